Source: an optimization exercise on an open RTL-to-GDS flow (aim: small area). Production flows keep margins and buffers that such runs may drop. Where RTL was checked, it was by simulation tests only, not by an equivalence proof against the original. Order is by start time. A run may have started before the one above it ended, and the first run may already hold edits. The series may have gaps, and a smaller design here may also do less where the tests do not look. The RTL of runs 4 and 5 was laid out without a check of its function.

## flow/config.mk

```make
export PLATFORM = sky130hd
export DESIGN_NAME = fir_ctrl
export DESIGN_NICKNAME = fir_ctrl
export VERILOG_FILES = /design/flow/design.v
export SDC_FILE = /design/flow/constraint.sdc
export NUM_CORES = 4
export LEC_CHECK = 0
export CAP_MARGIN = 20
export CORE_MARGIN = 2
export CORE_UTILIZATION = 40
export SLEW_MARGIN = 20
```

## flow/constraint.sdc

```tcl
create_clock -name core_clock -period 10.0 [get_ports {sys_clk}]
set_input_delay 2.0000 -clock core_clock [delete_from_list [all_inputs] [get_ports {sys_clk}]]
set_output_delay 2.0000 -clock core_clock [all_outputs]
set_load 0.01 [all_outputs]
```

## flow/design.v

```verilog
module mult_x8_h10_p18_dis3 (
    input  wire               CLK,
    input  wire signed [15:0] A,
    input  wire signed [9:0]  B,
    output wire signed [25:0] P
);
    assign P = A * B;
endmodule
module  fir_ctrl
#(
    parameter   FIR_IN  = 16,
    parameter   FIR_OUT = 16
)  
(
    input   wire                             sys_clk     ,
    input   wire                             sys_rst_n   ,  
    input   signed  [FIR_IN  - 1:0]          data_in     ,
    input   wire                             data_valid  ,
    output  signed  [FIR_OUT - 1:0]          fir_out     ,
    output  wire                             fir_out_valid
);
reg     signed  [9:0]   h[0:31];   
integer i;      
always@(posedge sys_clk or negedge sys_rst_n)
    if(sys_rst_n == 1'b0)
        begin
            for(i = 0;i < 32;i = i + 1)
                begin
                    h[i] <= 0;
                end
        end        
    else
        begin
            h[0 ] <= 10'd0;
            h[1 ] <= 10'd1;
            h[2 ] <= 10'd1;
            h[3 ] <= 10'd3;
            h[4 ] <= 10'd5;
            h[5 ] <= 10'd9;
            h[6 ] <= 10'd14;
            h[7 ] <= 10'd20;
            h[8 ] <= 10'd28;
            h[9 ] <= 10'd37;
            h[10] <= 10'd46;
            h[11] <= 10'd55;
            h[12] <= 10'd64;
            h[13] <= 10'd72;
            h[14] <= 10'd77;
            h[15] <= 10'd80;
            h[16] <= 10'd80;
            h[17] <= 10'd77;
            h[18] <= 10'd72;
            h[19] <= 10'd64;
            h[20] <= 10'd55;
            h[21] <= 10'd46;
            h[22] <= 10'd37;
            h[23] <= 10'd28;
            h[24] <= 10'd20;
            h[25] <= 10'd14;
            h[26] <= 10'd9;
            h[27] <= 10'd5;
            h[28] <= 10'd3;
            h[29] <= 10'd1;
            h[30] <= 10'd1;
            h[31] <= 10'd0; 
        end
reg     signed  [FIR_IN  - 1:0]  x[0:31];
genvar  k;
generate
    always@(posedge sys_clk or negedge sys_rst_n)
        if(sys_rst_n == 1'b0)
            x[0] <= 0;
        else 
            x[0] <= data_in;
    for(k = 1;k <  32;k = k + 1)    
        begin
            always@(posedge sys_clk or negedge sys_rst_n)
                if(sys_rst_n == 1'b0)
                    x[k] <= 0;
                else 
                    x[k] <= x[k - 1];
        end    
endgenerate               
wire     signed      [25:0]      xh_mul  [0:31];
genvar  q;
generate
    for(q = 0;q<32;q = q + 1)
        begin
            mult_x8_h10_p18_dis3  mult_x8_h10_p18_dis3_inst
            (
                .CLK  (sys_clk  ),            
                .A    (x[q]     ),            
                .B    (h[q]     ),            
                .P    (xh_mul[q])            
            );
        end
endgenerate
reg     signed    [26:0]    xh_add[0:7];    
integer     jk;
always@(posedge sys_clk or negedge sys_rst_n)
    if(sys_rst_n == 1'b0)
        for(jk = 0;jk < 8;jk = jk + 1)
            xh_add[jk] <= 0;
    else if(data_valid == 1'b1) 
        begin
            xh_add[0] <=  xh_mul[0 ] + xh_mul[1 ] + xh_mul[2 ] + xh_mul[3 ];
            xh_add[1] <=  xh_mul[4 ] + xh_mul[5 ] + xh_mul[6 ] + xh_mul[7 ]; 
            xh_add[2] <=  xh_mul[8 ] + xh_mul[9 ] + xh_mul[10] + xh_mul[11];
            xh_add[3] <=  xh_mul[12] + xh_mul[13] + xh_mul[14] + xh_mul[15];
            xh_add[4] <=  xh_mul[16] + xh_mul[17] + xh_mul[18] + xh_mul[19];
            xh_add[5] <=  xh_mul[20] + xh_mul[21] + xh_mul[22] + xh_mul[23];
            xh_add[6] <=  xh_mul[24] + xh_mul[25] + xh_mul[26] + xh_mul[27];
            xh_add[7] <=  xh_mul[28] + xh_mul[29] + xh_mul[30] + xh_mul[31];
        end
reg     signed    [26:0]    xh_add0123, xh_add4567;    
always@(posedge sys_clk or negedge sys_rst_n)
    if(sys_rst_n == 1'b0)
        begin
            xh_add0123 <= 0;
            xh_add4567 <= 0;
        end
    else if(data_valid == 1'b1) 
        begin
            xh_add0123 <=  xh_add[0] + xh_add[1] + xh_add[2] + xh_add[3];
            xh_add4567 <=  xh_add[4] + xh_add[5] + xh_add[6] + xh_add[7]; 
        end
reg     signed    [26:0]    xh_sum;    
always@(posedge sys_clk or negedge sys_rst_n)
    if(sys_rst_n == 1'b0)
        begin
            xh_sum <= 0;
        end
    else if(data_valid == 1'b1) 
            xh_sum <=  xh_add0123 + xh_add4567;
reg     signed        [FIR_OUT - 1:0]       fir_out_reg;          
always@(posedge sys_clk or negedge sys_rst_n)
    if(sys_rst_n == 1'b0)                  
        fir_out_reg <= 0;
    else if(data_valid == 1'b1)              
        fir_out_reg <= xh_sum[26:11];    
reg     out_valid_r1;        
reg     out_valid_r2;        
always@(posedge sys_clk or negedge sys_rst_n)
    if(sys_rst_n == 1'b0) 
        begin
            out_valid_r1 <= 1'b0;
            out_valid_r2 <= 1'b0;  
        end
    else             
        begin
            out_valid_r1 <= data_valid  ;
            out_valid_r2 <= out_valid_r1;
        end
reg     signed        [FIR_OUT - 1:0]       fir_out_hold;
always@(posedge sys_clk or negedge sys_rst_n)
    if(sys_rst_n == 1'b0)
        fir_out_hold <= 0;
    else if(data_valid == 1'b1)
        fir_out_hold <= fir_out_reg;
assign  fir_out = (data_valid == 1'b1)?fir_out_reg:fir_out_hold;                  
assign  fir_out_valid = out_valid_r2;                
endmodule                    
```

## flow/run.sh

```bash
#!/bin/bash
# synth_recipe.tcl (not shown) runs the flow's synth.tcl, then flattens the netlist and writes it again
# the make line also repeats each setting of config.mk as NAME=value (left out here)
make -C /OpenROAD-flow-scripts/flow DESIGN_CONFIG=/design/flow/config.mk WORK_HOME=/design/flow/orfs CLKGATE_MAP_FILE= SYNTH_SCRIPT=/design/flow/synth_recipe.tcl finish
```

==> metrics.md, run 1 <==
| Metric | Value |
|---|---|
| CP max stage delay | `0.86 ns` |
| I/O Buffers | `35` |
| Layout Nets | `9953` |
| ANT nets after route | `0` |
| Crit. End Element | `flip-flop` |
| I/O Pins | `36` |
| Multi-input combinational cell area | `0.05340 mm2` |
| Number of enable flip-flop cells after synthesis | `0` |
| Setup TNS Final | `0 ns` |
| Via total after detailed routing | `55120` |
| Fmax | `117.5 MHz` |
| TritonCTS Buffers | `95` |
| Final worst-path cycle share | `0.8511` |
| CTS root buffer | `clkbuf_16` |
| Fillcell total | `19050` |
| Clock Tree Buf Depth | `3` |
| CTS tree | `built` |
| First-pass GRT wire length | `312.3 mm` |
| Clk latency of the worst-skew pair | `0.73 ns` |
| Setup violators final | `0` |
| Reg2reg end | `xh_add[1][22]$_DFFE_PN0P_` |
| Synthesized area | `0.07949 mm2` |
| Rows | `163` |
| Initial antenna violation count | `9` |
| Unique masters post-synth | `86` |
| Setup slack, reg-to-reg | `1.49 ns` |
| Starting Density | `0.4027` |
| Ys Warns | `7` |
| Clock Skew | `0.02994 ns` |
| Resized cells post-CTS | `0` |
| Wire per inst | `17.59 um` |
| WHS Path Cells | `0` |
| #FFs+latches synth | `817` |
| Reg area | `0.02045 mm2` |
| RSZ-0062 raised after global routing | `false` |
| HP Start | `x[0][0]$_DFF_PN0_` |
| Largest Register | `x` |
| Sequential element share of the synthesized area | `0.2572` |
| WP data arrival | `9.07 ns` |
| Slew HR | `0.3202` |
| Post-Syn Instances | `8069` |
| Data required time of the critical path | `10.56 ns` |
| Syn-to-layout area delta | `8.457%` |
| Crit-path most repeated cell | `inv_1` |
| Drt first-iter violations | `3073` |
| Dpl hpwl | `156.3 mm` |
| Max reg flops | `496` |
| Vias in the first global route | `57530` |
| First-pass DRT Iterations | `8` |
| Placed Area | `0.08287 mm2` |
| Period minus WS final | `8.511 ns` |
| Placeable core area | `0.1974 mm2` |
| Hold endpoint | `x[1][0]$_DFF_PN0_` |
| Hold crit path type | `reg -> reg` |
| Mapped Avg Cell Area | `9.852 um2` |
| Worst-margin pin slew | `1.020 ns` |
| Layout cells sized above 1 | `0.05861` |
| Startpoint types | `flip-flop` |
| Post-route DRC | `0` |
| Vias per cell | `5.096` |
| Die width | `449.8 um` |
| Outcome | `no timing/DRC/antenna violations` |
| Clock Sinks | `817` |
| Fin. max-slew vios | `0` |
| Ys async rst share | `1.000` |
| Reg2Reg Depth | `29` |
| Htree depth | `3` |
| Die height | `449.8 um` |
| Post-synth top flop | `dfrtp_1` |
| Clock transition at path regs | `0.07 ns` |
| Kind of critical path | `reg -> reg` |
| Regs by FF count | `x (496), xh_add (216)` |
| Critical R2R Launch | `genblk2[10].mult_x8_h10_p18_dis3_inst.B[1]$_DFF_PN0_` |
| Largest fanout on the critical path | `102` |
| Grt total ovfl | `0` |
| All-layer global routing usage | `0.1919` |
| Routability-driven placement congestion ratio | `0.9049` |
| CTS hold repair buffers | `0` |
| Syn nets | `9929` |
| Die area | `0.2023 mm2` |
| Post-CTS Setup Bufs | `0` |
| Hold Fails Final Rpt | `0` |
| Slowest CP cell | `dfrtp_4` |
| Design area | `0.08622 mm2` |
| Max-Cap Viols | `0` |
| Largest net degree at the start of global routing | `166` |
| Drt total wl | `190.2 mm` |
-- worst max-delay path: cells and delay by family, from the launching register on --
family	cells	cell delay, ns
adders and majority gates	6	2.14
AOI/OAI and AO/OA	10	2.04
buffers and inverters	7	1.61
and+or+nand+nor	5	1.25
DFF	1	0.86
xor gates and xnor gates	1	0.19
-- area by class of cell --
type	count	area share
well taps	2640	0.03831
flip-flops and latches	817	0.2372
diodes	3	0.00008708
inverters	1370	0.05968
repair buffers	53	0.006618
multi-input cells	5756	0.6194
clock buffers	116	0.03024
clock inverters	61	0.008504
-- how the worst max path moves through the flow --
stage,start,end,slack [ns]
final,genblk2[10].mult_x8_h10_p18_dis3_inst.B[1]$_DFF_PN0_,xh_add[1][22]$_DFFE_PN0P_,1.49
after global routing,genblk2[10].mult_x8_h10_p18_dis3_inst.B[1]$_DFF_PN0_,xh_add[1][22]$_DFFE_PN0P_,0.90
after CTS,genblk2[10].mult_x8_h10_p18_dis3_inst.B[1]$_DFF_PN0_,xh_add[2][24]$_DFFE_PN0P_,1.58
after detailed placement,genblk2[10].mult_x8_h10_p18_dis3_inst.B[1]$_DFF_PN0_,xh_add[3][25]$_DFFE_PN0P_,1.63
after global placement,genblk2[10].mult_x8_h10_p18_dis3_inst.B[1]$_DFF_PN0_,xh_add[3][24]$_DFFE_PN0P_,1.74
after floorplan,genblk2[10].mult_x8_h10_p18_dis3_inst.B[1]$_DFF_PN0_,xh_add[4][23]$_DFFE_PN0P_,1.85
-- through the flow --
stage | hold slack (ns) | util | worst slack, ns | instances
2_1_floorplan | 0.3312 | - | 1.853 | 8069
3_3_place_gp | 0.3323 | 0.4198 | 1.736 | 10640
3_5_place_dp | 0.3347 | 0.4198 | 1.630 | 10640
4_1_cts | 0.3423 | 0.4367 | 1.575 | 10810
5_1_grt | 0.3563 | 0.4367 | 0.9016 | 10810
6_report | 0.3389 | 0.4367 | 1.489 | 10820
-- synthesized netlist by cell type, types with 46 or more instances --
| master | count | area share |
|---|---|---|
| inv_1 | 1370 | 0.065 |
| ha_1 | 1175 | 0.18 |
| dfrtp_1 | 817 | 0.26 |
| fa_1 | 666 | 0.17 |
| nand2_1 | 433 | 0.020 |
| a21oi_1 | 413 | 0.026 |
| xnor2_1 | 382 | 0.042 |
| nor2_1 | 334 | 0.016 |
| and2_1 | 321 | 0.025 |
| o21ai_0 | 279 | 0.018 |
| mux2_2 | 222 | 0.031 |
| xor2_1 | 203 | 0.022 |
| a21o_1 | 169 | 0.016 |
| clkbuf_1 | 115 | 0.0054 |
| nor3_1 | 108 | 0.0068 |
| nand3_1 | 107 | 0.0067 |
| nor2b_1 | 97 | 0.0076 |
| nand2b_1 | 73 | 0.0057 |
| o21a_1 | 67 | 0.0063 |
| a211oi_1 | 53 | 0.0050 |
| a21boi_0 | 50 | 0.0047 |
| o21bai_1 | 50 | 0.0047 |
| or3_1 | 46 | 0.0036 |
-- cells in the final DEF (no fill, tap or decap), drive strengths merged, types with 40 or more instances in the layout --
master  count
inv      1383
clkbuf    116
a21oi     416
and2      322
ha       1175
nand2b     73
mux2      223
dfrtp     817
o21ai     286
o21bai     50
xnor2     382
nand3     107
a211oi     53
a21boi     52
nor2      334
a21o      171
and3       41
nor3      108
nand2     433
a31oi      40
nor2b      97
fa        666
xor2      203
or3        46
o21a       67
-- layer usage --
layer | wire length (um) | global-route usage
met1 | 86020 | 0.2554
met2 | 94220 | 0.3349
met3 | 5271 | 0.01997
met4 | 4710 | 0.04368
met5 | 0 | 0
-- logic make-up after synthesis --
group,synth area share
multiplexers,0.03227
flip-flops,0.2572
adder cells (fa/ha/maj),0.3527
other,0.00004717
AO/OA/AOI/OAI,0.1154
buffers and inverters,0.07105
AND/OR/NAND/NOR,0.1069
XOR/XNOR,0.06445
Power of run 1 is not shown: the default activity estimate is doubtful for this run.
==> run 2: changes to the inputs <==
==> flow/design.v (replaced) <==
module mult_x8_h10_p18_dis3 (
    input  wire               CLK,
    input  wire signed [15:0] A,
    input  wire signed [9:0]  B,
    output wire signed [25:0] P
);
    assign P = A * B;
endmodule
module fir_ctrl
#(
    parameter   FIR_IN  = 16,
    parameter   FIR_OUT = 16
)
(
    input   wire                             sys_clk     ,
    input   wire                             sys_rst_n   ,
    input   signed  [FIR_IN  - 1:0]          data_in     ,
    input   wire                             data_valid  ,
    output  signed  [FIR_OUT - 1:0]          fir_out     ,
    output  wire                             fir_out_valid
);
    reg [15:0] x0;
    reg [15:0] x1;
    reg [15:0] x2;
    reg [15:0] x3;
    reg [15:0] x4;
    reg [15:0] x5;
    reg [15:0] x6;
    reg [15:0] x7;
    reg [15:0] x8;
    reg [15:0] x9;
    reg [15:0] x10;
    reg [15:0] x11;
    reg [15:0] x12;
    reg [15:0] x13;
    reg [15:0] x14;
    reg [15:0] x15;
    reg [15:0] x16;
    reg [15:0] x17;
    reg [15:0] x18;
    reg [15:0] x19;
    reg [15:0] x20;
    reg [15:0] x21;
    reg [15:0] x22;
    reg [15:0] x23;
    reg [15:0] x24;
    reg [15:0] x25;
    reg [15:0] x26;
    reg [15:0] x27;
    reg [15:0] x28;
    reg [15:0] x29;
    reg [15:0] x30;
    wire ud0 = ~data_in[15];
    always @(posedge sys_clk or negedge sys_rst_n)
        if (!sys_rst_n) begin
            x0 <= 16'h8000;
            x1 <= 16'h8000;
            x2 <= 16'h8000;
            x3 <= 16'h8000;
            x4 <= 16'h8000;
            x5 <= 16'h8000;
            x6 <= 16'h8000;
            x7 <= 16'h8000;
            x8 <= 16'h8000;
            x9 <= 16'h8000;
            x10 <= 16'h8000;
            x11 <= 16'h8000;
            x12 <= 16'h8000;
            x13 <= 16'h8000;
            x14 <= 16'h8000;
            x15 <= 16'h8000;
            x16 <= 16'h8000;
            x17 <= 16'h8000;
            x18 <= 16'h8000;
            x19 <= 16'h8000;
            x20 <= 16'h8000;
            x21 <= 16'h8000;
            x22 <= 16'h8000;
            x23 <= 16'h8000;
            x24 <= 16'h8000;
            x25 <= 16'h8000;
            x26 <= 16'h8000;
            x27 <= 16'h8000;
            x28 <= 16'h8000;
            x29 <= 16'h8000;
            x30 <= 16'h8000;
        end else begin
            x0 <= {ud0, data_in[14:0]};
            x1 <= x0;
            x2 <= x1;
            x3 <= x2;
            x4 <= x3;
            x5 <= x4;
            x6 <= x5;
            x7 <= x6;
            x8 <= x7;
            x9 <= x8;
            x10 <= x9;
            x11 <= x10;
            x12 <= x11;
            x13 <= x12;
            x14 <= x13;
            x15 <= x14;
            x16 <= x15;
            x17 <= x16;
            x18 <= x17;
            x19 <= x18;
            x20 <= x19;
            x21 <= x20;
            x22 <= x21;
            x23 <= x22;
            x24 <= x23;
            x25 <= x24;
            x26 <= x25;
            x27 <= x26;
            x28 <= x27;
            x29 <= x28;
            x30 <= x29;
        end
    reg [23:0] W;    
    reg [25:0] Y;    
    reg        cy;
    wire s1, c2;
    fir_fa us1 (.a(x0[0]), .b(x11[0]), .c(x18[0]), .s(s1), .co(c2));
    wire s3, c4;
    fir_fa us3 (.a(x0[1]), .b(x11[1]), .c(x13[0]), .s(s3), .co(c4));
    wire s5, c6;
    fir_fa us5 (.a(x16[0]), .b(x18[1]), .c(x29[1]), .s(s5), .co(c6));
    wire s7, c8;
    fir_fa us7 (.a(c2), .b(s3), .c(s5), .s(s7), .co(c8));
    wire s9, c10;
    fir_fa us9 (.a(x0[2]), .b(x11[2]), .c(x12[0]), .s(s9), .co(c10));
    wire s11, c12;
    fir_fa us11 (.a(x13[1]), .b(x14[0]), .c(x15[0]), .s(s11), .co(c12));
    wire s13, c14;
    fir_fa us13 (.a(x16[1]), .b(x17[0]), .c(x18[2]), .s(s13), .co(c14));
    wire s15, c16;
    fir_fa us15 (.a(x29[2]), .b(c4), .c(c6), .s(s15), .co(c16));
    wire s17, c18;
    fir_fa us17 (.a(s9), .b(s11), .c(s13), .s(s17), .co(c18));
    wire s19, c20;
    fir_fa us19 (.a(c8), .b(s15), .c(s17), .s(s19), .co(c20));
    wire s21, c22;
    fir_fa us21 (.a(x0[3]), .b(x11[3]), .c(x12[1]), .s(s21), .co(c22));
    wire s23, c24;
    fir_fa us23 (.a(x13[2]), .b(x14[1]), .c(x15[1]), .s(s23), .co(c24));
    wire s25, c26;
    fir_fa us25 (.a(x16[2]), .b(x17[1]), .c(x18[3]), .s(s25), .co(c26));
    wire s27, c28;
    fir_fa us27 (.a(x29[3]), .b(c10), .c(c12), .s(s27), .co(c28));
    wire s29, c30;
    fir_fa us29 (.a(c14), .b(s21), .c(s23), .s(s29), .co(c30));
    wire s31, c32;
    fir_fa us31 (.a(s25), .b(c16), .c(c18), .s(s31), .co(c32));
    wire s33, c34;
    fir_fa us33 (.a(s27), .b(s29), .c(c20), .s(s33), .co(c34));
    wire s35, c36;
    fir_fa us35 (.a(x0[4]), .b(x11[4]), .c(x12[2]), .s(s35), .co(c36));
    wire s37, c38;
    fir_fa us37 (.a(x13[3]), .b(x14[2]), .c(x15[2]), .s(s37), .co(c38));
    wire s39, c40;
    fir_fa us39 (.a(x16[3]), .b(x17[2]), .c(x18[4]), .s(s39), .co(c40));
    wire s41, c42;
    fir_fa us41 (.a(x29[4]), .b(c22), .c(c24), .s(s41), .co(c42));
    wire s43, c44;
    fir_fa us43 (.a(c26), .b(s35), .c(s37), .s(s43), .co(c44));
    wire s45, c46;
    fir_fa us45 (.a(s39), .b(c28), .c(c30), .s(s45), .co(c46));
    wire s47, c48;
    fir_fa us47 (.a(s41), .b(s43), .c(c32), .s(s47), .co(c48));
    wire s49, c50;
    fir_fa us49 (.a(s45), .b(c34), .c(s47), .s(s49), .co(c50));
    wire s51, c52;
    fir_fa us51 (.a(x0[5]), .b(x11[5]), .c(x12[3]), .s(s51), .co(c52));
    wire s53, c54;
    fir_fa us53 (.a(x13[4]), .b(x14[3]), .c(x15[3]), .s(s53), .co(c54));
    wire s55, c56;
    fir_fa us55 (.a(x16[4]), .b(x17[3]), .c(x18[5]), .s(s55), .co(c56));
    wire s57, c58;
    fir_fa us57 (.a(x29[5]), .b(c36), .c(c38), .s(s57), .co(c58));
    wire s59, c60;
    fir_fa us59 (.a(c40), .b(s51), .c(s53), .s(s59), .co(c60));
    wire s61, c62;
    fir_fa us61 (.a(s55), .b(c42), .c(c44), .s(s61), .co(c62));
    wire s63, c64;
    fir_fa us63 (.a(s57), .b(s59), .c(c46), .s(s63), .co(c64));
    wire s65, c66;
    fir_fa us65 (.a(s61), .b(c48), .c(s63), .s(s65), .co(c66));
    wire s67, c68;
    fir_fa us67 (.a(x0[6]), .b(x11[6]), .c(x12[4]), .s(s67), .co(c68));
    wire s69, c70;
    fir_fa us69 (.a(x13[5]), .b(x14[4]), .c(x15[4]), .s(s69), .co(c70));
    wire s71, c72;
    fir_fa us71 (.a(x16[5]), .b(x17[4]), .c(x18[6]), .s(s71), .co(c72));
    wire s73, c74;
    fir_fa us73 (.a(x29[6]), .b(c52), .c(c54), .s(s73), .co(c74));
    wire s75, c76;
    fir_fa us75 (.a(c56), .b(s67), .c(s69), .s(s75), .co(c76));
    wire s77, c78;
    fir_fa us77 (.a(s71), .b(c58), .c(c60), .s(s77), .co(c78));
    wire s79, c80;
    fir_fa us79 (.a(s73), .b(s75), .c(c62), .s(s79), .co(c80));
    wire s81, c82;
    fir_fa us81 (.a(s77), .b(c64), .c(s79), .s(s81), .co(c82));
    wire s83, c84;
    fir_fa us83 (.a(x0[7]), .b(x11[7]), .c(x12[5]), .s(s83), .co(c84));
    wire s85, c86;
    fir_fa us85 (.a(x13[6]), .b(x14[5]), .c(x15[5]), .s(s85), .co(c86));
    wire s87, c88;
    fir_fa us87 (.a(x16[6]), .b(x17[5]), .c(x18[7]), .s(s87), .co(c88));
    wire s89, c90;
    fir_fa us89 (.a(x29[7]), .b(c68), .c(c70), .s(s89), .co(c90));
    wire s91, c92;
    fir_fa us91 (.a(c72), .b(s83), .c(s85), .s(s91), .co(c92));
    wire s93, c94;
    fir_fa us93 (.a(s87), .b(c74), .c(c76), .s(s93), .co(c94));
    wire s95, c96;
    fir_fa us95 (.a(s89), .b(s91), .c(c78), .s(s95), .co(c96));
    wire s97, c98;
    fir_fa us97 (.a(s93), .b(c80), .c(s95), .s(s97), .co(c98));
    wire s99, c100;
    fir_fa us99 (.a(x0[8]), .b(x11[8]), .c(x12[6]), .s(s99), .co(c100));
    wire s101, c102;
    fir_fa us101 (.a(x13[7]), .b(x14[6]), .c(x15[6]), .s(s101), .co(c102));
    wire s103, c104;
    fir_fa us103 (.a(x16[7]), .b(x17[6]), .c(x18[8]), .s(s103), .co(c104));
    wire s105, c106;
    fir_fa us105 (.a(x29[8]), .b(c84), .c(c86), .s(s105), .co(c106));
    wire s107, c108;
    fir_fa us107 (.a(c88), .b(s99), .c(s101), .s(s107), .co(c108));
    wire s109, c110;
    fir_fa us109 (.a(s103), .b(c90), .c(c92), .s(s109), .co(c110));
    wire s111, c112;
    fir_fa us111 (.a(s105), .b(s107), .c(c94), .s(s111), .co(c112));
    wire s113, c114;
    fir_fa us113 (.a(s109), .b(c96), .c(s111), .s(s113), .co(c114));
    wire s115, c116;
    fir_fa us115 (.a(x0[9]), .b(x11[9]), .c(x12[7]), .s(s115), .co(c116));
    wire s117, c118;
    fir_fa us117 (.a(x13[8]), .b(x14[7]), .c(x15[7]), .s(s117), .co(c118));
    wire s119, c120;
    fir_fa us119 (.a(x16[8]), .b(x17[7]), .c(x18[9]), .s(s119), .co(c120));
    wire s121, c122;
    fir_fa us121 (.a(x29[9]), .b(c100), .c(c102), .s(s121), .co(c122));
    wire s123, c124;
    fir_fa us123 (.a(c104), .b(s115), .c(s117), .s(s123), .co(c124));
    wire s125, c126;
    fir_fa us125 (.a(s119), .b(c106), .c(c108), .s(s125), .co(c126));
    wire s127, c128;
    fir_fa us127 (.a(s121), .b(s123), .c(c110), .s(s127), .co(c128));
    wire s129, c130;
    fir_fa us129 (.a(s125), .b(c112), .c(s127), .s(s129), .co(c130));
    wire s131, c132;
    fir_fa us131 (.a(x0[10]), .b(x11[10]), .c(x12[8]), .s(s131), .co(c132));
    wire s133, c134;
    fir_fa us133 (.a(x13[9]), .b(x14[8]), .c(x15[8]), .s(s133), .co(c134));
    wire s135, c136;
    fir_fa us135 (.a(x16[9]), .b(x17[8]), .c(x18[10]), .s(s135), .co(c136));
    wire s137, c138;
    fir_fa us137 (.a(x29[10]), .b(c116), .c(c118), .s(s137), .co(c138));
    wire s139, c140;
    fir_fa us139 (.a(c120), .b(s131), .c(s133), .s(s139), .co(c140));
    wire s141, c142;
    fir_fa us141 (.a(s135), .b(c122), .c(c124), .s(s141), .co(c142));
    wire s143, c144;
    fir_fa us143 (.a(s137), .b(s139), .c(c126), .s(s143), .co(c144));
    wire s145, c146;
    fir_fa us145 (.a(s141), .b(c128), .c(s143), .s(s145), .co(c146));
    wire s147, c148;
    fir_fa us147 (.a(x0[11]), .b(x11[11]), .c(x12[9]), .s(s147), .co(c148));
    wire s149, c150;
    fir_fa us149 (.a(x13[10]), .b(x14[9]), .c(x15[9]), .s(s149), .co(c150));
    wire s151, c152;
    fir_fa us151 (.a(x16[10]), .b(x17[9]), .c(x18[11]), .s(s151), .co(c152));
    wire s153, c154;
    fir_fa us153 (.a(x29[11]), .b(c132), .c(c134), .s(s153), .co(c154));
    wire s155, c156;
    fir_fa us155 (.a(c136), .b(s147), .c(s149), .s(s155), .co(c156));
    wire s157, c158;
    fir_fa us157 (.a(s151), .b(c138), .c(c140), .s(s157), .co(c158));
    wire s159, c160;
    fir_fa us159 (.a(s153), .b(s155), .c(c142), .s(s159), .co(c160));
    wire s161, c162;
    fir_fa us161 (.a(s157), .b(c144), .c(s159), .s(s161), .co(c162));
    wire s163, c164;
    fir_fa us163 (.a(x0[12]), .b(x11[12]), .c(x12[10]), .s(s163), .co(c164));
    wire s165, c166;
    fir_fa us165 (.a(x13[11]), .b(x14[10]), .c(x15[10]), .s(s165), .co(c166));
    wire s167, c168;
    fir_fa us167 (.a(x16[11]), .b(x17[10]), .c(x18[12]), .s(s167), .co(c168));
    wire s169, c170;
    fir_fa us169 (.a(x29[12]), .b(c148), .c(c150), .s(s169), .co(c170));
    wire s171, c172;
    fir_fa us171 (.a(c152), .b(s163), .c(s165), .s(s171), .co(c172));
    wire s173, c174;
    fir_fa us173 (.a(s167), .b(c154), .c(c156), .s(s173), .co(c174));
    wire s175, c176;
    fir_fa us175 (.a(s169), .b(s171), .c(c158), .s(s175), .co(c176));
    wire s177, c178;
    fir_fa us177 (.a(s173), .b(c160), .c(s175), .s(s177), .co(c178));
    wire s179, c180;
    fir_fa us179 (.a(x0[13]), .b(x11[13]), .c(x12[11]), .s(s179), .co(c180));
    wire s181, c182;
    fir_fa us181 (.a(x13[12]), .b(x14[11]), .c(x15[11]), .s(s181), .co(c182));
    wire s183, c184;
    fir_fa us183 (.a(x16[12]), .b(x17[11]), .c(x18[13]), .s(s183), .co(c184));
    wire s185, c186;
    fir_fa us185 (.a(x29[13]), .b(c164), .c(c166), .s(s185), .co(c186));
    wire s187, c188;
    fir_fa us187 (.a(c168), .b(s179), .c(s181), .s(s187), .co(c188));
    wire s189, c190;
    fir_fa us189 (.a(s183), .b(c170), .c(c172), .s(s189), .co(c190));
    wire s191, c192;
    fir_fa us191 (.a(s185), .b(s187), .c(c174), .s(s191), .co(c192));
    wire s193, c194;
    fir_fa us193 (.a(s189), .b(c176), .c(s191), .s(s193), .co(c194));
    wire s195, c196;
    fir_fa us195 (.a(x0[14]), .b(x11[14]), .c(x12[12]), .s(s195), .co(c196));
    wire s197, c198;
    fir_fa us197 (.a(x13[13]), .b(x14[12]), .c(x15[12]), .s(s197), .co(c198));
    wire s199, c200;
    fir_fa us199 (.a(x16[13]), .b(x17[12]), .c(x18[14]), .s(s199), .co(c200));
    wire s201, c202;
    fir_fa us201 (.a(x29[14]), .b(c180), .c(c182), .s(s201), .co(c202));
    wire s203, c204;
    fir_fa us203 (.a(c184), .b(s195), .c(s197), .s(s203), .co(c204));
    wire s205, c206;
    fir_fa us205 (.a(s199), .b(c186), .c(c188), .s(s205), .co(c206));
    wire s207, c208;
    fir_fa us207 (.a(s201), .b(s203), .c(c190), .s(s207), .co(c208));
    wire s209, c210;
    fir_fa us209 (.a(s205), .b(c192), .c(s207), .s(s209), .co(c210));
    wire s211, c212;
    fir_fa us211 (.a(x0[15]), .b(x11[15]), .c(x12[13]), .s(s211), .co(c212));
    wire s213, c214;
    fir_fa us213 (.a(x13[14]), .b(x14[13]), .c(x15[13]), .s(s213), .co(c214));
    wire s215, c216;
    fir_fa us215 (.a(x16[14]), .b(x17[13]), .c(x18[15]), .s(s215), .co(c216));
    wire s217, c218;
    fir_fa us217 (.a(x29[15]), .b(c196), .c(c198), .s(s217), .co(c218));
    wire s219, c220;
    fir_fa us219 (.a(c200), .b(s211), .c(s213), .s(s219), .co(c220));
    wire s221, c222;
    fir_fa us221 (.a(s215), .b(c202), .c(c204), .s(s221), .co(c222));
    wire s223, c224;
    fir_fa us223 (.a(s217), .b(s219), .c(c206), .s(s223), .co(c224));
    wire s225, c226;
    fir_fa us225 (.a(s221), .b(c208), .c(s223), .s(s225), .co(c226));
    wire s227, c228;
    fir_fa us227 (.a(x12[14]), .b(x13[15]), .c(x14[14]), .s(s227), .co(c228));
    wire s229, c230;
    fir_fa us229 (.a(x15[14]), .b(x16[15]), .c(x17[14]), .s(s229), .co(c230));
    wire s231, c232;
    fir_fa us231 (.a(c212), .b(c214), .c(c216), .s(s231), .co(c232));
    wire s233, c234;
    fir_fa us233 (.a(s227), .b(s229), .c(c218), .s(s233), .co(c234));
    wire s235, c236;
    fir_fa us235 (.a(c220), .b(s231), .c(c222), .s(s235), .co(c236));
    wire s237, c238;
    fir_fa us237 (.a(s233), .b(c224), .c(s235), .s(s237), .co(c238));
    wire s239, c240;
    fir_fa us239 (.a(x12[15]), .b(x14[15]), .c(x15[15]), .s(s239), .co(c240));
    wire s241, c242;
    fir_fa us241 (.a(x17[15]), .b(c228), .c(c230), .s(s241), .co(c242));
    wire s243, c244;
    fir_fa us243 (.a(s239), .b(c232), .c(s241), .s(s243), .co(c244));
    wire s245, c246;
    fir_fa us245 (.a(c234), .b(s243), .c(c236), .s(s245), .co(c246));
    wire s247, c248;
    fir_fa us247 (.a(c240), .b(c242), .c(c244), .s(s247), .co(c248));
    wire i249 = ~x29[0];
    wire i250 = ~s1;
    wire i251 = ~s7;
    wire i252 = ~s19;
    wire i253 = ~s31;
    wire i254 = ~s33;
    wire i255 = ~s49;
    wire i256 = ~c50;
    wire i257 = ~s65;
    wire i258 = ~c66;
    wire i259 = ~s81;
    wire i260 = ~c82;
    wire i261 = ~s97;
    wire i262 = ~c98;
    wire i263 = ~s113;
    wire i264 = ~c114;
    wire i265 = ~s129;
    wire i266 = ~c130;
    wire i267 = ~s145;
    wire i268 = ~c146;
    wire i269 = ~s161;
    wire i270 = ~c162;
    wire i271 = ~s177;
    wire i272 = ~c178;
    wire i273 = ~s193;
    wire i274 = ~c194;
    wire i275 = ~s209;
    wire i276 = ~c210;
    wire i277 = ~s225;
    wire i278 = ~c226;
    wire i279 = ~s237;
    wire i280 = ~c238;
    wire i281 = ~s245;
    wire i282 = ~s247;
    wire i283 = ~c246;
    wire i284 = ~c248;
    wire s285, c286;
    fir_fa us285 (.a(x4[0]), .b(x5[0]), .c(x7[0]), .s(s285), .co(c286));
    wire s287, c288;
    fir_fa us287 (.a(x12[0]), .b(x14[0]), .c(x15[0]), .s(s287), .co(c288));
    wire s289, c290;
    fir_fa us289 (.a(x17[0]), .b(x22[0]), .c(x24[0]), .s(s289), .co(c290));
    wire s291, c292;
    fir_fa us291 (.a(x25[0]), .b(x30[0]), .c(W[0]), .s(s291), .co(c292));
    wire s293, c294;
    fir_fa us293 (.a(i249), .b(s285), .c(s287), .s(s293), .co(c294));
    wire s295, c296;
    fir_fa us295 (.a(s289), .b(s291), .c(i250), .s(s295), .co(c296));
    wire s297, c298;
    fir_fa us297 (.a(s293), .b(s295), .c(data_in[0]), .s(s297), .co(c298));
    wire s299, c300;
    fir_fa us299 (.a(x1[0]), .b(x3[0]), .c(x4[1]), .s(s299), .co(c300));
    wire s301, c302;
    fir_fa us301 (.a(x5[1]), .b(x6[0]), .c(x7[1]), .s(s301), .co(c302));
    wire s303, c304;
    fir_fa us303 (.a(x12[1]), .b(x14[1]), .c(x15[1]), .s(s303), .co(c304));
    wire s305, c306;
    fir_fa us305 (.a(x17[1]), .b(x22[1]), .c(x23[0]), .s(s305), .co(c306));
    wire s307, c308;
    fir_fa us307 (.a(x24[1]), .b(x25[1]), .c(x26[0]), .s(s307), .co(c308));
    wire s309, c310;
    fir_fa us309 (.a(x28[0]), .b(x30[1]), .c(W[1]), .s(s309), .co(c310));
    wire s311, c312;
    fir_fa us311 (.a(c286), .b(c288), .c(c290), .s(s311), .co(c312));
    wire s313, c314;
    fir_fa us313 (.a(c292), .b(s299), .c(s301), .s(s313), .co(c314));
    wire s315, c316;
    fir_fa us315 (.a(s303), .b(s305), .c(s307), .s(s315), .co(c316));
    wire s317, c318;
    fir_fa us317 (.a(s309), .b(c294), .c(s311), .s(s317), .co(c318));
    wire s319, c320;
    fir_fa us319 (.a(c296), .b(s313), .c(s315), .s(s319), .co(c320));
    wire s321, c322;
    fir_fa us321 (.a(i251), .b(s317), .c(s319), .s(s321), .co(c322));
    wire s323, c324;
    fir_fa us323 (.a(data_in[1]), .b(s321), .c(c298), .s(s323), .co(c324));
    wire s325, c326;
    fir_fa us325 (.a(x1[1]), .b(x3[1]), .c(x4[2]), .s(s325), .co(c326));
    wire s327, c328;
    fir_fa us327 (.a(x5[2]), .b(x6[1]), .c(x7[2]), .s(s327), .co(c328));
    wire s329, c330;
    fir_fa us329 (.a(x12[2]), .b(x14[2]), .c(x15[2]), .s(s329), .co(c330));
    wire s331, c332;
    fir_fa us331 (.a(x17[2]), .b(x22[2]), .c(x23[1]), .s(s331), .co(c332));
    wire s333, c334;
    fir_fa us333 (.a(x24[2]), .b(x25[2]), .c(x26[1]), .s(s333), .co(c334));
    wire s335, c336;
    fir_fa us335 (.a(x28[1]), .b(x30[2]), .c(W[2]), .s(s335), .co(c336));
    wire s337, c338;
    fir_fa us337 (.a(c300), .b(c302), .c(c304), .s(s337), .co(c338));
    wire s339, c340;
    fir_fa us339 (.a(c306), .b(c308), .c(c310), .s(s339), .co(c340));
    wire s341, c342;
    fir_fa us341 (.a(s325), .b(s327), .c(s329), .s(s341), .co(c342));
    wire s343, c344;
    fir_fa us343 (.a(s331), .b(s333), .c(s335), .s(s343), .co(c344));
    wire s345, c346;
    fir_fa us345 (.a(c312), .b(c314), .c(c316), .s(s345), .co(c346));
    wire s347, c348;
    fir_fa us347 (.a(s337), .b(s339), .c(s341), .s(s347), .co(c348));
    wire s349, c350;
    fir_fa us349 (.a(s343), .b(c318), .c(c320), .s(s349), .co(c350));
    wire s351, c352;
    fir_fa us351 (.a(s345), .b(s347), .c(i252), .s(s351), .co(c352));
    wire s353, c354;
    fir_fa us353 (.a(data_in[2]), .b(c322), .c(s349), .s(s353), .co(c354));
    wire s355, c356;
    fir_fa us355 (.a(s351), .b(s353), .c(c324), .s(s355), .co(c356));
    wire s357 = ~(x1[2] ^ x3[2]);
    wire c358 = x1[2] | x3[2];
    wire s359, c360;
    fir_fa us359 (.a(x4[3]), .b(x5[3]), .c(x6[2]), .s(s359), .co(c360));
    wire s361, c362;
    fir_fa us361 (.a(x7[3]), .b(x12[3]), .c(x14[3]), .s(s361), .co(c362));
    wire s363, c364;
    fir_fa us363 (.a(x15[3]), .b(x17[3]), .c(x22[3]), .s(s363), .co(c364));
    wire s365, c366;
    fir_fa us365 (.a(x23[2]), .b(x24[3]), .c(x25[3]), .s(s365), .co(c366));
    wire s367, c368;
    fir_fa us367 (.a(x26[2]), .b(x28[2]), .c(x30[3]), .s(s367), .co(c368));
    wire s369, c370;
    fir_fa us369 (.a(W[3]), .b(s357), .c(c326), .s(s369), .co(c370));
    wire s371, c372;
    fir_fa us371 (.a(c328), .b(c330), .c(c332), .s(s371), .co(c372));
    wire s373, c374;
    fir_fa us373 (.a(c334), .b(c336), .c(s359), .s(s373), .co(c374));
    wire s375, c376;
    fir_fa us375 (.a(s361), .b(s363), .c(s365), .s(s375), .co(c376));
    wire s377, c378;
    fir_fa us377 (.a(s367), .b(c338), .c(c340), .s(s377), .co(c378));
    wire s379, c380;
    fir_fa us379 (.a(c342), .b(c344), .c(s369), .s(s379), .co(c380));
    wire s381, c382;
    fir_fa us381 (.a(s371), .b(s373), .c(s375), .s(s381), .co(c382));
    wire s383, c384;
    fir_fa us383 (.a(c346), .b(s377), .c(c348), .s(s383), .co(c384));
    wire s385, c386;
    fir_fa us385 (.a(s379), .b(s381), .c(i253), .s(s385), .co(c386));
    wire s387, c388;
    fir_fa us387 (.a(c350), .b(data_in[3]), .c(s383), .s(s387), .co(c388));
    wire s389, c390;
    fir_fa us389 (.a(i254), .b(c352), .c(s385), .s(s389), .co(c390));
    wire s391, c392;
    fir_fa us391 (.a(c354), .b(s387), .c(s389), .s(s391), .co(c392));
    wire s393 = ~(x1[3] ^ x3[3]);
    wire c394 = x1[3] | x3[3];
    wire s395, c396;
    fir_fa us395 (.a(x4[4]), .b(x5[4]), .c(x6[3]), .s(s395), .co(c396));
    wire s397, c398;
    fir_fa us397 (.a(x7[4]), .b(x12[4]), .c(x14[4]), .s(s397), .co(c398));
    wire s399, c400;
    fir_fa us399 (.a(x15[4]), .b(x17[4]), .c(x22[4]), .s(s399), .co(c400));
    wire s401, c402;
    fir_fa us401 (.a(x23[3]), .b(x24[4]), .c(x25[4]), .s(s401), .co(c402));
    wire s403, c404;
    fir_fa us403 (.a(x26[3]), .b(x28[3]), .c(x30[4]), .s(s403), .co(c404));
    wire s405, c406;
    fir_fa us405 (.a(W[4]), .b(c358), .c(s393), .s(s405), .co(c406));
    wire s407, c408;
    fir_fa us407 (.a(c360), .b(c362), .c(c364), .s(s407), .co(c408));
    wire s409, c410;
    fir_fa us409 (.a(c366), .b(c368), .c(s395), .s(s409), .co(c410));
    wire s411, c412;
    fir_fa us411 (.a(s397), .b(s399), .c(s401), .s(s411), .co(c412));
    wire s413, c414;
    fir_fa us413 (.a(s403), .b(s405), .c(c370), .s(s413), .co(c414));
    wire s415, c416;
    fir_fa us415 (.a(c372), .b(c374), .c(c376), .s(s415), .co(c416));
    wire s417, c418;
    fir_fa us417 (.a(s407), .b(s409), .c(s411), .s(s417), .co(c418));
    wire s419, c420;
    fir_fa us419 (.a(c378), .b(c380), .c(s413), .s(s419), .co(c420));
    wire s421, c422;
    fir_fa us421 (.a(c382), .b(s415), .c(s417), .s(s421), .co(c422));
    wire s423, c424;
    fir_fa us423 (.a(c384), .b(s419), .c(data_in[4]), .s(s423), .co(c424));
    wire s425, c426;
    fir_fa us425 (.a(c386), .b(s421), .c(c388), .s(s425), .co(c426));
    wire s427, c428;
    fir_fa us427 (.a(s423), .b(i255), .c(c390), .s(s427), .co(c428));
    wire s429, c430;
    fir_fa us429 (.a(s425), .b(c392), .c(s427), .s(s429), .co(c430));
    wire s431, c432;
    fir_fa us431 (.a(x1[4]), .b(x3[4]), .c(x4[5]), .s(s431), .co(c432));
    wire s433, c434;
    fir_fa us433 (.a(x5[5]), .b(x6[4]), .c(x7[5]), .s(s433), .co(c434));
    wire s435, c436;
    fir_fa us435 (.a(x12[5]), .b(x14[5]), .c(x15[5]), .s(s435), .co(c436));
    wire s437, c438;
    fir_fa us437 (.a(x17[5]), .b(x22[5]), .c(x23[4]), .s(s437), .co(c438));
    wire s439, c440;
    fir_fa us439 (.a(x24[5]), .b(x25[5]), .c(x26[4]), .s(s439), .co(c440));
    wire s441, c442;
    fir_fa us441 (.a(x28[4]), .b(x30[5]), .c(W[5]), .s(s441), .co(c442));
    wire s443, c444;
    fir_fa us443 (.a(c394), .b(c396), .c(c398), .s(s443), .co(c444));
    wire s445, c446;
    fir_fa us445 (.a(c400), .b(c402), .c(c404), .s(s445), .co(c446));
    wire s447, c448;
    fir_fa us447 (.a(s431), .b(s433), .c(s435), .s(s447), .co(c448));
    wire s449, c450;
    fir_fa us449 (.a(s437), .b(s439), .c(s441), .s(s449), .co(c450));
    wire s451, c452;
    fir_fa us451 (.a(c406), .b(c408), .c(c410), .s(s451), .co(c452));
    wire s453, c454;
    fir_fa us453 (.a(c412), .b(s443), .c(s445), .s(s453), .co(c454));
    wire s455, c456;
    fir_fa us455 (.a(s447), .b(s449), .c(c414), .s(s455), .co(c456));
    wire s457, c458;
    fir_fa us457 (.a(c416), .b(c418), .c(s451), .s(s457), .co(c458));
    wire s459, c460;
    fir_fa us459 (.a(s453), .b(c420), .c(s455), .s(s459), .co(c460));
    wire s461, c462;
    fir_fa us461 (.a(data_in[5]), .b(c422), .c(s457), .s(s461), .co(c462));
    wire s463, c464;
    fir_fa us463 (.a(s459), .b(c424), .c(i256), .s(s463), .co(c464));
    wire s465, c466;
    fir_fa us465 (.a(s461), .b(i257), .c(c426), .s(s465), .co(c466));
    wire s467, c468;
    fir_fa us467 (.a(c428), .b(s463), .c(s465), .s(s467), .co(c468));
    wire s469, c470;
    fir_fa us469 (.a(x1[5]), .b(x3[5]), .c(x4[6]), .s(s469), .co(c470));
    wire s471, c472;
    fir_fa us471 (.a(x5[6]), .b(x6[5]), .c(x7[6]), .s(s471), .co(c472));
    wire s473, c474;
    fir_fa us473 (.a(x12[6]), .b(x14[6]), .c(x15[6]), .s(s473), .co(c474));
    wire s475, c476;
    fir_fa us475 (.a(x17[6]), .b(x22[6]), .c(x23[5]), .s(s475), .co(c476));
    wire s477, c478;
    fir_fa us477 (.a(x24[6]), .b(x25[6]), .c(x26[5]), .s(s477), .co(c478));
    wire s479, c480;
    fir_fa us479 (.a(x28[5]), .b(x30[6]), .c(W[6]), .s(s479), .co(c480));
    wire s481, c482;
    fir_fa us481 (.a(c432), .b(c434), .c(c436), .s(s481), .co(c482));
    wire s483, c484;
    fir_fa us483 (.a(c438), .b(c440), .c(c442), .s(s483), .co(c484));
    wire s485, c486;
    fir_fa us485 (.a(s469), .b(s471), .c(s473), .s(s485), .co(c486));
    wire s487, c488;
    fir_fa us487 (.a(s475), .b(s477), .c(s479), .s(s487), .co(c488));
    wire s489, c490;
    fir_fa us489 (.a(c444), .b(c446), .c(c448), .s(s489), .co(c490));
    wire s491, c492;
    fir_fa us491 (.a(c450), .b(s481), .c(s483), .s(s491), .co(c492));
    wire s493, c494;
    fir_fa us493 (.a(s485), .b(s487), .c(c452), .s(s493), .co(c494));
    wire s495, c496;
    fir_fa us495 (.a(c454), .b(s489), .c(s491), .s(s495), .co(c496));
    wire s497, c498;
    fir_fa us497 (.a(c456), .b(c458), .c(s493), .s(s497), .co(c498));
    wire s499, c500;
    fir_fa us499 (.a(data_in[6]), .b(s495), .c(c460), .s(s499), .co(c500));
    wire s501, c502;
    fir_fa us501 (.a(c462), .b(i258), .c(s497), .s(s501), .co(c502));
    wire s503, c504;
    fir_fa us503 (.a(i259), .b(s499), .c(c464), .s(s503), .co(c504));
    wire s505, c506;
    fir_fa us505 (.a(s501), .b(c466), .c(s503), .s(s505), .co(c506));
    wire s507, c508;
    fir_fa us507 (.a(x1[6]), .b(x3[6]), .c(x4[7]), .s(s507), .co(c508));
    wire s509, c510;
    fir_fa us509 (.a(x5[7]), .b(x6[6]), .c(x7[7]), .s(s509), .co(c510));
    wire s511, c512;
    fir_fa us511 (.a(x12[7]), .b(x14[7]), .c(x15[7]), .s(s511), .co(c512));
    wire s513, c514;
    fir_fa us513 (.a(x17[7]), .b(x22[7]), .c(x23[6]), .s(s513), .co(c514));
    wire s515, c516;
    fir_fa us515 (.a(x24[7]), .b(x25[7]), .c(x26[6]), .s(s515), .co(c516));
    wire s517, c518;
    fir_fa us517 (.a(x28[6]), .b(x30[7]), .c(W[7]), .s(s517), .co(c518));
    wire s519, c520;
    fir_fa us519 (.a(c470), .b(c472), .c(c474), .s(s519), .co(c520));
    wire s521, c522;
    fir_fa us521 (.a(c476), .b(c478), .c(c480), .s(s521), .co(c522));
    wire s523, c524;
    fir_fa us523 (.a(s507), .b(s509), .c(s511), .s(s523), .co(c524));
    wire s525, c526;
    fir_fa us525 (.a(s513), .b(s515), .c(s517), .s(s525), .co(c526));
    wire s527, c528;
    fir_fa us527 (.a(c482), .b(c484), .c(c486), .s(s527), .co(c528));
    wire s529, c530;
    fir_fa us529 (.a(c488), .b(s519), .c(s521), .s(s529), .co(c530));
    wire s531, c532;
    fir_fa us531 (.a(s523), .b(s525), .c(c490), .s(s531), .co(c532));
    wire s533, c534;
    fir_fa us533 (.a(c492), .b(s527), .c(s529), .s(s533), .co(c534));
    wire s535, c536;
    fir_fa us535 (.a(c494), .b(c496), .c(s531), .s(s535), .co(c536));
    wire s537, c538;
    fir_fa us537 (.a(data_in[7]), .b(s533), .c(c498), .s(s537), .co(c538));
    wire s539, c540;
    fir_fa us539 (.a(i260), .b(s535), .c(i261), .s(s539), .co(c540));
    wire s541, c542;
    fir_fa us541 (.a(c500), .b(c502), .c(s537), .s(s541), .co(c542));
    wire s543, c544;
    fir_fa us543 (.a(s539), .b(c504), .c(s541), .s(s543), .co(c544));
    wire s545, c546;
    fir_fa us545 (.a(x1[7]), .b(x3[7]), .c(x4[8]), .s(s545), .co(c546));
    wire s547, c548;
    fir_fa us547 (.a(x5[8]), .b(x6[7]), .c(x7[8]), .s(s547), .co(c548));
    wire s549, c550;
    fir_fa us549 (.a(x12[8]), .b(x14[8]), .c(x15[8]), .s(s549), .co(c550));
    wire s551, c552;
    fir_fa us551 (.a(x17[8]), .b(x22[8]), .c(x23[7]), .s(s551), .co(c552));
    wire s553, c554;
    fir_fa us553 (.a(x24[8]), .b(x25[8]), .c(x26[7]), .s(s553), .co(c554));
    wire s555, c556;
    fir_fa us555 (.a(x28[7]), .b(x30[8]), .c(W[8]), .s(s555), .co(c556));
    wire s557, c558;
    fir_fa us557 (.a(c508), .b(c510), .c(c512), .s(s557), .co(c558));
    wire s559, c560;
    fir_fa us559 (.a(c514), .b(c516), .c(c518), .s(s559), .co(c560));
    wire s561, c562;
    fir_fa us561 (.a(s545), .b(s547), .c(s549), .s(s561), .co(c562));
    wire s563, c564;
    fir_fa us563 (.a(s551), .b(s553), .c(s555), .s(s563), .co(c564));
    wire s565, c566;
    fir_fa us565 (.a(c520), .b(c522), .c(c524), .s(s565), .co(c566));
    wire s567, c568;
    fir_fa us567 (.a(c526), .b(s557), .c(s559), .s(s567), .co(c568));
    wire s569, c570;
    fir_fa us569 (.a(s561), .b(s563), .c(c528), .s(s569), .co(c570));
    wire s571, c572;
    fir_fa us571 (.a(c530), .b(s565), .c(s567), .s(s571), .co(c572));
    wire s573, c574;
    fir_fa us573 (.a(c532), .b(c534), .c(s569), .s(s573), .co(c574));
    wire s575, c576;
    fir_fa us575 (.a(data_in[8]), .b(s571), .c(c536), .s(s575), .co(c576));
    wire s577, c578;
    fir_fa us577 (.a(i262), .b(s573), .c(i263), .s(s577), .co(c578));
    wire s579, c580;
    fir_fa us579 (.a(c538), .b(s575), .c(c540), .s(s579), .co(c580));
    wire s581, c582;
    fir_fa us581 (.a(s577), .b(c542), .c(s579), .s(s581), .co(c582));
    wire s583, c584;
    fir_fa us583 (.a(x1[8]), .b(x3[8]), .c(x4[9]), .s(s583), .co(c584));
    wire s585, c586;
    fir_fa us585 (.a(x5[9]), .b(x6[8]), .c(x7[9]), .s(s585), .co(c586));
    wire s587, c588;
    fir_fa us587 (.a(x12[9]), .b(x14[9]), .c(x15[9]), .s(s587), .co(c588));
    wire s589, c590;
    fir_fa us589 (.a(x17[9]), .b(x22[9]), .c(x23[8]), .s(s589), .co(c590));
    wire s591, c592;
    fir_fa us591 (.a(x24[9]), .b(x25[9]), .c(x26[8]), .s(s591), .co(c592));
    wire s593, c594;
    fir_fa us593 (.a(x28[8]), .b(x30[9]), .c(W[9]), .s(s593), .co(c594));
    wire s595, c596;
    fir_fa us595 (.a(c546), .b(c548), .c(c550), .s(s595), .co(c596));
    wire s597, c598;
    fir_fa us597 (.a(c552), .b(c554), .c(c556), .s(s597), .co(c598));
    wire s599, c600;
    fir_fa us599 (.a(s583), .b(s585), .c(s587), .s(s599), .co(c600));
    wire s601, c602;
    fir_fa us601 (.a(s589), .b(s591), .c(s593), .s(s601), .co(c602));
    wire s603, c604;
    fir_fa us603 (.a(c558), .b(c560), .c(c562), .s(s603), .co(c604));
    wire s605, c606;
    fir_fa us605 (.a(c564), .b(s595), .c(s597), .s(s605), .co(c606));
    wire s607, c608;
    fir_fa us607 (.a(s599), .b(s601), .c(c566), .s(s607), .co(c608));
    wire s609, c610;
    fir_fa us609 (.a(c568), .b(s603), .c(s605), .s(s609), .co(c610));
    wire s611, c612;
    fir_fa us611 (.a(c570), .b(c572), .c(s607), .s(s611), .co(c612));
    wire s613, c614;
    fir_fa us613 (.a(data_in[9]), .b(s609), .c(c574), .s(s613), .co(c614));
    wire s615, c616;
    fir_fa us615 (.a(i264), .b(s611), .c(i265), .s(s615), .co(c616));
    wire s617, c618;
    fir_fa us617 (.a(c576), .b(s613), .c(c578), .s(s617), .co(c618));
    wire s619, c620;
    fir_fa us619 (.a(s615), .b(c580), .c(s617), .s(s619), .co(c620));
    wire s621, c622;
    fir_fa us621 (.a(x1[9]), .b(x3[9]), .c(x4[10]), .s(s621), .co(c622));
    wire s623, c624;
    fir_fa us623 (.a(x5[10]), .b(x6[9]), .c(x7[10]), .s(s623), .co(c624));
    wire s625, c626;
    fir_fa us625 (.a(x12[10]), .b(x14[10]), .c(x15[10]), .s(s625), .co(c626));
    wire s627, c628;
    fir_fa us627 (.a(x17[10]), .b(x22[10]), .c(x23[9]), .s(s627), .co(c628));
    wire s629, c630;
    fir_fa us629 (.a(x24[10]), .b(x25[10]), .c(x26[9]), .s(s629), .co(c630));
    wire s631, c632;
    fir_fa us631 (.a(x28[9]), .b(x30[10]), .c(W[10]), .s(s631), .co(c632));
    wire s633, c634;
    fir_fa us633 (.a(c584), .b(c586), .c(c588), .s(s633), .co(c634));
    wire s635, c636;
    fir_fa us635 (.a(c590), .b(c592), .c(c594), .s(s635), .co(c636));
    wire s637, c638;
    fir_fa us637 (.a(s621), .b(s623), .c(s625), .s(s637), .co(c638));
    wire s639, c640;
    fir_fa us639 (.a(s627), .b(s629), .c(s631), .s(s639), .co(c640));
    wire s641, c642;
    fir_fa us641 (.a(c596), .b(c598), .c(c600), .s(s641), .co(c642));
    wire s643, c644;
    fir_fa us643 (.a(c602), .b(s633), .c(s635), .s(s643), .co(c644));
    wire s645, c646;
    fir_fa us645 (.a(s637), .b(s639), .c(c604), .s(s645), .co(c646));
    wire s647, c648;
    fir_fa us647 (.a(c606), .b(s641), .c(s643), .s(s647), .co(c648));
    wire s649, c650;
    fir_fa us649 (.a(c608), .b(c610), .c(s645), .s(s649), .co(c650));
    wire s651, c652;
    fir_fa us651 (.a(data_in[10]), .b(s647), .c(c612), .s(s651), .co(c652));
    wire s653, c654;
    fir_fa us653 (.a(i266), .b(s649), .c(i267), .s(s653), .co(c654));
    wire s655, c656;
    fir_fa us655 (.a(c614), .b(s651), .c(c616), .s(s655), .co(c656));
    wire s657, c658;
    fir_fa us657 (.a(s653), .b(c618), .c(s655), .s(s657), .co(c658));
    wire s659, c660;
    fir_fa us659 (.a(x1[10]), .b(x3[10]), .c(x4[11]), .s(s659), .co(c660));
    wire s661, c662;
    fir_fa us661 (.a(x5[11]), .b(x6[10]), .c(x7[11]), .s(s661), .co(c662));
    wire s663, c664;
    fir_fa us663 (.a(x12[11]), .b(x14[11]), .c(x15[11]), .s(s663), .co(c664));
    wire s665, c666;
    fir_fa us665 (.a(x17[11]), .b(x22[11]), .c(x23[10]), .s(s665), .co(c666));
    wire s667, c668;
    fir_fa us667 (.a(x24[11]), .b(x25[11]), .c(x26[10]), .s(s667), .co(c668));
    wire s669, c670;
    fir_fa us669 (.a(x28[10]), .b(x30[11]), .c(W[11]), .s(s669), .co(c670));
    wire s671, c672;
    fir_fa us671 (.a(c622), .b(c624), .c(c626), .s(s671), .co(c672));
    wire s673, c674;
    fir_fa us673 (.a(c628), .b(c630), .c(c632), .s(s673), .co(c674));
    wire s675, c676;
    fir_fa us675 (.a(s659), .b(s661), .c(s663), .s(s675), .co(c676));
    wire s677, c678;
    fir_fa us677 (.a(s665), .b(s667), .c(s669), .s(s677), .co(c678));
    wire s679, c680;
    fir_fa us679 (.a(c634), .b(c636), .c(c638), .s(s679), .co(c680));
    wire s681, c682;
    fir_fa us681 (.a(c640), .b(s671), .c(s673), .s(s681), .co(c682));
    wire s683, c684;
    fir_fa us683 (.a(s675), .b(s677), .c(c642), .s(s683), .co(c684));
    wire s685, c686;
    fir_fa us685 (.a(c644), .b(s679), .c(s681), .s(s685), .co(c686));
    wire s687, c688;
    fir_fa us687 (.a(c646), .b(c648), .c(s683), .s(s687), .co(c688));
    wire s689, c690;
    fir_fa us689 (.a(data_in[11]), .b(s685), .c(c650), .s(s689), .co(c690));
    wire s691, c692;
    fir_fa us691 (.a(i268), .b(s687), .c(i269), .s(s691), .co(c692));
    wire s693, c694;
    fir_fa us693 (.a(c652), .b(s689), .c(c654), .s(s693), .co(c694));
    wire s695, c696;
    fir_fa us695 (.a(s691), .b(c656), .c(s693), .s(s695), .co(c696));
    wire s697, c698;
    fir_fa us697 (.a(x1[11]), .b(x3[11]), .c(x4[12]), .s(s697), .co(c698));
    wire s699, c700;
    fir_fa us699 (.a(x5[12]), .b(x6[11]), .c(x7[12]), .s(s699), .co(c700));
    wire s701, c702;
    fir_fa us701 (.a(x12[12]), .b(x14[12]), .c(x15[12]), .s(s701), .co(c702));
    wire s703, c704;
    fir_fa us703 (.a(x17[12]), .b(x22[12]), .c(x23[11]), .s(s703), .co(c704));
    wire s705, c706;
    fir_fa us705 (.a(x24[12]), .b(x25[12]), .c(x26[11]), .s(s705), .co(c706));
    wire s707, c708;
    fir_fa us707 (.a(x28[11]), .b(x30[12]), .c(W[12]), .s(s707), .co(c708));
    wire s709, c710;
    fir_fa us709 (.a(c660), .b(c662), .c(c664), .s(s709), .co(c710));
    wire s711, c712;
    fir_fa us711 (.a(c666), .b(c668), .c(c670), .s(s711), .co(c712));
    wire s713, c714;
    fir_fa us713 (.a(s697), .b(s699), .c(s701), .s(s713), .co(c714));
    wire s715, c716;
    fir_fa us715 (.a(s703), .b(s705), .c(s707), .s(s715), .co(c716));
    wire s717, c718;
    fir_fa us717 (.a(c672), .b(c674), .c(c676), .s(s717), .co(c718));
    wire s719, c720;
    fir_fa us719 (.a(c678), .b(s709), .c(s711), .s(s719), .co(c720));
    wire s721, c722;
    fir_fa us721 (.a(s713), .b(s715), .c(c680), .s(s721), .co(c722));
    wire s723, c724;
    fir_fa us723 (.a(c682), .b(s717), .c(s719), .s(s723), .co(c724));
    wire s725, c726;
    fir_fa us725 (.a(c684), .b(c686), .c(s721), .s(s725), .co(c726));
    wire s727, c728;
    fir_fa us727 (.a(data_in[12]), .b(s723), .c(c688), .s(s727), .co(c728));
    wire s729, c730;
    fir_fa us729 (.a(i270), .b(s725), .c(i271), .s(s729), .co(c730));
    wire s731, c732;
    fir_fa us731 (.a(c690), .b(s727), .c(c692), .s(s731), .co(c732));
    wire s733, c734;
    fir_fa us733 (.a(s729), .b(c694), .c(s731), .s(s733), .co(c734));
    wire s735, c736;
    fir_fa us735 (.a(x1[12]), .b(x3[12]), .c(x4[13]), .s(s735), .co(c736));
    wire s737, c738;
    fir_fa us737 (.a(x5[13]), .b(x6[12]), .c(x7[13]), .s(s737), .co(c738));
    wire s739, c740;
    fir_fa us739 (.a(x12[13]), .b(x14[13]), .c(x15[13]), .s(s739), .co(c740));
    wire s741, c742;
    fir_fa us741 (.a(x17[13]), .b(x22[13]), .c(x23[12]), .s(s741), .co(c742));
    wire s743, c744;
    fir_fa us743 (.a(x24[13]), .b(x25[13]), .c(x26[12]), .s(s743), .co(c744));
    wire s745, c746;
    fir_fa us745 (.a(x28[12]), .b(x30[13]), .c(W[13]), .s(s745), .co(c746));
    wire s747, c748;
    fir_fa us747 (.a(c698), .b(c700), .c(c702), .s(s747), .co(c748));
    wire s749, c750;
    fir_fa us749 (.a(c704), .b(c706), .c(c708), .s(s749), .co(c750));
    wire s751, c752;
    fir_fa us751 (.a(s735), .b(s737), .c(s739), .s(s751), .co(c752));
    wire s753, c754;
    fir_fa us753 (.a(s741), .b(s743), .c(s745), .s(s753), .co(c754));
    wire s755, c756;
    fir_fa us755 (.a(c710), .b(c712), .c(c714), .s(s755), .co(c756));
    wire s757, c758;
    fir_fa us757 (.a(c716), .b(s747), .c(s749), .s(s757), .co(c758));
    wire s759, c760;
    fir_fa us759 (.a(s751), .b(s753), .c(c718), .s(s759), .co(c760));
    wire s761, c762;
    fir_fa us761 (.a(c720), .b(s755), .c(s757), .s(s761), .co(c762));
    wire s763, c764;
    fir_fa us763 (.a(c722), .b(c724), .c(s759), .s(s763), .co(c764));
    wire s765, c766;
    fir_fa us765 (.a(data_in[13]), .b(s761), .c(c726), .s(s765), .co(c766));
    wire s767, c768;
    fir_fa us767 (.a(i272), .b(s763), .c(i273), .s(s767), .co(c768));
    wire s769, c770;
    fir_fa us769 (.a(c728), .b(s765), .c(c730), .s(s769), .co(c770));
    wire s771, c772;
    fir_fa us771 (.a(s767), .b(c732), .c(s769), .s(s771), .co(c772));
    wire s773, c774;
    fir_fa us773 (.a(x1[13]), .b(x3[13]), .c(x4[14]), .s(s773), .co(c774));
    wire s775, c776;
    fir_fa us775 (.a(x5[14]), .b(x6[13]), .c(x7[14]), .s(s775), .co(c776));
    wire s777, c778;
    fir_fa us777 (.a(x12[14]), .b(x14[14]), .c(x15[14]), .s(s777), .co(c778));
    wire s779, c780;
    fir_fa us779 (.a(x17[14]), .b(x22[14]), .c(x23[13]), .s(s779), .co(c780));
    wire s781, c782;
    fir_fa us781 (.a(x24[14]), .b(x25[14]), .c(x26[13]), .s(s781), .co(c782));
    wire s783, c784;
    fir_fa us783 (.a(x28[13]), .b(x30[14]), .c(W[14]), .s(s783), .co(c784));
    wire s785, c786;
    fir_fa us785 (.a(c736), .b(c738), .c(c740), .s(s785), .co(c786));
    wire s787, c788;
    fir_fa us787 (.a(c742), .b(c744), .c(c746), .s(s787), .co(c788));
    wire s789, c790;
    fir_fa us789 (.a(s773), .b(s775), .c(s777), .s(s789), .co(c790));
    wire s791, c792;
    fir_fa us791 (.a(s779), .b(s781), .c(s783), .s(s791), .co(c792));
    wire s793, c794;
    fir_fa us793 (.a(c748), .b(c750), .c(c752), .s(s793), .co(c794));
    wire s795, c796;
    fir_fa us795 (.a(c754), .b(s785), .c(s787), .s(s795), .co(c796));
    wire s797, c798;
    fir_fa us797 (.a(s789), .b(s791), .c(c756), .s(s797), .co(c798));
    wire s799, c800;
    fir_fa us799 (.a(c758), .b(s793), .c(s795), .s(s799), .co(c800));
    wire s801, c802;
    fir_fa us801 (.a(c760), .b(c762), .c(s797), .s(s801), .co(c802));
    wire s803, c804;
    fir_fa us803 (.a(data_in[14]), .b(s799), .c(c764), .s(s803), .co(c804));
    wire s805, c806;
    fir_fa us805 (.a(i274), .b(s801), .c(i275), .s(s805), .co(c806));
    wire s807, c808;
    fir_fa us807 (.a(c766), .b(s803), .c(c768), .s(s807), .co(c808));
    wire s809, c810;
    fir_fa us809 (.a(s805), .b(c770), .c(s807), .s(s809), .co(c810));
    wire s811, c812;
    fir_fa us811 (.a(x1[14]), .b(x3[14]), .c(x4[15]), .s(s811), .co(c812));
    wire s813, c814;
    fir_fa us813 (.a(x5[15]), .b(x6[14]), .c(x7[15]), .s(s813), .co(c814));
    wire s815, c816;
    fir_fa us815 (.a(x12[15]), .b(x14[15]), .c(x15[15]), .s(s815), .co(c816));
    wire s817, c818;
    fir_fa us817 (.a(x17[15]), .b(x22[15]), .c(x23[14]), .s(s817), .co(c818));
    wire s819, c820;
    fir_fa us819 (.a(x24[15]), .b(x25[15]), .c(x26[14]), .s(s819), .co(c820));
    wire s821, c822;
    fir_fa us821 (.a(x28[14]), .b(x30[15]), .c(W[15]), .s(s821), .co(c822));
    wire s823, c824;
    fir_fa us823 (.a(c774), .b(c776), .c(c778), .s(s823), .co(c824));
    wire s825, c826;
    fir_fa us825 (.a(c780), .b(c782), .c(c784), .s(s825), .co(c826));
    wire s827, c828;
    fir_fa us827 (.a(s811), .b(s813), .c(s815), .s(s827), .co(c828));
    wire s829, c830;
    fir_fa us829 (.a(s817), .b(s819), .c(s821), .s(s829), .co(c830));
    wire s831, c832;
    fir_fa us831 (.a(c786), .b(c788), .c(c790), .s(s831), .co(c832));
    wire s833, c834;
    fir_fa us833 (.a(c792), .b(s823), .c(s825), .s(s833), .co(c834));
    wire s835, c836;
    fir_fa us835 (.a(s827), .b(s829), .c(c794), .s(s835), .co(c836));
    wire s837, c838;
    fir_fa us837 (.a(c796), .b(s831), .c(s833), .s(s837), .co(c838));
    wire s839, c840;
    fir_fa us839 (.a(c798), .b(c800), .c(s835), .s(s839), .co(c840));
    wire s841, c842;
    fir_fa us841 (.a(ud0), .b(s837), .c(c802), .s(s841), .co(c842));
    wire s843, c844;
    fir_fa us843 (.a(i276), .b(s839), .c(i277), .s(s843), .co(c844));
    wire s845, c846;
    fir_fa us845 (.a(c804), .b(s841), .c(c806), .s(s845), .co(c846));
    wire s847, c848;
    fir_fa us847 (.a(s843), .b(c808), .c(s845), .s(s847), .co(c848));
    wire s849, c850;
    fir_fa us849 (.a(x1[15]), .b(x3[15]), .c(x6[15]), .s(s849), .co(c850));
    wire s851, c852;
    fir_fa us851 (.a(x23[15]), .b(x26[15]), .c(x28[15]), .s(s851), .co(c852));
    wire s853, c854;
    fir_fa us853 (.a(W[16]), .b(c812), .c(c814), .s(s853), .co(c854));
    wire s855, c856;
    fir_fa us855 (.a(c816), .b(c818), .c(c820), .s(s855), .co(c856));
    wire s857, c858;
    fir_fa us857 (.a(c822), .b(s849), .c(s851), .s(s857), .co(c858));
    wire s859, c860;
    fir_fa us859 (.a(c824), .b(c826), .c(c828), .s(s859), .co(c860));
    wire s861, c862;
    fir_fa us861 (.a(c830), .b(s853), .c(s855), .s(s861), .co(c862));
    wire s863, c864;
    fir_fa us863 (.a(s857), .b(c832), .c(c834), .s(s863), .co(c864));
    wire s865, c866;
    fir_fa us865 (.a(s859), .b(s861), .c(c836), .s(s865), .co(c866));
    wire s867, c868;
    fir_fa us867 (.a(c838), .b(s863), .c(c840), .s(s867), .co(c868));
    wire s869, c870;
    fir_fa us869 (.a(s865), .b(i278), .c(i279), .s(s869), .co(c870));
    wire s871, c872;
    fir_fa us871 (.a(c842), .b(s867), .c(c844), .s(s871), .co(c872));
    wire s873, c874;
    fir_fa us873 (.a(s869), .b(c846), .c(s871), .s(s873), .co(c874));
    wire s875, c876;
    fir_fa us875 (.a(W[17]), .b(c850), .c(c852), .s(s875), .co(c876));
    wire s877, c878;
    fir_fa us877 (.a(c854), .b(c856), .c(c858), .s(s877), .co(c878));
    wire s879, c880;
    fir_fa us879 (.a(s875), .b(c860), .c(c862), .s(s879), .co(c880));
    wire s881, c882;
    fir_fa us881 (.a(s877), .b(c864), .c(s879), .s(s881), .co(c882));
    wire s883, c884;
    fir_fa us883 (.a(c866), .b(i280), .c(i281), .s(s883), .co(c884));
    wire s885, c886;
    fir_fa us885 (.a(s881), .b(c868), .c(c870), .s(s885), .co(c886));
    wire s887, c888;
    fir_fa us887 (.a(s883), .b(c872), .c(s885), .s(s887), .co(c888));
    wire s889, c890;
    fir_fa us889 (.a(W[18]), .b(c876), .c(c878), .s(s889), .co(c890));
    wire s891, c892;
    fir_fa us891 (.a(c880), .b(s889), .c(i282), .s(s891), .co(c892));
    wire s893, c894;
    fir_fa us893 (.a(i283), .b(c882), .c(s891), .s(s893), .co(c894));
    wire s895, c896;
    fir_fa us895 (.a(c884), .b(s893), .c(c886), .s(s895), .co(c896));
    wire s897 = ~(W[19] ^ c890);
    wire c898 = W[19] | c890;
    wire s899, c900;
    fir_fa us899 (.a(i284), .b(s897), .c(c892), .s(s899), .co(c900));
    wire s901, c902;
    fir_fa us901 (.a(c894), .b(s899), .c(c896), .s(s901), .co(c902));
    wire s903, c904;
    fir_fa us903 (.a(W[20]), .b(c898), .c(c900), .s(s903), .co(c904));
    wire s905 = ~(W[21] ^ c904);
    wire c906 = W[21] | c904;
    wire s907 = ~(W[22] ^ c906);
    wire c908 = W[22] | c906;
    wire s909 = ~(W[23] ^ c908);
    wire c910 = W[23] | c908;
    wire s911, c912;
    fir_ha us911 (.a(s391), .b(c356), .s(s911), .co(c912));
    wire s913, c914;
    fir_ha us913 (.a(s429), .b(c912), .s(s913), .co(c914));
    wire s915, c916;
    fir_fa us915 (.a(c430), .b(s467), .c(c914), .s(s915), .co(c916));
    wire s917, c918;
    fir_fa us917 (.a(c468), .b(s505), .c(c916), .s(s917), .co(c918));
    wire s919, c920;
    fir_fa us919 (.a(c506), .b(s543), .c(c918), .s(s919), .co(c920));
    wire s921, c922;
    fir_fa us921 (.a(c544), .b(s581), .c(c920), .s(s921), .co(c922));
    wire s923, c924;
    fir_fa us923 (.a(c582), .b(s619), .c(c922), .s(s923), .co(c924));
    wire s925, c926;
    fir_fa us925 (.a(c620), .b(s657), .c(c924), .s(s925), .co(c926));
    wire s927, c928;
    fir_fa us927 (.a(c658), .b(s695), .c(c926), .s(s927), .co(c928));
    wire s929, c930;
    fir_fa us929 (.a(c696), .b(s733), .c(c928), .s(s929), .co(c930));
    wire s931, c932;
    fir_fa us931 (.a(c734), .b(s771), .c(c930), .s(s931), .co(c932));
    wire s933, c934;
    fir_fa us933 (.a(c772), .b(s809), .c(c932), .s(s933), .co(c934));
    wire s935, c936;
    fir_fa us935 (.a(c810), .b(s847), .c(c934), .s(s935), .co(c936));
    wire s937, c938;
    fir_ha us937 (.a(c848), .b(s873), .s(s937), .co(c938));
    wire s939, c940;
    fir_fa us939 (.a(c874), .b(s887), .c(c938), .s(s939), .co(c940));
    wire s941, c942;
    fir_fa us941 (.a(s895), .b(c888), .c(c940), .s(s941), .co(c942));
    wire s943, c944;
    fir_ha us943 (.a(s901), .b(c942), .s(s943), .co(c944));
    wire s945, c946;
    fir_fa us945 (.a(s903), .b(c902), .c(c944), .s(s945), .co(c946));
    wire s947, c948;
    fir_ha us947 (.a(s905), .b(c946), .s(s947), .co(c948));
    wire s949, c950;
    fir_ha us949 (.a(s907), .b(c948), .s(s949), .co(c950));
    wire s951, c952;
    fir_ha us951 (.a(s909), .b(c950), .s(s951), .co(c952));
    wire s953 = ~(c848 ^ s873);
    wire c954 = c848 | s873;
    wire s955, c956;
    fir_fa us955 (.a(c874), .b(s887), .c(c954), .s(s955), .co(c956));
    wire s957, c958;
    fir_fa us957 (.a(s895), .b(c888), .c(c956), .s(s957), .co(c958));
    wire s959, c960;
    fir_ha us959 (.a(s901), .b(c958), .s(s959), .co(c960));
    wire s961, c962;
    fir_fa us961 (.a(s903), .b(c902), .c(c960), .s(s961), .co(c962));
    wire s963, c964;
    fir_ha us963 (.a(s905), .b(c962), .s(s963), .co(c964));
    wire s965, c966;
    fir_ha us965 (.a(s907), .b(c964), .s(s965), .co(c966));
    wire s967, c968;
    fir_ha us967 (.a(s909), .b(c966), .s(s967), .co(c968));
    wire m969 = c936 ? s953 : s937;
    wire m970 = c936 ? s955 : s939;
    wire m971 = c936 ? s957 : s941;
    wire m972 = c936 ? s959 : s943;
    wire m973 = c936 ? s961 : s945;
    wire m974 = c936 ? s963 : s947;
    wire m975 = c936 ? s965 : s949;
    wire m976 = c936 ? s967 : s951;
    wire [23:0] W_next;
    assign W_next[0] = s297;
    assign W_next[1] = s323;
    assign W_next[2] = s355;
    assign W_next[3] = s911;
    assign W_next[4] = s913;
    assign W_next[5] = s915;
    assign W_next[6] = s917;
    assign W_next[7] = s919;
    assign W_next[8] = s921;
    assign W_next[9] = s923;
    assign W_next[10] = s925;
    assign W_next[11] = s927;
    assign W_next[12] = s929;
    assign W_next[13] = s931;
    assign W_next[14] = s933;
    assign W_next[15] = s935;
    assign W_next[16] = m969;
    assign W_next[17] = m970;
    assign W_next[18] = m971;
    assign W_next[19] = m972;
    assign W_next[20] = m973;
    assign W_next[21] = m974;
    assign W_next[22] = m975;
    assign W_next[23] = m976;
    wire s977, c978;
    fir_ha us977 (.a(Y[0]), .b(W[0]), .s(s977), .co(c978));
    wire s979, c980;
    fir_fa us979 (.a(Y[1]), .b(W[1]), .c(c978), .s(s979), .co(c980));
    wire s981, c982;
    fir_fa us981 (.a(Y[2]), .b(W[2]), .c(c980), .s(s981), .co(c982));
    wire s983, c984;
    fir_fa us983 (.a(Y[3]), .b(W[3]), .c(c982), .s(s983), .co(c984));
    wire s985, c986;
    fir_fa us985 (.a(Y[4]), .b(W[4]), .c(c984), .s(s985), .co(c986));
    wire s987, c988;
    fir_fa us987 (.a(Y[5]), .b(W[5]), .c(c986), .s(s987), .co(c988));
    wire s989, c990;
    fir_fa us989 (.a(Y[6]), .b(W[6]), .c(c988), .s(s989), .co(c990));
    wire s991, c992;
    fir_fa us991 (.a(Y[7]), .b(W[7]), .c(c990), .s(s991), .co(c992));
    wire s993, c994;
    fir_fa us993 (.a(Y[8]), .b(W[8]), .c(c992), .s(s993), .co(c994));
    wire s995, c996;
    fir_fa us995 (.a(Y[9]), .b(W[9]), .c(c994), .s(s995), .co(c996));
    wire s997, c998;
    fir_fa us997 (.a(Y[10]), .b(W[10]), .c(c996), .s(s997), .co(c998));
    wire s999, c1000;
    fir_fa us999 (.a(Y[11]), .b(W[11]), .c(c998), .s(s999), .co(c1000));
    wire s1001, c1002;
    fir_fa us1001 (.a(Y[12]), .b(W[12]), .c(c1000), .s(s1001), .co(c1002));
    wire s1003, c1004;
    fir_fa us1003 (.a(Y[13]), .b(W[13]), .c(c1002), .s(s1003), .co(c1004));
    wire s1005, c1006;
    fir_fa us1005 (.a(Y[14]), .b(W[14]), .c(c1004), .s(s1005), .co(c1006));
    wire s1007, c1008;
    fir_fa us1007 (.a(Y[15]), .b(W[15]), .c(c1006), .s(s1007), .co(c1008));
    wire s1009, c1010;
    fir_fa us1009 (.a(Y[16]), .b(W[16]), .c(c1008), .s(s1009), .co(c1010));
    wire s1011, c1012;
    fir_fa us1011 (.a(Y[17]), .b(W[17]), .c(c1010), .s(s1011), .co(c1012));
    wire s1013, c1014;
    fir_fa us1013 (.a(Y[18]), .b(W[18]), .c(c1012), .s(s1013), .co(c1014));
    wire s1015, c1016;
    fir_fa us1015 (.a(Y[19]), .b(W[19]), .c(c1014), .s(s1015), .co(c1016));
    wire s1017, c1018;
    fir_fa us1017 (.a(Y[20]), .b(W[20]), .c(cy), .s(s1017), .co(c1018));
    wire s1019, c1020;
    fir_fa us1019 (.a(Y[21]), .b(W[21]), .c(c1018), .s(s1019), .co(c1020));
    wire s1021, c1022;
    fir_fa us1021 (.a(Y[22]), .b(W[22]), .c(c1020), .s(s1021), .co(c1022));
    wire s1023, c1024;
    fir_fa us1023 (.a(Y[23]), .b(W[23]), .c(c1022), .s(s1023), .co(c1024));
    wire s1025, c1026;
    fir_fa us1025 (.a(Y[24]), .b(W[23]), .c(c1024), .s(s1025), .co(c1026));
    wire s1027, c1028;
    fir_fa us1027 (.a(Y[25]), .b(W[23]), .c(c1026), .s(s1027), .co(c1028));
    wire [25:0] Y_next;
    assign Y_next[0] = s977;
    assign Y_next[1] = s979;
    assign Y_next[2] = s981;
    assign Y_next[3] = s983;
    assign Y_next[4] = s985;
    assign Y_next[5] = s987;
    assign Y_next[6] = s989;
    assign Y_next[7] = s991;
    assign Y_next[8] = s993;
    assign Y_next[9] = s995;
    assign Y_next[10] = s997;
    assign Y_next[11] = s999;
    assign Y_next[12] = s1001;
    assign Y_next[13] = s1003;
    assign Y_next[14] = s1005;
    assign Y_next[15] = s1007;
    assign Y_next[16] = s1009;
    assign Y_next[17] = s1011;
    assign Y_next[18] = s1013;
    assign Y_next[19] = s1015;
    assign Y_next[20] = s1017;
    assign Y_next[21] = s1019;
    assign Y_next[22] = s1021;
    assign Y_next[23] = s1023;
    assign Y_next[24] = s1025;
    assign Y_next[25] = s1027;
    wire cy_next = c1016;
    wire s1029, c1030;
    fir_ha us1029 (.a(Y[20]), .b(cy), .s(s1029), .co(c1030));
    wire s1031, c1032;
    fir_ha us1031 (.a(Y[21]), .b(c1030), .s(s1031), .co(c1032));
    wire s1033, c1034;
    fir_ha us1033 (.a(Y[22]), .b(c1032), .s(s1033), .co(c1034));
    wire s1035, c1036;
    fir_ha us1035 (.a(Y[23]), .b(c1034), .s(s1035), .co(c1036));
    wire s1037, c1038;
    fir_ha us1037 (.a(Y[24]), .b(c1036), .s(s1037), .co(c1038));
    wire s1039, c1040;
    fir_ha us1039 (.a(Y[25]), .b(c1038), .s(s1039), .co(c1040));
    wire [14:0] a_in;
    assign a_in[0] = Y[11];
    assign a_in[1] = Y[12];
    assign a_in[2] = Y[13];
    assign a_in[3] = Y[14];
    assign a_in[4] = Y[15];
    assign a_in[5] = Y[16];
    assign a_in[6] = Y[17];
    assign a_in[7] = Y[18];
    assign a_in[8] = Y[19];
    assign a_in[9] = s1029;
    assign a_in[10] = s1031;
    assign a_in[11] = s1033;
    assign a_in[12] = s1035;
    assign a_in[13] = s1037;
    assign a_in[14] = s1039;
    always @(posedge sys_clk or negedge sys_rst_n)
        if (!sys_rst_n) begin
            W  <= 0;
            Y  <= 0;
            cy <= 1'b0;
        end else begin
            W  <= W_next;
            Y  <= Y_next;
            cy <= cy_next;
        end
    reg [14:0] pa, pb, ps, pr, ph;
    always @(posedge sys_clk or negedge sys_rst_n)
        if (!sys_rst_n) begin
            pa <= 0; pb <= 0; ps <= 0; pr <= 0; ph <= 0;
        end else if (data_valid) begin
            pa <= a_in;
            pb <= pa;
            ps <= pb;
            pr <= ps;
            ph <= pr;
        end
    reg out_valid_r1, out_valid_r2;
    always @(posedge sys_clk or negedge sys_rst_n)
        if (!sys_rst_n) begin
            out_valid_r1 <= 1'b0;
            out_valid_r2 <= 1'b0;
        end else begin
            out_valid_r1 <= data_valid;
            out_valid_r2 <= out_valid_r1;
        end
    wire [14:0] o = data_valid ? pr : ph;
    assign fir_out = {o[14], o};
    assign fir_out_valid = out_valid_r2;
endmodule
module fir_fa (input wire a, input wire b, input wire c, output wire s, output wire co);
    assign s  = a ^ b ^ c;
    assign co = (a & b) | (a & c) | (b & c);
endmodule
module fir_ha (input wire a, input wire b, output wire s, output wire co);
    assign s  = a ^ b;
    assign co = a & b;
endmodule
--- a/flow/config.mk
+++ b/flow/config.mk
@@ -5,7 +5,9 @@
 export SDC_FILE = /design/flow/constraint.sdc
 export NUM_CORES = 4
 export LEC_CHECK = 0
+export ABC_AREA = 1
 export CAP_MARGIN = 20
 export CORE_MARGIN = 2
 export CORE_UTILIZATION = 40
 export SLEW_MARGIN = 20
+export SYNTH_HIERARCHICAL = 1
==> metrics.md, run 2 <==
| Metric | Value |
|---|---|
| Drt first-iter violations | `699 (-77%)` |
| Clock Skew | `0.02716 ns (-0.002782 ns)` |
| Buf/Inv on CP | `1 (-6)` |
| Routability-driven placement congestion ratio | `0.8216 (-9.2%)` |
| Leading post-synthesis cells by instance count | `dfrtp_1, fa_1, nand2_1` |
| Outcome | `no timing/DRC/antenna violations` |
| Drt total wl | `46.15 mm (-76%)` |
| Resized cells post-CTS | `0 (unchanged)` |
| Number of enable flip-flop cells after synthesis | `0 (unchanged)` |
| Fin. max-slew vios | `0 (unchanged)` |
| Crit. End Element | `flip-flop` |
| Worst path top cell family by delay | `adder cells` |
| I/O Pins | `36 (unchanged)` |
| Syn nets | `1969 (-80%)` |
| Fillcell total | `5564 (-71%)` |
| Htree depth | `3 (unchanged)` |
| DP Worst Slack | `0.7180 ns (-0.9123 ns)` |
| Post-route DRC | `0 (unchanged)` |
| Kind of critical path | `reg -> reg` |
| Hold crit path type | `reg -> reg` |
| Most common cell after layout, fill and taps aside | `dfrtp_1` |
| # diodes | `0 (-3)` |
| Slowest CP cell | `fa_1` |
| Sequential element share of the synthesized area | `0.5861 (+0.3289)` |
| Die height | `262.4 um (-42%)` |
| Post-synth top area share | `0.5556 (+0.2984)` |
| Hold_ws | `0.3370 ns (-0.001842 ns)` |
| Slew HR | `0.3266 (+0.006461)` |
| Largest net degree at the start of global routing | `193 (+16%)` |
| TritonCTS Buffers | `67 (-29%)` |
| Critical path depth | `22 (-24%)` |
| Vias in the first global route | `13240 (-77%)` |
| Rows | `94 (-42%)` |
| Post-CTS Setup Bufs | `0 (unchanged)` |
| Startpoint types | `flip-flop` |
| ANT nets after route | `0 (unchanged)` |
| Max reg flops | `26 (-95%)` |
| Unique masters post-synth | `9 (-90%)` |
| CTS hold repair buffers | `0 (unchanged)` |
| Vias per cell | `4.418 (-13%)` |
| First-pass DRT Iterations | `4 (-4)` |
| Clock Sinks | `624 (-24%)` |
| Grt total ovfl | `0 (unchanged)` |
| Post-Syn Instances | `1453 (-82%)` |
| Reg area | `0.01565 mm2 (-23%)` |
| All-layer global routing usage | `0.1468 (-0.04515)` |
| Clock Tree Buf Depth | `3 (unchanged)` |
| WHS Path Cells | `0 (unchanged)` |
| Clock transition at path regs | `0.06 ns (about the same)` |
| Die width | `262.4 um (-42%)` |
| Hold Fails Final Rpt | `0 (unchanged)` |
| Layout Nets | `2062 (-79%)` |
| WP data arrival | `9.64 ns (+0.57 ns)` |
| Synth area leader | `dfrtp_1` |
| Final worst-path cycle share | `0.9116 (+0.06054)` |
| I/O Buffers | `35 (unchanged)` |
| #FFs+latches synth | `624 (-24%)` |
| Multi-input combinational cell area | `0.01072 mm2 (-80%)` |
| Initial antenna violation count | `0 (-9)` |
| Starting Density | `0.4048 (+0.002109)` |
| RSZ-0062 raised after global routing | `false` |
| Crit-path most repeated cell | `fa_1` |
| Data required time of the critical path | `10.53 ns (-0.03 ns)` |
| Ys async rst share | `1.000 (unchanged)` |
| Layout cells sized above 1 | `0.09881 (+0.04020)` |
| Worst-margin pin slew | `1.010 ns (-0.009691 ns)` |
| Dpl hpwl | `35.14 mm (-78%)` |
| Syn-to-layout area delta | `14.27%` |
| CTS tree | `built` |
| Regs by FF count | `Y (26), W (24)` |
| Placeable core area | `0.06598 mm2 (-67%)` |
| Setup violators final | `0 (unchanged)` |
| Ys Warns | `7 (unchanged)` |
| Wire per inst | `18.74 um (+6.6%)` |
| CTS root buffer | `clkbuf_16` |
| CP max stage delay | `0.54 ns (-0.32 ns)` |
| Top-count cell post-synth | `dfrtp_1` |
| First-pass GRT wire length | `76.85 mm (-75%)` |
| Fmax | `109.7 MHz (-6.6%)` |
| Reg2Reg Depth | `22 (-24%)` |
| Setup TNS Final | `0 ns (unchanged)` |
| Largest fanout on the critical path | `9 (-91%)` |
| Die area | `0.06885 mm2 (-66%)` |
| Synthesized area | `0.02671 mm2 (-66%)` |
| Period minus WS final | `9.116 ns (+0.6054 ns)` |
| Commonest cells after routing, fill and taps aside | `dfrtp_1, fa_1, nand2_1` |
| Top cells by area, synth | `dfrtp_1, fa_1, nand2_1` |
| Clk latency of the worst-skew pair | `0.61 ns (-0.12 ns)` |
| Mapped Avg Cell Area | `18.38 um2 (+87%)` |
| Final WS setup | `0.8838 ns (-0.6054 ns)` |
| Via total after detailed routing | `10880 (-80%)` |
| Sequence of cells on the critical path | `fa_1 > fa_1 > fa_1 > fa_1 > fa_1 > fa_1 > fa_1 > fa_1 > fa_1 > fa_1 > fa_1 > fa_1 > fa_1 > fa_1 > fa_1 > fa_1 > fa_1 > fa_1 > fa_1 > inv_1 > nand2_1 > nand2_1` |
| Largest Register | `Y` |
| Post-synth top flop | `dfrtp_1` |
| Max-Cap Viols | `0 (unchanged)` |
run 2: cell type report:
class	instances	area share
flip-flops and latches	624	0.5129
inverters	62	0.007626
multi-input cells	749	0.3511
clock inverters	34	0.01509
clock buffers	88	0.06314
well taps	864	0.03542
repair buffers	42	0.01468
run 2: metrics by stage:
stage	cell area, um2	instances	util
floorplan	26710	1453	-
global placement	28100	2340	0.4259
detailed placement	28100	2340	0.4259
CTS	30490	2462	0.4621
finish	30520	2463	0.4625
global route	30520	2463	0.4625
run 2: final timing paths:
path | start | end | slack [ns]
worst max register to register | x17[0]$_DFF_PN0_ | W[18]$_DFF_PN0_ | 0.88
worst min register to register | x20[3]$_DFF_PN0_ | x21[3]$_DFF_PN0_ | 0.34
max in group asynchronous | sys_rst_n | x6[10]$_DFF_PN0_ | 6.27
min in group asynchronous | sys_rst_n | Y[1]$_DFF_PN0_ | 1.48
worst max-delay path | x17[0]$_DFF_PN0_ | W[18]$_DFF_PN0_ | 0.88
worst min-delay path | x20[3]$_DFF_PN0_ | x21[3]$_DFF_PN0_ | 0.34
run 2: per-module statistics from Yosys (local to each module, per instance):
module,area [um2],flip-flops and latches,copies in the design,cells
fir_ha,12.51,0,18,1
fir_ctrl,17010,624,1,962
fir_fa,20.02,0,473,1
run 2: metal layers:
layer / share of wire / track usage
met3: 0.030 / 0.03017
met4: 0.022 / 0.04070
met2: 0.49 / 0.2320
met1: 0.45 / 0.2092
met5: 0 / 0
run 2: logic make-up after synthesis:
family / Yosys count / share of synthesized area
flip-flops: 624 / 0.5861
buffers and inverters: 80 / 0.01265
adder cells (fa/ha/maj): 497 / 0.3658
AND/OR/NAND/NOR: 252 / 0.03542
Power of run 2 is left out: the tool's default activity adds up to more than one toggle a clock period on the data nets, which glitch-free logic cannot reach.
==> run 3: changes to the inputs <==
--- a/flow/design.v
+++ b/flow/design.v
@@ -1053,11 +1053,11 @@
     wire s931, c932;
     fir_fa us931 (.a(c734), .b(s771), .c(c930), .s(s931), .co(c932));
     wire s933, c934;
-    fir_fa us933 (.a(c772), .b(s809), .c(c932), .s(s933), .co(c934));
+    fir_ha us933 (.a(c772), .b(s809), .s(s933), .co(c934));
     wire s935, c936;
     fir_fa us935 (.a(c810), .b(s847), .c(c934), .s(s935), .co(c936));
     wire s937, c938;
-    fir_ha us937 (.a(c848), .b(s873), .s(s937), .co(c938));
+    fir_fa us937 (.a(c848), .b(s873), .c(c936), .s(s937), .co(c938));
     wire s939, c940;
     fir_fa us939 (.a(c874), .b(s887), .c(c938), .s(s939), .co(c940));
     wire s941, c942;
@@ -1072,30 +1072,36 @@
     fir_ha us949 (.a(s907), .b(c948), .s(s949), .co(c950));
     wire s951, c952;
     fir_ha us951 (.a(s909), .b(c950), .s(s951), .co(c952));
-    wire s953 = ~(c848 ^ s873);
-    wire c954 = c848 | s873;
+    wire s953 = ~(c772 ^ s809);
+    wire c954 = c772 | s809;
     wire s955, c956;
-    fir_fa us955 (.a(c874), .b(s887), .c(c954), .s(s955), .co(c956));
+    fir_fa us955 (.a(c810), .b(s847), .c(c954), .s(s955), .co(c956));
     wire s957, c958;
-    fir_fa us957 (.a(s895), .b(c888), .c(c956), .s(s957), .co(c958));
+    fir_fa us957 (.a(c848), .b(s873), .c(c956), .s(s957), .co(c958));
     wire s959, c960;
-    fir_ha us959 (.a(s901), .b(c958), .s(s959), .co(c960));
+    fir_fa us959 (.a(c874), .b(s887), .c(c958), .s(s959), .co(c960));
     wire s961, c962;
-    fir_fa us961 (.a(s903), .b(c902), .c(c960), .s(s961), .co(c962));
+    fir_fa us961 (.a(s895), .b(c888), .c(c960), .s(s961), .co(c962));
     wire s963, c964;
-    fir_ha us963 (.a(s905), .b(c962), .s(s963), .co(c964));
+    fir_ha us963 (.a(s901), .b(c962), .s(s963), .co(c964));
     wire s965, c966;
-    fir_ha us965 (.a(s907), .b(c964), .s(s965), .co(c966));
+    fir_fa us965 (.a(s903), .b(c902), .c(c964), .s(s965), .co(c966));
     wire s967, c968;
-    fir_ha us967 (.a(s909), .b(c966), .s(s967), .co(c968));
-    wire m969 = c936 ? s953 : s937;
-    wire m970 = c936 ? s955 : s939;
-    wire m971 = c936 ? s957 : s941;
-    wire m972 = c936 ? s959 : s943;
-    wire m973 = c936 ? s961 : s945;
-    wire m974 = c936 ? s963 : s947;
-    wire m975 = c936 ? s965 : s949;
-    wire m976 = c936 ? s967 : s951;
+    fir_ha us967 (.a(s905), .b(c966), .s(s967), .co(c968));
+    wire s969, c970;
+    fir_ha us969 (.a(s907), .b(c968), .s(s969), .co(c970));
+    wire s971, c972;
+    fir_ha us971 (.a(s909), .b(c970), .s(s971), .co(c972));
+    wire m973 = c932 ? s953 : s933;
+    wire m974 = c932 ? s955 : s935;
+    wire m975 = c932 ? s957 : s937;
+    wire m976 = c932 ? s959 : s939;
+    wire m977 = c932 ? s961 : s941;
+    wire m978 = c932 ? s963 : s943;
+    wire m979 = c932 ? s965 : s945;
+    wire m980 = c932 ? s967 : s947;
+    wire m981 = c932 ? s969 : s949;
+    wire m982 = c932 ? s971 : s951;
     wire [23:0] W_next;
     assign W_next[0] = s297;
     assign W_next[1] = s323;
@@ -1111,108 +1117,108 @@
     assign W_next[11] = s927;
     assign W_next[12] = s929;
     assign W_next[13] = s931;
-    assign W_next[14] = s933;
-    assign W_next[15] = s935;
-    assign W_next[16] = m969;
-    assign W_next[17] = m970;
-    assign W_next[18] = m971;
-    assign W_next[19] = m972;
-    assign W_next[20] = m973;
-    assign W_next[21] = m974;
-    assign W_next[22] = m975;
-    assign W_next[23] = m976;
-    wire s977, c978;
-    fir_ha us977 (.a(Y[0]), .b(W[0]), .s(s977), .co(c978));
-    wire s979, c980;
-    fir_fa us979 (.a(Y[1]), .b(W[1]), .c(c978), .s(s979), .co(c980));
-    wire s981, c982;
-    fir_fa us981 (.a(Y[2]), .b(W[2]), .c(c980), .s(s981), .co(c982));
+    assign W_next[14] = m973;
+    assign W_next[15] = m974;
+    assign W_next[16] = m975;
+    assign W_next[17] = m976;
+    assign W_next[18] = m977;
+    assign W_next[19] = m978;
+    assign W_next[20] = m979;
+    assign W_next[21] = m980;
+    assign W_next[22] = m981;
+    assign W_next[23] = m982;
     wire s983, c984;
-    fir_fa us983 (.a(Y[3]), .b(W[3]), .c(c982), .s(s983), .co(c984));
+    fir_ha us983 (.a(Y[0]), .b(W[0]), .s(s983), .co(c984));
     wire s985, c986;
-    fir_fa us985 (.a(Y[4]), .b(W[4]), .c(c984), .s(s985), .co(c986));
+    fir_fa us985 (.a(Y[1]), .b(W[1]), .c(c984), .s(s985), .co(c986));
     wire s987, c988;
-    fir_fa us987 (.a(Y[5]), .b(W[5]), .c(c986), .s(s987), .co(c988));
+    fir_fa us987 (.a(Y[2]), .b(W[2]), .c(c986), .s(s987), .co(c988));
     wire s989, c990;
-    fir_fa us989 (.a(Y[6]), .b(W[6]), .c(c988), .s(s989), .co(c990));
+    fir_fa us989 (.a(Y[3]), .b(W[3]), .c(c988), .s(s989), .co(c990));
     wire s991, c992;
-    fir_fa us991 (.a(Y[7]), .b(W[7]), .c(c990), .s(s991), .co(c992));
+    fir_fa us991 (.a(Y[4]), .b(W[4]), .c(c990), .s(s991), .co(c992));
     wire s993, c994;
-    fir_fa us993 (.a(Y[8]), .b(W[8]), .c(c992), .s(s993), .co(c994));
+    fir_fa us993 (.a(Y[5]), .b(W[5]), .c(c992), .s(s993), .co(c994));
     wire s995, c996;
-    fir_fa us995 (.a(Y[9]), .b(W[9]), .c(c994), .s(s995), .co(c996));
+    fir_fa us995 (.a(Y[6]), .b(W[6]), .c(c994), .s(s995), .co(c996));
     wire s997, c998;
-    fir_fa us997 (.a(Y[10]), .b(W[10]), .c(c996), .s(s997), .co(c998));
+    fir_fa us997 (.a(Y[7]), .b(W[7]), .c(c996), .s(s997), .co(c998));
     wire s999, c1000;
-    fir_fa us999 (.a(Y[11]), .b(W[11]), .c(c998), .s(s999), .co(c1000));
+    fir_fa us999 (.a(Y[8]), .b(W[8]), .c(c998), .s(s999), .co(c1000));
     wire s1001, c1002;
-    fir_fa us1001 (.a(Y[12]), .b(W[12]), .c(c1000), .s(s1001), .co(c1002));
+    fir_fa us1001 (.a(Y[9]), .b(W[9]), .c(c1000), .s(s1001), .co(c1002));
     wire s1003, c1004;
-    fir_fa us1003 (.a(Y[13]), .b(W[13]), .c(c1002), .s(s1003), .co(c1004));
+    fir_fa us1003 (.a(Y[10]), .b(W[10]), .c(c1002), .s(s1003), .co(c1004));
     wire s1005, c1006;
-    fir_fa us1005 (.a(Y[14]), .b(W[14]), .c(c1004), .s(s1005), .co(c1006));
+    fir_fa us1005 (.a(Y[11]), .b(W[11]), .c(c1004), .s(s1005), .co(c1006));
     wire s1007, c1008;
-    fir_fa us1007 (.a(Y[15]), .b(W[15]), .c(c1006), .s(s1007), .co(c1008));
+    fir_fa us1007 (.a(Y[12]), .b(W[12]), .c(c1006), .s(s1007), .co(c1008));
     wire s1009, c1010;
-    fir_fa us1009 (.a(Y[16]), .b(W[16]), .c(c1008), .s(s1009), .co(c1010));
+    fir_fa us1009 (.a(Y[13]), .b(W[13]), .c(c1008), .s(s1009), .co(c1010));
     wire s1011, c1012;
-    fir_fa us1011 (.a(Y[17]), .b(W[17]), .c(c1010), .s(s1011), .co(c1012));
+    fir_fa us1011 (.a(Y[14]), .b(W[14]), .c(c1010), .s(s1011), .co(c1012));
     wire s1013, c1014;
-    fir_fa us1013 (.a(Y[18]), .b(W[18]), .c(c1012), .s(s1013), .co(c1014));
+    fir_fa us1013 (.a(Y[15]), .b(W[15]), .c(c1012), .s(s1013), .co(c1014));
     wire s1015, c1016;
-    fir_fa us1015 (.a(Y[19]), .b(W[19]), .c(c1014), .s(s1015), .co(c1016));
+    fir_fa us1015 (.a(Y[16]), .b(W[16]), .c(c1014), .s(s1015), .co(c1016));
     wire s1017, c1018;
-    fir_fa us1017 (.a(Y[20]), .b(W[20]), .c(cy), .s(s1017), .co(c1018));
+    fir_fa us1017 (.a(Y[17]), .b(W[17]), .c(c1016), .s(s1017), .co(c1018));
     wire s1019, c1020;
-    fir_fa us1019 (.a(Y[21]), .b(W[21]), .c(c1018), .s(s1019), .co(c1020));
+    fir_fa us1019 (.a(Y[18]), .b(W[18]), .c(c1018), .s(s1019), .co(c1020));
     wire s1021, c1022;
-    fir_fa us1021 (.a(Y[22]), .b(W[22]), .c(c1020), .s(s1021), .co(c1022));
+    fir_fa us1021 (.a(Y[19]), .b(W[19]), .c(c1020), .s(s1021), .co(c1022));
     wire s1023, c1024;
-    fir_fa us1023 (.a(Y[23]), .b(W[23]), .c(c1022), .s(s1023), .co(c1024));
+    fir_fa us1023 (.a(Y[20]), .b(W[20]), .c(cy), .s(s1023), .co(c1024));
     wire s1025, c1026;
-    fir_fa us1025 (.a(Y[24]), .b(W[23]), .c(c1024), .s(s1025), .co(c1026));
+    fir_fa us1025 (.a(Y[21]), .b(W[21]), .c(c1024), .s(s1025), .co(c1026));
     wire s1027, c1028;
-    fir_fa us1027 (.a(Y[25]), .b(W[23]), .c(c1026), .s(s1027), .co(c1028));
-    wire [25:0] Y_next;
-    assign Y_next[0] = s977;
-    assign Y_next[1] = s979;
-    assign Y_next[2] = s981;
-    assign Y_next[3] = s983;
-    assign Y_next[4] = s985;
-    assign Y_next[5] = s987;
-    assign Y_next[6] = s989;
-    assign Y_next[7] = s991;
-    assign Y_next[8] = s993;
-    assign Y_next[9] = s995;
-    assign Y_next[10] = s997;
-    assign Y_next[11] = s999;
-    assign Y_next[12] = s1001;
-    assign Y_next[13] = s1003;
-    assign Y_next[14] = s1005;
-    assign Y_next[15] = s1007;
-    assign Y_next[16] = s1009;
-    assign Y_next[17] = s1011;
-    assign Y_next[18] = s1013;
-    assign Y_next[19] = s1015;
-    assign Y_next[20] = s1017;
-    assign Y_next[21] = s1019;
-    assign Y_next[22] = s1021;
-    assign Y_next[23] = s1023;
-    assign Y_next[24] = s1025;
-    assign Y_next[25] = s1027;
-    wire cy_next = c1016;
+    fir_fa us1027 (.a(Y[22]), .b(W[22]), .c(c1026), .s(s1027), .co(c1028));
     wire s1029, c1030;
-    fir_ha us1029 (.a(Y[20]), .b(cy), .s(s1029), .co(c1030));
+    fir_fa us1029 (.a(Y[23]), .b(W[23]), .c(c1028), .s(s1029), .co(c1030));
     wire s1031, c1032;
-    fir_ha us1031 (.a(Y[21]), .b(c1030), .s(s1031), .co(c1032));
+    fir_fa us1031 (.a(Y[24]), .b(W[23]), .c(c1030), .s(s1031), .co(c1032));
     wire s1033, c1034;
-    fir_ha us1033 (.a(Y[22]), .b(c1032), .s(s1033), .co(c1034));
+    fir_fa us1033 (.a(Y[25]), .b(W[23]), .c(c1032), .s(s1033), .co(c1034));
+    wire [25:0] Y_next;
+    assign Y_next[0] = s983;
+    assign Y_next[1] = s985;
+    assign Y_next[2] = s987;
+    assign Y_next[3] = s989;
+    assign Y_next[4] = s991;
+    assign Y_next[5] = s993;
+    assign Y_next[6] = s995;
+    assign Y_next[7] = s997;
+    assign Y_next[8] = s999;
+    assign Y_next[9] = s1001;
+    assign Y_next[10] = s1003;
+    assign Y_next[11] = s1005;
+    assign Y_next[12] = s1007;
+    assign Y_next[13] = s1009;
+    assign Y_next[14] = s1011;
+    assign Y_next[15] = s1013;
+    assign Y_next[16] = s1015;
+    assign Y_next[17] = s1017;
+    assign Y_next[18] = s1019;
+    assign Y_next[19] = s1021;
+    assign Y_next[20] = s1023;
+    assign Y_next[21] = s1025;
+    assign Y_next[22] = s1027;
+    assign Y_next[23] = s1029;
+    assign Y_next[24] = s1031;
+    assign Y_next[25] = s1033;
+    wire cy_next = c1022;
     wire s1035, c1036;
-    fir_ha us1035 (.a(Y[23]), .b(c1034), .s(s1035), .co(c1036));
+    fir_ha us1035 (.a(Y[20]), .b(cy), .s(s1035), .co(c1036));
     wire s1037, c1038;
-    fir_ha us1037 (.a(Y[24]), .b(c1036), .s(s1037), .co(c1038));
+    fir_ha us1037 (.a(Y[21]), .b(c1036), .s(s1037), .co(c1038));
     wire s1039, c1040;
-    fir_ha us1039 (.a(Y[25]), .b(c1038), .s(s1039), .co(c1040));
+    fir_ha us1039 (.a(Y[22]), .b(c1038), .s(s1039), .co(c1040));
+    wire s1041, c1042;
+    fir_ha us1041 (.a(Y[23]), .b(c1040), .s(s1041), .co(c1042));
+    wire s1043, c1044;
+    fir_ha us1043 (.a(Y[24]), .b(c1042), .s(s1043), .co(c1044));
+    wire s1045, c1046;
+    fir_ha us1045 (.a(Y[25]), .b(c1044), .s(s1045), .co(c1046));
     wire [14:0] a_in;
     assign a_in[0] = Y[11];
     assign a_in[1] = Y[12];
@@ -1223,12 +1229,12 @@
     assign a_in[6] = Y[17];
     assign a_in[7] = Y[18];
     assign a_in[8] = Y[19];
-    assign a_in[9] = s1029;
-    assign a_in[10] = s1031;
-    assign a_in[11] = s1033;
-    assign a_in[12] = s1035;
-    assign a_in[13] = s1037;
-    assign a_in[14] = s1039;
+    assign a_in[9] = s1035;
+    assign a_in[10] = s1037;
+    assign a_in[11] = s1039;
+    assign a_in[12] = s1041;
+    assign a_in[13] = s1043;
+    assign a_in[14] = s1045;
     always @(posedge sys_clk or negedge sys_rst_n)
         if (!sys_rst_n) begin
             W  <= 0;
==> metrics.md, run 3 <==
| Metric | Value |
|---|---|
| Outcome | `no timing/DRC/antenna violations` |
| Hold Fails Final Rpt | `0 (unchanged)` |
| Fmax | `119.3 MHz (+8.7%)` |
| Period minus WS final | `8.386 ns (-0.7305 ns)` |
| I/O Buffers | `35 (unchanged)` |
| Synth area leader | `dfrtp_1` |
| Commonest cells after routing, fill and taps aside | `dfrtp_1, fa_1, nand2_1` |
| Worst-margin pin slew | `1.047 ns (+0.03667 ns)` |
| Post-Syn Instances | `1461 (+0.55%)` |
| Clk latency of the worst-skew pair | `0.60 ns (about the same)` |
| Leading post-synthesis cells by instance count | `dfrtp_1, fa_1, nand2_1` |
| Most common cell after layout, fill and taps aside | `dfrtp_1` |
| Layout Nets | `2072 (+0.48%)` |
| Data required time of the critical path | `10.53 ns (about the same)` |
| Fillcell total | `5606 (+0.75%)` |
| Grt total ovfl | `0 (unchanged)` |
| WP data arrival | `8.91 ns (-0.73 ns)` |
| WHS Path Cells | `0 (unchanged)` |
| Setup violators final | `0 (unchanged)` |
| Startpoint types | `flip-flop` |
| Final worst-path cycle share | `0.8386 (-0.07305)` |
| Vias per cell | `4.445 (+0.60%)` |
| Ys async rst share | `1.000 (unchanged)` |
| Hold crit path type | `reg -> reg` |
| Rows | `94 (unchanged)` |
| Crit. End Element | `flip-flop` |
| Clock transition at path regs | `0.06 ns (about the same)` |
| First-pass DRT Iterations | `5 (+1)` |
| Fin. max-slew vios | `0 (unchanged)` |
| Post-synth top flop | `dfrtp_1` |
| Starting Density | `0.4056 (+0.0008154)` |
| Drt first-iter violations | `751 (+7.4%)` |
| CTS tree | `built` |
| Top-count cell post-synth | `dfrtp_1` |
| Dpl hpwl | `35.57 mm (+1.2%)` |
| Routability-driven placement congestion ratio | `0.8298 (+1.0%)` |
| Vias in the first global route | `13370 (+0.98%)` |
| Slew HR | `0.3022 (-0.02445)` |
| Wire per inst | `18.86 um (+0.65%)` |
| CTS root buffer | `clkbuf_16` |
| Largest fanout on the critical path | `11 (+2)` |
| Die area | `0.06899 mm2 (+0.20%)` |
| CTS hold repair buffers | `0 (unchanged)` |
| Clock Sinks | `624 (unchanged)` |
| Largest net degree at the start of global routing | `177 (-8.3%)` |
| Htree depth | `3 (unchanged)` |
| Reg2Reg Depth | `20 (-9.1%)` |
| CP max stage delay | `0.56 ns (+0.02 ns)` |
| Drt total wl | `46.51 mm (+0.77%)` |
| Layout cells sized above 1 | `0.09363 (-0.005179)` |
| I/O Pins | `36 (unchanged)` |
| RSZ-0062 raised after global routing | `false` |
| First-pass GRT wire length | `77.95 mm (+1.4%)` |
| Slowest CP cell | `fa_1` |
| Max-Cap Viols | `0 (unchanged)` |
| Die width | `262.7 um (about the same)` |
| Sequential element share of the synthesized area | `0.5850 (-0.001178)` |
| Via total after detailed routing | `10960 (+0.73%)` |
| Sequence of cells on the critical path | `fa_1 > fa_1 > fa_1 > fa_1 > fa_1 > fa_1 > fa_1 > fa_1 > fa_1 > fa_1 > fa_1 > fa_1 > fa_1 > fa_1 > fa_1 > fa_1 > fa_1 > clkinv_1 > nand2_1 > nand2_1` |
| Post-route DRC | `0 (unchanged)` |
| Unique masters post-synth | `11 (+2)` |
| Die height | `262.7 um (about the same)` |
| Clock Skew | `0.02082 ns (-0.006346 ns)` |
| Post-CTS Setup Bufs | `0 (unchanged)` |
| Clock Tree Buf Depth | `3 (unchanged)` |
| Post-synth top area share | `0.5545 (-0.001117)` |
| Synthesized area | `0.02676 mm2 (+0.20%)` |
| Top cells by area, synth | `dfrtp_1, fa_1, nand2_1` |
| Syn-to-layout area delta | `13.53%` |
| Max reg flops | `26 (unchanged)` |
| Mapped Avg Cell Area | `18.32 um2 (-0.35%)` |
| # diodes | `0 (unchanged)` |
| ANT nets after route | `0 (unchanged)` |
| Setup TNS Final | `0 ns (unchanged)` |
| Regs by FF count | `Y (26), W (24)` |
| Resized cells post-CTS | `0 (unchanged)` |
| Ys Warns | `7 (unchanged)` |
| Syn nets | `1979 (+0.51%)` |
| Initial antenna violation count | `1 (+1)` |
| All-layer global routing usage | `0.1494 (+0.002602)` |
| Placeable core area | `0.06598 mm2 (unchanged)` |
| Number of enable flip-flop cells after synthesis | `0 (unchanged)` |
| Largest Register | `Y` |
| Kind of critical path | `reg -> reg` |
| Crit-path most repeated cell | `fa_1` |
| #FFs+latches synth | `624 (unchanged)` |
| TritonCTS Buffers | `66 (-1.5%)` |
==> run 3: modules after synthesis, one instance, submodules excluded <==
module,copies in the design,flops+latches
fir_fa,475,0
fir_ctrl,1,624
fir_ha,18,0
==> run 3: critical path: cells and delay by family (launching register included) <==
kind,cells,cell delay [ns]
buf+inv,1,0.24
simple gates,2,0.15
flops,1,0.46
fa+ha+maj,17,7.47
==> run 3: path summary, 6_finish.rpt <==
| path | start | endpoint | slack (ns) |
|---|---|---|---|
| hold / removal | x9[10]$_DFF_PN0_ | x10[10]$_DFF_PN0_ | 0.34 |
| hold reg to reg | x9[10]$_DFF_PN0_ | x10[10]$_DFF_PN0_ | 0.34 |
| setup reg to reg | x17[0]$_DFF_PN0_ | W[22]$_DFF_PN0_ | 1.61 |
| max in group asynchronous | sys_rst_n | x7[12]$_DFF_PN0_ | 6.21 |
| setup / recovery | x17[0]$_DFF_PN0_ | W[22]$_DFF_PN0_ | 1.61 |
| min in group asynchronous | sys_rst_n | x22[0]$_DFF_PN0_ | 1.45 |
==> run 3: kinds of logic after synthesis <==
kind of cell,synth area share
flip-flops,0.5850
adder cells (fa/ha/maj),0.3666
AND/OR/NAND/NOR,0.03619
buffers and inverters,0.01230
==> run 3: stage by stage <==
step / area, um2 / hold slack, ns / instances / setup WS (ns) / utilization
after floorplan: 26760 / 0.3312 / 1461 / 2.066 / -
after global placement: 28170 / 0.3312 / 2350 / 1.554 / 0.4269
after detailed placement: 28170 / 0.3347 / 2350 / 1.383 / 0.4269
after CTS: 30380 / 0.3396 / 2466 / 1.519 / 0.4604
after global routing: 30380 / 0.3484 / 2466 / 1.246 / 0.4604
final: 30380 / 0.3413 / 2466 / 1.614 / 0.4604
==> run 3: layout make-up <==
type / instances / area [um2] / area share
inverters: 62 / 232.7 / 0.007660
well taps: 864 / 1081 / 0.03558
repair buffers: 43 / 422.9 / 0.01392
multi-input cells: 757 / 10780 / 0.3548
clock buffers: 83 / 1817 / 0.05980
flip-flops and latches: 624 / 15650 / 0.5153
clock inverters: 33 / 395.4 / 0.01301
==> run 3: layer usage <==
layer	global-route usage	vias to the layer above	routed length, um
met1	0.2118	6101	20570
met3	0.02895	81	1658
met5	0	-	0
met2	0.2378	154	23130
li1	-	4625	-
met4	0.04303	0	1155
Power of run 3 is left out for the same reason.
==> run 4: changes to the inputs <==
==> flow/design.v (replaced) <==
module mult_x8_h10_p18_dis3 (
    input  wire               CLK,
    input  wire signed [15:0] A,
    input  wire signed [9:0]  B,
    output wire signed [25:0] P
);
    assign P = A * B;
endmodule
module fir_ctrl
#(
    parameter   FIR_IN  = 16,
    parameter   FIR_OUT = 16
)
(
    input   wire                             sys_clk     ,
    input   wire                             sys_rst_n   ,
    input   signed  [FIR_IN  - 1:0]          data_in     ,
    input   wire                             data_valid  ,
    output  signed  [FIR_OUT - 1:0]          fir_out     ,
    output  wire                             fir_out_valid
);
    reg [15:0] x0;
    reg [15:0] x1;
    reg [15:0] x2;
    reg [15:0] x3;
    reg [15:0] x4;
    reg [15:0] x5;
    reg [15:0] x6;
    reg [15:0] x7;
    reg [15:0] x8;
    reg [15:0] x9;
    reg [15:0] x10;
    reg [15:0] x11;
    reg [15:0] x12;
    reg [15:0] x13;
    reg [15:0] x14;
    reg [15:0] x15;
    reg [15:0] x16;
    reg [15:0] x17;
    reg [15:0] x18;
    reg [15:0] x19;
    reg [15:0] x20;
    reg [15:0] x21;
    reg [15:0] x22;
    reg [15:0] x23;
    reg [15:0] x24;
    reg [15:0] x25;
    reg [15:0] x26;
    reg [15:0] x27;
    reg [15:0] x28;
    reg [15:0] x29;
    reg [15:0] x30;
    always @(posedge sys_clk or negedge sys_rst_n)
        if (!sys_rst_n) begin
            x0 <= 16'd0;
            x1 <= 16'd0;
            x2 <= 16'd0;
            x3 <= 16'd0;
            x4 <= 16'd0;
            x5 <= 16'd0;
            x6 <= 16'd0;
            x7 <= 16'd0;
            x8 <= 16'd0;
            x9 <= 16'd0;
            x10 <= 16'd0;
            x11 <= 16'd0;
            x12 <= 16'd0;
            x13 <= 16'd0;
            x14 <= 16'd0;
            x15 <= 16'd0;
            x16 <= 16'd0;
            x17 <= 16'd0;
            x18 <= 16'd0;
            x19 <= 16'd0;
            x20 <= 16'd0;
            x21 <= 16'd0;
            x22 <= 16'd0;
            x23 <= 16'd0;
            x24 <= 16'd0;
            x25 <= 16'd0;
            x26 <= 16'd0;
            x27 <= 16'd0;
            x28 <= 16'd0;
            x29 <= 16'd0;
            x30 <= 16'd0;
        end else begin
            x0 <= data_in;
            x1 <= x0;
            x2 <= x1;
            x3 <= x2;
            x4 <= x3;
            x5 <= x4;
            x6 <= x5;
            x7 <= x6;
            x8 <= x7;
            x9 <= x8;
            x10 <= x9;
            x11 <= x10;
            x12 <= x11;
            x13 <= x12;
            x14 <= x13;
            x15 <= x14;
            x16 <= x15;
            x17 <= x16;
            x18 <= x17;
            x19 <= x18;
            x20 <= x19;
            x21 <= x20;
            x22 <= x21;
            x23 <= x22;
            x24 <= x23;
            x25 <= x24;
            x26 <= x25;
            x27 <= x26;
            x28 <= x27;
            x29 <= x28;
            x30 <= x29;
        end
    reg [23:0] W;    
    reg [25:0] Y;    
    reg        cy;
    reg [14:0] pa, pb, ps, pr, ph;
    reg        pa_c;
    wire s1, c2;
    fir_fa us1 (.a(x11[3]), .b(x13[0]), .c(x16[0]), .s(s1), .co(c2));
    wire s3, c4;
    fir_fa us3 (.a(x11[4]), .b(x13[1]), .c(x16[1]), .s(s3), .co(c4));
    wire s5, c6;
    fir_fa us5 (.a(x18[4]), .b(c2), .c(s3), .s(s5), .co(c6));
    wire s7, c8;
    fir_fa us7 (.a(x11[5]), .b(x13[2]), .c(x16[2]), .s(s7), .co(c8));
    wire s9, c10;
    fir_fa us9 (.a(x18[5]), .b(c4), .c(s7), .s(s9), .co(c10));
    wire s11, c12;
    fir_fa us11 (.a(x11[6]), .b(x13[3]), .c(x16[3]), .s(s11), .co(c12));
    wire s13, c14;
    fir_fa us13 (.a(x18[6]), .b(c8), .c(s11), .s(s13), .co(c14));
    wire s15, c16;
    fir_fa us15 (.a(x11[7]), .b(x13[4]), .c(x16[4]), .s(s15), .co(c16));
    wire s17, c18;
    fir_fa us17 (.a(x18[7]), .b(c12), .c(s15), .s(s17), .co(c18));
    wire s19, c20;
    fir_fa us19 (.a(x11[8]), .b(x13[5]), .c(x16[5]), .s(s19), .co(c20));
    wire s21, c22;
    fir_fa us21 (.a(x18[8]), .b(c16), .c(s19), .s(s21), .co(c22));
    wire s23, c24;
    fir_fa us23 (.a(x11[9]), .b(x13[6]), .c(x16[6]), .s(s23), .co(c24));
    wire s25, c26;
    fir_fa us25 (.a(x18[9]), .b(c20), .c(s23), .s(s25), .co(c26));
    wire s27, c28;
    fir_fa us27 (.a(x11[10]), .b(x13[7]), .c(x16[7]), .s(s27), .co(c28));
    wire s29, c30;
    fir_fa us29 (.a(x18[10]), .b(c24), .c(s27), .s(s29), .co(c30));
    wire s31, c32;
    fir_fa us31 (.a(x11[11]), .b(x13[8]), .c(x16[8]), .s(s31), .co(c32));
    wire s33, c34;
    fir_fa us33 (.a(x18[11]), .b(c28), .c(s31), .s(s33), .co(c34));
    wire s35, c36;
    fir_fa us35 (.a(x11[12]), .b(x13[9]), .c(x16[9]), .s(s35), .co(c36));
    wire s37, c38;
    fir_fa us37 (.a(x18[12]), .b(c32), .c(s35), .s(s37), .co(c38));
    wire s39, c40;
    fir_fa us39 (.a(x11[13]), .b(x13[10]), .c(x16[10]), .s(s39), .co(c40));
    wire s41, c42;
    fir_fa us41 (.a(x18[13]), .b(c36), .c(s39), .s(s41), .co(c42));
    wire s43, c44;
    fir_fa us43 (.a(x11[14]), .b(x13[11]), .c(x16[11]), .s(s43), .co(c44));
    wire s45, c46;
    fir_fa us45 (.a(x18[14]), .b(c40), .c(s43), .s(s45), .co(c46));
    wire s47, c48;
    fir_fa us47 (.a(x4[15]), .b(x13[12]), .c(x16[12]), .s(s47), .co(c48));
    wire s49, c50;
    fir_fa us49 (.a(x25[15]), .b(c44), .c(s47), .s(s49), .co(c50));
    wire s51, c52;
    fir_fa us51 (.a(x1[15]), .b(x3[15]), .c(x13[13]), .s(s51), .co(c52));
    wire s53, c54;
    fir_fa us53 (.a(x16[13]), .b(x26[15]), .c(x28[15]), .s(s53), .co(c54));
    wire s55, c56;
    fir_fa us55 (.a(c48), .b(s51), .c(s53), .s(s55), .co(c56));
    wire s57, c58;
    fir_fa us57 (.a(x6[15]), .b(x13[14]), .c(x16[14]), .s(s57), .co(c58));
    wire s59, c60;
    fir_fa us59 (.a(x23[15]), .b(c52), .c(c54), .s(s59), .co(c60));
    wire s61, c62;
    fir_fa us61 (.a(s57), .b(c56), .c(s59), .s(s61), .co(c62));
    wire s63, c64;
    fir_fa us63 (.a(c58), .b(c60), .c(c62), .s(s63), .co(c64));
    wire i65 = ~x11[0];
    wire i66 = ~x18[0];
    wire i67 = ~x11[1];
    wire i68 = ~x18[1];
    wire i69 = ~x11[2];
    wire i70 = ~x18[2];
    wire i71 = ~x18[3];
    wire i72 = ~s1;
    wire i73 = ~s5;
    wire i74 = ~c6;
    wire i75 = ~s9;
    wire i76 = ~c10;
    wire i77 = ~s13;
    wire i78 = ~c14;
    wire i79 = ~s17;
    wire i80 = ~c18;
    wire i81 = ~s21;
    wire i82 = ~c22;
    wire i83 = ~s25;
    wire i84 = ~c26;
    wire i85 = ~s29;
    wire i86 = ~c30;
    wire i87 = ~s33;
    wire i88 = ~c34;
    wire i89 = ~s37;
    wire i90 = ~c38;
    wire i91 = ~s41;
    wire i92 = ~c42;
    wire i93 = ~s45;
    wire i94 = ~c46;
    wire i95 = ~s49;
    wire i96 = ~c50;
    wire i97 = ~s55;
    wire i98 = ~s61;
    wire i99 = ~s63;
    wire i100 = ~c64;
    wire s101, c102;
    fir_fa us101 (.a(W[0]), .b(x4[0]), .c(x25[0]), .s(s101), .co(c102));
    wire s103, c104;
    fir_fa us103 (.a(i65), .b(i66), .c(s101), .s(s103), .co(c104));
    wire s105 = ~(W[1] ^ x1[0]);
    wire c106 = W[1] | x1[0];
    wire s107, c108;
    fir_fa us107 (.a(x3[0]), .b(x4[1]), .c(x25[1]), .s(s107), .co(c108));
    wire s109, c110;
    fir_fa us109 (.a(x26[0]), .b(x28[0]), .c(i67), .s(s109), .co(c110));
    wire s111, c112;
    fir_fa us111 (.a(i68), .b(s105), .c(c102), .s(s111), .co(c112));
    wire s113, c114;
    fir_fa us113 (.a(s107), .b(s109), .c(c104), .s(s113), .co(c114));
    wire s115, c116;
    fir_fa us115 (.a(W[2]), .b(x1[1]), .c(x3[1]), .s(s115), .co(c116));
    wire s117, c118;
    fir_fa us117 (.a(x4[2]), .b(x6[0]), .c(x23[0]), .s(s117), .co(c118));
    wire s119, c120;
    fir_fa us119 (.a(x25[2]), .b(x26[1]), .c(x28[1]), .s(s119), .co(c120));
    wire s121, c122;
    fir_fa us121 (.a(i69), .b(i70), .c(c106), .s(s121), .co(c122));
    wire s123, c124;
    fir_fa us123 (.a(c108), .b(c110), .c(s115), .s(s123), .co(c124));
    wire s125, c126;
    fir_fa us125 (.a(s117), .b(s119), .c(s121), .s(s125), .co(c126));
    wire s127, c128;
    fir_fa us127 (.a(c112), .b(s123), .c(s125), .s(s127), .co(c128));
    wire s129, c130;
    fir_fa us129 (.a(W[3]), .b(x1[2]), .c(x3[2]), .s(s129), .co(c130));
    wire s131, c132;
    fir_fa us131 (.a(x4[3]), .b(x6[1]), .c(x23[1]), .s(s131), .co(c132));
    wire s133, c134;
    fir_fa us133 (.a(x25[3]), .b(x26[2]), .c(x28[2]), .s(s133), .co(c134));
    wire s135, c136;
    fir_fa us135 (.a(i71), .b(c116), .c(c118), .s(s135), .co(c136));
    wire s137, c138;
    fir_fa us137 (.a(c120), .b(s129), .c(s131), .s(s137), .co(c138));
    wire s139, c140;
    fir_fa us139 (.a(s133), .b(i72), .c(c122), .s(s139), .co(c140));
    wire s141, c142;
    fir_fa us141 (.a(c124), .b(s135), .c(s137), .s(s141), .co(c142));
    wire s143, c144;
    fir_fa us143 (.a(c126), .b(s139), .c(s141), .s(s143), .co(c144));
    wire s145 = ~(W[4] ^ x1[3]);
    wire c146 = W[4] | x1[3];
    wire s147, c148;
    fir_fa us147 (.a(x3[3]), .b(x4[4]), .c(x6[2]), .s(s147), .co(c148));
    wire s149, c150;
    fir_fa us149 (.a(x23[2]), .b(x25[4]), .c(x26[3]), .s(s149), .co(c150));
    wire s151, c152;
    fir_fa us151 (.a(x28[3]), .b(s145), .c(c130), .s(s151), .co(c152));
    wire s153, c154;
    fir_fa us153 (.a(c132), .b(c134), .c(s147), .s(s153), .co(c154));
    wire s155, c156;
    fir_fa us155 (.a(s149), .b(c136), .c(c138), .s(s155), .co(c156));
    wire s157, c158;
    fir_fa us157 (.a(s151), .b(s153), .c(c140), .s(s157), .co(c158));
    wire s159, c160;
    fir_fa us159 (.a(i73), .b(c142), .c(s155), .s(s159), .co(c160));
    wire s161, c162;
    fir_fa us161 (.a(s157), .b(c144), .c(s159), .s(s161), .co(c162));
    wire s163, c164;
    fir_fa us163 (.a(W[5]), .b(x1[4]), .c(x3[4]), .s(s163), .co(c164));
    wire s165, c166;
    fir_fa us165 (.a(x4[5]), .b(x6[3]), .c(x23[3]), .s(s165), .co(c166));
    wire s167, c168;
    fir_fa us167 (.a(x25[5]), .b(x26[4]), .c(x28[4]), .s(s167), .co(c168));
    wire s169, c170;
    fir_fa us169 (.a(c146), .b(c148), .c(c150), .s(s169), .co(c170));
    wire s171, c172;
    fir_fa us171 (.a(s163), .b(s165), .c(s167), .s(s171), .co(c172));
    wire s173, c174;
    fir_fa us173 (.a(c152), .b(c154), .c(s169), .s(s173), .co(c174));
    wire s175, c176;
    fir_fa us175 (.a(s171), .b(i74), .c(i75), .s(s175), .co(c176));
    wire s177, c178;
    fir_fa us177 (.a(c156), .b(s173), .c(c158), .s(s177), .co(c178));
    wire s179, c180;
    fir_fa us179 (.a(s175), .b(c160), .c(s177), .s(s179), .co(c180));
    wire s181, c182;
    fir_fa us181 (.a(W[6]), .b(x1[5]), .c(x3[5]), .s(s181), .co(c182));
    wire s183, c184;
    fir_fa us183 (.a(x4[6]), .b(x6[4]), .c(x23[4]), .s(s183), .co(c184));
    wire s185, c186;
    fir_fa us185 (.a(x25[6]), .b(x26[5]), .c(x28[5]), .s(s185), .co(c186));
    wire s187, c188;
    fir_fa us187 (.a(c164), .b(c166), .c(c168), .s(s187), .co(c188));
    wire s189, c190;
    fir_fa us189 (.a(s181), .b(s183), .c(s185), .s(s189), .co(c190));
    wire s191, c192;
    fir_fa us191 (.a(c170), .b(c172), .c(s187), .s(s191), .co(c192));
    wire s193, c194;
    fir_fa us193 (.a(s189), .b(i76), .c(i77), .s(s193), .co(c194));
    wire s195, c196;
    fir_fa us195 (.a(c174), .b(s191), .c(c176), .s(s195), .co(c196));
    wire s197, c198;
    fir_fa us197 (.a(s193), .b(c178), .c(s195), .s(s197), .co(c198));
    wire s199, c200;
    fir_fa us199 (.a(W[7]), .b(x1[6]), .c(x3[6]), .s(s199), .co(c200));
    wire s201, c202;
    fir_fa us201 (.a(x4[7]), .b(x6[5]), .c(x23[5]), .s(s201), .co(c202));
    wire s203, c204;
    fir_fa us203 (.a(x25[7]), .b(x26[6]), .c(x28[6]), .s(s203), .co(c204));
    wire s205, c206;
    fir_fa us205 (.a(c182), .b(c184), .c(c186), .s(s205), .co(c206));
    wire s207, c208;
    fir_fa us207 (.a(s199), .b(s201), .c(s203), .s(s207), .co(c208));
    wire s209, c210;
    fir_fa us209 (.a(c188), .b(c190), .c(s205), .s(s209), .co(c210));
    wire s211, c212;
    fir_fa us211 (.a(s207), .b(i78), .c(i79), .s(s211), .co(c212));
    wire s213, c214;
    fir_fa us213 (.a(c192), .b(s209), .c(c194), .s(s213), .co(c214));
    wire s215, c216;
    fir_fa us215 (.a(s211), .b(c196), .c(s213), .s(s215), .co(c216));
    wire s217, c218;
    fir_fa us217 (.a(W[8]), .b(x1[7]), .c(x3[7]), .s(s217), .co(c218));
    wire s219, c220;
    fir_fa us219 (.a(x4[8]), .b(x6[6]), .c(x23[6]), .s(s219), .co(c220));
    wire s221, c222;
    fir_fa us221 (.a(x25[8]), .b(x26[7]), .c(x28[7]), .s(s221), .co(c222));
    wire s223, c224;
    fir_fa us223 (.a(c200), .b(c202), .c(c204), .s(s223), .co(c224));
    wire s225, c226;
    fir_fa us225 (.a(s217), .b(s219), .c(s221), .s(s225), .co(c226));
    wire s227, c228;
    fir_fa us227 (.a(c206), .b(c208), .c(s223), .s(s227), .co(c228));
    wire s229, c230;
    fir_fa us229 (.a(s225), .b(i80), .c(i81), .s(s229), .co(c230));
    wire s231, c232;
    fir_fa us231 (.a(c210), .b(s227), .c(c212), .s(s231), .co(c232));
    wire s233, c234;
    fir_fa us233 (.a(s229), .b(c214), .c(s231), .s(s233), .co(c234));
    wire s235, c236;
    fir_fa us235 (.a(W[9]), .b(x1[8]), .c(x3[8]), .s(s235), .co(c236));
    wire s237, c238;
    fir_fa us237 (.a(x4[9]), .b(x6[7]), .c(x23[7]), .s(s237), .co(c238));
    wire s239, c240;
    fir_fa us239 (.a(x25[9]), .b(x26[8]), .c(x28[8]), .s(s239), .co(c240));
    wire s241, c242;
    fir_fa us241 (.a(c218), .b(c220), .c(c222), .s(s241), .co(c242));
    wire s243, c244;
    fir_fa us243 (.a(s235), .b(s237), .c(s239), .s(s243), .co(c244));
    wire s245, c246;
    fir_fa us245 (.a(c224), .b(c226), .c(s241), .s(s245), .co(c246));
    wire s247, c248;
    fir_fa us247 (.a(s243), .b(i82), .c(i83), .s(s247), .co(c248));
    wire s249, c250;
    fir_fa us249 (.a(c228), .b(s245), .c(c230), .s(s249), .co(c250));
    wire s251, c252;
    fir_fa us251 (.a(s247), .b(c232), .c(s249), .s(s251), .co(c252));
    wire s253, c254;
    fir_fa us253 (.a(W[10]), .b(x1[9]), .c(x3[9]), .s(s253), .co(c254));
    wire s255, c256;
    fir_fa us255 (.a(x4[10]), .b(x6[8]), .c(x23[8]), .s(s255), .co(c256));
    wire s257, c258;
    fir_fa us257 (.a(x25[10]), .b(x26[9]), .c(x28[9]), .s(s257), .co(c258));
    wire s259, c260;
    fir_fa us259 (.a(c236), .b(c238), .c(c240), .s(s259), .co(c260));
    wire s261, c262;
    fir_fa us261 (.a(s253), .b(s255), .c(s257), .s(s261), .co(c262));
    wire s263, c264;
    fir_fa us263 (.a(c242), .b(c244), .c(s259), .s(s263), .co(c264));
    wire s265, c266;
    fir_fa us265 (.a(s261), .b(i84), .c(i85), .s(s265), .co(c266));
    wire s267, c268;
    fir_fa us267 (.a(c246), .b(s263), .c(c248), .s(s267), .co(c268));
    wire s269, c270;
    fir_fa us269 (.a(s265), .b(c250), .c(s267), .s(s269), .co(c270));
    wire s271, c272;
    fir_fa us271 (.a(W[11]), .b(x1[10]), .c(x3[10]), .s(s271), .co(c272));
    wire s273, c274;
    fir_fa us273 (.a(x4[11]), .b(x6[9]), .c(x23[9]), .s(s273), .co(c274));
    wire s275, c276;
    fir_fa us275 (.a(x25[11]), .b(x26[10]), .c(x28[10]), .s(s275), .co(c276));
    wire s277, c278;
    fir_fa us277 (.a(c254), .b(c256), .c(c258), .s(s277), .co(c278));
    wire s279, c280;
    fir_fa us279 (.a(s271), .b(s273), .c(s275), .s(s279), .co(c280));
    wire s281, c282;
    fir_fa us281 (.a(c260), .b(c262), .c(s277), .s(s281), .co(c282));
    wire s283, c284;
    fir_fa us283 (.a(s279), .b(i86), .c(i87), .s(s283), .co(c284));
    wire s285, c286;
    fir_fa us285 (.a(c264), .b(s281), .c(c266), .s(s285), .co(c286));
    wire s287, c288;
    fir_fa us287 (.a(s283), .b(c268), .c(s285), .s(s287), .co(c288));
    wire s289, c290;
    fir_fa us289 (.a(W[12]), .b(x1[11]), .c(x3[11]), .s(s289), .co(c290));
    wire s291, c292;
    fir_fa us291 (.a(x4[12]), .b(x6[10]), .c(x23[10]), .s(s291), .co(c292));
    wire s293, c294;
    fir_fa us293 (.a(x25[12]), .b(x26[11]), .c(x28[11]), .s(s293), .co(c294));
    wire s295, c296;
    fir_fa us295 (.a(c272), .b(c274), .c(c276), .s(s295), .co(c296));
    wire s297, c298;
    fir_fa us297 (.a(s289), .b(s291), .c(s293), .s(s297), .co(c298));
    wire s299, c300;
    fir_fa us299 (.a(c278), .b(c280), .c(s295), .s(s299), .co(c300));
    wire s301, c302;
    fir_fa us301 (.a(s297), .b(i88), .c(i89), .s(s301), .co(c302));
    wire s303, c304;
    fir_fa us303 (.a(c282), .b(s299), .c(c284), .s(s303), .co(c304));
    wire s305, c306;
    fir_fa us305 (.a(s301), .b(c286), .c(s303), .s(s305), .co(c306));
    wire s307, c308;
    fir_fa us307 (.a(W[13]), .b(x1[12]), .c(x3[12]), .s(s307), .co(c308));
    wire s309, c310;
    fir_fa us309 (.a(x4[13]), .b(x6[11]), .c(x23[11]), .s(s309), .co(c310));
    wire s311, c312;
    fir_fa us311 (.a(x25[13]), .b(x26[12]), .c(x28[12]), .s(s311), .co(c312));
    wire s313, c314;
    fir_fa us313 (.a(c290), .b(c292), .c(c294), .s(s313), .co(c314));
    wire s315, c316;
    fir_fa us315 (.a(s307), .b(s309), .c(s311), .s(s315), .co(c316));
    wire s317, c318;
    fir_fa us317 (.a(c296), .b(c298), .c(s313), .s(s317), .co(c318));
    wire s319, c320;
    fir_fa us319 (.a(s315), .b(i90), .c(i91), .s(s319), .co(c320));
    wire s321, c322;
    fir_fa us321 (.a(c300), .b(s317), .c(c302), .s(s321), .co(c322));
    wire s323, c324;
    fir_fa us323 (.a(s319), .b(c304), .c(s321), .s(s323), .co(c324));
    wire s325, c326;
    fir_fa us325 (.a(W[14]), .b(x1[13]), .c(x3[13]), .s(s325), .co(c326));
    wire s327, c328;
    fir_fa us327 (.a(x4[14]), .b(x6[12]), .c(x23[12]), .s(s327), .co(c328));
    wire s329, c330;
    fir_fa us329 (.a(x25[14]), .b(x26[13]), .c(x28[13]), .s(s329), .co(c330));
    wire s331, c332;
    fir_fa us331 (.a(c308), .b(c310), .c(c312), .s(s331), .co(c332));
    wire s333, c334;
    fir_fa us333 (.a(s325), .b(s327), .c(s329), .s(s333), .co(c334));
    wire s335, c336;
    fir_fa us335 (.a(c314), .b(c316), .c(s331), .s(s335), .co(c336));
    wire s337, c338;
    fir_fa us337 (.a(s333), .b(i92), .c(i93), .s(s337), .co(c338));
    wire s339, c340;
    fir_fa us339 (.a(c318), .b(s335), .c(c320), .s(s339), .co(c340));
    wire s341, c342;
    fir_fa us341 (.a(s337), .b(c322), .c(s339), .s(s341), .co(c342));
    wire s343, c344;
    fir_fa us343 (.a(W[15]), .b(x1[14]), .c(x3[14]), .s(s343), .co(c344));
    wire s345, c346;
    fir_fa us345 (.a(x6[13]), .b(x11[15]), .c(x18[15]), .s(s345), .co(c346));
    wire s347, c348;
    fir_fa us347 (.a(x23[13]), .b(x26[14]), .c(x28[14]), .s(s347), .co(c348));
    wire s349, c350;
    fir_fa us349 (.a(c326), .b(c328), .c(c330), .s(s349), .co(c350));
    wire s351, c352;
    fir_fa us351 (.a(s343), .b(s345), .c(s347), .s(s351), .co(c352));
    wire s353, c354;
    fir_fa us353 (.a(c332), .b(c334), .c(s349), .s(s353), .co(c354));
    wire s355, c356;
    fir_fa us355 (.a(s351), .b(i94), .c(i95), .s(s355), .co(c356));
    wire s357, c358;
    fir_fa us357 (.a(c336), .b(s353), .c(c338), .s(s357), .co(c358));
    wire s359, c360;
    fir_fa us359 (.a(s355), .b(c340), .c(s357), .s(s359), .co(c360));
    wire s361, c362;
    fir_fa us361 (.a(W[16]), .b(x6[14]), .c(x23[14]), .s(s361), .co(c362));
    wire s363, c364;
    fir_fa us363 (.a(c344), .b(c346), .c(c348), .s(s363), .co(c364));
    wire s365, c366;
    fir_fa us365 (.a(s361), .b(c350), .c(c352), .s(s365), .co(c366));
    wire s367, c368;
    fir_fa us367 (.a(s363), .b(i96), .c(i97), .s(s367), .co(c368));
    wire s369, c370;
    fir_fa us369 (.a(c354), .b(s365), .c(c356), .s(s369), .co(c370));
    wire s371, c372;
    fir_fa us371 (.a(s367), .b(c358), .c(s369), .s(s371), .co(c372));
    wire s373 = ~(W[17] ^ c362);
    wire c374 = W[17] | c362;
    wire s375, c376;
    fir_fa us375 (.a(s373), .b(c364), .c(c366), .s(s375), .co(c376));
    wire s377, c378;
    fir_fa us377 (.a(c368), .b(i98), .c(s375), .s(s377), .co(c378));
    wire s379, c380;
    fir_fa us379 (.a(c370), .b(s377), .c(c372), .s(s379), .co(c380));
    wire s381 = ~(W[18] ^ x13[15]);
    wire c382 = W[18] | x13[15];
    wire s383, c384;
    fir_fa us383 (.a(x16[15]), .b(s381), .c(c374), .s(s383), .co(c384));
    wire s385, c386;
    fir_fa us385 (.a(s383), .b(c376), .c(i99), .s(s385), .co(c386));
    wire s387, c388;
    fir_fa us387 (.a(c378), .b(s385), .c(c380), .s(s387), .co(c388));
    wire s389 = ~(W[19] ^ c382);
    wire c390 = W[19] | c382;
    wire s391, c392;
    fir_fa us391 (.a(s389), .b(c384), .c(i100), .s(s391), .co(c392));
    wire s393, c394;
    fir_fa us393 (.a(c386), .b(s391), .c(c388), .s(s393), .co(c394));
    wire s395, c396;
    fir_fa us395 (.a(W[20]), .b(c390), .c(c392), .s(s395), .co(c396));
    wire s397 = ~(W[21] ^ c396);
    wire c398 = W[21] | c396;
    wire s399 = ~(W[22] ^ c398);
    wire c400 = W[22] | c398;
    wire s401 = ~(W[23] ^ c400);
    wire c402 = W[23] | c400;
    wire s403, c404;
    fir_ha us403 (.a(s111), .b(s113), .s(s403), .co(c404));
    wire s405, c406;
    fir_fa us405 (.a(c114), .b(s127), .c(c404), .s(s405), .co(c406));
    wire s407, c408;
    fir_fa us407 (.a(c128), .b(s143), .c(c406), .s(s407), .co(c408));
    wire s409, c410;
    fir_ha us409 (.a(s161), .b(c408), .s(s409), .co(c410));
    wire s411, c412;
    fir_fa us411 (.a(c162), .b(s179), .c(c410), .s(s411), .co(c412));
    wire s413, c414;
    fir_fa us413 (.a(c180), .b(s197), .c(c412), .s(s413), .co(c414));
    wire s415, c416;
    fir_fa us415 (.a(c198), .b(s215), .c(c414), .s(s415), .co(c416));
    wire s417, c418;
    fir_fa us417 (.a(c216), .b(s233), .c(c416), .s(s417), .co(c418));
    wire s419, c420;
    fir_fa us419 (.a(c234), .b(s251), .c(c418), .s(s419), .co(c420));
    wire s421, c422;
    fir_fa us421 (.a(c252), .b(s269), .c(c420), .s(s421), .co(c422));
    wire s423, c424;
    fir_fa us423 (.a(c270), .b(s287), .c(c422), .s(s423), .co(c424));
    wire s425, c426;
    fir_fa us425 (.a(c288), .b(s305), .c(c424), .s(s425), .co(c426));
    wire s427, c428;
    fir_fa us427 (.a(c306), .b(s323), .c(c426), .s(s427), .co(c428));
    wire s429, c430;
    fir_ha us429 (.a(c324), .b(s341), .s(s429), .co(c430));
    wire s431, c432;
    fir_fa us431 (.a(c342), .b(s359), .c(c430), .s(s431), .co(c432));
    wire s433, c434;
    fir_fa us433 (.a(c360), .b(s371), .c(c432), .s(s433), .co(c434));
    wire s435, c436;
    fir_ha us435 (.a(s379), .b(c434), .s(s435), .co(c436));
    wire s437, c438;
    fir_ha us437 (.a(s387), .b(c436), .s(s437), .co(c438));
    wire s439, c440;
    fir_ha us439 (.a(s393), .b(c438), .s(s439), .co(c440));
    wire s441, c442;
    fir_fa us441 (.a(s395), .b(c394), .c(c440), .s(s441), .co(c442));
    wire s443, c444;
    fir_ha us443 (.a(s397), .b(c442), .s(s443), .co(c444));
    wire s445, c446;
    fir_ha us445 (.a(s399), .b(c444), .s(s445), .co(c446));
    wire s447, c448;
    fir_ha us447 (.a(s401), .b(c446), .s(s447), .co(c448));
    wire s449 = ~(c324 ^ s341);
    wire c450 = c324 | s341;
    wire s451, c452;
    fir_fa us451 (.a(c342), .b(s359), .c(c450), .s(s451), .co(c452));
    wire s453, c454;
    fir_fa us453 (.a(c360), .b(s371), .c(c452), .s(s453), .co(c454));
    wire s455, c456;
    fir_ha us455 (.a(s379), .b(c454), .s(s455), .co(c456));
    wire s457, c458;
    fir_ha us457 (.a(s387), .b(c456), .s(s457), .co(c458));
    wire s459, c460;
    fir_ha us459 (.a(s393), .b(c458), .s(s459), .co(c460));
    wire s461, c462;
    fir_fa us461 (.a(s395), .b(c394), .c(c460), .s(s461), .co(c462));
    wire s463, c464;
    fir_ha us463 (.a(s397), .b(c462), .s(s463), .co(c464));
    wire s465, c466;
    fir_ha us465 (.a(s399), .b(c464), .s(s465), .co(c466));
    wire s467, c468;
    fir_ha us467 (.a(s401), .b(c466), .s(s467), .co(c468));
    wire m469 = c428 ? s449 : s429;
    wire m470 = c428 ? s451 : s431;
    wire m471 = c428 ? s453 : s433;
    wire m472 = c428 ? s455 : s435;
    wire m473 = c428 ? s457 : s437;
    wire m474 = c428 ? s459 : s439;
    wire m475 = c428 ? s461 : s441;
    wire m476 = c428 ? s463 : s443;
    wire m477 = c428 ? s465 : s445;
    wire m478 = c428 ? s467 : s447;
    wire [23:0] W_next;
    assign W_next[0] = s103;
    assign W_next[1] = s403;
    assign W_next[2] = s405;
    assign W_next[3] = s407;
    assign W_next[4] = s409;
    assign W_next[5] = s411;
    assign W_next[6] = s413;
    assign W_next[7] = s415;
    assign W_next[8] = s417;
    assign W_next[9] = s419;
    assign W_next[10] = s421;
    assign W_next[11] = s423;
    assign W_next[12] = s425;
    assign W_next[13] = s427;
    assign W_next[14] = m469;
    assign W_next[15] = m470;
    assign W_next[16] = m471;
    assign W_next[17] = m472;
    assign W_next[18] = m473;
    assign W_next[19] = m474;
    assign W_next[20] = m475;
    assign W_next[21] = m476;
    assign W_next[22] = m477;
    assign W_next[23] = m478;
    wire i479 = ~x30[0];
    wire i480 = ~x30[1];
    wire i481 = ~x30[2];
    wire i482 = ~x30[3];
    wire i483 = ~x30[4];
    wire i484 = ~x30[5];
    wire i485 = ~x30[6];
    wire i486 = ~x30[7];
    wire i487 = ~x30[8];
    wire i488 = ~x30[9];
    wire i489 = ~x30[10];
    wire i490 = ~x30[11];
    wire i491 = ~x30[12];
    wire i492 = ~x30[13];
    wire i493 = ~x30[14];
    wire i494 = ~x0[15];
    wire s495 = ~(Y[0] ^ W[0]);
    wire c496 = Y[0] | W[0];
    wire s497, c498;
    fir_fa us497 (.a(x0[0]), .b(i479), .c(s495), .s(s497), .co(c498));
    wire s499, c500;
    fir_fa us499 (.a(Y[1]), .b(W[1]), .c(x0[1]), .s(s499), .co(c500));
    wire s501, c502;
    fir_fa us501 (.a(i480), .b(c496), .c(s499), .s(s501), .co(c502));
    wire s503, c504;
    fir_fa us503 (.a(Y[2]), .b(W[2]), .c(x0[2]), .s(s503), .co(c504));
    wire s505, c506;
    fir_fa us505 (.a(i481), .b(c500), .c(s503), .s(s505), .co(c506));
    wire s507, c508;
    fir_fa us507 (.a(Y[3]), .b(W[3]), .c(x0[3]), .s(s507), .co(c508));
    wire s509, c510;
    fir_fa us509 (.a(i482), .b(c504), .c(s507), .s(s509), .co(c510));
    wire s511, c512;
    fir_fa us511 (.a(Y[4]), .b(W[4]), .c(x0[4]), .s(s511), .co(c512));
    wire s513, c514;
    fir_fa us513 (.a(i483), .b(c508), .c(s511), .s(s513), .co(c514));
    wire s515, c516;
    fir_fa us515 (.a(Y[5]), .b(W[5]), .c(x0[5]), .s(s515), .co(c516));
    wire s517, c518;
    fir_fa us517 (.a(i484), .b(c512), .c(s515), .s(s517), .co(c518));
    wire s519, c520;
    fir_fa us519 (.a(Y[6]), .b(W[6]), .c(x0[6]), .s(s519), .co(c520));
    wire s521, c522;
    fir_fa us521 (.a(i485), .b(c516), .c(s519), .s(s521), .co(c522));
    wire s523, c524;
    fir_fa us523 (.a(Y[7]), .b(W[7]), .c(x0[7]), .s(s523), .co(c524));
    wire s525, c526;
    fir_fa us525 (.a(i486), .b(c520), .c(s523), .s(s525), .co(c526));
    wire s527, c528;
    fir_fa us527 (.a(Y[8]), .b(W[8]), .c(x0[8]), .s(s527), .co(c528));
    wire s529, c530;
    fir_fa us529 (.a(i487), .b(c524), .c(s527), .s(s529), .co(c530));
    wire s531, c532;
    fir_fa us531 (.a(Y[9]), .b(W[9]), .c(x0[9]), .s(s531), .co(c532));
    wire s533, c534;
    fir_fa us533 (.a(i488), .b(c528), .c(s531), .s(s533), .co(c534));
    wire s535, c536;
    fir_fa us535 (.a(Y[10]), .b(W[10]), .c(x0[10]), .s(s535), .co(c536));
    wire s537, c538;
    fir_fa us537 (.a(i489), .b(c532), .c(s535), .s(s537), .co(c538));
    wire s539, c540;
    fir_fa us539 (.a(Y[11]), .b(W[11]), .c(x0[11]), .s(s539), .co(c540));
    wire s541, c542;
    fir_fa us541 (.a(i490), .b(c536), .c(s539), .s(s541), .co(c542));
    wire s543, c544;
    fir_fa us543 (.a(Y[12]), .b(W[12]), .c(x0[12]), .s(s543), .co(c544));
    wire s545, c546;
    fir_fa us545 (.a(i491), .b(c540), .c(s543), .s(s545), .co(c546));
    wire s547, c548;
    fir_fa us547 (.a(Y[13]), .b(W[13]), .c(x0[13]), .s(s547), .co(c548));
    wire s549, c550;
    fir_fa us549 (.a(i492), .b(c544), .c(s547), .s(s549), .co(c550));
    wire s551, c552;
    fir_fa us551 (.a(Y[14]), .b(W[14]), .c(x0[14]), .s(s551), .co(c552));
    wire s553, c554;
    fir_fa us553 (.a(i493), .b(c548), .c(s551), .s(s553), .co(c554));
    wire s555, c556;
    fir_fa us555 (.a(Y[15]), .b(W[15]), .c(x30[15]), .s(s555), .co(c556));
    wire s557, c558;
    fir_fa us557 (.a(i494), .b(c552), .c(s555), .s(s557), .co(c558));
    wire s559 = ~(Y[16] ^ W[16]);
    wire c560 = Y[16] | W[16];
    wire s561, c562;
    fir_fa us561 (.a(s559), .b(c556), .c(c558), .s(s561), .co(c562));
    wire s563 = ~(Y[17] ^ cy);
    wire c564 = Y[17] | cy;
    wire s565, c566;
    fir_fa us565 (.a(W[17]), .b(c560), .c(s563), .s(s565), .co(c566));
    wire s567 = ~(Y[18] ^ W[18]);
    wire c568 = Y[18] | W[18];
    wire s569, c570;
    fir_fa us569 (.a(c564), .b(s567), .c(c566), .s(s569), .co(c570));
    wire s571 = ~(Y[19] ^ W[19]);
    wire c572 = Y[19] | W[19];
    wire s573, c574;
    fir_fa us573 (.a(c568), .b(s571), .c(c570), .s(s573), .co(c574));
    wire s575 = ~(Y[20] ^ W[20]);
    wire c576 = Y[20] | W[20];
    wire s577, c578;
    fir_fa us577 (.a(c572), .b(s575), .c(c574), .s(s577), .co(c578));
    wire s579 = ~(Y[21] ^ W[21]);
    wire c580 = Y[21] | W[21];
    wire s581, c582;
    fir_fa us581 (.a(c576), .b(s579), .c(c578), .s(s581), .co(c582));
    wire s583 = ~(Y[22] ^ W[22]);
    wire c584 = Y[22] | W[22];
    wire s585, c586;
    fir_fa us585 (.a(c580), .b(s583), .c(c582), .s(s585), .co(c586));
    wire s587, c588;
    fir_fa us587 (.a(Y[23]), .b(W[23]), .c(c584), .s(s587), .co(c588));
    wire s589 = ~(Y[24] ^ c588);
    wire c590 = Y[24] | c588;
    wire s591 = ~(Y[25] ^ c590);
    wire c592 = Y[25] | c590;
    wire s593, c594;
    fir_ha us593 (.a(c498), .b(s501), .s(s593), .co(c594));
    wire s595, c596;
    fir_fa us595 (.a(c502), .b(s505), .c(c594), .s(s595), .co(c596));
    wire s597, c598;
    fir_fa us597 (.a(c506), .b(s509), .c(c596), .s(s597), .co(c598));
    wire s599, c600;
    fir_fa us599 (.a(c510), .b(s513), .c(c598), .s(s599), .co(c600));
    wire s601, c602;
    fir_fa us601 (.a(c514), .b(s517), .c(c600), .s(s601), .co(c602));
    wire s603, c604;
    fir_fa us603 (.a(c518), .b(s521), .c(c602), .s(s603), .co(c604));
    wire s605, c606;
    fir_fa us605 (.a(c522), .b(s525), .c(c604), .s(s605), .co(c606));
    wire s607, c608;
    fir_fa us607 (.a(c526), .b(s529), .c(c606), .s(s607), .co(c608));
    wire s609, c610;
    fir_fa us609 (.a(c530), .b(s533), .c(c608), .s(s609), .co(c610));
    wire s611, c612;
    fir_fa us611 (.a(c534), .b(s537), .c(c610), .s(s611), .co(c612));
    wire s613, c614;
    fir_fa us613 (.a(c538), .b(s541), .c(c612), .s(s613), .co(c614));
    wire s615, c616;
    fir_fa us615 (.a(c542), .b(s545), .c(c614), .s(s615), .co(c616));
    wire s617, c618;
    fir_fa us617 (.a(c546), .b(s549), .c(c616), .s(s617), .co(c618));
    wire s619, c620;
    fir_fa us619 (.a(c550), .b(s553), .c(c618), .s(s619), .co(c620));
    wire s621, c622;
    fir_fa us621 (.a(c554), .b(s557), .c(c620), .s(s621), .co(c622));
    wire s623, c624;
    fir_ha us623 (.a(s561), .b(c622), .s(s623), .co(c624));
    wire s625, c626;
    fir_ha us625 (.a(s565), .b(c562), .s(s625), .co(c626));
    wire s627, c628;
    fir_ha us627 (.a(s569), .b(c626), .s(s627), .co(c628));
    wire s629, c630;
    fir_ha us629 (.a(s573), .b(c628), .s(s629), .co(c630));
    wire s631, c632;
    fir_ha us631 (.a(s577), .b(c630), .s(s631), .co(c632));
    wire s633, c634;
    fir_ha us633 (.a(s581), .b(c632), .s(s633), .co(c634));
    wire s635, c636;
    fir_ha us635 (.a(s585), .b(c634), .s(s635), .co(c636));
    wire s637, c638;
    fir_fa us637 (.a(s587), .b(c586), .c(c636), .s(s637), .co(c638));
    wire s639, c640;
    fir_ha us639 (.a(s589), .b(c638), .s(s639), .co(c640));
    wire s641, c642;
    fir_ha us641 (.a(s591), .b(c640), .s(s641), .co(c642));
    wire [25:0] Y_next;
    assign Y_next[0] = s497;
    assign Y_next[1] = s593;
    assign Y_next[2] = s595;
    assign Y_next[3] = s597;
    assign Y_next[4] = s599;
    assign Y_next[5] = s601;
    assign Y_next[6] = s603;
    assign Y_next[7] = s605;
    assign Y_next[8] = s607;
    assign Y_next[9] = s609;
    assign Y_next[10] = s611;
    assign Y_next[11] = s613;
    assign Y_next[12] = s615;
    assign Y_next[13] = s617;
    assign Y_next[14] = s619;
    assign Y_next[15] = s621;
    assign Y_next[16] = s623;
    assign Y_next[17] = s625;
    assign Y_next[18] = s627;
    assign Y_next[19] = s629;
    assign Y_next[20] = s631;
    assign Y_next[21] = s633;
    assign Y_next[22] = s635;
    assign Y_next[23] = s637;
    assign Y_next[24] = s639;
    assign Y_next[25] = s641;
    wire cy_next = c624;
    wire s643, c644;
    fir_fa us643 (.a(x7[15]), .b(x14[15]), .c(x14[13]), .s(s643), .co(c644));
    wire s645, c646;
    fir_fa us645 (.a(x17[15]), .b(x17[13]), .c(x24[15]), .s(s645), .co(c646));
    wire s647, c648;
    fir_fa us647 (.a(x14[14]), .b(x17[14]), .c(c644), .s(s647), .co(c648));
    wire i649 = ~x14[0];
    wire i650 = ~x17[0];
    wire i651 = ~x14[1];
    wire i652 = ~x17[1];
    wire i653 = ~x14[2];
    wire i654 = ~x17[2];
    wire i655 = ~x14[3];
    wire i656 = ~x17[3];
    wire i657 = ~x14[4];
    wire i658 = ~x17[4];
    wire i659 = ~x14[5];
    wire i660 = ~x17[5];
    wire i661 = ~x14[6];
    wire i662 = ~x17[6];
    wire i663 = ~x14[7];
    wire i664 = ~x17[7];
    wire i665 = ~x14[8];
    wire i666 = ~x17[8];
    wire i667 = ~x14[9];
    wire i668 = ~x17[9];
    wire i669 = ~x14[10];
    wire i670 = ~x17[10];
    wire i671 = ~x14[11];
    wire i672 = ~x17[11];
    wire i673 = ~x14[12];
    wire i674 = ~x17[12];
    wire i675 = ~s643;
    wire i676 = ~s645;
    wire i677 = ~c646;
    wire i678 = ~s647;
    wire i679 = ~c648;
    wire s680, c681;
    fir_fa us680 (.a(Y[0]), .b(x7[0]), .c(x14[0]), .s(s680), .co(c681));
    wire s682, c683;
    fir_fa us682 (.a(x17[0]), .b(x24[0]), .c(s680), .s(s682), .co(c683));
    wire s684, c685;
    fir_fa us684 (.a(Y[1]), .b(x7[1]), .c(x14[1]), .s(s684), .co(c685));
    wire s686, c687;
    fir_fa us686 (.a(x17[1]), .b(x24[1]), .c(c681), .s(s686), .co(c687));
    wire s688, c689;
    fir_fa us688 (.a(s684), .b(c683), .c(s686), .s(s688), .co(c689));
    wire s690, c691;
    fir_fa us690 (.a(Y[2]), .b(x7[2]), .c(x14[2]), .s(s690), .co(c691));
    wire s692, c693;
    fir_fa us692 (.a(x17[2]), .b(x24[2]), .c(i649), .s(s692), .co(c693));
    wire s694, c695;
    fir_fa us694 (.a(i650), .b(c685), .c(s690), .s(s694), .co(c695));
    wire s696, c697;
    fir_fa us696 (.a(s692), .b(c687), .c(s694), .s(s696), .co(c697));
    wire s698 = ~(Y[3] ^ x7[3]);
    wire c699 = Y[3] | x7[3];
    wire s700, c701;
    fir_fa us700 (.a(x14[3]), .b(x17[3]), .c(x24[3]), .s(s700), .co(c701));
    wire s702, c703;
    fir_fa us702 (.a(i651), .b(i652), .c(s698), .s(s702), .co(c703));
    wire s704, c705;
    fir_fa us704 (.a(c691), .b(c693), .c(s700), .s(s704), .co(c705));
    wire s706, c707;
    fir_fa us706 (.a(s702), .b(c695), .c(s704), .s(s706), .co(c707));
    wire s708, c709;
    fir_fa us708 (.a(Y[4]), .b(x7[4]), .c(x14[4]), .s(s708), .co(c709));
    wire s710, c711;
    fir_fa us710 (.a(x17[4]), .b(x24[4]), .c(i653), .s(s710), .co(c711));
    wire s712, c713;
    fir_fa us712 (.a(i654), .b(c699), .c(c701), .s(s712), .co(c713));
    wire s714, c715;
    fir_fa us714 (.a(s708), .b(s710), .c(c703), .s(s714), .co(c715));
    wire s716, c717;
    fir_fa us716 (.a(c705), .b(s712), .c(s714), .s(s716), .co(c717));
    wire s718, c719;
    fir_fa us718 (.a(Y[5]), .b(x7[5]), .c(x14[5]), .s(s718), .co(c719));
    wire s720, c721;
    fir_fa us720 (.a(x17[5]), .b(x24[5]), .c(i655), .s(s720), .co(c721));
    wire s722, c723;
    fir_fa us722 (.a(i656), .b(c709), .c(c711), .s(s722), .co(c723));
    wire s724, c725;
    fir_fa us724 (.a(s718), .b(s720), .c(c713), .s(s724), .co(c725));
    wire s726, c727;
    fir_fa us726 (.a(s722), .b(c715), .c(s724), .s(s726), .co(c727));
    wire s728, c729;
    fir_fa us728 (.a(Y[6]), .b(x7[6]), .c(x14[6]), .s(s728), .co(c729));
    wire s730, c731;
    fir_fa us730 (.a(x17[6]), .b(x24[6]), .c(i657), .s(s730), .co(c731));
    wire s732, c733;
    fir_fa us732 (.a(i658), .b(c719), .c(c721), .s(s732), .co(c733));
    wire s734, c735;
    fir_fa us734 (.a(s728), .b(s730), .c(c723), .s(s734), .co(c735));
    wire s736, c737;
    fir_fa us736 (.a(s732), .b(c725), .c(s734), .s(s736), .co(c737));
    wire s738, c739;
    fir_fa us738 (.a(Y[7]), .b(x7[7]), .c(x14[7]), .s(s738), .co(c739));
    wire s740, c741;
    fir_fa us740 (.a(x17[7]), .b(x24[7]), .c(i659), .s(s740), .co(c741));
    wire s742, c743;
    fir_fa us742 (.a(i660), .b(c729), .c(c731), .s(s742), .co(c743));
    wire s744, c745;
    fir_fa us744 (.a(s738), .b(s740), .c(c733), .s(s744), .co(c745));
    wire s746, c747;
    fir_fa us746 (.a(s742), .b(c735), .c(s744), .s(s746), .co(c747));
    wire s748, c749;
    fir_fa us748 (.a(Y[8]), .b(x7[8]), .c(x14[8]), .s(s748), .co(c749));
    wire s750, c751;
    fir_fa us750 (.a(x17[8]), .b(x24[8]), .c(i661), .s(s750), .co(c751));
    wire s752, c753;
    fir_fa us752 (.a(i662), .b(c739), .c(c741), .s(s752), .co(c753));
    wire s754, c755;
    fir_fa us754 (.a(s748), .b(s750), .c(c743), .s(s754), .co(c755));
    wire s756, c757;
    fir_fa us756 (.a(s752), .b(c745), .c(s754), .s(s756), .co(c757));
    wire s758, c759;
    fir_fa us758 (.a(Y[9]), .b(x7[9]), .c(x14[9]), .s(s758), .co(c759));
    wire s760, c761;
    fir_fa us760 (.a(x17[9]), .b(x24[9]), .c(i663), .s(s760), .co(c761));
    wire s762, c763;
    fir_fa us762 (.a(i664), .b(c749), .c(c751), .s(s762), .co(c763));
    wire s764, c765;
    fir_fa us764 (.a(s758), .b(s760), .c(c753), .s(s764), .co(c765));
    wire s766, c767;
    fir_fa us766 (.a(s762), .b(c755), .c(s764), .s(s766), .co(c767));
    wire s768, c769;
    fir_fa us768 (.a(Y[10]), .b(x7[10]), .c(x14[10]), .s(s768), .co(c769));
    wire s770, c771;
    fir_fa us770 (.a(x17[10]), .b(x24[10]), .c(i665), .s(s770), .co(c771));
    wire s772, c773;
    fir_fa us772 (.a(i666), .b(c759), .c(c761), .s(s772), .co(c773));
    wire s774, c775;
    fir_fa us774 (.a(s768), .b(s770), .c(c763), .s(s774), .co(c775));
    wire s776, c777;
    fir_fa us776 (.a(s772), .b(c765), .c(s774), .s(s776), .co(c777));
    wire s778, c779;
    fir_fa us778 (.a(Y[11]), .b(x7[11]), .c(x14[11]), .s(s778), .co(c779));
    wire s780, c781;
    fir_fa us780 (.a(x17[11]), .b(x24[11]), .c(i667), .s(s780), .co(c781));
    wire s782, c783;
    fir_fa us782 (.a(i668), .b(c769), .c(c771), .s(s782), .co(c783));
    wire s784, c785;
    fir_fa us784 (.a(s778), .b(s780), .c(c773), .s(s784), .co(c785));
    wire s786, c787;
    fir_fa us786 (.a(s782), .b(c775), .c(s784), .s(s786), .co(c787));
    wire s788, c789;
    fir_fa us788 (.a(Y[12]), .b(x7[12]), .c(x14[12]), .s(s788), .co(c789));
    wire s790, c791;
    fir_fa us790 (.a(x17[12]), .b(x24[12]), .c(i669), .s(s790), .co(c791));
    wire s792, c793;
    fir_fa us792 (.a(i670), .b(c779), .c(c781), .s(s792), .co(c793));
    wire s794, c795;
    fir_fa us794 (.a(s788), .b(s790), .c(c783), .s(s794), .co(c795));
    wire s796, c797;
    fir_fa us796 (.a(s792), .b(c785), .c(s794), .s(s796), .co(c797));
    wire s798, c799;
    fir_fa us798 (.a(Y[13]), .b(x7[13]), .c(x14[13]), .s(s798), .co(c799));
    wire s800, c801;
    fir_fa us800 (.a(x17[13]), .b(x24[13]), .c(i671), .s(s800), .co(c801));
    wire s802, c803;
    fir_fa us802 (.a(i672), .b(c789), .c(c791), .s(s802), .co(c803));
    wire s804, c805;
    fir_fa us804 (.a(s798), .b(s800), .c(c793), .s(s804), .co(c805));
    wire s806, c807;
    fir_fa us806 (.a(s802), .b(c795), .c(s804), .s(s806), .co(c807));
    wire s808, c809;
    fir_fa us808 (.a(Y[14]), .b(x7[14]), .c(x14[14]), .s(s808), .co(c809));
    wire s810, c811;
    fir_fa us810 (.a(x17[14]), .b(x24[14]), .c(i673), .s(s810), .co(c811));
    wire s812, c813;
    fir_fa us812 (.a(i674), .b(c799), .c(c801), .s(s812), .co(c813));
    wire s814, c815;
    fir_fa us814 (.a(s808), .b(s810), .c(c803), .s(s814), .co(c815));
    wire s816, c817;
    fir_fa us816 (.a(s812), .b(c805), .c(s814), .s(s816), .co(c817));
    wire s818, c819;
    fir_fa us818 (.a(Y[15]), .b(c809), .c(c811), .s(s818), .co(c819));
    wire s820, c821;
    fir_fa us820 (.a(i675), .b(i676), .c(c813), .s(s820), .co(c821));
    wire s822, c823;
    fir_fa us822 (.a(s818), .b(c815), .c(s820), .s(s822), .co(c823));
    wire s824, c825;
    fir_fa us824 (.a(Y[16]), .b(i677), .c(c819), .s(s824), .co(c825));
    wire s826, c827;
    fir_fa us826 (.a(i678), .b(c821), .c(s824), .s(s826), .co(c827));
    wire s828 = ~(Y[17] ^ cy);
    wire c829 = Y[17] | cy;
    wire s830, c831;
    fir_fa us830 (.a(x14[15]), .b(x17[15]), .c(s828), .s(s830), .co(c831));
    wire s832, c833;
    fir_fa us832 (.a(s830), .b(i679), .c(c825), .s(s832), .co(c833));
    wire s834, c835;
    fir_fa us834 (.a(Y[18]), .b(c829), .c(c831), .s(s834), .co(c835));
    wire s836 = ~(Y[19] ^ c835);
    wire c837 = Y[19] | c835;
    wire s838 = ~(Y[20] ^ c837);
    wire c839 = Y[20] | c837;
    wire s840 = ~(Y[21] ^ c839);
    wire c841 = Y[21] | c839;
    wire s842 = ~(Y[22] ^ c841);
    wire c843 = Y[22] | c841;
    wire s844 = ~(Y[23] ^ c843);
    wire c845 = Y[23] | c843;
    wire s846 = ~(Y[24] ^ c845);
    wire c847 = Y[24] | c845;
    wire s848 = ~(Y[25] ^ c847);
    wire c849 = Y[25] | c847;
    wire c850 = c689 & s696;
    wire c851 = (c697 & s706) | (c697 & c850) | (s706 & c850);
    wire c852 = (c707 & s716) | (c707 & c851) | (s716 & c851);
    wire c853 = (c717 & s726) | (c717 & c852) | (s726 & c852);
    wire c854 = (c727 & s736) | (c727 & c853) | (s736 & c853);
    wire c855 = (c737 & s746) | (c737 & c854) | (s746 & c854);
    wire c856 = (c747 & s756) | (c747 & c855) | (s756 & c855);
    wire c857 = (c757 & s766) | (c757 & c856) | (s766 & c856);
    wire c858 = (c767 & s776) | (c767 & c857) | (s776 & c857);
    wire s859, c860;
    fir_fa us859 (.a(c777), .b(s786), .c(c858), .s(s859), .co(c860));
    wire s861, c862;
    fir_fa us861 (.a(c787), .b(s796), .c(c860), .s(s861), .co(c862));
    wire s863, c864;
    fir_fa us863 (.a(c797), .b(s806), .c(c862), .s(s863), .co(c864));
    wire s865, c866;
    fir_ha us865 (.a(c807), .b(s816), .s(s865), .co(c866));
    wire s867, c868;
    fir_fa us867 (.a(c817), .b(s822), .c(c866), .s(s867), .co(c868));
    wire s869, c870;
    fir_fa us869 (.a(c823), .b(s826), .c(c868), .s(s869), .co(c870));
    wire s871, c872;
    fir_fa us871 (.a(c827), .b(s832), .c(c870), .s(s871), .co(c872));
    wire s873, c874;
    fir_fa us873 (.a(s834), .b(c833), .c(c872), .s(s873), .co(c874));
    wire s875, c876;
    fir_ha us875 (.a(s836), .b(c874), .s(s875), .co(c876));
    wire s877, c878;
    fir_ha us877 (.a(s838), .b(c876), .s(s877), .co(c878));
    wire s879, c880;
    fir_ha us879 (.a(s840), .b(c878), .s(s879), .co(c880));
    wire s881, c882;
    fir_ha us881 (.a(s842), .b(c880), .s(s881), .co(c882));
    wire s883, c884;
    fir_ha us883 (.a(s844), .b(c882), .s(s883), .co(c884));
    wire s885, c886;
    fir_ha us885 (.a(s846), .b(c884), .s(s885), .co(c886));
    wire s887, c888;
    fir_ha us887 (.a(s848), .b(c886), .s(s887), .co(c888));
    wire [14:0] a_in;
    assign a_in[0] = s859;
    assign a_in[1] = s861;
    assign a_in[2] = s863;
    assign a_in[3] = s865;
    assign a_in[4] = s867;
    assign a_in[5] = s869;
    assign a_in[6] = s871;
    assign a_in[7] = s873;
    assign a_in[8] = s875;
    assign a_in[9] = s877;
    assign a_in[10] = s879;
    assign a_in[11] = s881;
    assign a_in[12] = s883;
    assign a_in[13] = s885;
    assign a_in[14] = s887;
    wire a_c = c864;
    wire s889, c890;
    fir_ha us889 (.a(pa[3]), .b(pa_c), .s(s889), .co(c890));
    wire s891, c892;
    fir_ha us891 (.a(pa[4]), .b(c890), .s(s891), .co(c892));
    wire s893, c894;
    fir_ha us893 (.a(pa[5]), .b(c892), .s(s893), .co(c894));
    wire s895, c896;
    fir_ha us895 (.a(pa[6]), .b(c894), .s(s895), .co(c896));
    wire s897, c898;
    fir_ha us897 (.a(pa[7]), .b(c896), .s(s897), .co(c898));
    wire s899, c900;
    fir_ha us899 (.a(pa[8]), .b(c898), .s(s899), .co(c900));
    wire s901, c902;
    fir_ha us901 (.a(pa[9]), .b(c900), .s(s901), .co(c902));
    wire s903, c904;
    fir_ha us903 (.a(pa[10]), .b(c902), .s(s903), .co(c904));
    wire s905, c906;
    fir_ha us905 (.a(pa[11]), .b(c904), .s(s905), .co(c906));
    wire s907, c908;
    fir_ha us907 (.a(pa[12]), .b(c906), .s(s907), .co(c908));
    wire s909, c910;
    fir_ha us909 (.a(pa[13]), .b(c908), .s(s909), .co(c910));
    wire s911, c912;
    fir_ha us911 (.a(pa[14]), .b(c910), .s(s911), .co(c912));
    wire [14:0] b_in;
    assign b_in[0] = pa[0];
    assign b_in[1] = pa[1];
    assign b_in[2] = pa[2];
    assign b_in[3] = s889;
    assign b_in[4] = s891;
    assign b_in[5] = s893;
    assign b_in[6] = s895;
    assign b_in[7] = s897;
    assign b_in[8] = s899;
    assign b_in[9] = s901;
    assign b_in[10] = s903;
    assign b_in[11] = s905;
    assign b_in[12] = s907;
    assign b_in[13] = s909;
    assign b_in[14] = s911;
    always @(posedge sys_clk or negedge sys_rst_n)
        if (!sys_rst_n) begin
            W  <= 24'h800000;
            Y  <= 0;
            cy <= 1'b0;
        end else begin
            W  <= W_next;
            Y  <= Y_next;
            cy <= cy_next;
        end
    always @(posedge sys_clk or negedge sys_rst_n)
        if (!sys_rst_n) begin
            pa <= 0; pa_c <= 1'b0; pb <= 0; ps <= 0; pr <= 0; ph <= 0;
        end else if (data_valid) begin
            pa <= a_in;
            pa_c <= a_c;
            pb <= b_in;
            ps <= pb;
            pr <= ps;
            ph <= pr;
        end
    reg out_valid_r1, out_valid_r2;
    always @(posedge sys_clk or negedge sys_rst_n)
        if (!sys_rst_n) begin
            out_valid_r1 <= 1'b0;
            out_valid_r2 <= 1'b0;
        end else begin
            out_valid_r1 <= data_valid;
            out_valid_r2 <= out_valid_r1;
        end
    wire [14:0] o = data_valid ? pr : ph;
    assign fir_out = {o[14], o};
    assign fir_out_valid = out_valid_r2;
endmodule
module fir_fa (input wire a, input wire b, input wire c, output wire s, output wire co);
    assign s  = a ^ b ^ c;
    assign co = (a & b) | (a & c) | (b & c);
endmodule
module fir_ha (input wire a, input wire b, output wire s, output wire co);
    assign s  = a ^ b;
    assign co = a & b;
endmodule
==> metrics.md, run 4 <==
| Metric | Value |
|---|---|
| Post-route DRC | `0 (unchanged)` |
| Reg2Reg Depth | `18 (-10%)` |
| CTS hold repair buffers | `0 (unchanged)` |
| Layout Nets | `1926 (-7.0%)` |
| Grt total ovfl | `0 (unchanged)` |
| Hold crit path type | `reg -> reg` |
| Top-count cell post-synth | `dfrtp_1` |
| Reg2reg end | `Y[16]$_DFF_PN0_` |
| Fmax | `130.8 MHz (+9.7%)` |
| Startpoint types | `flip-flop` |
| Final Non-Filler Cells | `2395 (-2.9%)` |
| M2 GR Usage | `0.2345 (-0.003245)` |
| Syn-to-layout area delta | `14.85%` |
| Wire per inst | `17.63 um (-6.5%)` |
| Syn nets | `1834 (-7.3%)` |
| Met3 usage | `0.02868 (-0.0002750)` |
| Post-Syn Instances | `1414 (-3.2%)` |
| Design area | `0.02887 mm2 (-5.0%)` |
| Die area | `0.06487 mm2 (-6.0%)` |
| Sequential element share of the synthesized area | `0.6222 (+0.03726)` |
| Htree depth | `3 (unchanged)` |
| Crit path from | `Y[1]$_DFF_PN0_` |
| Hold endpoint | `x10[10]$_DFF_PN0_` |
| Initial antenna violation count | `0 (-1)` |
| Post-synth top area share | `0.6212 (+0.06666)` |
| TritonCTS Buffers | `67 (+1.5%)` |
| Kind of critical path | `reg -> reg` |
| First-pass DRT Iterations | `4 (-1)` |
| Die height | `254.7 um (-3.0%)` |
| Dpl hpwl | `30.25 mm (-15%)` |
| I/O Pins | `36 (unchanged)` |
| Clock transition at path regs | `0.06 ns (about the same)` |
| Leading post-synthesis cells by instance count | `dfrtp_1, fa_1, inv_1` |
| Ys Warns | `7 (unchanged)` |
| Fillcell total | `5325 (-5.0%)` |
| Vias in the first global route | `12330 (-7.8%)` |
| Hold Fails Final Rpt | `0 (unchanged)` |
| Unique masters post-synth | `22 (+11)` |
| Clock Sinks | `625 (+0.16%)` |
| CTS root buffer | `clkbuf_16` |
| Clock Tree Buf Depth | `3 (unchanged)` |
| All-layer global routing usage | `0.1448 (-0.004587)` |
| Routability-driven placement congestion ratio | `0.7843 (-5.5%)` |
| Post-CTS Setup Bufs | `0 (unchanged)` |
| WP data arrival | `8.13 ns (-0.78 ns)` |
| Critical R2R Launch | `Y[1]$_DFF_PN0_` |
| WHS Path Cells | `0 (unchanged)` |
| Top Usage Layer GRT | `met2` |
| HP Start | `x9[10]$_DFF_PN0_` |
| Setup slack, reg-to-reg | `2.35 ns (+0.74 ns)` |
| First-pass GRT wire length | `69.99 mm (-10%)` |
| Max reg flops | `26 (unchanged)` |
| Outcome | `no timing/DRC/antenna violations` |
| Synthesized area | `0.02514 mm2 (-6.1%)` |
| Max-Cap Viols | `0 (unchanged)` |
| Synth area leader | `dfrtp_1` |
| Ys async rst share | `1.000 (unchanged)` |
| Largest net degree at the start of global routing | `194 (+9.6%)` |
| CTS tree | `built` |
| RSZ-0062 raised after global routing | `false` |
| Die width | `254.7 um (-3.0%)` |
| Crit. End Element | `flip-flop` |
| Clock Skew | `0.02057 ns (-0.0002415 ns)` |
| Placed Area | `0.02648 mm2 (-6.0%)` |
| ANT nets after route | `0 (unchanged)` |
| M1 GR Usage | `0.1993 (-0.01248)` |
| Fin. max-slew vios | `0 (unchanged)` |
| Clk latency of the worst-skew pair | `0.60 ns (about the same)` |
| Mapped Avg Cell Area | `17.78 um2 (-2.9%)` |
| Largest fanout on the critical path | `2 (-9)` |
| Drt total wl | `42.22 mm (-9.2%)` |
| Post-synth top flop | `dfrtp_1` |
| Setup violators final | `0 (unchanged)` |
| Layout Utilization | `0.4661 (+0.005661)` |
| Resized cells post-CTS | `0 (unchanged)` |
| Largest Register | `Y` |
| Multi-input combinational cell area | `0.008627 mm2 (-20%)` |
| Data required time of the critical path | `10.48 ns (-0.05 ns)` |
| Commonest cells after routing, fill and taps aside | `dfrtp_1, fa_1, inv_1` |
| #FFs+latches synth | `625 (+0.16%)` |
| Layout cells sized above 1 | `0.1118 (+0.01819)` |
| Rows | `91 (-3.2%)` |
| Vias per cell | `4.334 (-2.5%)` |
| Worst-margin pin slew | `1.048 ns (+0.001087 ns)` |
| Placeable core area | `0.06194 mm2 (-6.1%)` |
| Placed cells | `2273 (-3.3%)` |
| Period minus WS final | `7.646 ns (-0.7398 ns)` |
| Slew HR | `0.3015 (-0.0007250)` |
| Setup TNS Final | `0 ns (unchanged)` |
| Reg area | `0.01564 mm2 (about the same)` |
| Top cells by area, synth | `dfrtp_1, fa_1, ha_1` |
| Via total after detailed routing | `10380 (-5.3%)` |
| Drt first-iter violations | `496 (-34%)` |
| Regs by FF count | `Y (26), W (24)` |
| Number of enable flip-flop cells after synthesis | `0 (unchanged)` |
| I/O Buffers | `35 (unchanged)` |
| Most common cell after layout, fill and taps aside | `dfrtp_1` |
| Starting Density | `0.4058 (about the same)` |
| Final worst-path cycle share | `0.7646 (-0.07398)` |
[run 4: cell count changes after synthesis, moves of 20 or more]
cell	before	now
nor2_1	0	33
ha_1	24	69
fa_1	475	332
dfstp_2	31	1
inv_1	60	195
dfrtp_1	593	624
o21ai_0	0	20
a21oi_2	0	30
nand2_1	258	46
[run 4: per-layer routing]
layer	share of wire	wire, um	vias up
met3	0.033	1396	81
met4	0.021	906	0
li1	-	-	4486
met2	0.50	21200	117
met1	0.44	18720	5696
met5	0	0	-
[run 4: critical path: stages, from the launching register on]
cell and delay (ns):
dfrtp_1 0.42, fa_1 0.57, fa_1 0.42, ha_1 0.21, fa_1 0.40, fa_1 0.41, fa_1 0.42, fa_1 0.39
fa_1 0.39, fa_1 0.45, fa_1 0.41, fa_1 0.41, fa_1 0.39, fa_1 0.39, fa_1 0.39, fa_1 0.41
fa_1 0.39, fa_1 0.37, ha_1 0.28
[run 4: worst max path at each step]
stage / endpoint / cells past startpoint
final: Y[16]$_DFF_PN0_ / 18
after global routing: Y[16]$_DFF_PN0_ / 18
after CTS: Y[16]$_DFF_PN0_ / 18
after detailed placement: Y[16]$_DFF_PN0_ / 18
after global placement: Y[16]$_DFF_PN0_ / 18
after floorplan: Y[16]$_DFF_PN0_ / 18
[run 4: layout make-up]
type / count / share of cell area
Antenna cell: 2 / 0.0001734
Clock buffer: 91 / 0.06644
Clock inverter: 28 / 0.01539
Inverter: 197 / 0.02561
Multi-Input combinational cell: 575 / 0.2988
Sequential cell: 625 / 0.5418
Tap cell: 837 / 0.03627
Timing Repair Buffer: 40 / 0.01552
[run 4: logic make-up after synthesis]
kind of cell	count (synthesis)	share of synthesized area
AO/OA/AOI/OAI	66	0.01782
XOR/XNOR	3	0.001045
adder cells (fa/ha/maj)	401	0.2987
buffers and inverters	214	0.03459
flip-flops	625	0.6222
multiplexers	25	0.01359
AND/OR/NAND/NOR	80	0.01200
[run 4: metrics by stage]
stage / setup WS (ns) / hold WS, ns
floorplan: 2.773 / 0.3312
global placement: 2.342 / 0.3314
detailed placement: 2.240 / 0.3347
CTS: 2.275 / 0.3234
global route: 2.151 / 0.3344
finish: 2.354 / 0.3321
[run 4: Yosys stat by module (local to each module, per instance)]
module / times used / flip-flops and latches / cell area [um2]
fir_ctrl: 1 / 625 / 17930
fir_fa: 332 / 0 / 20.02
fir_ha: 45 / 0 / 12.51
Power of run 4 is not shown: the default activity estimate is doubtful for this run.
==> run 5: changes to the inputs <==
--- a/flow/config.mk
+++ b/flow/config.mk
@@ -9,5 +9,8 @@
 export CAP_MARGIN = 20
 export CORE_MARGIN = 2
 export CORE_UTILIZATION = 40
+export CTS_BUF_LIST = sky130_fd_sc_hd__clkbuf_8
+export CTS_CLUSTER_DIAMETER = 60
+export CTS_CLUSTER_SIZE = 20
 export SLEW_MARGIN = 20
 export SYNTH_HIERARCHICAL = 1
==> metrics.md, run 5 <==
| Metric | Value |
|---|---|
| Mapped Avg Cell Area | `17.78 um2 (unchanged)` |
| Initial antenna violation count | `0 (unchanged)` |
| Placed cells | `2273 (unchanged)` |
| Rows | `91 (unchanged)` |
| Post-synthesis mux area share | `0.01359 (unchanged)` |
| ANT nets after route | `0 (unchanged)` |
| Dpl hpwl | `30.25 mm (unchanged)` |
| WP data arrival | `8.21 ns (+0.08 ns)` |
| #FFs+latches synth | `625 (unchanged)` |
| Grt total ovfl | `0 (unchanged)` |
| Clock Skew | `0.02994 ns (+0.009362 ns)` |
| First-pass GRT wire length | `68.41 mm (-2.2%)` |
| Syn-to-layout area delta | `9.333%` |
| I/O Buffers | `35 (unchanged)` |
| Vias per cell | `4.303 (-0.71%)` |
| Hold crit path type | `reg -> reg` |
| Layout cells sized above 1 | `0.09061 (-0.02122)` |
| Post-Syn Instances | `1414 (unchanged)` |
| I/O Pins | `36 (unchanged)` |
| CTS root buffer | `clkbuf_8` |
| Unique masters post-synth | `22 (unchanged)` |
| Routability-driven placement congestion ratio | `0.7843 (unchanged)` |
| Largest Register | `Y` |
| Htree depth | `2 (-1)` |
| HP Start | `x27[0]$_DFF_PN0_` |
| Startpoint types | `flip-flop` |
| Largest net degree at the start of global routing | `194 (unchanged)` |
| Hold Fails Final Rpt | `0 (unchanged)` |
| Largest family of logic cells by synthesized area | `adder cells` |
| Syn nets | `1834 (unchanged)` |
| Via total after detailed routing | `10120 (-2.5%)` |
| Compound-gate portion of the synthesized area | `0.01782 (unchanged)` |
| Vias in the first global route | `12040 (-2.3%)` |
| Clk latency of the worst-skew pair | `0.67 ns (+0.07 ns)` |
| Final Non-Filler Cells | `2351 (-1.8%)` |
| Reg2Reg Depth | `18 (unchanged)` |
| Critical R2R Launch | `Y[1]$_DFF_PN0_` |
| RSZ-0062 raised after global routing | `false` |
| Post-route DRC | `0 (unchanged)` |
| Starting Density | `0.4058 (unchanged)` |
| Placeable core area | `0.06194 mm2 (unchanged)` |
| Max-Cap Viols | `0 (unchanged)` |
| Outcome | `no timing/DRC/antenna violations` |
| Most common cell after layout, fill and taps aside | `dfrtp_1` |
| Sequential element share of the synthesized area | `0.6222 (unchanged)` |
| Clock transition at path regs | `0.12 ns (+0.06 ns)` |
| Ys Warns | `7 (unchanged)` |
| Max reg flops | `26 (unchanged)` |
| CTS hold repair buffers | `0 (unchanged)` |
| Resized cells post-CTS | `0 (unchanged)` |
| Largest fanout on the critical path | `2 (unchanged)` |
| WHS Path Cells | `0 (unchanged)` |
| Post-Synth Adder-Cell Area | `0.2987 (unchanged)` |
| Commonest cells after routing, fill and taps aside | `dfrtp_1, fa_1, inv_1` |
| Leading post-synthesis cells by instance count | `dfrtp_1, fa_1, inv_1` |
| Final worst-path cycle share | `0.7663 (+0.001731)` |
| Ys async rst share | `1.000 (unchanged)` |
| Hold endpoint | `x28[0]$_DFF_PN0_` |
| Clock Sinks | `625 (unchanged)` |
| Die width | `254.7 um (unchanged)` |
| Top cells by area, synth | `dfrtp_1, fa_1, ha_1` |
| Synthesized area | `0.02514 mm2 (unchanged)` |
| TritonCTS Buffers | `46 (-31%)` |
| Fillcell total | `5447 (+2.3%)` |
| Clock Tree Buf Depth | `3 (unchanged)` |
| Synth area leader | `dfrtp_1` |
| Crit. End Element | `flip-flop` |
| Worst-margin pin slew | `1.056 ns (+0.008136 ns)` |
| Reg2reg end | `Y[16]$_DFF_PN0_` |
| Layout Nets | `1905 (-1.1%)` |
| Kind of critical path | `reg -> reg` |
| Simple logic cell fraction of the synthesized area | `0.01200 (unchanged)` |
| Top-count cell post-synth | `dfrtp_1` |
| Drt first-iter violations | `580 (+17%)` |
| Period minus WS final | `7.663 ns (+0.01731 ns)` |
| Wire per inst | `17.54 um (-0.50%)` |
| Fraction of synthesized cell area in xor and xnor cells | `0.001045 (unchanged)` |
| CTS tree | `built` |
| Fmax | `130.5 MHz (-0.23%)` |
| All-layer global routing usage | `0.1404 (-0.004376)` |
| Post-synth top flop | `dfrtp_1` |
| Setup TNS Final | `0 ns (unchanged)` |
| Fin. max-slew vios | `0 (unchanged)` |
| Die height | `254.7 um (unchanged)` |
| Drt total wl | `41.24 mm (-2.3%)` |
| Crit path from | `Y[1]$_DFF_PN0_` |
| Number of enable flip-flop cells after synthesis | `0 (unchanged)` |
| Setup slack, reg-to-reg | `2.34 ns (-0.02 ns)` |
| First-pass DRT Iterations | `4 (unchanged)` |
| Regs by FF count | `Y (26), W (24)` |
| Die area | `0.06487 mm2 (unchanged)` |
| Data required time of the critical path | `10.55 ns (+0.07 ns)` |
| Slew HR | `0.2960 (-0.005424)` |
| Setup violators final | `0 (unchanged)` |
| Post-synth top area share | `0.6212 (unchanged)` |
| Post-CTS Setup Bufs | `0 (unchanged)` |
==> run 5: cell counts after synthesis <==
Identical to the previous run, type by type.
==> run 5: cell families (layout without fill, tap and decap cells) <==
| group | count (synthesis) | after routing |
|---|---|---|
| muxes | 25 | 25 |
| AOI/OAI and AO/OA | 66 | 66 |
| and+or+nand+nor | 80 | 80 |
| adders and majority gates | 401 | 401 |
| DFF | 625 | 625 |
| xor gates and xnor gates | 3 | 3 |
| other | 0 | 2 |
| buffers and inverters | 214 | 312 |
==> run 5: through the flow <==
step | setup slack [ns] | hold slack [ns] | instance area, um2 | util
2_1_floorplan | 2.773 | 0.3312 | 25140 | -
3_3_place_gp | 2.342 | 0.3314 | 26480 | 0.4274
3_5_place_dp | 2.240 | 0.3347 | 26480 | 0.4274
4_1_cts | 2.255 | 0.3416 | 27450 | 0.4432
5_1_grt | 2.134 | 0.3395 | 27480 | 0.4436
6_report | 2.337 | 0.3379 | 27480 | 0.4437
==> run 5: final cells by class <==
| cell class | instances | area [um2] | area share |
|---|---|---|---|
| well taps | 837 | 1047 | 0.03810 |
| clock buffers | 50 | 688.2 | 0.02504 |
| diodes | 2 | 5.005 | 0.0001821 |
| clock inverters | 25 | 287.8 | 0.01047 |
| repair buffers | 40 | 447.9 | 0.01630 |
| multi-input cells | 575 | 8627 | 0.3139 |
| inverters | 197 | 739.5 | 0.02691 |
| flip-flops and latches | 625 | 15640 | 0.5691 |
==> run 5: modules after synthesis (local to each module, per instance) <==
module / cell area, um2 / cells inside / flops+latches
fir_ctrl: 17930 / 1037 / 625
fir_fa: 20.02 / 1 / 0
fir_ha: 12.51 / 1 / 0
==> run 5: worst max path at each step <==
stage,to
after floorplan,Y[16]$_DFF_PN0_
after global placement,Y[16]$_DFF_PN0_
after detailed placement,Y[16]$_DFF_PN0_
after CTS,Y[16]$_DFF_PN0_
after global routing,Y[16]$_DFF_PN0_
final,Y[16]$_DFF_PN0_
==> run 5: layer usage <==
| layer | global-route usage | part of all wire |
|---|---|---|
| met4 | 0.03860 | 0.020 |
| met1 | 0.2006 | 0.45 |
| met5 | 0 | 0 |
| met3 | 0.02235 | 0.031 |
| met2 | 0.2259 | 0.49 |
==> run 5: worst max-delay path, cell delays in order (launching register included) <==
cell	delay, ns
dfrtp_1	0.44
fa_1	0.57
fa_1	0.42
ha_1	0.20
fa_1	0.40
fa_1	0.42
fa_1	0.42
fa_1	0.39
fa_1	0.40
fa_1	0.45
fa_1	0.41
fa_1	0.41
fa_1	0.39
fa_1	0.39
fa_1	0.39
fa_1	0.41
fa_1	0.39
fa_1	0.37
ha_1	0.28
Power of run 5 is not shown: the default activity estimate is doubtful for this run.
==> run 6: too many edits to list; what changed since run 5 <==
flow/design.v: 1163 -> 1768 lines; modules unchanged: 3
  fir_ctrl: edited, 1147 -> 1731 lines, shown in part
  fir_xnor2: new, 3 lines
  fir_maj: new, 3 lines
  fir_and2: new, 3 lines
  fir_nand2: new, 3 lines
  fir_or2: new, 3 lines
  fir_inv: new, 3 lines
  fir_ao22: new, 3 lines
==> module fir_ctrl, changes in run 6, first 75 of 2515 lines <==
@@ -42,1075 +42,1644 @@
     reg [15:0] x28;
     reg [15:0] x29;
     reg [15:0] x30;
+    always @(posedge sys_clk) begin
+        x0 <= data_in;
+        x1 <= x0;
+        x2 <= x1;
+        x3 <= x2;
+        x4 <= x3;
+        x5 <= x4;
+        x6 <= x5;
+        x7 <= x6;
+        x8 <= x7;
+        x9 <= x8;
+        x10 <= x9;
+        x11 <= x10;
+        x12 <= x11;
+        x13 <= x12;
+        x14 <= x13;
+        x15 <= x14;
+        x16 <= x15;
+        x17 <= x16;
+        x18 <= x17;
+        x19 <= x18;
+        x20 <= x19;
+        x21 <= x20;
+        x22 <= x21;
+        x23 <= x22;
+        x24 <= x23;
+        x25 <= x24;
+        x26 <= x25;
+        x27 <= x26;
+        x28 <= x27;
+        x29 <= x28;
+        x30 <= x29;
+    end
+    reg [4:0] fill;
     always @(posedge sys_clk or negedge sys_rst_n)
-        if (!sys_rst_n) begin
-            x0 <= 16'd0;
-            x1 <= 16'd0;
-            x2 <= 16'd0;
-            x3 <= 16'd0;
-            x4 <= 16'd0;
-            x5 <= 16'd0;
-            x6 <= 16'd0;
-            x7 <= 16'd0;
-            x8 <= 16'd0;
-            x9 <= 16'd0;
-            x10 <= 16'd0;
-            x11 <= 16'd0;
-            x12 <= 16'd0;
-            x13 <= 16'd0;
-            x14 <= 16'd0;
-            x15 <= 16'd0;
-            x16 <= 16'd0;
-            x17 <= 16'd0;
-            x18 <= 16'd0;
-            x19 <= 16'd0;
-            x20 <= 16'd0;
-            x21 <= 16'd0;
-            x22 <= 16'd0;
-            x23 <= 16'd0;
-            x24 <= 16'd0;
-            x25 <= 16'd0;
-            x26 <= 16'd0;
-            x27 <= 16'd0;
-            x28 <= 16'd0;
-            x29 <= 16'd0;
-            x30 <= 16'd0;
-        end else begin
-            x0 <= data_in;
-            x1 <= x0;
-            x2 <= x1;
==> module fir_xnor2 as of run 6 <==
module fir_xnor2 (input wire a, input wire b, output wire y);
    assign y = ~(a ^ b);
endmodule
==> module fir_maj as of run 6 <==
module fir_maj (input wire a, input wire b, input wire c, output wire y);
    assign y = (a & b) | (a & c) | (b & c);
endmodule
==> module fir_and2 as of run 6 <==
module fir_and2 (input wire a, input wire b, output wire y);
    assign y = a & b;
endmodule
==> module fir_nand2 as of run 6 <==
module fir_nand2 (input wire a, input wire b, output wire y);
    assign y = ~(a & b);
endmodule
==> module fir_or2 as of run 6 <==
module fir_or2 (input wire a, input wire b, output wire y);
    assign y = a | b;
endmodule
==> module fir_inv as of run 6 <==
module fir_inv (input wire a, output wire y);
    assign y = ~a;
endmodule
==> module fir_ao22 as of run 6 <==
module fir_ao22 (input wire a, input wire b, input wire c, input wire d, output wire y);
    assign y = (a & b) | (c & d);
endmodule
--- a/flow/config.mk
+++ b/flow/config.mk
@@ -5,12 +5,11 @@
 export SDC_FILE = /design/flow/constraint.sdc
 export NUM_CORES = 4
 export LEC_CHECK = 0
-export ABC_AREA = 1
 export CAP_MARGIN = 20
 export CORE_MARGIN = 2
 export CORE_UTILIZATION = 40
 export CTS_BUF_LIST = sky130_fd_sc_hd__clkbuf_8
 export CTS_CLUSTER_DIAMETER = 60
-export CTS_CLUSTER_SIZE = 20
+export CTS_CLUSTER_SIZE = 16
 export SLEW_MARGIN = 20
 export SYNTH_HIERARCHICAL = 1
==> metrics.md, run 6 <==
| Metric | Value |
|---|---|
| Outcome | `no timing/DRC/antenna violations` |
| Buf/Inv on CP | `3 (+3)` |
| Clock Sinks | `630 (+0.80%)` |
| Ys Warns | `7 (unchanged)` |
| Syn-to-layout area delta | `10.09%` |
| Resized cells post-CTS | `0 (unchanged)` |
| First-pass GRT wire length | `78.99 mm (+15%)` |
| Clk latency of the worst-skew pair | `0.67 ns (about the same)` |
| Startpoint types | `flip-flop` |
| Largest fanout on the critical path | `11 (+9)` |
| Grt total ovfl | `0 (unchanged)` |
| Hold crit path type | `reg -> reg` |
| Post-synth top flop | `dfxtp_1` |
| Drt first-iter violations | `745 (+28%)` |
| Worst path top cell family by delay | `adder cells` |
| Rows | `89 (-2.2%)` |
| Critical path depth | `24 (+6)` |
| Placeable core area | `0.05913 mm2 (-4.5%)` |
| Htree depth | `2 (unchanged)` |
| Max-Cap Viols | `0 (unchanged)` |
| Data required time of the critical path | `10.59 ns (+0.04 ns)` |
| Reg2reg end | `W[19]$_DFF_PN0_` |
| Synthesized area | `0.02393 mm2 (-4.8%)` |
| Top-count cell post-synth | `dfxtp_1` |
| Critical R2R Launch | `fill[1]$_DFFE_PN0P_` |
| Kind of critical path | `reg -> reg` |
| Fin. max-slew vios | `0 (unchanged)` |
| Period minus WS final | `8.881 ns (+1.218 ns)` |
| Slew HR | `0.3701 (+0.07407)` |
| CTS hold repair buffers | `0 (unchanged)` |
| CTS root buffer | `clkbuf_8` |
| Setup violators final | `0 (unchanged)` |
| Die height | `248.6 um (-2.4%)` |
| Routability-driven placement congestion ratio | `0.8500 (+8.4%)` |
| Crit path from | `fill[1]$_DFFE_PN0P_` |
| All-layer global routing usage | `0.1709 (+0.03047)` |
| Post-synth top area share | `0.4149 (-0.2063)` |
| Setup slack, reg-to-reg | `1.12 ns (-1.22 ns)` |
| Unique masters post-synth | `31 (+41%)` |
| Final worst-path cycle share | `0.8881 (+0.1218)` |
| Sequence of cells on the critical path | `inv_1 > ha_1 > o21bai_1 > nand2_1 > buf_4 > and2_1 > or2_1 > fa_1 > fa_1 > fa_1 > fa_1 > fa_1 > ha_1 > fa_1 > fa_1 > fa_1 > fa_1 > fa_1 > fa_1 > fa_1 > fa_1 > fa_1 > inv_1 > a22o_1` |
| Most common cell after layout, fill and taps aside | `dfxtp_1` |
| TritonCTS Buffers | `50 (+8.7%)` |
| Starting Density | `0.4048 (-0.001077)` |
| Number of enable flip-flop cells after synthesis | `0 (unchanged)` |
| #FFs+latches synth | `630 (+0.80%)` |
| Die width | `248.6 um (-2.4%)` |
| Top cells by area, synth | `dfxtp_1, fa_1, dfrtp_1` |
| First-pass DRT Iterations | `7 (+3)` |
| Clock Tree Buf Depth | `3 (unchanged)` |
| Design area | `0.02635 mm2 (-4.1%)` |
| Die area | `0.06181 mm2 (-4.7%)` |
| Largest Register | `Y` |
| Placed Area | `0.02537 mm2 (-4.2%)` |
| Clock transition at path regs | `0.10 ns (-0.02 ns)` |
| Hold_ws | `0.3199 ns (-0.01801 ns)` |
| RSZ-0062 raised after global routing | `false` |
| Setup TNS Final | `0 ns (unchanged)` |
| Vias in the first global route | `13140 (+9.1%)` |
| Hold Fails Final Rpt | `0 (unchanged)` |
| Post-Syn Instances | `1543 (+9.1%)` |
| Wire per inst | `20.66 um (+18%)` |
| Commonest cells after routing, fill and taps aside | `dfxtp_1, fa_1, and2_1` |
| Via total after detailed routing | `11540 (+14%)` |
| Syn nets | `1943 (+5.9%)` |
| Clock Skew | `0.03746 ns (+0.007523 ns)` |
| Worst-margin pin slew | `0.9385 ns (-0.1174 ns)` |
| I/O Buffers | `35 (unchanged)` |
| Reg2Reg Depth | `24 (+6)` |
| CP endpoint | `W[19]$_DFF_PN0_` |
| Crit-path most repeated cell | `fa_1` |
| Fmax | `112.6 MHz (-14%)` |
| Initial antenna violation count | `4 (+4)` |
| Leading post-synthesis cells by instance count | `dfxtp_1, fa_1, and2_1` |
| Post-route DRC | `0 (unchanged)` |
| Ys async rst share | `0.2127 (-0.7873)` |
| Slowest CP cell | `fa_1` |
| Post-CTS Setup Bufs | `0 (unchanged)` |
| Largest net degree at the start of global routing | `94 (-52%)` |
| Dpl hpwl | `37.69 mm (+25%)` |
| Layout Utilization | `0.4456 (+0.001886)` |
| Max reg flops | `26 (unchanged)` |
| CTS tree | `built` |
| Drt total wl | `50.68 mm (+23%)` |
| CP max stage delay | `0.60 ns (+0.03 ns)` |
| WP data arrival | `9.47 ns (+1.26 ns)` |
| Vias per cell | `4.705 (+9.3%)` |
| Synth area leader | `dfxtp_1` |
| ANT nets after route | `0 (unchanged)` |
| Layout Nets | `2046 (+7.4%)` |
| Crit. End Element | `flip-flop` |
| Mapped Avg Cell Area | `15.51 um2 (-13%)` |
| Regs by FF count | `Y (26), W (24)` |
| Sequential element share of the synthesized area | `0.5550 (-0.06720)` |
| Layout cells sized above 1 | `0.06317 (-0.02744)` |
| I/O Pins | `36 (unchanged)` |
| HP Start | `x2[13]$_DFF_P_` |
run 6: worst reg2reg max path: stages (launching register included):
cell	delay [ns]
dfrtp_1	0.48
inv_1	0.12
ha_1	0.14
o21bai_1	0.22
nand2_1	0.34
buf_4	0.30
and2_1	0.18
or2_1	0.24
fa_1	0.45
fa_1	0.51
fa_1	0.43
fa_1	0.41
fa_1	0.39
ha_1	0.21
fa_1	0.40
fa_1	0.41
fa_1	0.40
fa_1	0.40
fa_1	0.39
fa_1	0.43
fa_1	0.40
fa_1	0.40
fa_1	0.60
inv_1	0.35
a22o_1	0.19
run 6: through the flow:
stage	std cells	setup slack (ns)
2_1_floorplan	1543	1.984
3_3_place_gp	2367	1.233
3_5_place_dp	2367	1.081
4_1_cts	2451	1.064
5_1_grt	2452	0.7813
6_report	2453	1.119
run 6: kinds of logic (layout without fill, tap and decap cells):
logic type | count (synthesis) | count (layout) | share of synthesized area
AND/OR/NAND/NOR | 365 | 365 | 0.08223
other | 0 | 2 | 0
AO/OA/AOI/OAI | 116 | 116 | 0.04083
adder cells (fa/ha/maj) | 389 | 389 | 0.3071
XOR/XNOR | 31 | 31 | 0.01134
flip-flops | 630 | 630 | 0.5550
buffers and inverters | 10 | 145 | 0.002561
multiplexers | 2 | 2 | 0.0009409
run 6: cell type report:
cell class	count	area [um2]
Antenna cell	2	5.005
Fill cell	5208	32780
Inverter	5	18.77
Clock buffer	56	770.7
Multi-Input combinational cell	903	10610
Clock inverter	28	191.4
Timing Repair Buffer	56	504.2
Sequential cell	630	13280
Tap cell	773	967.2
run 6: worst min-delay path by stage:
stage / end / slack, ns / cells after the start
after floorplan: x10[0]$_DFF_P_ / 0.31 / 0
after global routing: x29[10]$_DFF_P_ / 0.32 / 0
final: x3[13]$_DFF_P_ / 0.32 / 0
after global placement: x21[14]$_DFF_P_ / 0.31 / 0
after CTS: x13[4]$_DFF_P_ / 0.32 / 0
after detailed placement: x11[11]$_DFF_P_ / 0.31 / 0
run 6: metal layers:
layer  track usage  vias up  wire length [um]
li1              -     5178                 -
met2        0.2738      198             23870
met4       0.04952        0              1079
met5             0        -                 0
met1        0.2406     6100             23380
met3       0.02858       65              2342
run 6: modules after synthesis, one instance, submodules excluded:
module     cells  times used  flip-flops and latches
fir_ctrl     681           1                     630
fir_fa         1         332                       0
fir_ha         1          45                       0
fir_maj        1           8                       0
fir_ao22       1         101                       0
fir_xnor2      1          28                       0
fir_and2       1         203                       0
fir_or2        1          25                       0
fir_inv        1           2                       0
fir_nand2      1         118                       0
Power of run 6 is not shown: the default activity estimate is doubtful for this run.
==> run 7: changes to the inputs <==
==> flow/flow/run.sh (new file) <==
#!/bin/bash
# The standard layout (standard.sh, unchanged synthesis) with two changes:
# a clock tree of fewer, larger clusters without dummy loads, and the smallest
# buffer for the port buffers. The full make output goes to standard.log here.
set -euo pipefail
bash standard.sh \
  "CTS_ARGS=-sink_clustering_enable -repair_clock_nets -dont_use_dummy_load -buf_list sky130_fd_sc_hd__clkbuf_16 -sink_clustering_size 30 -sink_clustering_max_diameter 100" \
  "BUFFER_PORTS_ARGS=-buffer_cell sky130_fd_sc_hd__buf_1" \
  finish > standard.log 2>&1
==> flow/standard.sh (new file) <==
#!/bin/bash
# synth_recipe.tcl (not shown) runs the flow's synth.tcl, then flattens the netlist and writes it again
# the make line also repeats each setting of config.mk as NAME=value (left out here)
make -C /OpenROAD-flow-scripts/flow DESIGN_CONFIG=/design/flow/config.mk WORK_HOME=/design/flow/orfs CLKGATE_MAP_FILE= SYNTH_SCRIPT=/design/flow/synth_recipe.tcl "${@:-finish}"
--- a/flow/config.mk
+++ b/flow/config.mk
@@ -8,8 +8,5 @@
 export CAP_MARGIN = 20
 export CORE_MARGIN = 2
 export CORE_UTILIZATION = 40
-export CTS_BUF_LIST = sky130_fd_sc_hd__clkbuf_8
-export CTS_CLUSTER_DIAMETER = 60
-export CTS_CLUSTER_SIZE = 16
 export SLEW_MARGIN = 20
 export SYNTH_HIERARCHICAL = 1
removed: flow/run.sh
==> metrics.md, run 7 <==
| Metric | Value |
|---|---|
| Outcome | `no timing/DRC/antenna violations` |
| Most common cell after layout, fill and taps aside | `dfxtp_1` |
| HP Start | `x10[15]$_DFF_P_` |
| Largest net degree at the start of global routing | `94 (unchanged)` |
| Layout Nets | `2023 (-1.1%)` |
| Htree depth | `1 (-1)` |
| Placed cells | `2367 (unchanged)` |
| Fraction of synthesized cell area in xor and xnor cells | `0.01134 (unchanged)` |
| Rows | `89 (unchanged)` |
| Simple logic cell fraction of the synthesized area | `0.08223 (unchanged)` |
| Layout Utilization | `0.4372 (-0.008379)` |
| M1 GR Usage | `0.2419 (+0.001293)` |
| Top cells by area, synth | `dfxtp_1, fa_1, dfrtp_1` |
| Sequential element share of the synthesized area | `0.5550 (unchanged)` |
| I/O Buffers | `35 (unchanged)` |
| Number of enable flip-flop cells after synthesis | `0 (unchanged)` |
| Via total after detailed routing | `11400 (-1.2%)` |
| Drt total wl | `49.04 mm (-3.2%)` |
| M2 GR Usage | `0.2623 (-0.01148)` |
| CTS tree | `built` |
| Post-Syn Instances | `1543 (unchanged)` |
| #FFs+latches synth | `630 (unchanged)` |
| Fmax | `110.8 MHz (-1.6%)` |
| Post-CTS Setup Bufs | `0 (unchanged)` |
| Final worst-path cycle share | `0.9027 (+0.01458)` |
| Period minus WS final | `9.027 ns (+0.1458 ns)` |
| WP data arrival | `9.52 ns (+0.05 ns)` |
| Starting Density | `0.4048 (unchanged)` |
| Fin. max-slew vios | `0 (unchanged)` |
| Largest family of logic cells by synthesized area | `adder cells` |
| Post-Synth Adder-Cell Area | `0.3071 (unchanged)` |
| Top Usage Layer GRT | `met2` |
| Drt first-iter violations | `872 (+17%)` |
| Data required time of the critical path | `10.49 ns (-0.10 ns)` |
| Clock Skew | `0.05105 ns (+0.01359 ns)` |
| Regs by FF count | `Y (26), W (24)` |
| First-pass DRT Iterations | `7 (unchanged)` |
| Top-count cell post-synth | `dfxtp_1` |
| Die height | `248.6 um (unchanged)` |
| Crit. End Element | `flip-flop` |
| Max-Cap Viols | `0 (unchanged)` |
| CTS hold repair buffers | `0 (unchanged)` |
| Startpoint types | `flip-flop` |
| Initial antenna violation count | `0 (-4)` |
| Vias per cell | `4.762 (+1.2%)` |
| Commonest cells after routing, fill and taps aside | `dfxtp_1, fa_1, and2_1` |
| Mapped Avg Cell Area | `15.51 um2 (unchanged)` |
| Syn-to-layout area delta | `8.019%` |
| Ys Warns | `7 (unchanged)` |
| Synth area leader | `dfxtp_1` |
| CTS root buffer | `clkbuf_16` |
| Critical R2R Launch | `fill[1]$_DFFE_PN0P_` |
| Kind of critical path | `reg -> reg` |
| First-pass GRT wire length | `77.63 mm (-1.7%)` |
| Largest fanout on the critical path | `16 (+5)` |
| Leading post-synthesis cells by instance count | `dfxtp_1, fa_1, and2_1` |
| RSZ-0062 raised after global routing | `false` |
| Dpl hpwl | `37.36 mm (-0.88%)` |
| Clock Sinks | `630 (unchanged)` |
| Resized cells post-CTS | `0 (unchanged)` |
| Syn nets | `1943 (unchanged)` |
| Die width | `248.6 um (unchanged)` |
| Setup TNS Final | `0 ns (unchanged)` |
| Ys async rst share | `0.2127 (unchanged)` |
| ANT nets after route | `0 (unchanged)` |
| Synthesized area | `0.02393 mm2 (unchanged)` |
| Setup violators final | `0 (unchanged)` |
| Post-synth top flop | `dfxtp_1` |
| Setup slack, reg-to-reg | `0.97 ns (-0.15 ns)` |
| Vias in the first global route | `12830 (-2.4%)` |
| Routability-driven placement congestion ratio | `0.8203 (-3.5%)` |
| Clock Tree Buf Depth | `3 (unchanged)` |
| Placeable core area | `0.05913 mm2 (unchanged)` |
| Layout cells sized above 1 | `0.04072 (-0.02245)` |
| Hold Fails Final Rpt | `0 (unchanged)` |
| WHS Path Cells | `0 (unchanged)` |
| Compound-gate portion of the synthesized area | `0.04083 (unchanged)` |
| Hold endpoint | `x11[15]$_DFF_P_` |
| Met3 usage | `0.02680 (-0.001780)` |
| Reg2Reg Depth | `23 (-4.2%)` |
| Clock transition at path regs | `0.10 ns (about the same)` |
| Die area | `0.06181 mm2 (unchanged)` |
| Worst-margin pin slew | `1.093 ns (+0.1547 ns)` |
| Wire per inst | `20.47 um (-0.89%)` |
| TritonCTS Buffers | `27 (-46%)` |
| Clk latency of the worst-skew pair | `0.60 ns (-0.07 ns)` |
| Post-synth top area share | `0.4149 (unchanged)` |
| Unique masters post-synth | `31 (unchanged)` |
| Post-route DRC | `0 (unchanged)` |
| All-layer global routing usage | `0.1653 (-0.005549)` |
| Hold crit path type | `reg -> reg` |
| Final Non-Filler Cells | `2395 (-2.4%)` |
| Post-synthesis mux area share | `0.0009410 (unchanged)` |
| Max reg flops | `26 (unchanged)` |
| Reg2reg end | `W[20]$_DFF_PN0_` |
| Grt total ovfl | `0 (unchanged)` |
| I/O Pins | `36 (unchanged)` |
| Slew HR | `0.2663 (-0.1038)` |
| Largest Register | `Y` |
[run 7: how the worst max path moves through the flow]
| stage | startpoint | slack, ns | end |
|---|---|---|---|
| floorplan | fill[0]$_DFFE_PN0P_ | 1.98 | Y[16]$_DFF_PN0_ |
| global route | fill[1]$_DFFE_PN0P_ | 0.60 | W[20]$_DFF_PN0_ |
| detailed placement | fill[1]$_DFFE_PN0P_ | 1.0 | W[20]$_DFF_PN0_ |
| CTS | fill[1]$_DFFE_PN0P_ | 0.95 | W[20]$_DFF_PN0_ |
| finish | fill[1]$_DFFE_PN0P_ | 0.97 | W[20]$_DFF_PN0_ |
| global placement | fill[1]$_DFFE_PN0P_ | 1.21 | W[15]$_DFF_PN0_ |
[run 7: cells by family (layout without fill, tap and decap cells)]
logic type,count (synthesis),after routing
AO/OA/AOI/OAI,116,116
other,0,1
adder cells (fa/ha/maj),389,389
AND/OR/NAND/NOR,365,365
flip-flops,630,630
multiplexers,2,2
buffers and inverters,10,88
XOR/XNOR,31,31
[run 7: modules after synthesis (local to each module, per instance)]
| module | flip-flops and latches | times used |
|---|---|---|
| fir_ctrl | 630 | 1 |
| fir_fa | 0 | 332 |
| fir_ha | 0 | 45 |
| fir_maj | 0 | 8 |
| fir_ao22 | 0 | 101 |
| fir_xnor2 | 0 | 28 |
| fir_and2 | 0 | 203 |
| fir_or2 | 0 | 25 |
| fir_inv | 0 | 2 |
| fir_nand2 | 0 | 118 |
[run 7: metrics by stage]
stage / worst slack, ns / area, um2 / hold WS (ns)
CTS: 0.9519 / 25840 / 0.2965
detailed placement: 1.000 / 25160 / 0.3121
global route: 0.5983 / 25850 / 0.2974
finish: 0.9734 / 25850 / 0.2930
global placement: 1.209 / 25160 / 0.3098
floorplan: 1.984 / 23930 / 0.3096
[run 7: critical path, stage by stage, from the launching register on]
cell and delay, ns:
dfrtp_1 0.48, inv_1 0.12, ha_1 0.13, o21bai_1 0.20
nand2_1 0.63, and2_1 0.40, or2_1 0.25, fa_1 0.45
fa_1 0.51, fa_1 0.44, fa_1 0.42, fa_1 0.39
ha_1 0.20, fa_1 0.39, fa_1 0.40, fa_1 0.39
fa_1 0.39, fa_1 0.43, fa_1 0.41, fa_1 0.40
fa_1 0.39, fa_1 0.58, inv_1 0.35, a22o_1 0.18
[run 7: routing by layer]
metal	share of wire	up-vias
met4	0.016	0
met2	0.47	216
met5	0	-
met3	0.051	44
met1	0.46	6036
li1	-	5108
[run 7: cell type report]
type	instances	area (um2)
fill	5229	33280
sequential	630	13280
multi-input combinational	903	10610
tap	773	967.2
clock buffer	27	675.6
timing repair buffer	56	297.8
inverter	5	18.77
antenna	1	2.502
Power of run 7 is not shown: the default activity estimate is doubtful for this run.
==> run 8: too many edits to list; what changed since run 7 <==
flow/design.v: 1768 -> 1745 lines; modules unchanged: 10
  fir_ctrl: edited, 1731 -> 1708 lines, shown in part
==> module fir_ctrl as of run 8, first 80 of 1708 lines <==
module fir_ctrl
#(
    parameter   FIR_IN  = 16,
    parameter   FIR_OUT = 16
)
(
    input   wire                             sys_clk     ,
    input   wire                             sys_rst_n   ,
    input   signed  [FIR_IN  - 1:0]          data_in     ,
    input   wire                             data_valid  ,
    output  signed  [FIR_OUT - 1:0]          fir_out     ,
    output  wire                             fir_out_valid
);
    reg [15:0] x0;
    reg [15:0] x1;
    reg [15:0] x2;
    reg [15:0] x3;
    reg [15:0] x4;
    reg [15:0] x5;
    reg [15:0] x6;
    reg [15:0] x7;
    reg [15:0] x8;
    reg [15:0] x9;
    reg [15:0] x10;
    reg [15:0] x11;
    reg [15:0] x12;
    reg [15:0] x13;
    reg [15:0] x14;
    reg [15:0] x15;
    reg [15:0] x16;
    reg [15:0] x17;
    reg [15:0] x18;
    reg [15:0] x19;
    reg [15:0] x20;
    reg [15:0] x21;
    reg [15:0] x22;
    reg [15:0] x23;
    reg [15:0] x24;
    reg [15:0] x25;
    reg [15:0] x26;
    reg [15:0] x27;
    reg [15:0] x28;
    reg [15:0] x29;
    reg [15:0] x30;
    always @(posedge sys_clk) begin
        x0 <= data_in;
        x1 <= x0;
        x2 <= x1;
        x3 <= x2;
        x4 <= x3;
        x5 <= x4;
        x6 <= x5;
        x7 <= x6;
        x8 <= x7;
        x9 <= x8;
        x10 <= x9;
        x11 <= x10;
        x12 <= x11;
        x13 <= x12;
        x14 <= x13;
        x15 <= x14;
        x16 <= x15;
        x17 <= x16;
        x18 <= x17;
        x19 <= x18;
        x20 <= x19;
        x21 <= x20;
        x22 <= x21;
        x23 <= x22;
        x24 <= x23;
        x25 <= x24;
        x26 <= x25;
        x27 <= x26;
        x28 <= x27;
        x29 <= x28;
        x30 <= x29;
    end
    reg [4:0] fill;
    always @(posedge sys_clk or negedge sys_rst_n)
        if (!sys_rst_n)
==> flow/flow/run.sh (replaced) <==
#!/bin/bash
# The standard layout (standard.sh, unchanged synthesis) with two changes:
# a clock tree of fewer, larger clusters without dummy loads, and the smallest
# buffer for the port buffers. The full make output goes to standard.log here.
set -euo pipefail
bash standard.sh \
  "CTS_ARGS=-sink_clustering_enable -repair_clock_nets -dont_use_dummy_load -buf_list sky130_fd_sc_hd__clkbuf_16 -sink_clustering_size 26 -sink_clustering_max_diameter 90" \
  "BUFFER_PORTS_ARGS=-buffer_cell sky130_fd_sc_hd__buf_1" \
  finish > standard.log 2>&1
==> metrics.md, run 8 <==
| Metric | Value |
|---|---|
| Htree depth | `1 (unchanged)` |
| Fmax | `109.4 MHz (-1.2%)` |
| Number of enable flip-flop cells after synthesis | `0 (unchanged)` |
| Routability-driven placement congestion ratio | `0.8436 (+2.8%)` |
| All-layer global routing usage | `0.1680 (+0.002692)` |
| Vias per cell | `4.684 (-1.6%)` |
| Wire per inst | `20.58 um (+0.53%)` |
| CTS tree | `built` |
| Layout Utilization | `0.4377 (+0.0004620)` |
| Reg area | `0.01328 mm2 (unchanged)` |
| Clock transition at path regs | `0.10 ns (about the same)` |
| Die area | `0.06105 mm2 (-1.2%)` |
| Clk latency of the worst-skew pair | `0.61 ns (about the same)` |
| Max-Cap Viols | `0 (unchanged)` |
| Final worst-path cycle share | `0.9138 (+0.01112)` |
| Data required time of the critical path | `10.49 ns (about the same)` |
| Layout cells sized above 1 | `0.04488 (+0.004164)` |
| CTS hold repair buffers | `0 (unchanged)` |
| Kind of critical path | `reg -> reg` |
| Most common cell after layout, fill and taps aside | `dfxtp_1` |
| Post-synth top flop | `dfxtp_1` |
| Resized cells post-CTS | `0 (unchanged)` |
| Multi-input combinational cell area | `0.01032 mm2 (-2.7%)` |
| I/O Pins | `36 (unchanged)` |
| Crit. End Element | `flip-flop` |
| Ys Warns | `7 (unchanged)` |
| ANT nets after route | `0 (unchanged)` |
| Vias in the first global route | `12400 (-3.3%)` |
| Ys async rst share | `0.2127 (unchanged)` |
| Clock Tree Buf Depth | `3 (unchanged)` |
| Clock Sinks | `630 (unchanged)` |
| Setup TNS Final | `0 ns (unchanged)` |
| CTS root buffer | `clkbuf_16` |
| Post-CTS Setup Bufs | `0 (unchanged)` |
| First-pass DRT Iterations | `5 (-2)` |
| Largest net degree at the start of global routing | `80 (-15%)` |
| Syn-to-layout area delta | `8.677%` |
| Period minus WS final | `9.138 ns (+0.1112 ns)` |
| Hold Fails Final Rpt | `0 (unchanged)` |
| Regs by FF count | `Y (26), W (24)` |
| Commonest cells after routing, fill and taps aside | `dfxtp_1, fa_1, and2_1` |
| I/O Buffers | `35 (unchanged)` |
| Leading post-synthesis cells by instance count | `dfxtp_1, fa_1, and2_1` |
| Placeable core area | `0.05869 mm2 (-0.75%)` |
| Rows | `89 (unchanged)` |
| Fillcell total | `5201 (-0.54%)` |
| Startpoint types | `flip-flop` |
| Starting Density | `0.4027 (-0.002023)` |
| Initial antenna violation count | `1 (+1)` |
| Die width | `247.1 um (-0.62%)` |
| WP data arrival | `9.63 ns (+0.11 ns)` |
| Post-synth top area share | `0.4201 (+0.005249)` |
| Synth area leader | `dfxtp_1` |
| TritonCTS Buffers | `31 (+15%)` |
| Largest Register | `Y` |
| Slew HR | `0.3548 (+0.08853)` |
| Clock Skew | `0.06225 ns (+0.01121 ns)` |
| Top-count cell post-synth | `dfxtp_1` |
| Syn nets | `1899 (-2.3%)` |
| Worst-margin pin slew | `0.9667 ns (-0.1265 ns)` |
| Top cells by area, synth | `dfxtp_1, fa_1, dfrtp_1` |
| Fin. max-slew vios | `0 (unchanged)` |
| First-pass GRT wire length | `76.25 mm (-1.8%)` |
| Grt total ovfl | `0 (unchanged)` |
| Layout Nets | `1985 (-1.9%)` |
| Die height | `247.1 um (-0.62%)` |
| Max reg flops | `26 (unchanged)` |
| Drt first-iter violations | `664 (-24%)` |
| #FFs+latches synth | `630 (unchanged)` |
| Mapped Avg Cell Area | `15.78 um2 (+1.7%)` |
| Post-route DRC | `0 (unchanged)` |
| Synthesized area | `0.02364 mm2 (-1.2%)` |
| RSZ-0062 raised after global routing | `false` |
| Unique masters post-synth | `28 (-9.7%)` |
| Sequential element share of the synthesized area | `0.5620 (+0.007022)` |
| Dpl hpwl | `36.88 mm (-1.3%)` |
| Hold crit path type | `reg -> reg` |
| Setup violators final | `0 (unchanged)` |
| Post-Syn Instances | `1498 (-2.9%)` |
| Largest fanout on the critical path | `10 (-6)` |
| Drt total wl | `48.49 mm (-1.1%)` |
| Outcome | `no timing/DRC/antenna violations` |
| Via total after detailed routing | `11040 (-3.2%)` |
run 8: worst paths after layout:
kind | to | slack (ns) | depth (start not counted) | from
max | Y[16]$_DFF_PN0_ | 0.86 | 23 | fill[0]$_DFFE_PN0P_
min | x1[14]$_DFF_P_ | 0.25 | 0 | x0[14]$_DFF_P_
max reg2reg | Y[16]$_DFF_PN0_ | 0.86 | 23 | fill[0]$_DFFE_PN0P_
min reg2reg | x1[14]$_DFF_P_ | 0.25 | 0 | x0[14]$_DFF_P_
max in group asynchronous | W[3]$_DFF_PN0_ | 7.18 | 2 | sys_rst_n
min in group asynchronous | Y[25]$_DFF_PN0_ | 1.54 | 1 | sys_rst_n
run 8: per-stage QoR:
step	instance area (um2)	setup WS (ns)	hold slack [ns]	instances
global placement	24900	1.002	0.3099	2324
detailed placement	24900	0.8374	0.3121	2324
finish	25690	0.8622	0.2546	2356
global route	25680	0.5786	0.2513	2355
floorplan	23640	0.8521	0.3096	1498
CTS	25680	0.8432	0.2570	2355
run 8: final cells by class:
type                       count  area share
timing repair buffer          56     0.01169
multi-input combinational    856      0.4019
clock buffer                  31     0.03020
tap                          773     0.03765
antenna                        1  0.00009742
sequential                   630      0.5172
inverter                       9    0.001315
run 8: kinds of logic after synthesis:
family,after synthesis,share of synthesized area
mux,1,0.0004235
compound gates,116,0.04113
xor+xnor,33,0.01223
simple gates,315,0.07035
buf+inv,12,0.002170
fa+ha+maj,391,0.3116
flops,630,0.5620
run 8: critical path, stage by stage, from the launching register on:
cell	delay [ns]
dfrtp_1	0.51
ha_1	0.28
and3_2	0.23
ha_1	0.17
a21oi_1	0.27
nand2_1	0.21
fa_1	0.56
fa_1	0.42
fa_1	0.47
fa_1	0.43
fa_1	0.39
fa_1	0.39
fa_1	0.39
fa_1	0.38
fa_1	0.39
fa_1	0.39
fa_1	0.38
fa_1	0.38
fa_1	0.39
fa_1	0.39
fa_1	0.39
fa_1	0.39
fa_1	0.39
fa_1	0.43
run 8: per-module statistics from Yosys, one instance, submodules excluded, excerpt:
module     cell area [um2]  flops+latches  copies in the design  cells inside
fir_maj              11.26              0                     9             1
fir_inv              3.754              0                     3             1
fir_or2              6.256              0                    27             1
fir_ha               12.51              0                    46             1
fir_nand2            3.754              0                   115             1
fir_fa               20.02              0                   331             1
fir_xnor2            8.758              0                    30             1
fir_ctrl             13580            630                     1           677
run 8: per-layer routing:
| layer | global-route usage | routed length, um |
|---|---|---|
| met3 | 0.02203 | 1694 |
| met5 | 0 | 0 |
| met2 | 0.2739 | 23380 |
| met1 | 0.2395 | 22450 |
| met4 | 0.03898 | 969 |
Power of run 8 is not shown: the default activity estimate is doubtful for this run.
==> run 9: changes to the inputs <==
--- a/flow/design.v
+++ b/flow/design.v
@@ -1677,6 +1677,7 @@
         end
     wire dvn;
     fir_inv udvn (.a(data_valid), .y(dvn));
+    wire selr, selh;    
     wire [15:0] pa_d;
     wire [14:0] pb_d, ps_d, pr_d, ph_d, o;
     genvar i;
@@ -1687,21 +1688,26 @@
             fir_ao22 us (.a(pb[i]),   .b(data_valid), .c(ps[i]), .d(dvn), .y(ps_d[i]));
             fir_ao22 ur (.a(ps[i]),   .b(data_valid), .c(pr[i]), .d(dvn), .y(pr_d[i]));
             fir_ao22 uh (.a(pr[i]),   .b(data_valid), .c(ph[i]), .d(dvn), .y(ph_d[i]));
-            fir_ao22 uo (.a(pr[i]),   .b(data_valid), .c(ph[i]), .d(dvn), .y(o[i]));
+            fir_ao22 uo (.a(pr[i]),   .b(selr), .c(ph[i]), .d(selh), .y(o[i]));
         end
     endgenerate
     fir_ao22 uac (.a(a_c), .b(data_valid), .c(pa_c), .d(dvn), .y(pa_d[15]));
+    always @(posedge sys_clk) begin
+        pa <= pa_d[14:0];
+        pa_c <= pa_d[15];
+        pb <= pb_d;
+        ps <= ps_d;
+        pr <= pr_d;
+        ph <= ph_d;
+    end
+    reg [2:0] nv;
     always @(posedge sys_clk or negedge sys_rst_n)
-        if (!sys_rst_n) begin
-            pa <= 0; pa_c <= 1'b0; pb <= 0; ps <= 0; pr <= 0; ph <= 0;
-        end else begin
-            pa <= pa_d[14:0];
-            pa_c <= pa_d[15];
-            pb <= pb_d;
-            ps <= ps_d;
-            pr <= pr_d;
-            ph <= ph_d;
-        end
+        if (!sys_rst_n)
+            nv <= 3'd0;
+        else if (data_valid && nv != 3'd5)
+            nv <= nv + 3'd1;
+    assign selr = data_valid & nv[2];
+    assign selh = dvn & nv[2] & nv[0];
     reg out_valid_r1, out_valid_r2;
     always @(posedge sys_clk or negedge sys_rst_n)
         if (!sys_rst_n) begin
==> metrics.md, run 9 <==
| Metric | Value |
|---|---|
| Design area | `0.02541 mm2 (-1.1%)` |
| Setup TNS Final | `0 ns (unchanged)` |
| First-pass DRT Iterations | `5 (unchanged)` |
| Rows | `88 (-1.1%)` |
| Layout Nets | `2000 (+0.76%)` |
| Clk latency of the worst-skew pair | `0.61 ns (about the same)` |
| Crit path from | `fill[0]$_DFFE_PN0P_` |
| Hold crit path type | `reg -> reg` |
| Setup slack, reg-to-reg | `0.67 ns (-0.19 ns)` |
| Layout cells sized above 1 | `0.04451 (-0.0003658)` |
| CTS hold repair buffers | `0 (unchanged)` |
| CTS root buffer | `clkbuf_16` |
| Routability-driven placement congestion ratio | `0.8598 (+1.9%)` |
| Clock Tree Buf Depth | `3 (unchanged)` |
| Period minus WS final | `9.326 ns (+0.1880 ns)` |
| Htree depth | `1 (unchanged)` |
| Simple logic cell fraction of the synthesized area | `0.07181 (+0.001452)` |
| Ys Warns | `7 (unchanged)` |
| I/O Pins | `36 (unchanged)` |
| Synthesized area | `0.02342 mm2 (-0.92%)` |
| #FFs+latches synth | `633 (+0.48%)` |
| Synth area leader | `dfxtp_1` |
| Reg2reg end | `Y[16]$_DFF_PN0_` |
| Clock Skew | `0.04886 ns (-0.01339 ns)` |
| Placed Area | `0.02468 mm2 (-0.89%)` |
| Die width | `246.0 um (-0.45%)` |
| Met3 WL | `1.801 mm (+6.3%)` |
| Vias per cell | `4.697 (+0.29%)` |
| # diodes | `0 (-1)` |
| Hold endpoint | `x10[9]$_DFF_P_` |
| Worst-margin pin slew | `1.110 ns (+0.1432 ns)` |
| Top-count cell post-synth | `dfxtp_1` |
| Top cells by area, synth | `dfxtp_1, fa_1, dfrtp_1` |
| ANT nets after route | `0 (unchanged)` |
| Startpoint types | `flip-flop` |
| Post-Syn Instances | `1512 (+0.93%)` |
| Initial antenna violation count | `1 (unchanged)` |
| Die area | `0.06050 mm2 (-0.90%)` |
| Largest Register | `Y` |
| Clock Sinks | `633 (+0.48%)` |
| Syn-to-layout area delta | `8.495%` |
| Most common cell after layout, fill and taps aside | `dfxtp_1` |
| Kind of critical path | `reg -> reg` |
| Post-Synth Adder-Cell Area | `0.3156 (+0.003949)` |
| WP data arrival | `9.80 ns (+0.17 ns)` |
| Mapped Avg Cell Area | `15.49 um2 (-1.8%)` |
| Unique masters post-synth | `31 (+11%)` |
| Setup violators final | `0 (unchanged)` |
| Slew HR | `0.2600 (-0.09478)` |
| Fraction of synthesized cell area in xor and xnor cells | `0.01272 (+0.0004870)` |
| Post-synthesis mux area share | `0.0008548 (+0.0004313)` |
| I/O Buffers | `35 (unchanged)` |
| Post-synth top flop | `dfxtp_1` |
| Compound-gate portion of the synthesized area | `0.04247 (+0.001342)` |
| Largest fanout on the critical path | `10 (unchanged)` |
| Reg2Reg Depth | `24 (+4.3%)` |
| Starting Density | `0.4051 (+0.002384)` |
| Clock transition at path regs | `0.10 ns (about the same)` |
| Largest net degree at the start of global routing | `83 (+3.8%)` |
| Post-synth top area share | `0.4890 (+0.06885)` |
| WL met2 | `23.03 mm (-1.5%)` |
| Number of enable flip-flop cells after synthesis | `0 (unchanged)` |
| Largest family of logic cells by synthesized area | `adder cells` |
| Regs by FF count | `Y (26), W (24)` |
| RSZ-0062 raised after global routing | `false` |
| Fmax | `107.2 MHz (-2.0%)` |
| Final worst-path cycle share | `0.9326 (+0.01880)` |
| Critical R2R Launch | `fill[0]$_DFFE_PN0P_` |
| Post-CTS Setup Bufs | `0 (unchanged)` |
| Wire per inst | `20.22 um (-1.8%)` |
| Resized cells post-CTS | `0 (unchanged)` |
| Hold Fails Final Rpt | `0 (unchanged)` |
| Fin. max-slew vios | `0 (unchanged)` |
| Via total after detailed routing | `11090 (+0.46%)` |
| Drt total wl | `47.72 mm (-1.6%)` |
| Max-Cap Viols | `0 (unchanged)` |
| Placeable core area | `0.05781 mm2 (-1.5%)` |
| Ys async rst share | `0.09637 (-0.1163)` |
| Post-Route M1 WL | `21.91 mm (-2.4%)` |
| First-pass GRT wire length | `76.76 mm (+0.66%)` |
| WHS Path Cells | `0 (unchanged)` |
| Leading post-synthesis cells by instance count | `dfxtp_1, fa_1, and2_1` |
| Dpl hpwl | `35.75 mm (-3.1%)` |
| Max reg flops | `26 (unchanged)` |
| Commonest cells after routing, fill and taps aside | `dfxtp_1, fa_1, and2_1` |
| Die height | `246.0 um (-0.45%)` |
| Data required time of the critical path | `10.48 ns (about the same)` |
| Outcome | `no timing/DRC/antenna violations` |
| HP Start | `x9[9]$_DFF_P_` |
| Post-route DRC | `0 (unchanged)` |
| CTS tree | `built` |
| Drt first-iter violations | `640 (-3.6%)` |
| All-layer global routing usage | `0.1687 (+0.0007072)` |
| Grt total ovfl | `0 (unchanged)` |
| Sequential element share of the synthesized area | `0.5542 (-0.007841)` |
| Vias in the first global route | `12780 (+3.1%)` |
| Top Layer Used | `met4` |
| TritonCTS Buffers | `29 (-6.5%)` |
| Syn nets | `1915 (+0.84%)` |
| Crit. End Element | `flip-flop` |
-- run 9: cell count changes after synthesis, sizes merged --
cell,previous run,this run
ha,51,53
and2,159,160
mux2i,1,2
inv,9,10
dfxtp,496,572
dfrtp,133,60
a31oi,2,3
a21boi,0,1
a21oi,5,6
xor2,0,1
and3,1,2
nor2b,1,2
-- run 9: cell families (layout without fill, tap and decap cells) --
family / Yosys count / after routing
compound gates: 119 / 119
buf+inv: 13 / 96
fa+ha+maj: 393 / 393
mux: 2 / 2
flops: 633 / 633
simple gates: 318 / 318
xor+xnor: 34 / 34
-- run 9: modules after synthesis (local to each module, per instance) --
module,cell area [um2],copies in the design
fir_maj,11.26,9
fir_ha,12.51,46
fir_fa,20.02,331
fir_or2,6.256,27
fir_xnor2,8.758,30
fir_nand2,3.754,115
fir_ao22,8.758,101
fir_inv,3.754,3
fir_ctrl,13360,1
fir_and2,6.256,159
-- run 9: through the flow --
step | utilization | std cells | hold WS (ns) | setup WS, ns
finish | 0.4395 | 2360 | 0.3025 | 0.6743
global route | 0.4395 | 2360 | 0.3096 | 0.2897
CTS | 0.4395 | 2360 | 0.3003 | 0.6624
detailed placement | 0.4270 | 2331 | 0.3121 | 0.6610
global placement | 0.4270 | 2331 | 0.3097 | 0.8147
floorplan | - | 1512 | 0.3096 | 0.8521
-- run 9: routing by layer --
| metal | vias to the layer above | GRT usage |
|---|---|---|
| li1 | 5022 | - |
| met1 | 5806 | 0.2379 |
| met2 | 197 | 0.2794 |
| met3 | 61 | 0.02314 |
| met4 | 0 | 0.03333 |
| met5 | - | 0 |
-- run 9: worst max path at each step --
stage / endpoint / slack, ns / cells after the start
after floorplan: Y[16]$_DFF_PN0_ / 0.85 / 23
after global placement: Y[16]$_DFF_PN0_ / 0.81 / 24
after detailed placement: Y[16]$_DFF_PN0_ / 0.66 / 24
after CTS: Y[16]$_DFF_PN0_ / 0.66 / 24
after global routing: Y[16]$_DFF_PN0_ / 0.29 / 24
final: Y[16]$_DFF_PN0_ / 0.67 / 24
-- run 9: worst max-delay path, cell delays in order (launching register included) --
cell and delay (ns):
dfrtp_1 0.50, ha_1 0.28, and3_2 0.23, ha_1 0.17, a21oi_1 0.30, buf_4 0.24, nand2_1 0.13, fa_1 0.52
fa_1 0.41, fa_1 0.47, fa_1 0.42, fa_1 0.40, fa_1 0.40, fa_1 0.39, fa_1 0.39, fa_1 0.38
fa_1 0.39, fa_1 0.39, fa_1 0.39, fa_1 0.39, fa_1 0.38, fa_1 0.40, fa_1 0.39, fa_1 0.40
fa_1 0.43
-- run 9: final cells by class --
type	count	area [um2]
well taps	765	957.2
fillers	5163	32400
flip-flops and latches	633	12980
repair buffers	57	301.5
inverters	10	37.54
multi-input cells	866	10410
clock buffers	29	725.7
Power of run 9 is not shown: the default activity estimate is doubtful for this run.
==> run 10: changes to the inputs <==
==> flow/flow/run.sh (replaced) <==
#!/bin/bash
# The standard layout (standard.sh, unchanged synthesis) with two changes:
# a clock tree of fewer, larger clusters without dummy loads, and the smallest
# buffer for the port buffers. The full make output goes to standard.log here.
set -euo pipefail
bash standard.sh \
  "CTS_ARGS=-sink_clustering_enable -repair_clock_nets -dont_use_dummy_load -buf_list sky130_fd_sc_hd__clkbuf_16 -sink_clustering_size 30 -sink_clustering_max_diameter 80" \
  "BUFFER_PORTS_ARGS=-buffer_cell sky130_fd_sc_hd__buf_1" \
  finish > standard.log 2>&1
--- a/flow/config.mk
+++ b/flow/config.mk
@@ -7,6 +7,6 @@
 export LEC_CHECK = 0
 export CAP_MARGIN = 20
 export CORE_MARGIN = 2
-export CORE_UTILIZATION = 40
+export CORE_UTILIZATION = 60
 export SLEW_MARGIN = 20
 export SYNTH_HIERARCHICAL = 1
==> metrics.md, run 10 <==
| Metric | Value |
|---|---|
| Via total after detailed routing | `11060 (-0.20%)` |
| Post-CTS Setup Bufs | `0 (unchanged)` |
| Max-Cap Viols | `0 (unchanged)` |
| CTS hold repair buffers | `0 (unchanged)` |
| Grt total ovfl | `0 (unchanged)` |
| Hold Fails Final Rpt | `0 (unchanged)` |
| Mapped Avg Cell Area | `15.49 um2 (unchanged)` |
| Met3 usage | `0.04065 (+0.01752)` |
| Kind of critical path | `reg -> reg` |
| Post-synth top flop | `dfxtp_1` |
| Post-synth top area share | `0.4890 (unchanged)` |
| Top cells by area, synth | `dfxtp_1, fa_1, dfrtp_1` |
| Rows | `72 (-18%)` |
| Layout cells sized above 1 | `0.04394 (-0.0005719)` |
| #FFs+latches synth | `633 (unchanged)` |
| Largest family of logic cells by synthesized area | `adder cells` |
| Placeable core area | `0.03856 mm2 (-33%)` |
| Setup TNS Final | `0 ns (unchanged)` |
| Crit. End Element | `flip-flop` |
| RSZ-0062 raised after global routing | `false` |
| Clk latency of the worst-skew pair | `0.61 ns (about the same)` |
| CTS tree | `built` |
| Starting Density | `0.6074 (+0.2022)` |
| CP max stage delay | `0.54 ns (+0.02 ns)` |
| Setup violators final | `0 (unchanged)` |
| Ys async rst share | `0.09637 (unchanged)` |
| Crit-path most repeated cell | `fa_1` |
| Hold crit path type | `reg -> reg` |
| Top Usage Layer GRT | `met2` |
| Vias in the first global route | `12270 (-4.0%)` |
| Regs by FF count | `Y (26), W (24)` |
| CTS root buffer | `clkbuf_16` |
| Worst-margin pin slew | `0.9996 ns (-0.1104 ns)` |
| Clock Sinks | `633 (unchanged)` |
| Die area | `0.04063 mm2 (-33%)` |
| Htree depth | `1 (unchanged)` |
| Slew HR | `0.3336 (+0.07358)` |
| Resized cells post-CTS | `0 (unchanged)` |
| Die width | `201.6 um (-18%)` |
| Slowest CP cell | `fa_1` |
| First-pass DRT Iterations | `5 (unchanged)` |
| Ys Warns | `7 (unchanged)` |
| Largest net degree at the start of global routing | `77 (-7.2%)` |
| Dpl hpwl | `36.47 mm (+2.0%)` |
| Syn-to-layout area delta | `7.213%` |
| Clock Tree Buf Depth | `3 (unchanged)` |
| Layout Nets | `1998 (-0.10%)` |
| Post-route DRC | `0 (unchanged)` |
| Fraction of synthesized cell area in xor and xnor cells | `0.01272 (unchanged)` |
| WP data arrival | `9.66 ns (-0.14 ns)` |
| ANT nets after route | `0 (unchanged)` |
| Routability-driven placement congestion ratio | `0.8662 (+0.74%)` |
| Wire per inst | `22.78 um (+13%)` |
| TritonCTS Buffers | `30 (+3.4%)` |
| Drt first-iter violations | `683 (+6.7%)` |
| Fmax | `109.1 MHz (+1.8%)` |
| All-layer global routing usage | `0.2513 (+0.08260)` |
| Post-synthesis mux area share | `0.0008548 (unchanged)` |
| Clock Skew | `0.05154 ns (+0.002677 ns)` |
| Largest Register | `Y` |
| Number of enable flip-flop cells after synthesis | `0 (unchanged)` |
| First-pass GRT wire length | `74.85 mm (-2.5%)` |
| Unique masters post-synth | `31 (unchanged)` |
| M2 GR Usage | `0.4083 (+0.1288)` |
| M1 GR Usage | `0.3622 (+0.1243)` |
| Outcome | `no timing/DRC/antenna violations` |
| Final worst-path cycle share | `0.9164 (-0.01619)` |
| Data required time of the critical path | `10.49 ns (about the same)` |
| Sequential element share of the synthesized area | `0.5542 (unchanged)` |
| Startpoint types | `flip-flop` |
| Period minus WS final | `9.164 ns (-0.1619 ns)` |
| Drt total wl | `48.10 mm (+0.80%)` |
| Max reg flops | `26 (unchanged)` |
| Syn nets | `1915 (unchanged)` |
| Clock transition at path regs | `0.11 ns (about the same)` |
| Top-count cell post-synth | `dfxtp_1` |
| Sequence of cells on the critical path | `ha_1 > and3_2 > ha_1 > a21oi_2 > buf_4 > nand2_1 > fa_1 > fa_1 > fa_1 > fa_1 > fa_1 > fa_1 > fa_1 > fa_1 > fa_1 > fa_1 > fa_1 > fa_1 > fa_1 > fa_1 > fa_1 > fa_1 > fa_1 > fa_1` |
| Leading post-synthesis cells by instance count | `dfxtp_1, fa_1, and2_1` |
| Post-Synth Adder-Cell Area | `0.3156 (unchanged)` |
| Post-Syn Instances | `1512 (unchanged)` |
| Synthesized area | `0.02342 mm2 (unchanged)` |
| Compound-gate portion of the synthesized area | `0.04247 (unchanged)` |
| Commonest cells after routing, fill and taps aside | `dfxtp_1, fa_1, and2_1` |
| Fin. max-slew vios | `0 (unchanged)` |
| Largest fanout on the critical path | `10 (unchanged)` |
| I/O Pins | `36 (unchanged)` |
| Synth area leader | `dfxtp_1` |
| Initial antenna violation count | `2 (+1)` |
| Vias per cell | `5.239 (+12%)` |
| Die height | `201.6 um (-18%)` |
| I/O Buffers | `35 (unchanged)` |
| Simple logic cell fraction of the synthesized area | `0.07181 (unchanged)` |
| Most common cell after layout, fill and taps aside | `dfxtp_1` |
-- run 10: final timing paths --
path / from / endpoint / slack (ns) / depth (start not counted)
min in group asynchronous: sys_rst_n / W[2]$_DFF_PN0_ / 1.54 / 1
hold / removal: x27[8]$_DFF_P_ / x28[8]$_DFF_P_ / 0.29 / 0
max in group asynchronous: sys_rst_n / W[16]$_DFF_PN0_ / 7.73 / 1
setup / recovery: fill[0]$_DFFE_PN0P_ / Y[16]$_DFF_PN0_ / 0.84 / 24
hold reg to reg: x27[8]$_DFF_P_ / x28[8]$_DFF_P_ / 0.29 / 0
setup reg to reg: fill[0]$_DFFE_PN0P_ / Y[16]$_DFF_PN0_ / 0.84 / 24
-- run 10: area by class of cell --
| class | instances | area, um2 |
|---|---|---|
| Clock buffer | 30 | 750.7 |
| Inverter | 10 | 37.54 |
| Sequential cell | 633 | 12980 |
| Multi-Input combinational cell | 866 | 10410 |
| Timing Repair Buffer | 54 | 279.0 |
| Fill cell | 2916 | 13450 |
| Tap cell | 518 | 648.1 |
| Antenna cell | 1 | 2.502 |
-- run 10: Yosys stat by module, one instance, submodules excluded, excerpt --
module | copies in the design | area, um2
fir_or2 | 27 | 6.256
fir_ao22 | 101 | 8.758
fir_ctrl | 1 | 13360
fir_maj | 9 | 11.26
fir_nand2 | 115 | 3.754
fir_xnor2 | 30 | 8.758
fir_fa | 331 | 20.02
fir_inv | 3 | 3.754
-- run 10: kinds of logic after synthesis --
logic type | after synthesis
buf+inv | 13
mux | 2
simple gates | 318
compound gates | 119
fa+ha+maj | 393
flops | 633
xor+xnor | 34
-- run 10: worst max-delay path, delay by kind of cell, from the launching register on --
kind,cells,cell delay [ns]
compound gates,1,0.10
fa+ha+maj,20,7.85
buf+inv,1,0.22
simple gates,2,0.38
flops,1,0.51
-- run 10: stage by stage --
step	instances	instance area, um2	util	hold slack, ns	worst slack [ns]
2_1_floorplan	1512	23420	-	0.3096	0.8521
3_3_place_gp	2081	24350	0.6317	0.3096	0.9369
3_5_place_dp	2081	24350	0.6317	0.3121	0.8112
4_1_cts	2111	25110	0.6511	0.2950	0.8125
5_1_grt	2111	25110	0.6511	0.2927	0.5603
6_report	2112	25110	0.6512	0.2887	0.8362
-- run 10: layer usage --
metal | part of all wire | vias to the layer above
met5 | 0 | -
met4 | 0.020 | 0
met3 | 0.045 | 51
met2 | 0.48 | 218
met1 | 0.45 | 5770
li1 | - | 5025
Power of run 10 is not shown: the default activity estimate is doubtful for this run.
==> run 11: changes to the inputs <==
--- a/flow/config.mk
+++ b/flow/config.mk
@@ -7,6 +7,7 @@
 export LEC_CHECK = 0
 export CAP_MARGIN = 20
 export CORE_MARGIN = 2
-export CORE_UTILIZATION = 60
+export CORE_UTILIZATION = 70
+export PLACE_DENSITY = 0.8
 export SLEW_MARGIN = 20
 export SYNTH_HIERARCHICAL = 1
==> metrics.md, run 11 <==
| Metric | Value |
|---|---|
| Outcome | `no timing/DRC/antenna violations` |
| Data required time of the critical path | `10.49 ns (about the same)` |
| I/O Buffers | `35 (unchanged)` |
| Top-count cell post-synth | `dfxtp_1` |
| Compound-gate portion of the synthesized area | `0.04247 (unchanged)` |
| Synthesized area | `0.02342 mm2 (unchanged)` |
| CTS root buffer | `clkbuf_16` |
| Leading post-synthesis cells by instance count | `dfxtp_1, fa_1, and2_1` |
| Clock Tree Buf Depth | `3 (unchanged)` |
| Final WS setup | `0.8610 ns (+0.02478 ns)` |
| Unique masters post-synth | `31 (unchanged)` |
| #FFs+latches synth | `633 (unchanged)` |
| Slowest CP cell | `a21oi_2` |
| Post-Synth Adder-Cell Area | `0.3156 (unchanged)` |
| Ys Warns | `7 (unchanged)` |
| Layout Nets | `1996 (-0.10%)` |
| Regs by FF count | `Y (26), W (24)` |
| Die area | `0.03493 mm2 (-14%)` |
| Fillcell total | `1997 (-32%)` |
| Wire per inst | `22.99 um (+0.93%)` |
| Rows | `66 (-8.3%)` |
| Clock Skew | `0.03493 ns (-0.01661 ns)` |
| Hold crit path type | `reg -> reg` |
| Hold Fails Final Rpt | `0 (unchanged)` |
| Max-Cap Viols | `0 (unchanged)` |
| Post-synthesis mux area share | `0.0008548 (unchanged)` |
| RSZ-0062 raised after global routing | `false` |
| Post-synth top flop | `dfxtp_1` |
| I/O Pins | `36 (unchanged)` |
| Post-synth top area share | `0.4890 (unchanged)` |
| Clock transition at path regs | `0.10 ns (about the same)` |
| Syn nets | `1915 (unchanged)` |
| Largest fanout on the critical path | `11 (+1)` |
| Period minus WS final | `9.139 ns (-0.02478 ns)` |
| ANT nets after route | `0 (unchanged)` |
| Clk latency of the worst-skew pair | `0.58 ns (-0.03 ns)` |
| Number of enable flip-flop cells after synthesis | `0 (unchanged)` |
| Drt total wl | `46.73 mm (-2.9%)` |
| Resized cells post-CTS | `0 (unchanged)` |
| Sequential element share of the synthesized area | `0.5542 (unchanged)` |
| Ys async rst share | `0.09637 (unchanged)` |
| Setup TNS Final | `0 ns (unchanged)` |
| Vias in the first global route | `12830 (+4.6%)` |
| Sequence of cells on the critical path | `inv_1 > ha_1 > o21bai_1 > a21oi_2 > nand2_1 > fa_1 > fa_1 > fa_1 > fa_1 > fa_1 > ha_1 > fa_1 > fa_1 > fa_1 > fa_1 > fa_1 > fa_1 > fa_1 > fa_1 > fa_1 > inv_1 > a22o_1` |
| Die height | `186.9 um (-7.3%)` |
| Drt first-iter violations | `775 (+13%)` |
| Placed cells | `2007 (-3.6%)` |
| Kind of critical path | `reg -> reg` |
| DP Worst Slack | `0.8656 ns (+0.05438 ns)` |
| First-pass DRT Iterations | `5 (unchanged)` |
| Post-CTS Setup Bufs | `0 (unchanged)` |
| Clock Sinks | `633 (unchanged)` |
| Slew HR | `0.3054 (-0.02816)` |
| Vias per cell | `5.639 (+7.7%)` |
| Post-route DRC | `0 (unchanged)` |
| Setup violators final | `0 (unchanged)` |
| Fin. max-slew vios | `0 (unchanged)` |
| Top cells by area, synth | `dfxtp_1, fa_1, dfrtp_1` |
| CTS tree | `built` |
| Largest net degree at the start of global routing | `83 (+7.8%)` |
| Mapped Avg Cell Area | `15.49 um2 (unchanged)` |
| Starting Density | `0.7161 (+0.1088)` |
| Layout cells sized above 1 | `0.04211 (-0.001830)` |
| Placeable core area | `0.03270 mm2 (-15%)` |
| Post-Syn Instances | `1512 (unchanged)` |
| Simple logic cell fraction of the synthesized area | `0.07181 (unchanged)` |
| Dpl hpwl | `34.87 mm (-4.4%)` |
| Final worst-path cycle share | `0.9139 (-0.002478)` |
| Largest family of logic cells by synthesized area | `adder cells` |
| CTS hold repair buffers | `0 (unchanged)` |
| Worst-margin pin slew | `1.035 ns (+0.03530 ns)` |
| Most common cell after layout, fill and taps aside | `dfxtp_1` |
| Grt total ovfl | `0 (unchanged)` |
| Largest Register | `Y` |
| Crit. End Element | `flip-flop` |
| Crit-path most repeated cell | `fa_1` |
| All-layer global routing usage | `0.2819 (+0.03056)` |
| Fmax | `109.4 MHz (+0.27%)` |
| First-pass GRT wire length | `73.65 mm (-1.6%)` |
| Fraction of synthesized cell area in xor and xnor cells | `0.01272 (unchanged)` |
| Commonest cells after routing, fill and taps aside | `dfxtp_1, fa_1, and2_1` |
| # diodes | `0 (-1)` |
| Initial antenna violation count | `2 (unchanged)` |
| Syn-to-layout area delta | `6.390%` |
| Die width | `186.9 um (-7.3%)` |
| Max reg flops | `26 (unchanged)` |
| Via total after detailed routing | `11470 (+3.6%)` |
| Htree depth | `1 (unchanged)` |
| Routability-driven placement congestion ratio | `0.9232 (+6.6%)` |
| Startpoint types | `flip-flop` |
| Final Non-Filler Cells | `2033 (-3.7%)` |
| CP max stage delay | `0.64 ns (+0.10 ns)` |
| Synth area leader | `dfxtp_1` |
| TritonCTS Buffers | `26 (-13%)` |
| WP data arrival | `9.63 ns (-0.03 ns)` |
run 11: cell counts after synthesis:
No cell type changed its count.
run 11: path summary, 6_finish.rpt:
path | from | endpoint | slack (ns) | depth (start not counted)
max | fill[1]$_DFFE_PN0P_ | W[22]$_DFF_PN0_ | 0.86 | 22
min | x29[3]$_DFF_P_ | x30[3]$_DFF_P_ | 0.29 | 0
max reg2reg | fill[1]$_DFFE_PN0P_ | W[22]$_DFF_PN0_ | 0.86 | 22
min reg2reg | x29[3]$_DFF_P_ | x30[3]$_DFF_P_ | 0.29 | 0
max in group asynchronous | sys_rst_n | Y[17]$_DFF_PN0_ | 7.75 | 1
min in group asynchronous | sys_rst_n | nv[2]$_DFFE_PN0P_ | 1.54 | 1
run 11: kinds of logic after synthesis:
family | after synthesis
muxes | 2
buffers and inverters | 13
AOI/OAI and AO/OA | 119
xor gates and xnor gates | 34
and+or+nand+nor | 318
adders and majority gates | 393
DFF | 633
run 11: cell type report:
| class | instances | area (um2) | share of cell area |
|---|---|---|---|
| tap | 442 | 553.0 | 0.02220 |
| timing repair buffer | 56 | 294.0 | 0.01180 |
| multi-input combinational | 866 | 10400 | 0.4175 |
| inverter | 10 | 37.54 | 0.001507 |
| clock buffer | 26 | 650.6 | 0.02611 |
| sequential | 633 | 12980 | 0.5209 |
run 11: metrics by stage:
step,instance area [um2],util,hold slack (ns)
finish,24920,0.7619,0.2947
CTS,24920,0.7619,0.2971
floorplan,23420,-,0.3096
global route,24920,0.7619,0.2970
detailed placement,24260,0.7420,0.3121
global placement,24260,0.7418,0.3096
run 11: metal layers:
metal / up-vias / track usage / share of wire
met5: - / 0 / 0.00028
li1: 5009 / - / -
met2: 373 / 0.4562 / 0.48
met1: 5988 / 0.3957 / 0.42
met4: 2 / 0.09219 / 0.036
met3: 93 / 0.04897 / 0.058
run 11: modules after synthesis (local to each module, per instance), excerpt:
module | copies in the design | cell area, um2 | cells
fir_and2 | 159 | 6.256 | 1
fir_ao22 | 101 | 8.758 | 1
fir_fa | 331 | 20.02 | 1
fir_inv | 3 | 3.754 | 1
fir_maj | 9 | 11.26 | 1
fir_or2 | 27 | 6.256 | 1
fir_xnor2 | 30 | 8.758 | 1
run 11: critical path: cells and delay by family (launching register included):
family	cells	cell delay (ns)
adders and majority gates	16	6.76
AOI/OAI and AO/OA	3	1.06
DFF	1	0.54
buffers and inverters	2	0.53
and+or+nand+nor	1	0.16
Power of run 11 is not shown: the default activity estimate is doubtful for this run.
==> run 12: changes to the inputs <==
==> flow/flow/run.sh (replaced) <==
#!/bin/bash
# The standard layout (standard.sh, unchanged synthesis) with two changes:
# a clock tree of fewer, larger clusters without dummy loads, and the smallest
# buffer for the port buffers. The full make output goes to standard.log here.
set -euo pipefail
bash standard.sh \
  "CTS_ARGS=-sink_clustering_enable -repair_clock_nets -dont_use_dummy_load -buf_list sky130_fd_sc_hd__clkbuf_4 -sink_clustering_size 9 -sink_clustering_max_diameter 40" \
  "BUFFER_PORTS_ARGS=-buffer_cell sky130_fd_sc_hd__buf_1" \
  finish > standard.log 2>&1
==> metrics.md, run 12 <==
| Metric | Value |
|---|---|
| Outcome | `no timing/DRC/antenna violations` |
| Commonest cells after routing, fill and taps aside | `dfxtp_1, fa_1, and2_1` |
| Largest net degree at the start of global routing | `83 (unchanged)` |
| Vias per cell | `5.628 (-0.20%)` |
| Regs by FF count | `Y (26), W (24)` |
| Simple logic cell fraction of the synthesized area | `0.07181 (unchanged)` |
| Max-Cap Viols | `0 (unchanged)` |
| Vias in the first global route | `13290 (+3.6%)` |
| Max reg flops | `26 (unchanged)` |
| CTS hold repair buffers | `0 (unchanged)` |
| Top-count cell post-synth | `dfxtp_1` |
| Layout Nets | `2055 (+3.0%)` |
| CTS root buffer | `clkbuf_4` |
| Period minus WS final | `9.176 ns (+0.03654 ns)` |
| Rows | `66 (unchanged)` |
| Die area | `0.03493 mm2 (unchanged)` |
| Post-Synth Adder-Cell Area | `0.3156 (unchanged)` |
| First-pass DRT Iterations | `5 (unchanged)` |
| Die height | `186.9 um (unchanged)` |
| Routability-driven placement congestion ratio | `0.9232 (unchanged)` |
| Placeable core area | `0.03270 mm2 (unchanged)` |
| RSZ-0062 raised after global routing | `false` |
| ANT nets after route | `0 (unchanged)` |
| Layout cells sized above 1 | `0.07636 (+0.03425)` |
| Post-synth top flop | `dfxtp_1` |
| Top cells by area, synth | `dfxtp_1, fa_1, dfrtp_1` |
| I/O Buffers | `35 (unchanged)` |
| Clock Skew | `0.1006 ns (+0.06562 ns)` |
| Final worst-path cycle share | `0.9176 (+0.003654)` |
| Htree depth | `3 (+2)` |
| Post-Syn Instances | `1512 (unchanged)` |
| Largest family of logic cells by synthesized area | `adder cells` |
| Kind of critical path | `reg -> reg` |
| Drt total wl | `46.63 mm (-0.22%)` |
| Largest Register | `Y` |
| Starting Density | `0.7161 (unchanged)` |
| Dpl hpwl | `34.87 mm (unchanged)` |
| Setup violators final | `0 (unchanged)` |
| #FFs+latches synth | `633 (unchanged)` |
| Post-synthesis mux area share | `0.0008548 (unchanged)` |
| Largest fanout on the critical path | `11 (unchanged)` |
| Compound-gate portion of the synthesized area | `0.04247 (unchanged)` |
| Unique masters post-synth | `31 (unchanged)` |
| Number of enable flip-flop cells after synthesis | `0 (unchanged)` |
| Resized cells post-CTS | `0 (unchanged)` |
| Grt total ovfl | `0 (unchanged)` |
| Sequential element share of the synthesized area | `0.5542 (unchanged)` |
| Ys async rst share | `0.09637 (unchanged)` |
| Fin. max-slew vios | `0 (unchanged)` |
| CTS tree | `built` |
| Synth area leader | `dfxtp_1` |
| Initial antenna violation count | `2 (unchanged)` |
| Data required time of the critical path | `10.61 ns (+0.12 ns)` |
| I/O Pins | `36 (unchanged)` |
| Post-route DRC | `0 (unchanged)` |
| Post-CTS Setup Bufs | `0 (unchanged)` |
| Fraction of synthesized cell area in xor and xnor cells | `0.01272 (unchanged)` |
| Top Usage Layer GRT | `met2` |
| Post-synth top area share | `0.4890 (unchanged)` |
| Mapped Avg Cell Area | `15.49 um2 (unchanged)` |
| Wire per inst | `22.28 um (-3.1%)` |
| Syn nets | `1915 (unchanged)` |
| Drt first-iter violations | `808 (+4.3%)` |
| All-layer global routing usage | `0.2854 (+0.003477)` |
| WP data arrival | `9.79 ns (+0.16 ns)` |
| TritonCTS Buffers | `85 (+230%)` |
| Worst-margin pin slew | `1.070 ns (+0.03484 ns)` |
| Leading post-synthesis cells by instance count | `dfxtp_1, fa_1, and2_1` |
| Clock Sinks | `633 (unchanged)` |
| First-pass GRT wire length | `74.10 mm (+0.61%)` |
| Crit. End Element | `flip-flop` |
| Fmax | `109.0 MHz (-0.40%)` |
| Clk latency of the worst-skew pair | `0.78 ns (+0.20 ns)` |
| Slew HR | `0.2821 (-0.02338)` |
| Via total after detailed routing | `11780 (+2.7%)` |
| Syn-to-layout area delta | `6.347% (about the same)` |
| Startpoint types | `flip-flop` |
| Met3 usage | `0.07298 (+0.02402)` |
| M2 GR Usage | `0.4428 (-0.01344)` |
| Ys Warns | `7 (unchanged)` |
| M1 GR Usage | `0.3915 (-0.004244)` |
| Setup TNS Final | `0 ns (unchanged)` |
| Most common cell after layout, fill and taps aside | `dfxtp_1` |
| Clock Tree Buf Depth | `3 (unchanged)` |
| Clock transition at path regs | `0.10 ns (about the same)` |
| Hold crit path type | `reg -> reg` |
| Die width | `186.9 um (unchanged)` |
| Synthesized area | `0.02342 mm2 (unchanged)` |
| Hold Fails Final Rpt | `0 (unchanged)` |
[run 12: cell types whose count changed in the layout (fill, tap and decap cells not counted)]
cell,change
clkbuf_16,-26
clkbuf_4,+85
diode_2,+1
[run 12: critical path, cell delays in order (launching register included)]
cell      delay (ns)
dfrtp_1         0.53
inv_1           0.19
ha_1            0.24
o21bai_1        0.22
a21oi_2         0.63
nand2_1         0.16
fa_1            0.51
fa_1            0.44
fa_1            0.47
fa_1            0.56
fa_1            0.43
ha_1            0.23
fa_1            0.41
fa_1            0.41
fa_1            0.39
fa_1            0.41
fa_1            0.40
fa_1            0.44
fa_1            0.41
fa_1            0.40
fa_1            0.59
inv_1           0.33
a22o_1          0.20
[run 12: metal layers]
| metal | up-vias | share of wire |
|---|---|---|
| met5 | - | 0.00024 |
| met4 | 2 | 0.036 |
| met3 | 124 | 0.066 |
| met2 | 401 | 0.48 |
| met1 | 6085 | 0.42 |
| li1 | 5168 | - |
[run 12: worst paths after layout]
check	slack, ns	start	to	depth (start not counted)
max	0.82	fill[1]$_DFFE_PN0P_	W[22]$_DFF_PN0_	22
max in group asynchronous	7.88	sys_rst_n	W[22]$_DFF_PN0_	1
max reg2reg	0.82	fill[1]$_DFFE_PN0P_	W[22]$_DFF_PN0_	22
min reg2reg	0.30	x0[8]$_DFF_P_	x1[8]$_DFF_P_	0
min in group asynchronous	1.36	sys_rst_n	out_valid_r2$_DFF_PN0_	1
min	0.30	x0[8]$_DFF_P_	x1[8]$_DFF_P_	0
[run 12: cell type report]
type                    instances  area [um2]
well taps                     442       553.0
inverters                      10       37.54
fillers                      2013        7796
clock buffers                  85       638.1
diodes                          1       2.502
repair buffers                 56       294.0
multi-input cells             866       10400
flip-flops and latches        633       12980
[run 12: through the flow]
step / util / cell area, um2 / worst slack (ns) / cells / hold slack, ns
floorplan: - / 23420 / 0.8521 / 1512 / 0.3096
global placement: 0.7418 / 24260 / 1.063 / 2007 / 0.3096
detailed placement: 0.7420 / 24260 / 0.8656 / 2007 / 0.3121
finish: 0.7616 / 24910 / 0.8244 / 2093 / 0.3020
CTS: 0.7615 / 24900 / 0.8445 / 2092 / 0.2917
global route: 0.7616 / 24910 / 0.5445 / 2093 / 0.3138
[run 12: modules after synthesis, one instance, submodules excluded]
module     times used  area (um2)
fir_inv             3       3.754
fir_ha             46       12.51
fir_nand2         115       3.754
fir_xnor2          30       8.758
fir_maj             9       11.26
fir_ao22          101       8.758
fir_fa            331       20.02
fir_ctrl            1       13360
fir_and2          159       6.256
fir_or2            27       6.256
[run 12: cell families after synthesis]
group / count (synthesis)
AND/OR/NAND/NOR: 318
flip-flops: 633
buffers and inverters: 13
adder cells (fa/ha/maj): 393
multiplexers: 2
XOR/XNOR: 34
AO/OA/AOI/OAI: 119
Power of run 12 is not shown: the default activity estimate is doubtful for this run.
==> run 13: changes to the inputs <==
==> flow/flow/run.sh (replaced) <==
#!/bin/bash
# The standard layout (standard.sh, unchanged synthesis) with two changes:
# a clock tree of fewer, larger clusters without dummy loads, and the smallest
# buffer for the port buffers. The full make output goes to standard.log here.
set -euo pipefail
bash standard.sh \
  "CTS_ARGS=-sink_clustering_enable -repair_clock_nets -dont_use_dummy_load -buf_list sky130_fd_sc_hd__clkbuf_8 -sink_clustering_size 18 -sink_clustering_max_diameter 60" \
  "BUFFER_PORTS_ARGS=-buffer_cell sky130_fd_sc_hd__buf_1" \
  finish > standard.log 2>&1
==> metrics.md, run 13 <==
| Metric | Value |
|---|---|
| Reg area | `0.01298 mm2 (unchanged)` |
| I/O Buffers | `35 (unchanged)` |
| Crit path from | `fill[0]$_DFFE_PN0P_` |
| Placed Area | `0.02426 mm2 (unchanged)` |
| # diodes | `0 (-1)` |
| Grt total ovfl | `0 (unchanged)` |
| Post-route DRC | `0 (unchanged)` |
| Kind of critical path | `reg -> reg` |
| CTS hold repair buffers | `0 (unchanged)` |
| Vias per cell | `5.599 (-0.53%)` |
| Hold_ws | `0.2912 ns (-0.01076 ns)` |
| Slew HR | `0.2923 (+0.01025)` |
| Max reg flops | `26 (unchanged)` |
| CTS tree | `built` |
| Post-Syn Instances | `1512 (unchanged)` |
| Syn-to-layout area delta | `6.139%` |
| Number of enable flip-flop cells after synthesis | `0 (unchanged)` |
| Hold crit path type | `reg -> reg` |
| Sequential element share of the synthesized area | `0.5542 (unchanged)` |
| Placeable core area | `0.03270 mm2 (unchanged)` |
| Leading post-synthesis cells by instance count | `dfxtp_1, fa_1, and2_1` |
| Regs by FF count | `Y (26), W (24)` |
| Reg2reg end | `Y[16]$_DFF_PN0_` |
| Most common cell after layout, fill and taps aside | `dfxtp_1` |
| Die height | `186.9 um (unchanged)` |
| Commonest cells after routing, fill and taps aside | `dfxtp_1, fa_1, and2_1` |
| Drt total wl | `45.77 mm (-1.9%)` |
| Ys async rst share | `0.09637 (unchanged)` |
| Htree depth | `2 (-1)` |
| TritonCTS Buffers | `43 (-49%)` |
| Synthesized area | `0.02342 mm2 (unchanged)` |
| Wire per inst | `22.32 um (+0.21%)` |
| Fillcell total | `2019 (+0.30%)` |
| Data required time of the critical path | `10.46 ns (-0.15 ns)` |
| Critical R2R Launch | `fill[0]$_DFFE_PN0P_` |
| Post-CTS Setup Bufs | `0 (unchanged)` |
| Final worst-path cycle share | `0.9128 (-0.004776)` |
| Clk latency of the worst-skew pair | `0.60 ns (-0.18 ns)` |
| HP Start | `x19[14]$_DFF_P_` |
| CTS root buffer | `clkbuf_8` |
| Resized cells post-CTS | `0 (unchanged)` |
| Worst-margin pin slew | `1.054 ns (-0.01528 ns)` |
| Max-Cap Viols | `0 (unchanged)` |
| Layout cells sized above 1 | `0.05224 (-0.02412)` |
| Startpoint types | `flip-flop` |
| #FFs+latches synth | `633 (unchanged)` |
| Multi-input combinational cell area | `0.01040 mm2 (unchanged)` |
| ANT nets after route | `0 (unchanged)` |
| Initial antenna violation count | `0 (-2)` |
| Ys Warns | `7 (unchanged)` |
| Rows | `66 (unchanged)` |
| Die area | `0.03493 mm2 (unchanged)` |
| Post-synth top area share | `0.4890 (unchanged)` |
| Dpl hpwl | `34.87 mm (unchanged)` |
| Starting Density | `0.7161 (unchanged)` |
| Clock transition at path regs | `0.10 ns (about the same)` |
| Clock Sinks | `633 (unchanged)` |
| WP data arrival | `9.59 ns (-0.20 ns)` |
| Unique masters post-synth | `31 (unchanged)` |
| Synth area leader | `dfxtp_1` |
| Clock Tree Buf Depth | `3 (unchanged)` |
| First-pass DRT Iterations | `5 (unchanged)` |
| Top cells by area, synth | `dfxtp_1, fa_1, dfrtp_1` |
| Setup slack, reg-to-reg | `0.87 ns (+0.05 ns)` |
| Setup TNS Final | `0 ns (unchanged)` |
| Mapped Avg Cell Area | `15.49 um2 (unchanged)` |
| I/O Pins | `36 (unchanged)` |
| Outcome | `no timing/DRC/antenna violations` |
| Hold endpoint | `x20[14]$_DFF_P_` |
| Reg2Reg Depth | `23 (+4.5%)` |
| Syn nets | `1915 (unchanged)` |
| Crit. End Element | `flip-flop` |
| Largest net degree at the start of global routing | `83 (unchanged)` |
| Largest Register | `Y` |
| Post-synth top flop | `dfxtp_1` |
| Fmax | `109.6 MHz (+0.52%)` |
| Setup violators final | `0 (unchanged)` |
| Layout Nets | `2013 (-2.0%)` |
| All-layer global routing usage | `0.2786 (-0.006806)` |
| Vias in the first global route | `12860 (-3.2%)` |
| Top-count cell post-synth | `dfxtp_1` |
| Period minus WS final | `9.128 ns (-0.04776 ns)` |
| Design area | `0.02486 mm2 (-0.20%)` |
| Via total after detailed routing | `11480 (-2.6%)` |
| Die width | `186.9 um (unchanged)` |
| First-pass GRT wire length | `73.30 mm (-1.1%)` |
| Drt first-iter violations | `759 (-6.1%)` |
| Largest fanout on the critical path | `10 (-1)` |
| Hold Fails Final Rpt | `0 (unchanged)` |
| Routability-driven placement congestion ratio | `0.9232 (unchanged)` |
| Clock Skew | `0.06858 ns (-0.03197 ns)` |
| Fin. max-slew vios | `0 (unchanged)` |
| WHS Path Cells | `0 (unchanged)` |
| RSZ-0062 raised after global routing | `false` |
## run 13: cells by family after synthesis
| group | count (synthesis) | synth area share |
|---|---|---|
| adder cells (fa/ha/maj) | 393 | 0.3156 |
| multiplexers | 2 | 0.0008549 |
| XOR/XNOR | 34 | 0.01272 |
| buffers and inverters | 13 | 0.002351 |
| AND/OR/NAND/NOR | 318 | 0.07181 |
| AO/OA/AOI/OAI | 119 | 0.04247 |
| flip-flops | 633 | 0.5542 |
## run 13: Yosys stat by module (local to each module, per instance), a selection
module	copies in the design	cells inside	flops+latches	cell area (um2)
fir_nand2	115	1	0	3.754
fir_ao22	101	1	0	8.758
fir_xnor2	30	1	0	8.758
fir_ctrl	1	691	633	13360
fir_and2	159	1	0	6.256
fir_inv	3	1	0	3.754
fir_maj	9	1	0	11.26
fir_fa	331	1	0	20.02
## run 13: layout make-up
type / instances / share of cell area
clock buffer: 43 / 0.02381
inverter: 10 / 0.001510
tap: 442 / 0.02225
multi-input combinational: 866 / 0.4185
timing repair buffer: 56 / 0.01183
sequential: 633 / 0.5221
## run 13: critical path, cell delays in order, from the launching register on
cell and delay, ns:
dfrtp_1 0.51, ha_1 0.29, and3_2 0.24, ha_1 0.19, a21oi_1 0.23, nand2_1 0.19
fa_1 0.53, fa_1 0.39, fa_1 0.46, fa_1 0.43, fa_1 0.40, fa_1 0.39
fa_1 0.38, fa_1 0.39, fa_1 0.39, fa_1 0.38, fa_1 0.39, fa_1 0.41
fa_1 0.40, fa_1 0.40, fa_1 0.39, fa_1 0.39, fa_1 0.38, fa_1 0.44
## run 13: how the worst max path moves through the flow
stage	end	slack, ns
6_report	Y[16]$_DFF_PN0_	0.87
4_1_cts	Y[16]$_DFF_PN0_	0.84
5_1_grt	Y[16]$_DFF_PN0_	0.53
3_5_place_dp	Y[16]$_DFF_PN0_	0.87
2_1_floorplan	Y[16]$_DFF_PN0_	0.85
3_3_place_gp	Y[16]$_DFF_PN0_	1.06
## run 13: metal layers
metal	global-route usage	part of all wire	wire, um	vias to the layer above
met5	0	0	0	-
met4	0.08486	0.031	1439	0
met3	0.05103	0.065	2991	106
met2	0.4451	0.48	21860	383
met1	0.3974	0.43	19470	5946
li1	-	-	-	5042
## run 13: stage by stage
step / cells / util / setup WS [ns]
6_report: 2050 / 0.7601 / 0.8722
5_1_grt: 2050 / 0.7601 / 0.5334
4_1_cts: 2050 / 0.7601 / 0.8377
3_5_place_dp: 2007 / 0.7420 / 0.8656
3_3_place_gp: 2007 / 0.7418 / 1.063
2_1_floorplan: 1512 / - / 0.8521
Power of run 13 is not shown: the default activity estimate is doubtful for this run.
==> run 14: changes to the inputs <==
==> flow/flow/run.sh (replaced) <==
#!/bin/bash
# The standard layout (standard.sh, unchanged synthesis) with two changes:
# a clock tree of fewer, larger clusters without dummy loads, and the smallest
# buffer for the port buffers. The full make output goes to standard.log here.
set -euo pipefail
bash standard.sh \
  "CTS_ARGS=-sink_clustering_enable -repair_clock_nets -dont_use_dummy_load -buf_list sky130_fd_sc_hd__clkbuf_8 -sink_clustering_size 20 -sink_clustering_max_diameter 55" \
  "BUFFER_PORTS_ARGS=-buffer_cell sky130_fd_sc_hd__buf_1" \
  finish > standard.log 2>&1
==> metrics.md, run 14 <==
| Metric | Value |
|---|---|
| Outcome | `no timing/DRC/antenna violations` |
| Reg2Reg Depth | `23 (unchanged)` |
| Sequential element share of the synthesized area | `0.5542 (unchanged)` |
| Top-count cell post-synth | `dfxtp_1` |
| I/O Pins | `36 (unchanged)` |
| Routability-driven placement congestion ratio | `0.9232 (unchanged)` |
| Leading post-synthesis cells by instance count | `dfxtp_1, fa_1, and2_1` |
| Data required time of the critical path | `10.49 ns (+0.03 ns)` |
| Most common cell after layout, fill and taps aside | `dfxtp_1` |
| Startpoint types | `flip-flop` |
| #FFs+latches synth | `633 (unchanged)` |
| Placed Area | `0.02426 mm2 (unchanged)` |
| First-pass GRT wire length | `72.82 mm (-0.65%)` |
| Starting Density | `0.7161 (unchanged)` |
| ANT nets after route | `0 (unchanged)` |
| Fmax | `109.2 MHz (-0.30%)` |
| Hold crit path type | `reg -> reg` |
| Setup TNS Final | `0 ns (unchanged)` |
| CTS hold repair buffers | `0 (unchanged)` |
| Worst-margin pin slew | `1.046 ns (-0.008359 ns)` |
| Mapped Avg Cell Area | `15.49 um2 (unchanged)` |
| Vias in the first global route | `12840 (-0.20%)` |
| Critical R2R Launch | `fill[0]$_DFFE_PN0P_` |
| Design area | `0.02486 mm2 (unchanged)` |
| Kind of critical path | `reg -> reg` |
| TritonCTS Buffers | `43 (unchanged)` |
| Post-synth top flop | `dfxtp_1` |
| Post-Syn Instances | `1512 (unchanged)` |
| Htree depth | `2 (unchanged)` |
| Ys async rst share | `0.09637 (unchanged)` |
| Slew HR | `0.2979 (+0.005610)` |
| Synth area leader | `dfxtp_1` |
| Syn-to-layout area delta | `6.139% (unchanged)` |
| Clock Skew | `0.05567 ns (-0.01291 ns)` |
| Initial antenna violation count | `1 (+1)` |
| Max-Cap Viols | `0 (unchanged)` |
| Dpl hpwl | `34.87 mm (unchanged)` |
| Resized cells post-CTS | `0 (unchanged)` |
| Final worst-path cycle share | `0.9155 (+0.002741)` |
| Crit. End Element | `flip-flop` |
| Drt total wl | `46.00 mm (+0.52%)` |
| Rows | `66 (unchanged)` |
| Regs by FF count | `Y (26), W (24)` |
| Ys Warns | `7 (unchanged)` |
| Commonest cells after routing, fill and taps aside | `dfxtp_1, fa_1, and2_1` |
| Setup violators final | `0 (unchanged)` |
| WHS Path Cells | `0 (unchanged)` |
| Placeable core area | `0.03270 mm2 (unchanged)` |
| Clk latency of the worst-skew pair | `0.62 ns (+0.02 ns)` |
| Post-route DRC | `0 (unchanged)` |
| Wire per inst | `22.44 um (+0.52%)` |
| Top cells by area, synth | `dfxtp_1, fa_1, dfrtp_1` |
| Setup slack, reg-to-reg | `0.84 ns (-0.03 ns)` |
| Synthesized area | `0.02342 mm2 (unchanged)` |
| Layout Nets | `2013 (unchanged)` |
| All-layer global routing usage | `0.2793 (+0.0007334)` |
| Clock transition at path regs | `0.11 ns (about the same)` |
| Hold endpoint | `x15[7]$_DFF_P_` |
| CTS root buffer | `clkbuf_8` |
| Max reg flops | `26 (unchanged)` |
| Syn nets | `1915 (unchanged)` |
| WP data arrival | `9.64 ns (+0.05 ns)` |
| I/O Buffers | `35 (unchanged)` |
| Largest fanout on the critical path | `10 (unchanged)` |
| CTS tree | `built` |
| Post-synth top area share | `0.4890 (unchanged)` |
| Die area | `0.03493 mm2 (unchanged)` |
| Fin. max-slew vios | `0 (unchanged)` |
| HP Start | `x14[7]$_DFF_P_` |
| Period minus WS final | `9.155 ns (+0.02741 ns)` |
| Post-CTS Setup Bufs | `0 (unchanged)` |
| Die width | `186.9 um (unchanged)` |
| Die height | `186.9 um (unchanged)` |
| RSZ-0062 raised after global routing | `false` |
| Hold Fails Final Rpt | `0 (unchanged)` |
| Largest net degree at the start of global routing | `83 (unchanged)` |
| Reg2reg end | `Y[16]$_DFF_PN0_` |
| Clock Sinks | `633 (unchanged)` |
| Drt first-iter violations | `860 (+13%)` |
| Largest Register | `Y` |
| Layout cells sized above 1 | `0.05224 (unchanged)` |
| Vias per cell | `5.657 (+1.0%)` |
| First-pass DRT Iterations | `7 (+2)` |
| # diodes | `0 (unchanged)` |
| Clock Tree Buf Depth | `3 (unchanged)` |
| Unique masters post-synth | `31 (unchanged)` |
| Via total after detailed routing | `11600 (+1.0%)` |
| Grt total ovfl | `0 (unchanged)` |
| Number of enable flip-flop cells after synthesis | `0 (unchanged)` |
[run 14: cell counts in the layout (fill, tap and decap cells not counted)]
No cell type changed its count.
[run 14: area by class of cell]
cell class	count	area (um2)
fillers	2022	7845
clock buffers	43	591.8
repair buffers	56	294.0
well taps	442	553.0
inverters	10	37.54
multi-input cells	866	10400
flip-flops and latches	633	12980
[run 14: how the worst max path moves through the flow]
stage / endpoint / from / depth (start not counted) / slack (ns)
after floorplan: Y[16]$_DFF_PN0_ / fill[1]$_DFFE_PN0P_ / 23 / 0.85
after global placement: Y[16]$_DFF_PN0_ / fill[0]$_DFFE_PN0P_ / 23 / 1.06
after detailed placement: Y[16]$_DFF_PN0_ / fill[0]$_DFFE_PN0P_ / 23 / 0.87
after CTS: Y[16]$_DFF_PN0_ / fill[0]$_DFFE_PN0P_ / 23 / 0.86
after global routing: Y[16]$_DFF_PN0_ / fill[0]$_DFFE_PN0P_ / 23 / 0.54
final: Y[16]$_DFF_PN0_ / fill[0]$_DFFE_PN0P_ / 23 / 0.84
[run 14: per-module statistics from Yosys (local to each module, per instance)]
module,flops+latches,times used
fir_fa,0,331
fir_maj,0,9
fir_xnor2,0,30
fir_or2,0,27
fir_inv,0,3
fir_ao22,0,101
fir_ha,0,46
fir_nand2,0,115
fir_and2,0,159
fir_ctrl,633,1
[run 14: logic make-up (layout without fill, tap and decap cells)]
family | Yosys count | count (layout) | synth area share
flip-flops | 633 | 633 | 0.5542
adder cells (fa/ha/maj) | 393 | 393 | 0.3156
AND/OR/NAND/NOR | 318 | 318 | 0.07181
AO/OA/AOI/OAI | 119 | 119 | 0.04247
XOR/XNOR | 34 | 34 | 0.01272
buffers and inverters | 13 | 109 | 0.002351
multiplexers | 2 | 2 | 0.0008549
[run 14: routing by layer]
| layer | vias to the layer above | track usage | part of all wire | routed length (um) |
|---|---|---|---|---|
| li1 | 5041 | - | - | - |
| met1 | 6000 | 0.3951 | 0.42 | 19220 |
| met2 | 430 | 0.4392 | 0.47 | 21820 |
| met3 | 123 | 0.05572 | 0.072 | 3306 |
| met4 | 2 | 0.1001 | 0.036 | 1642 |
| met5 | - | 0 | 0.00028 | 13 |
[run 14: stage by stage]
step / instances / util / setup WS, ns / hold WS, ns
floorplan: 1512 / - / 0.8521 / 0.3096
global placement: 2007 / 0.7418 / 1.063 / 0.3096
detailed placement: 2007 / 0.7420 / 0.8656 / 0.3121
CTS: 2050 / 0.7601 / 0.8617 / 0.2873
global route: 2050 / 0.7601 / 0.5394 / 0.2875
finish: 2050 / 0.7601 / 0.8448 / 0.2866
[run 14: critical path: stages, from the launching register on]
cell,delay [ns]
dfrtp_1,0.52
ha_1,0.29
and3_2,0.24
ha_1,0.18
a21oi_1,0.25
nand2_1,0.19
fa_1,0.52
fa_1,0.40
fa_1,0.47
fa_1,0.43
fa_1,0.40
fa_1,0.39
fa_1,0.38
fa_1,0.39
fa_1,0.39
fa_1,0.38
fa_1,0.39
fa_1,0.41
fa_1,0.40
fa_1,0.40
fa_1,0.39
fa_1,0.39
fa_1,0.38
fa_1,0.44
Power of run 14 is not shown: the default activity estimate is doubtful for this run.
==> run 15: changes to the inputs <==
==> flow/flow/run.sh (replaced) <==
#!/bin/bash
# The standard layout (standard.sh, unchanged synthesis) with two changes:
# a clock tree of fewer, larger clusters without dummy loads, and the smallest
# buffer for the port buffers. The full make output goes to standard.log here.
set -euo pipefail
bash standard.sh \
  "CTS_ARGS=-sink_clustering_enable -repair_clock_nets -dont_use_dummy_load -buf_list sky130_fd_sc_hd__clkbuf_8 -sink_clustering_size 18 -sink_clustering_max_diameter 60" \
  "BUFFER_PORTS_ARGS=-buffer_cell sky130_fd_sc_hd__buf_1" \
  finish > standard.log 2>&1
--- a/flow/config.mk
+++ b/flow/config.mk
@@ -7,7 +7,7 @@
 export LEC_CHECK = 0
 export CAP_MARGIN = 20
 export CORE_MARGIN = 2
-export CORE_UTILIZATION = 70
-export PLACE_DENSITY = 0.8
+export CORE_UTILIZATION = 80
+export PLACE_DENSITY = 0.9
 export SLEW_MARGIN = 20
 export SYNTH_HIERARCHICAL = 1
==> metrics.md, run 15 <==
| Metric | Value |
|---|---|
| Hold crit path type | `reg -> reg` |
| Die area | `0.03066 mm2 (-12%)` |
| Layout cells sized above 1 | `0.04984 (-0.002395)` |
| WP data arrival | `9.70 ns (+0.06 ns)` |
| Crit. End Element | `flip-flop` |
| Resized cells post-CTS | `0 (unchanged)` |
| Die width | `175.1 um (-6.3%)` |
| First-pass GRT wire length | `79.09 mm (+8.6%)` |
| Final WS setup | `0.7394 ns (-0.1054 ns)` |
| Worst-margin pin slew | `1.039 ns (-0.007411 ns)` |
| RSZ-0062 raised after global routing | `false` |
| Largest fanout on the critical path | `10 (unchanged)` |
| TritonCTS Buffers | `42 (-2.3%)` |
| Ys Warns | `7 (unchanged)` |
| Syn-to-layout area delta | `5.706%` |
| Placed cells | `1947 (-3.0%)` |
| I/O Buffers | `35 (unchanged)` |
| Critical R2R Launch | `fill[0]$_DFFE_PN0P_` |
| Htree depth | `2 (unchanged)` |
| Post-Synth Adder-Cell Area | `0.3156 (unchanged)` |
| Post-synth top flop | `dfxtp_1` |
| Synth area leader | `dfxtp_1` |
| Wire per inst | `25.73 um (+15%)` |
| Simple logic cell fraction of the synthesized area | `0.07181 (unchanged)` |
| Placed Area | `0.02418 mm2 (-0.36%)` |
| Dpl hpwl | `37.60 mm (+7.8%)` |
| M1 GR Usage | `0.4653 (+0.07019)` |
| Unique masters post-synth | `31 (unchanged)` |
| All-layer global routing usage | `0.3565 (+0.07715)` |
| First-pass DRT Iterations | `5 (-2)` |
| Setup violators final | `0 (unchanged)` |
| Grt total ovfl | `0 (unchanged)` |
| Die height | `175.1 um (-6.3%)` |
| Clock Tree Buf Depth | `3 (unchanged)` |
| Ys async rst share | `0.09637 (unchanged)` |
| Mapped Avg Cell Area | `15.49 um2 (unchanged)` |
| Max reg flops | `26 (unchanged)` |
| Setup TNS Final | `0 ns (unchanged)` |
| DP Worst Slack | `0.7608 ns (-0.1048 ns)` |
| Routability-driven placement congestion ratio | `0.9113 (-1.3%)` |
| Leading post-synthesis cells by instance count | `dfxtp_1, fa_1, and2_1` |
| Clk latency of the worst-skew pair | `0.58 ns (-0.04 ns)` |
| Period minus WS final | `9.261 ns (+0.1054 ns)` |
| CTS root buffer | `clkbuf_8` |
| M2 GR Usage | `0.5945 (+0.1553)` |
| Synthesized area | `0.02342 mm2 (unchanged)` |
| Rows | `62 (-6.1%)` |
| Clock Skew | `0.03401 ns (-0.02166 ns)` |
| Top Usage Layer GRT | `met2` |
| Reg2Reg Depth | `24 (+4.3%)` |
| Startpoint types | `flip-flop` |
| Final Non-Filler Cells | `1989 (-3.0%)` |
| Post-CTS Setup Bufs | `0 (unchanged)` |
| Kind of critical path | `reg -> reg` |
| Post-route DRC | `0 (unchanged)` |
| Top-count cell post-synth | `dfxtp_1` |
| Fin. max-slew vios | `0 (unchanged)` |
| Largest Register | `Y` |
| Number of enable flip-flop cells after synthesis | `0 (unchanged)` |
| Most common cell after layout, fill and taps aside | `dfxtp_1` |
| Vias per cell | `6.031 (+6.6%)` |
| Slew HR | `0.3029 (+0.004974)` |
| Post-synthesis mux area share | `0.0008548 (unchanged)` |
| Placeable core area | `0.02878 mm2 (-12%)` |
| ANT nets after route | `0 (unchanged)` |
| Max-Cap Viols | `0 (unchanged)` |
| Top cells by area, synth | `dfxtp_1, fa_1, dfrtp_1` |
| Hold Fails Final Rpt | `0 (unchanged)` |
| Fmax | `108.0 MHz (-1.1%)` |
| #FFs+latches synth | `633 (unchanged)` |
| Design area | `0.02476 mm2 (-0.41%)` |
| Layout Nets | `2010 (-0.15%)` |
| I/O Pins | `36 (unchanged)` |
| CP endpoint | `Y[16]$_DFF_PN0_` |
| Drt total wl | `51.17 mm (+11%)` |
| Vias in the first global route | `13690 (+6.6%)` |
| Starting Density | `0.8137 (+0.09757)` |
| Largest net degree at the start of global routing | `83 (unchanged)` |
| Post-Syn Instances | `1512 (unchanged)` |
| CTS tree | `built` |
| Outcome | `no timing/DRC/antenna violations` |
| Fraction of synthesized cell area in xor and xnor cells | `0.01272 (unchanged)` |
| Commonest cells after routing, fill and taps aside | `dfxtp_1, fa_1, and2_1` |
| Largest family of logic cells by synthesized area | `adder cells` |
| Initial antenna violation count | `1 (unchanged)` |
| Data required time of the critical path | `10.44 ns (-0.05 ns)` |
| Drt first-iter violations | `861 (+0.12%)` |
| Post-synth top area share | `0.4890 (unchanged)` |
| Fillcell total | `1263 (-38%)` |
| Setup slack, reg-to-reg | `0.74 ns (-0.11 ns)` |
| Regs by FF count | `Y (26), W (24)` |
| Sequential element share of the synthesized area | `0.5542 (unchanged)` |
| Reg2reg end | `Y[16]$_DFF_PN0_` |
| Syn nets | `1915 (unchanged)` |
| CTS hold repair buffers | `0 (unchanged)` |
| Final worst-path cycle share | `0.9261 (+0.01054)` |
| Via total after detailed routing | `12000 (+3.4%)` |
| Clock Sinks | `633 (unchanged)` |
| # diodes | `0 (unchanged)` |
| Compound-gate portion of the synthesized area | `0.04247 (unchanged)` |
| Clock transition at path regs | `0.11 ns (about the same)` |
| Met3 usage | `0.06897 (+0.01325)` |
| Crit path from | `fill[0]$_DFFE_PN0P_` |
run 15: stage by stage:
step / hold WS (ns) / utilization
2_1_floorplan: 0.3096 / -
3_3_place_gp: 0.3099 / 0.8394
3_5_place_dp: 0.3121 / 0.8401
4_1_cts: 0.3137 / 0.8601
5_1_grt: 0.3070 / 0.8601
6_report: 0.3140 / 0.8601
run 15: cells by family (layout without fill, tap and decap cells):
kind of cell             count (synthesis)  after routing
flip-flops                             633            633
adder cells (fa/ha/maj)                393            393
AND/OR/NAND/NOR                        318            318
AO/OA/AOI/OAI                          119            119
XOR/XNOR                                34             34
buffers and inverters                   13            106
multiplexers                             2              2
run 15: per-layer routing:
metal / share of wire / up-vias
met3: 0.077 / 184
met2: 0.50 / 547
li1: - / 5033
met4: 0.053 / 0
met1: 0.37 / 6231
met5: 0 / -
run 15: layout make-up:
cell class	count	area, um2	area share
inverters	10	37.54	0.001516
multi-input cells	866	10400	0.4200
clock buffers	42	578.1	0.02335
flip-flops and latches	633	12980	0.5243
well taps	384	480.5	0.01941
repair buffers	54	282.8	0.01142
run 15: how the worst min path moves through the flow:
stage,start,endpoint,cells past startpoint
floorplan,x9[0]$_DFF_P_,x10[0]$_DFF_P_,0
global placement,x10[11]$_DFF_P_,x11[11]$_DFF_P_,0
detailed placement,x14[8]$_DFF_P_,x15[8]$_DFF_P_,0
CTS,x22[13]$_DFF_P_,x23[13]$_DFF_P_,0
global route,x22[13]$_DFF_P_,x23[13]$_DFF_P_,0
finish,x22[13]$_DFF_P_,x23[13]$_DFF_P_,0
run 15: critical path: stages, from the launching register on:
cell and delay (ns):
dfrtp_1 0.51, ha_1 0.28, and3_2 0.23, ha_1 0.18, a21oi_1 0.14, buf_4 0.22
nand2_1 0.16, fa_1 0.52, fa_1 0.41, fa_1 0.47, fa_1 0.41, fa_1 0.41
fa_1 0.40, fa_1 0.39, fa_1 0.38, fa_1 0.41, fa_1 0.39, fa_1 0.38
fa_1 0.39, fa_1 0.39, fa_1 0.39, fa_1 0.42, fa_1 0.41, fa_1 0.40
fa_1 0.43
run 15: Yosys stat by module (local to each module, per instance):
module,cells,flip-flops and latches
fir_fa,1,0
fir_ha,1,0
fir_ctrl,691,633
fir_xnor2,1,0
fir_nand2,1,0
fir_ao22,1,0
fir_or2,1,0
fir_and2,1,0
fir_inv,1,0
fir_maj,1,0
Power of run 15 is left out: the tool's default activity adds up to more than one toggle a clock period on the data nets, which glitch-free logic cannot reach.

## separate check: timing with driven ports
In the flow no input, the clock included, has a driving cell. The finished layouts below were timed again as built, in two steps.
Step 1 assumes that a clkbuf_16 drives the clock port and a buf_2 every other input.
Step 2 also shifts input and output timing later by t, the mid clock arrival at the registers, as if the neighbouring blocks saw the same clock.
Slacks: ideal ports / drivers / drivers and shift; pairs: ideal ports / drivers.
run	t (ns)	slack for setup (ns)	latest minus earliest clock arrival (ns)
run 1	0.792	1.489 / 1.489 / 1.489	0.031 / 0.031
run 2	0.653	0.884 / 0.884 / 0.787	0.028 / 0.029
run 3	0.647	1.614 / 1.614 / 1.470	0.023 / 0.023
run 4	0.651	2.354 / 2.354 / 2.354	0.023 / 0.023
run 5	0.707	2.337 / 2.337 / 2.337	0.031 / 0.032
run 6	0.703	1.119 / 1.119 / 1.119	0.039 / 0.038
run 7	0.637	0.973 / 0.973 / 0.973	0.051 / 0.051
run 8	0.634	0.862 / 0.862 / 0.862	0.062 / 0.062
run 9	0.643	0.674 / 0.674 / 0.674	0.050 / 0.051
run 10	0.636	0.836 / 0.836 / 0.836	0.054 / 0.054
run 11	0.617	0.861 / 0.861 / 0.861	0.037 / 0.036
run 12	0.781	0.824 / 0.824 / 0.824	0.101 / 0.100
run 13	0.612	0.872 / 0.872 / 0.872	0.069 / 0.068
run 14	0.639	0.845 / 0.845 / 0.845	0.060 / 0.060
run 15	0.607	0.739 / 0.739 / 0.739	0.037 / 0.037
After both steps setup and hold are still met in every run listed. For run 3, which loses most, drivers alone change the setup slack by 0.000 ns; drivers and shift together by -0.144 ns.
